This design comes from an exercise in tuning for small area on the open sky130 flow, not from production work.
Where RTL was checked, it was by simulation tests only, not by an equivalence proof against the original.
The runs stand in the order in which they began. Some may have run side by side, so a run need not build on the results above it, and the first need not be the original design.
Not every run is shown, and edits may drop behaviour that the tests do not exercise.
The RTL of runs 3, 4, 6 and 7 was laid out without a check of its function.
The clock port is modelled as an ideal driver; clocking choices that lean on that would not hold on a real chip.
Power and IR drop assume default switching activity.

$ cat design/flow/run.sh
#!/bin/bash
# synth_recipe.tcl (not shown) runs the flow's synth.tcl, then flattens the netlist and writes it again
# the make line also repeats each setting of config.mk as NAME=value (left out here)
make -C /OpenROAD-flow-scripts/flow DESIGN_CONFIG=/design/flow/config.mk WORK_HOME=/design/flow/orfs CLKGATE_MAP_FILE= SYNTH_SCRIPT=/design/flow/synth_recipe.tcl finish
$ cat design/flow/config.mk
export PLATFORM = sky130hd
export DESIGN_NAME = usb2_packet
export DESIGN_NICKNAME = usb2_packet
export VERILOG_FILES = /design/flow/design.v
export SDC_FILE = /design/flow/constraint.sdc
export NUM_CORES = 4
export LEC_CHECK = 0
export CAP_MARGIN = 20
export CORE_MARGIN = 2
export CORE_UTILIZATION = 40
export PLACE_DENSITY = 0.6
export SLEW_MARGIN = 20
$ cat design/flow/constraint.sdc
create_clock -name core_clock -period 10.0 [get_ports {phy_clk}]
set_input_delay 2.0000 -clock core_clock [delete_from_list [all_inputs] [get_ports {phy_clk}]]
set_output_delay 2.0000 -clock core_clock [all_outputs]
set_load 0.01 [all_outputs]
$ cat design/flow/design.v
module usb2_crc5 (
input	wire	[4:0]	c,
input	wire	[10:0]	data,
output	wire	[4:0]	next_crc
);
	wire	[10:0]	d = { 	data[0], data[1], data[2], data[3], data[4],
							data[5], data[6], data[7], data[8], data[9],
							data[10] };
	wire	[4:0]	q = {
		^d[10:9] ^ ^d[6:5] ^ d[3] ^ d[0] ^ c[0] ^ ^c[4:3],
		d[10] ^ ^d[7:6] ^ d[4] ^ d[1] ^ ^c[1:0] ^ c[4],
		^d[10:7] ^ d[6] ^ ^d[3:2] ^ d[0] ^ ^c[4:0],
		^d[10:7] ^^ d[4:3] ^ d[1] ^ ^c[4:1],
		^d[10:8] ^ ^d[5:4] ^ d[2] ^ ^c[4:2]
	};
	assign	next_crc = ~q;
endmodule
module usb2_crc16 (
input	wire	[15:0]	c,
input	wire	[7:0]	data,
output	wire	[15:0]	next_crc
);
	wire	[7:0]	d = {data[0], data[1], data[2], data[3],
						data[4], data[5], data[6], data[7]};
	assign next_crc = {
		^d[7:0] ^ ^c[15:7],
		c[6],
		c[5],
		c[4],
		c[3],
		c[2],
		d[7] ^ c[1] ^ c[15],
		^d[7:6] ^ ^c[0] ^ ^c[15:14],
		^d[6:5] ^ ^c[14:13],
		^d[5:4] ^ ^c[13:12],
		^d[4:3] ^ ^c[12:11],
		^d[3:2] ^ ^c[11:10],
		^d[2:1] ^ ^c[10:9],
		^d[1:0] ^ ^c[9:8],
		^d[7:1] ^ ^c[15:9],
		^d[7:0] ^ ^c[15:8]
	};
endmodule
module usb2_packet (
input	wire			phy_clk,
input	wire			reset_n,
input	wire			in_act,
input	wire	[7:0]	in_byte,
input	wire			in_latch,
input	wire			out_cts,
input	wire			out_nxt,
output	wire	[7:0]	out_byte,
output	reg				out_latch,
output	reg				out_stp,
output	reg		[3:0]	sel_endp,
output	wire	[8:0]	buf_in_addr,
output	wire	[7:0]	buf_in_data,
output	wire			buf_in_wren,
input	wire			buf_in_ready,
output	reg				buf_in_commit,
output	reg		[9:0]	buf_in_commit_len,
input	wire			buf_in_commit_ack,
output	reg		[9:0]	buf_out_addr,
input	wire	[7:0]	buf_out_q,
input	wire	[9:0]	buf_out_len,
input	wire			buf_out_hasdata,
output	reg				buf_out_arm,
input	wire			buf_out_arm_ack,
input	wire	[1:0]	endp_mode,
output	reg				data_toggle_act,
input	wire	[1:0]	data_toggle,
input	wire	[6:0]	dev_addr,
output	reg				err_crc_pid,
output	reg				err_crc_tok,
output	reg				err_crc_pkt,
output	reg				err_pid_out_of_seq,
output	reg		[10:0]	dbg_frame_num,
output	wire	[2:0]	dbg_pkt_type
);
	reg 			reset_1, reset_2;
	reg				in_act_1;
	reg				out_nxt_1, out_nxt_2;
	wire	[3:0]	pid					= in_byte[7:4];
	wire			pid_valid 			= (pid == ~in_byte[3:0]);
	reg		[3:0]	pid_stored;
	reg		[3:0]	pid_last;
	reg		[3:0]	pid_send;
	parameter [3:0]	PID_TOKEN_OUT		= 4'hE,
					PID_TOKEN_IN		= 4'h6,
					PID_TOKEN_SOF		= 4'hA,
					PID_TOKEN_SETUP		= 4'h2,
					PID_TOKEN_PING		= 4'hB,
					PID_DATA_0			= 4'hC,
					PID_DATA_1			= 4'h4,
					PID_DATA_2			= 4'h8,
					PID_DATA_M			= 4'h0,
					PID_HAND_ACK		= 4'hD,
					PID_HAND_NAK		= 4'h5,
					PID_HAND_STALL		= 4'h1,
					PID_HAND_NYET		= 4'h9,
					PID_SPEC_PREERR		= 4'h3,
					PID_SPEC_SPLIT		= 4'h7,
					PID_SPEC_LPM		= 4'hF;
	reg		[2:0]	pkt_type;
	parameter [2:0]	PKT_TYPE_UNDEF		= 3'h0,
					PKT_TYPE_TOKEN		= 3'h1,
					PKT_TYPE_DATA		= 3'h2,
					PKT_TYPE_HAND		= 3'h3,
					PKT_TYPE_SPEC		= 3'h4;
	reg		[15:0]	packet_crc;
	parameter [1:0]	EP_MODE_CONTROL		= 2'd0,
					EP_MODE_ISOCH		= 2'd1,
					EP_MODE_BULK		= 2'd2,
					EP_MODE_INTERRUPT	= 2'd3;
	wire	[3:0]	data_pid 			= 	data_toggle == DATA_TOGGLE_1 ? PID_DATA_1 :
											data_toggle == DATA_TOGGLE_2 ? PID_DATA_2 :
											data_toggle == DATA_TOGGLE_M ? PID_DATA_M : PID_DATA_0;
	parameter [1:0]	DATA_TOGGLE_0		= 2'b00;
	parameter [1:0]	DATA_TOGGLE_1		= 2'b01;
	parameter [1:0]	DATA_TOGGLE_2		= 2'b10;
	parameter [1:0]	DATA_TOGGLE_M		= 2'b11;
	reg		[15:0]	packet_token;
	wire	[6:0]	packet_token_addr	= packet_token[14:8]  ;
	reg		[6:0]	packet_token_addr_stored;
	wire	[3:0]	packet_token_endp	= {packet_token[2:0], packet_token[15]}  ;
	wire	[4:0]	packet_token_crc5 	= packet_token[7:3];
	wire	[10:0]	packet_token_frame	= {packet_token[2:0], packet_token[15:8]};
	reg		[10:0]	dc;		 
	reg		[10:0]	bc;		 
	reg		[6:0]	local_dev_addr;
	reg		[15:0]	crc16, crc16_1, crc16_2;
	wire	[15:0]	crc16_fix = ~{crc16_2[8], crc16_2[9], crc16_2[10], crc16_2[11], 
									crc16_2[12], crc16_2[13], crc16_2[14], crc16_2[15],
									crc16_2[0], crc16_2[1], crc16_2[2], crc16_2[3], 
									crc16_2[4], crc16_2[5], crc16_2[6], crc16_2[7]}; 
	wire	[15:0]	crc16_fix_out = ~{crc16[8], crc16[9], crc16[10], crc16[11], 
									crc16[12], crc16[13], crc16[14], crc16[15],
									crc16[0], crc16[1], crc16[2], crc16[3], 
									crc16[4], crc16[5], crc16[6], crc16[7]}; 
	assign			buf_in_addr = buf_in_addr_0;
	assign			buf_in_data = buf_in_data_0;
	assign			buf_in_wren = buf_in_wren_0 && (state == ST_IN_1) && (pkt_type == PKT_TYPE_DATA);
	reg		[8:0]	buf_in_addr_2, buf_in_addr_1, buf_in_addr_0;
	reg		[7:0]	buf_in_data_1, buf_in_data_0;
	reg				buf_in_wren_1, buf_in_wren_0;
	reg				buf_in_ready_latch;
	reg				buf_out_ready_latch;
	reg				out_byte_buf;
	reg		[7:0]	out_byte_out;
	reg		[1:0]	out_byte_crc;
	wire	[7:0]	out_crc_mux = 	out_byte_crc[0] ? crc16_fix_out[15:8] : crc16_fix_out[7:0];
	assign			out_byte	= 	out_byte_crc[1] ? out_crc_mux :
									out_byte_buf ? buf_out_q : out_byte_out;
	reg		[5:0]	state;
	parameter [5:0]	ST_RST_0			= 6'd0,
					ST_RST_1			= 6'd1,
					ST_IDLE				= 6'd10,
					ST_IN_1				= 6'd21,
					ST_IN_TOK			= 6'd22,
					ST_IN_TOK_PING		= 6'd23,
					ST_PRE_EOP			= 6'd24,
					ST_WAIT_EOP			= 6'd25,
					ST_DATA_CRC			= 6'd26,
					ST_OUT_PRE_0		= 6'd38,
					ST_OUT_PRE_1		= 6'd39,
					ST_OUT_0			= 6'd40,
					ST_OUT_1			= 6'd41,
					ST_OUT_2			= 6'd42,
					ST_OUT_3			= 6'd43;
	assign dbg_pkt_type = pkt_type;
always @(posedge phy_clk) begin
	in_act_1 <= in_act;
	out_nxt_1 <= out_nxt;
	out_nxt_2 <= out_nxt_1;
	{reset_2, reset_1} <= {reset_1, reset_n};
	if(in_latch) begin
		{buf_in_addr_1, buf_in_addr_0} <= {buf_in_addr_2, buf_in_addr_1};
		{buf_in_data_1, buf_in_data_0} <= {in_byte, buf_in_data_1};
		{buf_in_wren_1, buf_in_wren_0} <= {in_latch && (bc < 512) && buf_in_ready_latch && 
											(packet_token_addr_stored == dev_addr), buf_in_wren_1};
	end
	dc <= dc + 1'b1;
	out_stp <= 0;
	buf_in_commit <= 0;
	buf_out_arm <= 0;
	data_toggle_act <= 0;
	case(state)
	ST_RST_0: begin
		bc <= 0;
		err_crc_pid <= 0;
		err_crc_tok <= 0;
		err_crc_pkt <= 0;
		err_pid_out_of_seq <= 0;
		pid_send <= 0;
		pid_stored <= 0;
		pid_last <= 0;
		local_dev_addr <= 0;
		buf_in_commit <= 0;
		buf_out_arm <= 0;
		pkt_type <= PKT_TYPE_UNDEF;
		packet_token <= 0;
		packet_token_addr_stored <= 0;
		packet_crc <= 0;
		sel_endp <= 0;
		dbg_frame_num <= 0;
		crc16 <= 0;
		crc16_1 <= 0;
		crc16_2 <= 0;
		crc5_data <= 0;
		crc16_byte_sel <= 0;
		dc <= 0;
		{buf_in_addr_2, buf_in_addr_1, buf_in_addr_0} <= 0;
		{buf_in_data_1, buf_in_data_0} <= 0;
		{buf_in_wren_1, buf_in_wren_0} <= 0;
		buf_in_ready_latch <= 0;
		buf_in_commit_len <= 0;
		buf_out_addr <= 0;
		out_byte_buf <= 0;
		out_byte_out <= 0;
		out_byte_crc <= 0;
		out_latch <= 0;
		state <= ST_RST_1;
	end
	ST_RST_1: begin
		state <= ST_IDLE;
	end
	ST_IDLE: begin
		if(in_act) begin
			if(in_latch) begin
				if(pid_valid) begin
					pid_stored <= pid;
					pid_last <= pid_stored;
					case(pid) 
					PID_TOKEN_OUT, 	
					PID_TOKEN_IN, 
					PID_TOKEN_SOF, 
					PID_TOKEN_PING,
					PID_TOKEN_SETUP: pkt_type <= PKT_TYPE_TOKEN;  
					PID_DATA_0,	
					PID_DATA_1, 
					PID_DATA_2,	
					PID_DATA_M:  	pkt_type <= PKT_TYPE_DATA; 	 
					PID_HAND_ACK, 
					PID_HAND_NAK, 
					PID_HAND_STALL, 
					PID_HAND_NYET:  pkt_type <= PKT_TYPE_HAND; 	 
					PID_SPEC_PREERR, 
					PID_SPEC_SPLIT, 
					PID_SPEC_LPM:  	pkt_type <= PKT_TYPE_SPEC; 	 
					endcase
					bc <= 0;
					crc16 <= 16'hffff;
					buf_in_addr_2 <= 0;
					state <= ST_IN_1;
					buf_in_ready_latch <= buf_in_ready;
				end else begin
					err_crc_pid <= 1;
					state <= ST_WAIT_EOP;
				end
			end
		end
	end
	ST_IN_1: begin
		crc16_byte_sel <= 0;
		if(in_latch) begin
			bc <= bc + 1'b1;
			buf_in_addr_2 <= buf_in_addr_2 + 1'b1;
			crc16 <= next_crc16;
			crc16_1 <= crc16;
			crc16_2 <= crc16_1;
			if(pkt_type == PKT_TYPE_TOKEN) begin
				case(bc)
				0: packet_token[15:8] <= in_byte;
				1: begin 
					packet_token[7:0] <= in_byte;
					crc5_data <= {in_byte[2:0], packet_token[15:8]};
					state <= ST_IN_TOK;
				end
				endcase
			end
			packet_crc <= {packet_crc[7:0], in_byte};
		end
		if(~in_act) begin
			state <= ST_IDLE;
			if(packet_token_addr_stored == local_dev_addr) begin
				if(pid_stored == PID_HAND_ACK) begin
					data_toggle_act <= 1;
					if(pid_last == PID_TOKEN_IN) begin
						buf_out_arm <= 1;
					end
				end
			end
			if(packet_token_addr == local_dev_addr) begin
				if(pid_last == PID_TOKEN_OUT && bc == 2) begin
					pid_send <= PID_HAND_ACK;
					bc <= 0;
					state <= ST_OUT_0;
					buf_in_commit <= 1;
					buf_in_commit_len <= 0;
				end else if(pid_last == PID_TOKEN_OUT || pid_last == PID_TOKEN_SETUP) begin
					state <= ST_DATA_CRC;
					buf_in_commit <= 1;
					buf_in_commit_len <= bc-10'h2;
				end
			end
		end
	end
	ST_IN_TOK: begin
		state <= ST_WAIT_EOP;
		if(packet_token_crc5 != next_crc5) begin
			err_crc_tok <= 1;
			state <= ST_PRE_EOP;
		end
		case(pid_stored)
		PID_TOKEN_SOF: begin
			dbg_frame_num <= packet_token_frame;
		end
		endcase
		if(packet_token_addr == local_dev_addr) begin
			case(pid_stored)
			PID_TOKEN_IN: begin
				local_dev_addr <= dev_addr;
				state <= ST_OUT_PRE_0;
			end
			PID_TOKEN_OUT: begin
			end
			PID_TOKEN_SETUP: begin
			end
			PID_TOKEN_PING: begin
				dc <= 0;
				state <= ST_IN_TOK_PING;
			end
			endcase
			if(pid_stored != PID_TOKEN_SOF) begin
				sel_endp <= packet_token_endp;
			end
		end
		if(pid_stored != PID_TOKEN_SOF) begin
			packet_token_addr_stored <= packet_token_addr;
		end
	end
	ST_IN_TOK_PING: begin
		if(dc == 7) begin
			pid_send <= buf_in_ready ? PID_HAND_ACK : PID_HAND_NAK;
			bc <= 0;
			state <= ST_OUT_0;
		end		
	end
	ST_PRE_EOP: begin				
		state <= ST_WAIT_EOP;
	end
	ST_WAIT_EOP: begin
		out_latch <= 0;
		if(~in_act) state <= ST_IDLE;
	end
	ST_DATA_CRC: begin
		if(packet_crc == crc16_fix) begin
			pid_send <= buf_in_ready_latch ? PID_HAND_ACK : PID_HAND_NAK;
			bc <= 0;
			state <= (endp_mode == EP_MODE_ISOCH) ? ST_WAIT_EOP : ST_OUT_0;
		end else begin
			err_crc_pkt <= 1;
			state <= ST_WAIT_EOP;
		end
	end
	ST_OUT_PRE_0: begin
		dc <= 0;
		pid_send <= data_pid;
		state <= ST_OUT_PRE_1;
	end
	ST_OUT_PRE_1: begin
		if(buf_out_hasdata) begin
			bc <= buf_out_len + 11'h2;
			state <= ST_OUT_0;
		end else begin
			if(dc == 31) begin
					pid_send <= PID_HAND_NAK;
					bc <= 0;
				state <= (endp_mode == EP_MODE_ISOCH) ? ST_WAIT_EOP : ST_OUT_0;
			end
		end
	end
	ST_OUT_0: begin
		crc16_byte_sel <= 1;
		crc16 <= 16'hffff;
		out_byte_buf <= 0;
		if(out_cts) state <= ST_OUT_1;
	end
	ST_OUT_1: begin
		out_byte_out <= {4'h4, ~pid_send};
		out_latch <= 1;
		buf_out_addr <= 0;
		state <= ST_OUT_2;
	end
	ST_OUT_2: begin
		out_latch <= 1'b0;
		if(bc > 0) begin
			out_latch <= 1;
			state <= ST_OUT_3;
		end else begin
			if(out_nxt) begin
				out_stp <= 1;
				if(endp_mode == EP_MODE_ISOCH) begin
					data_toggle_act <= 1;
					buf_out_arm <= 1;
				end
				state <= ST_WAIT_EOP;
			end
		end
	end
	ST_OUT_3: begin
		if(out_nxt) begin
			if(bc == 0) begin
				out_stp <= 1;
				state <= ST_WAIT_EOP;
				buf_out_ready_latch <= 0;
				out_byte_crc <= 2'b00;
			end else begin
				out_byte_buf <= 1;
			end
			buf_out_addr <= buf_out_addr + 1'b1;
			bc <= bc - 1'b1;
			if(buf_out_addr > 0 && bc > 1) begin
				crc16 <= next_crc16;
			end
			if(bc == 2) out_byte_crc <= 2'b11;
			if(bc == 1) out_byte_crc <= 2'b10;
		end
		if(~out_nxt & out_nxt_1 ) begin 
			out_byte_out <= buf_out_q;
			out_byte_buf <= 0;
		end
	end
	default: state <= ST_RST_0;
	endcase
	if(~reset_2) begin
		state <= ST_RST_0;
	end
end
	wire	[4:0]	next_crc5;
	reg		[10:0]	crc5_data;
usb2_crc5 ic5 (
	.c			( 5'h1F ),
	.data		( crc5_data ),
	.next_crc	( next_crc5 )
);
	wire	[15:0]	next_crc16;
	reg				crc16_byte_sel;
	wire	[7:0]	crc16_byte	= crc16_byte_sel ? out_byte : in_byte;
usb2_crc16 ic16 ( 
	.c			( crc16 ),
	.data		( crc16_byte ),
	.next_crc	( next_crc16 )
);
endmodule
==> results.ini, run 1 <==
[layout]
design_area_um2=15000
syn_to_final_growth_pct=19.82
antenna_cells=0
final_nets=1301
drive_above_1_share_pct=6.825
fillers=2794

[floorplanning]
dieHeight_um=180.9
io_pins=120
die_w_um=180.9
coreArea_um2=30670
die_area_um2=32730
initial_core_util_pct=40.82
rows=64

[timing]
relSlewSlack_pct=30.09
fmax_ghz=0.1799
setup_viol=0
fin_crit_sh_pct=55.59
min_period_ns=5.559
tns_ns=0
clock_skew_ns=0.02550
worstMarginPinSlew_ns=1.039
finalMaxSlewViolations=0
final_hold_viol_count=0
timing.hold.ws_ns=0.3458
rsz0062_at_grt=no
setup_ws_ns=4.441

[logic_synthesis]
synthFlopType=edfxtp_1
synth_most_common_cell=edfxtp_1
syn_area_um2=12520
ys_warn_count=1
yosysTopAreaCellShare_pct=45.82
ys_ff_latch=251
synth_top_area_cell=edfxtp_1
synth_area_leaders=edfxtp_1 46%, dfxtp_1 9.6%, xnor2_1 5.3%
syn_nets=1197
synth-seq-area-share_pct=55.41
syn_inst=1135
synth.distinct_cells=70
synthArstFlopShare_pct=0
synth_common_cells=191 x edfxtp_1, 135 x nor2_1, 94 x and2_1, 82 x nand2_1, 76 x xnor2_1
avgSynthCellArea_um2=11.03
synth_edf_count=191

[placement]
placed_cell_area_um2=14070
portBuffers=116
dp_hpwl_um=21020
place_ws_ns=4.418
gp_congestion=0.9024

[cts]
cts.htree.levels=1
clk_latency_ns=0.56
cts_setup_buffers=0
cts_root_buffer=clkbuf_16
cts_resized=0
clkTransAtPathRegs_ns=0.06
cts.sinks=251
cts_hold_buffers=0
cts_buffer_depth=3
cts_buffers=28
cts_tree=yes

[worst_setup_path]
path_cells=clkdlybuf4s50_1 -> mux2i_1 -> mux2i_1 -> clkdlybuf4s50_1
worstSetupStartpoint=buf_out_q[0]
worst-path-buf-inv=2
worstSetupPathType=primary input to primary output
path_delay_family=buffers and inverters
reg2reg_depth=6
worstPathMaxFanout=2
cp_data_required_time_ns=8.00
rrSetupSlack_ns=6.55
cpMaxStageDelayCell=clkdlybuf4s50_1
setup.worst_path.start_class=primary input
r2r-start=state[2]$_SDFFE_PN0P_
arrival_ns=3.56
critPathMaxStageDelay_ns=0.61
regToRegEndpoint=sel_endp[3]$_SDFFCE_PN0P_
worstSetupEndpointType=primary output

[detailed_routing]
wl_met2_um=13720
m1WireLength_um=13700
drc=0
routed_wl_um=30030
first_pass_iters=5
topRoutingLayerUsed=met4
first_iter_violations=747
ant_nets=0
viasPerCell=5.281
vias=8746
met3_length_um=1881
wire_per_inst_um=18.14

[pwr]
p_leak_nw=5.564
seqPwrFrac_pct=42.8
combPwrFrac_pct=36.3
p_clk_share_pct=21.0
max-vdd-ir-drop_uv=137.4
p_int_w=0.003121
switching_share_pct=35.61
switching_power_w=0.001726
power_w=0.004847
powerDensity_nw_per_um2=323.2

[outcome]
status=complete, no violations

[global_routing]
grt_usage_pct=18.40
antenna_found_initial=0
grt_remaining_overflow=0
grt_max_degree=71
grt_pass1_wl_um=48110
grt_pass1_vias=8533

[worst_hold_path]
whs_path_depth=0
hold_path_class=flop to flop
worstHoldEndpoint=reset_2$_DFF_P_
worstHoldStart=reset_1$_DFF_P_

[flow_run]
maxCapViolations=0

-- cells by family after synthesis --
group / Yosys count / synth area share, %
other cells: 1 / 0.02996
simple gates: 466 / 18.99
xor+xnor: 128 / 9.525
fa+ha+maj: 15 / 1.499
buf+inv: 81 / 2.619
flops: 251 / 55.41
compound gates: 130 / 6.807
mux: 63 / 5.117
-- metal layers --
layer  vias to the layer above  GRT usage (%)
li1                       4242              -
met1                      4194          26.45
met2                       260          28.65
met3                        50          3.427
met4                         0          4.710
met5                         -              0
-- worst register-to-register path: cells and delay by family (launching register included) --
family,cells,cell delay (ns)
buffers and inverters,1,0.54
AND/OR/NAND/NOR,4,1.34
AO/OA/AOI/OAI,1,0.61
flip-flops,1,0.60
-- sequential cells by signal (all words and copies together), names as in the netlist, 4 cells and up --
name and cells:
crc5_data 11, buf_in_addr_2 9, pid_stored 4, buf_in_data_1 8, crc16_1 16, pid_last 4, crc16_2 16, packet_crc 16
crc16 16, state 6, dbg_frame_num 11, sel_endp 4, buf_in_commit_len 10, out_byte_out 8, dc 11, packet_token 16
packet_token_addr_stored 7, buf_out_addr 10, buf_in_addr_0 9, local_dev_addr 7, buf_in_data_0 8, buf_in_addr_1 9, bc 11
-- power groups by stage --
| stage | clock, W | sequential (W) | combinational (W) |
|---|---|---|---|
| 3_3_place_gp | 0 | 0.00209 | 0.00174 |
| 5_1_grt | 0.00108 | 0.00214 | 0.00193 |
| 6_report | 0.00102 | 0.00207 | 0.00176 |
| 4_1_cts | 0.00104 | 0.00207 | 0.00177 |
| 2_1_floorplan | 0 | 0.00196 | 0.00123 |
| 3_5_place_dp | 0 | 0.00209 | 0.00176 |
-- final cells by class --
type                       instances  area (µm²)  area share (%)
clock inverter                    17       171.4           1.143
sequential                       251        6937           46.25
tap                              396       495.5           3.303
clock buffer                      34       753.2           5.022
multi-input combinational        803        5269           35.13
timing repair buffer             135        1299           8.659
inverter                          20       75.07          0.5005
-- stage by stage --
stage	util, %	std cells
2_1_floorplan	-	1135
3_3_place_gp	45.87	1604
3_5_place_dp	45.87	1604
4_1_cts	48.88	1655
5_1_grt	48.91	1656
6_report	48.91	1656
-- worst max path at each step --
stage	endpoint	depth (start not counted)	slack, ns
floorplan	crc16[0]$_DFFE_PP_	4	5.54
global placement	out_byte[2]	5	4.40
detailed placement	out_byte[2]	5	4.42
CTS	out_byte[2]	5	4.41
global route	out_byte[1]	4	4.38
finish	out_byte[0]	4	4.44
-- cell usage in the layout, fill, tap and decap left out, drive strengths merged, types with 9 or more instances in the layout --
cell	instances
xor2	47
nand2	82
dfxtp	60
buf	19
edfxtp	191
clkinv	12
inv	21
and2	95
nor4	18
clkbuf	35
o21ai	36
nor2b	9
nor3	21
ha	15
nand2b	11
nand4	13
nand3	35
a21oi	28
xnor2	76
mux2i	55
clkdlybuf4s50	115
nor2	135
and3	10
==> run 2: changes to the inputs <==
==> design/flow/design.v (replaced) <==
module usb2_crc16 (
input	wire	[15:0]	c,
input	wire	[7:0]	data,
output	wire	[15:0]	next_crc
);
	wire	[7:0]	d = {data[0], data[1], data[2], data[3],
						data[4], data[5], data[6], data[7]};
	assign next_crc = {
		^d[7:0] ^ ^c[15:7],
		c[6],
		c[5],
		c[4],
		c[3],
		c[2],
		d[7] ^ c[1] ^ c[15],
		^d[7:6] ^ ^c[0] ^ ^c[15:14],
		^d[6:5] ^ ^c[14:13],
		^d[5:4] ^ ^c[13:12],
		^d[4:3] ^ ^c[12:11],
		^d[3:2] ^ ^c[11:10],
		^d[2:1] ^ ^c[10:9],
		^d[1:0] ^ ^c[9:8],
		^d[7:1] ^ ^c[15:9],
		^d[7:0] ^ ^c[15:8]
	};
endmodule
module usb2_crc5 (
input	wire	[4:0]	c,
input	wire	[10:0]	data,
output	wire	[4:0]	next_crc
);
	wire	[10:0]	d = { 	data[0], data[1], data[2], data[3], data[4],
							data[5], data[6], data[7], data[8], data[9],
							data[10] };
	wire	[4:0]	q = {
		^d[10:9] ^ ^d[6:5] ^ d[3] ^ d[0] ^ c[0] ^ ^c[4:3],
		d[10] ^ ^d[7:6] ^ d[4] ^ d[1] ^ ^c[1:0] ^ c[4],
		^d[10:7] ^ d[6] ^ ^d[3:2] ^ d[0] ^ ^c[4:0],
		^d[10:7] ^^ d[4:3] ^ d[1] ^ ^c[4:1],
		^d[10:8] ^ ^d[5:4] ^ d[2] ^ ^c[4:2]
	};
	assign	next_crc = ~q;
endmodule
module usb2_packet (
input	wire			phy_clk,
input	wire			reset_n,
input	wire			in_act,
input	wire	[7:0]	in_byte,
input	wire			in_latch,
input	wire			out_cts,
input	wire			out_nxt,
output	wire	[7:0]	out_byte,
output	reg				out_latch,
output	reg				out_stp,
output	reg		[3:0]	sel_endp,
output	wire	[8:0]	buf_in_addr,
output	wire	[7:0]	buf_in_data,
output	wire			buf_in_wren,
input	wire			buf_in_ready,
output	reg				buf_in_commit,
output	reg		[9:0]	buf_in_commit_len,
input	wire			buf_in_commit_ack,
output	reg		[9:0]	buf_out_addr,
input	wire	[7:0]	buf_out_q,
input	wire	[9:0]	buf_out_len,
input	wire			buf_out_hasdata,
output	reg				buf_out_arm,
input	wire			buf_out_arm_ack,
input	wire	[1:0]	endp_mode,
output	reg				data_toggle_act,
input	wire	[1:0]	data_toggle,
input	wire	[6:0]	dev_addr,
output	reg				err_crc_pid,
output	reg				err_crc_tok,
output	reg				err_crc_pkt,
output	wire			err_pid_out_of_seq,
output	reg		[10:0]	dbg_frame_num,
output	wire	[2:0]	dbg_pkt_type
);
	parameter [3:0]	PID_TOKEN_OUT		= 4'hE,
					PID_TOKEN_IN		= 4'h6,
					PID_TOKEN_SOF		= 4'hA,
					PID_TOKEN_SETUP		= 4'h2,
					PID_TOKEN_PING		= 4'hB,
					PID_DATA_0			= 4'hC,
					PID_DATA_1			= 4'h4,
					PID_DATA_2			= 4'h8,
					PID_DATA_M			= 4'h0,
					PID_HAND_ACK		= 4'hD,
					PID_HAND_NAK		= 4'h5;
	parameter [2:0]	PKT_TYPE_UNDEF		= 3'h0,
					PKT_TYPE_TOKEN		= 3'h1,
					PKT_TYPE_DATA		= 3'h2,
					PKT_TYPE_HAND		= 3'h3,
					PKT_TYPE_SPEC		= 3'h4;
	parameter [1:0]	EP_MODE_ISOCH		= 2'd1;
	parameter [1:0]	PL_OTHER			= 2'd0,
					PL_IN				= 2'd1,
					PL_OUT				= 2'd2,
					PL_SETUP			= 2'd3;
	parameter [3:0]	ST_RST_0			= 4'd0,
					ST_RST_1			= 4'd1,
					ST_IDLE				= 4'd2,
					ST_IN_1				= 4'd3,
					ST_IN_TOK			= 4'd4,
					ST_IN_TOK_PING		= 4'd5,
					ST_PRE_EOP			= 4'd6,
					ST_WAIT_EOP			= 4'd7,
					ST_DATA_CRC			= 4'd8,
					ST_OUT_PRE_0		= 4'd9,
					ST_OUT_PRE_1		= 4'd10,
					ST_OUT_0			= 4'd11,
					ST_OUT_1			= 4'd12,
					ST_OUT_2			= 4'd13,
					ST_OUT_3			= 4'd14;
	reg				reset_1, reset_2;
	reg				out_nxt_1;
	wire	[3:0]	pid			= in_byte[7:4];
	wire			pid_valid	= (pid == ~in_byte[3:0]);
	reg		[3:0]	pid_stored;
	reg		[1:0]	pid_last;
	reg		[3:0]	pid_send;
	reg		[2:0]	pkt_type;
	wire	[3:0]	data_pid	= data_toggle == 2'b01 ? PID_DATA_1 :
								  data_toggle == 2'b10 ? PID_DATA_2 :
								  data_toggle == 2'b11 ? PID_DATA_M : PID_DATA_0;
	reg		[6:0]	tok_addr;
	reg		[6:0]	packet_token_addr_stored;
	reg		[6:0]	local_dev_addr;
	reg		[10:0]	bc;
	wire	[6:0]	tok_addr_now	= buf_in_data_0[6:0];
	wire	[3:0]	tok_endp_now	= {buf_in_data_1[2:0], buf_in_data_0[7]};
	wire	[4:0]	tok_crc5_now	= buf_in_data_1[7:3];
	wire	[10:0]	tok_frame_now	= {buf_in_data_1[2:0], buf_in_data_0};
	reg		[15:0]	crc16;
	reg				crc16_byte_sel;
	reg				crc_v;
	reg		[7:0]	crc_e;
	reg				crc_ok;
	wire	[15:0]	crc16_fix_out = ~{crc16[8], crc16[9], crc16[10], crc16[11],
									crc16[12], crc16[13], crc16[14], crc16[15],
									crc16[0], crc16[1], crc16[2], crc16[3],
									crc16[4], crc16[5], crc16[6], crc16[7]};
	reg		[8:0]	buf_in_addr_2, buf_in_addr_1, buf_in_addr_0;
	reg		[7:0]	buf_in_data_1, buf_in_data_0;
	reg				buf_in_wren_1, buf_in_wren_0;
	reg				buf_in_ready_latch;
	reg		[3:0]	state;
	assign			buf_in_addr = buf_in_addr_0;
	assign			buf_in_data = buf_in_data_0;
	assign			buf_in_wren = buf_in_wren_0 && (state == ST_IN_1) && (pkt_type == PKT_TYPE_DATA);
	reg				out_byte_buf;
	reg		[7:0]	out_byte_out;
	reg		[1:0]	out_byte_crc;
	wire	[7:0]	out_crc_mux = 	out_byte_crc[0] ? crc16_fix_out[15:8] : crc16_fix_out[7:0];
	assign			out_byte	= 	out_byte_crc[1] ? out_crc_mux :
									out_byte_buf ? buf_out_q : out_byte_out;
	assign dbg_pkt_type = pkt_type;
	assign err_pid_out_of_seq = 1'b0;
	wire	[4:0]	next_crc5;
	usb2_crc5 ic5 (
		.c			( 5'h1F ),
		.data		( tok_frame_now ),
		.next_crc	( next_crc5 )
	);
	wire	[15:0]	next_crc16;
	wire	[7:0]	crc16_byte	= crc16_byte_sel ? out_byte : in_byte;
	usb2_crc16 ic16 (
		.c			( crc16 ),
		.data		( crc16_byte ),
		.next_crc	( next_crc16 )
	);
	wire	[15:0]	first_crc16;
	usb2_crc16 ic16f (
		.c			( 16'hffff ),
		.data		( in_byte ),
		.next_crc	( first_crc16 )
	);
	wire	[7:0]	p_hi	= crc16_byte_sel ? first_crc16[15:8] : next_crc16[15:8];
	wire			p_v		= crc16_byte_sel ? (in_byte == 8'h00) : (next_crc16[7:0] == 8'h02);
always @(posedge phy_clk) begin
	out_nxt_1 <= out_nxt;
	{reset_2, reset_1} <= {reset_1, reset_n};
	if(in_latch) begin
		{buf_in_addr_1, buf_in_addr_0} <= {buf_in_addr_2, buf_in_addr_1};
		{buf_in_data_1, buf_in_data_0} <= {in_byte, buf_in_data_1};
		{buf_in_wren_1, buf_in_wren_0} <= {(bc < 512) && buf_in_ready_latch &&
											(packet_token_addr_stored == dev_addr), buf_in_wren_1};
	end
	out_stp <= 0;
	buf_in_commit <= 0;
	buf_out_arm <= 0;
	data_toggle_act <= 0;
	case(state)
	ST_RST_0: begin
		bc <= 0;
		err_crc_pid <= 0;
		err_crc_tok <= 0;
		err_crc_pkt <= 0;
		pid_stored <= 0;
		local_dev_addr <= 0;
		pkt_type <= PKT_TYPE_UNDEF;
		tok_addr <= 0;
		packet_token_addr_stored <= 0;
		sel_endp <= 0;
		dbg_frame_num <= 0;
		crc_v <= 0;
		crc_ok <= 0;
		crc16_byte_sel <= 0;
		{buf_in_addr_2, buf_in_addr_1, buf_in_addr_0} <= 0;
		{buf_in_data_1, buf_in_data_0} <= 0;
		{buf_in_wren_1, buf_in_wren_0} <= 0;
		buf_in_ready_latch <= 0;
		buf_in_commit_len <= 0;
		buf_out_addr <= 0;
		out_byte_buf <= 0;
		out_byte_out <= 0;
		out_byte_crc <= 0;
		out_latch <= 0;
		state <= ST_RST_1;
	end
	ST_RST_1: begin
		state <= ST_IDLE;
	end
	ST_IDLE: begin
		if(in_act & in_latch) begin
			if(pid_valid) begin
				pid_stored <= pid;
				pid_last <= (pid_stored == PID_TOKEN_IN) ? PL_IN :
							(pid_stored == PID_TOKEN_OUT) ? PL_OUT :
							(pid_stored == PID_TOKEN_SETUP) ? PL_SETUP : PL_OTHER;
				case(pid[1:0])
				2'b10:	pkt_type <= PKT_TYPE_TOKEN;
				2'b00:	pkt_type <= PKT_TYPE_DATA;
				2'b01:	pkt_type <= PKT_TYPE_HAND;
				2'b11:	pkt_type <= (pid == PID_TOKEN_PING) ? PKT_TYPE_TOKEN : PKT_TYPE_SPEC;
				endcase
				bc <= 0;
				crc16 <= 16'hffff;
				buf_in_addr_2 <= 0;
				state <= ST_IN_1;
				buf_in_ready_latch <= buf_in_ready;
			end else begin
				err_crc_pid <= 1;
				state <= ST_WAIT_EOP;
			end
		end
	end
	ST_IN_1: begin
		crc16_byte_sel <= 0;
		if(in_latch) begin
			bc <= bc + 1'b1;
			buf_in_addr_2 <= buf_in_addr_2 + 1'b1;
			crc16 <= next_crc16;
			crc_ok <= crc_v && (in_byte == crc_e);
			crc_v <= p_v;
			crc_e <= {p_hi[0], p_hi[1], p_hi[2], p_hi[3], p_hi[4], p_hi[5], p_hi[6], p_hi[7]} ^ 8'hbf;
			if(pkt_type == PKT_TYPE_TOKEN) begin
				if(bc == 0) tok_addr <= in_byte[6:0];
				if(bc == 1) state <= ST_IN_TOK;
			end
		end
		if(~in_act) begin
			state <= ST_IDLE;
			if(packet_token_addr_stored == local_dev_addr) begin
				if(pid_stored == PID_HAND_ACK) begin
					data_toggle_act <= 1;
					if(pid_last == PL_IN) buf_out_arm <= 1;
				end
			end
			if(tok_addr == local_dev_addr) begin
				if(pid_last == PL_OUT && bc == 2) begin
					pid_send <= PID_HAND_ACK;
					bc <= 0;
					state <= ST_OUT_0;
					buf_in_commit <= 1;
					buf_in_commit_len <= 0;
				end else if(pid_last == PL_OUT || pid_last == PL_SETUP) begin
					state <= ST_DATA_CRC;
					buf_in_commit <= 1;
					buf_in_commit_len <= bc - 10'h2;
				end
			end
		end
	end
	ST_IN_TOK: begin
		state <= ST_WAIT_EOP;
		if(tok_crc5_now != next_crc5) begin
			err_crc_tok <= 1;
			state <= ST_PRE_EOP;
		end
		if(pid_stored == PID_TOKEN_SOF)
			dbg_frame_num <= tok_frame_now;
		if(tok_addr_now == local_dev_addr) begin
			case(pid_stored)
			PID_TOKEN_IN: begin
				local_dev_addr <= dev_addr;
				state <= ST_OUT_PRE_0;
			end
			PID_TOKEN_PING: begin
				bc <= 0;
				state <= ST_IN_TOK_PING;
			end
			endcase
			if(pid_stored != PID_TOKEN_SOF)
				sel_endp <= tok_endp_now;
		end
		if(pid_stored != PID_TOKEN_SOF)
			packet_token_addr_stored <= tok_addr_now;
	end
	ST_IN_TOK_PING: begin
		bc <= bc + 1'b1;
		if(bc == 7) begin
			pid_send <= buf_in_ready ? PID_HAND_ACK : PID_HAND_NAK;
			bc <= 0;
			state <= ST_OUT_0;
		end
	end
	ST_PRE_EOP: begin
		state <= ST_WAIT_EOP;
	end
	ST_WAIT_EOP: begin
		out_latch <= 0;
		if(~in_act) state <= ST_IDLE;
	end
	ST_DATA_CRC: begin
		if(crc_ok) begin
			pid_send <= buf_in_ready_latch ? PID_HAND_ACK : PID_HAND_NAK;
			bc <= 0;
			state <= (endp_mode == EP_MODE_ISOCH) ? ST_WAIT_EOP : ST_OUT_0;
		end else begin
			err_crc_pkt <= 1;
			state <= ST_WAIT_EOP;
		end
	end
	ST_OUT_PRE_0: begin
		bc <= 0;
		pid_send <= data_pid;
		state <= ST_OUT_PRE_1;
	end
	ST_OUT_PRE_1: begin
		bc <= bc + 1'b1;
		if(buf_out_hasdata) begin
			bc <= buf_out_len + 11'h2;
			state <= ST_OUT_0;
		end else if(bc == 31) begin
			pid_send <= PID_HAND_NAK;
			bc <= 0;
			state <= (endp_mode == EP_MODE_ISOCH) ? ST_WAIT_EOP : ST_OUT_0;
		end
	end
	ST_OUT_0: begin
		crc16_byte_sel <= 1;
		crc16 <= 16'hffff;
		out_byte_buf <= 0;
		if(out_cts) state <= ST_OUT_1;
	end
	ST_OUT_1: begin
		out_byte_out <= {4'h4, ~pid_send};
		out_latch <= 1;
		buf_out_addr <= 0;
		state <= ST_OUT_2;
	end
	ST_OUT_2: begin
		out_latch <= 1'b0;
		if(bc > 0) begin
			out_latch <= 1;
			state <= ST_OUT_3;
		end else begin
			if(out_nxt) begin
				out_stp <= 1;
				if(endp_mode == EP_MODE_ISOCH) begin
					data_toggle_act <= 1;
					buf_out_arm <= 1;
				end
				state <= ST_WAIT_EOP;
			end
		end
	end
	ST_OUT_3: begin
		if(out_nxt) begin
			if(bc == 0) begin
				out_stp <= 1;
				state <= ST_WAIT_EOP;
				out_byte_crc <= 2'b00;
			end else begin
				out_byte_buf <= 1;
			end
			buf_out_addr <= buf_out_addr + 1'b1;
			bc <= bc - 1'b1;
			if(buf_out_addr > 0 && bc > 1)
				crc16 <= next_crc16;
			if(bc == 2) out_byte_crc <= 2'b11;
			if(bc == 1) out_byte_crc <= 2'b10;
		end
		if(~out_nxt & out_nxt_1) begin
			out_byte_out <= buf_out_q;
			out_byte_buf <= 0;
		end
	end
	default: state <= ST_RST_0;
	endcase
	if(~reset_2) begin
		state <= ST_RST_0;
	end
end
endmodule
==> results.ini, run 2 <==
[timing]
rsz0062_at_grt=no
clock_skew_ns=0.009357  ; -0.01614 ns
fin_crit_sh_pct=55.27  ; -0.33 points
fmax_ghz=0.1809  ; +0.59%
final_hold_viol_count=0  ; unchanged
worstMarginPinSlew_ns=0.8616  ; -0.1774 ns
timing.hold.ws_ns=0.3365  ; -0.009316 ns
setup_viol=0  ; unchanged
relSlewSlack_pct=42.35  ; +12 points
finalMaxSlewViolations=0  ; unchanged
min_period_ns=5.527  ; -0.03258 ns
tns_ns=0  ; unchanged

[layout]
syn_to_final_growth_pct=20.08
design_area_um2=11960  ; -20%
final_nets=1148  ; -12%
layout_common_cells=142 x nor2_1, 131 x edfxtp_1, 115 x clkdlybuf4s50_1
stdcell_count=1419  ; -14%
reg.largest.list=crc16 (16), bc (11), dbg_frame_num (11)
layout_commonest_cell=nor2_1
largest-register=crc16
antenna_cells=0  ; unchanged
drive_above_1_share_pct=5.936  ; -0.89 points
fillers=2296  ; -18%
largest_reg_flops=16

[logic_synthesis]
synth-seq-area-share_pct=48.94  ; -6.5 points
ys_warn_count=1  ; unchanged
synthFlopType=edfxtp_1
synth_edf_count=131  ; -31%
synth_area_leaders=edfxtp_1 39%, dfxtp_1 9.4%, xnor2_1 6.1%
synth_most_common_cell=nor2_1
avgSynthCellArea_um2=10.10  ; -8.4%
yosysTopAreaCellShare_pct=39.50  ; -6.3 points
syn_area_um2=9960  ; -20%
synthArstFlopShare_pct=0  ; unchanged
synth-simple-area-share_pct=18.12  ; -0.87 points
syn_inst=986  ; -13%
synth_top_area_cell=edfxtp_1
synth_xor_area_share_pct=11.23  ; +1.7 points
ys_ff_latch=178  ; -29%
synth_top_family_by_area=simple AND/OR/NAND/NOR gates
synth_common_cells=142 x nor2_1, 131 x edfxtp_1, 80 x nand2_1, 69 x xnor2_1, 56 x xor2_1
muxShareOfSynthArea_pct=6.608  ; +1.5 points
synth_compound_area_share_pct=9.359  ; +2.6 points
synth.distinct_cells=71  ; +1.4%
yosys.area_share.adder_pct=2.387  ; +0.89 points
syn_nets=1052  ; -12%

[worst_setup_path]
rrSetupSlack_ns=6.68  ; +0.13 ns
r2r-start=out_byte_crc[0]$_SDFFCE_PP0P_
worst-path-buf-inv=2  ; unchanged
path_common_cell=clkdlybuf4s50_1
path_cells=clkdlybuf4s50_1 -> mux2i_1 -> mux2i_2 -> clkdlybuf4s50_1
cpMaxStageDelayCell=clkdlybuf4s50_1
setup.worst_path.start_class=primary input
critPathMaxStageDelay_ns=0.60  ; about the same
worstSetupPathType=primary input to primary output
arrival_ns=3.53  ; -0.03 ns
path_delay_family=buffers and inverters
worstSetupEndpointType=primary output
regToRegEndpoint=crc16[15]$_SDFFCE_PP1P_
reg2reg_depth=8  ; +2
cp_data_required_time_ns=8.00  ; about the same
crit_cells=4  ; unchanged
worstPathMaxFanout=2  ; unchanged

[cts]
cts_buffer_depth=2  ; -1
cts_root_buffer=clkbuf_16
clk_latency_ns=0.44  ; -0.12 ns
cts_hold_buffers=0  ; unchanged
cts.sinks=178  ; -29%
cts_buffers=17  ; -39%
clkTransAtPathRegs_ns=0.07  ; about the same
cts_resized=0  ; unchanged
cts_setup_buffers=0  ; unchanged
cts.htree.levels=4  ; +3
cts_tree=yes

[outcome]
status=complete, no violations

[floorplanning]
rows=57  ; -11%
initial_core_util_pct=40.83  ; about the same
dieHeight_um=161.8  ; -11%
die_area_um2=26180  ; -20%
die_w_um=161.8  ; -11%
coreArea_um2=24390  ; -20%
io_pins=120  ; unchanged

[pwr]
p_leak_nw=4.389  ; -21%
max-vdd-ir-drop_uv=124.6  ; -9.3%
powerDensity_nw_per_um2=322.5  ; -0.20%

[detailed_routing]
first_pass_iters=6  ; +1
wire_per_inst_um=18.47  ; +1.9%
ant_nets=0  ; unchanged
first_iter_violations=614  ; -18%
vias=7683  ; -12%
routed_wl_um=26210  ; -13%
viasPerCell=5.414  ; +2.5%
drc=0  ; unchanged

[global_routing]
grt_remaining_overflow=0  ; unchanged
grt_pass1_wl_um=41300  ; -14%
grt_usage_pct=20.22  ; +1.8 points
grt_max_degree=52  ; -27%
antenna_found_initial=0  ; unchanged
grt_pass1_vias=7399  ; -13%

[worst_hold_path]
hold_path_class=flop to flop
worstHoldEndpoint=reset_2$_DFF_P_
worstHoldStart=reset_1$_DFF_P_
whs_path_depth=0  ; unchanged

[placement]
placed_cell_area_um2=11430  ; -19%
gp_congestion=0.9052  ; +0.31%
portBuffers=116  ; unchanged
dp.cells=1387  ; -14%
dp_hpwl_um=19020  ; -9.5%

[flow_run]
maxCapViolations=0  ; unchanged

-- run 2: worst register-to-register path: cells and delay by family, from the launching register on --
| family | cells | cell delay [ns] |
|---|---|---|
| XOR/XNOR | 4 | 1.48 |
| flip-flops | 1 | 0.72 |
| multiplexers | 4 | 0.87 |
-- run 2: how the worst max path moves through the flow --
stage / startpoint / end / slack, ns
floorplan: in_byte[1] / buf_in_addr_2[0]$_SDFFCE_PN0P_ / 4.95
global placement: buf_out_q[0] / out_byte[0] / 4.48
detailed placement: buf_out_q[0] / out_byte[0] / 4.50
CTS: buf_out_q[0] / out_byte[0] / 4.49
global route: buf_out_q[0] / out_byte[0] / 4.41
finish: buf_out_q[3] / out_byte[3] / 4.47
-- run 2: cells by family after synthesis --
family	after synthesis
AOI/OAI and AO/OA	140
other	1
buffers and inverters	82
xor gates and xnor gates	126
adders and majority gates	19
DFF	178
muxes	62
and+or+nand+nor	378
-- run 2: stage by stage --
| step | utilization (%) | setup WS (ns) | power (W) |
|---|---|---|---|
| 2_1_floorplan | - | 4.952 | 0.002565 |
| 3_3_place_gp | 46.85 | 4.484 | 0.003233 |
| 3_5_place_dp | 46.85 | 4.503 | 0.003242 |
| 4_1_cts | 49.03 | 4.486 | 0.003874 |
| 5_1_grt | 49.03 | 4.406 | 0.004107 |
| 6_report | 49.03 | 4.473 | 0.003857 |
-- run 2: per-layer routing --
metal	routed length [µm]	track usage (%)	vias up
met4	590	7.200	0
met5	0	0	-
li1	-	-	3716
met3	1467	3.907	46
met2	12250	32.01	232
met1	11900	27.74	3689
-- run 2: layout make-up --
class / instances / area [µm²] / share of cell area, %
Clock inverter: 13 / 98.84 / 0.8265
Inverter: 26 / 97.59 / 0.8161
Clock buffer: 19 / 432.9 / 3.620
Timing Repair Buffer: 133 / 1284 / 10.73
Sequential cell: 178 / 4875 / 40.76
Multi-Input combinational cell: 726 / 4766 / 39.85
Tap cell: 324 / 405.4 / 3.390
-- run 2: where the power goes --
group	internal (W)	leakage (nW)	switching (W)
sequential	0.00119	1.64	0.000305
clock	0.000322	0.259	0.000301
combinational	0.000778	2.49	0.000962
total	0.00229	4.39	0.00157
==> run 3: changes to the inputs <==
--- a/design/flow/design.v
+++ b/design/flow/design.v
@@ -94,6 +94,18 @@
 					PKT_TYPE_HAND		= 3'h3,
 					PKT_TYPE_SPEC		= 3'h4;
 	parameter [1:0]	EP_MODE_ISOCH		= 2'd1;
+	parameter [3:0]	PC_UNDEF			= 4'b0000,
+					PC_DATA				= 4'b0010,
+					PC_HAND				= 4'b0011,
+					PC_ACK				= 4'b0111,
+					PC_SPEC				= 4'b0100,
+					PC_IN				= 4'b1001,
+					PC_OUT				= 4'b1010,
+					PC_SETUP			= 4'b1011,
+					PC_SOF				= 4'b1100,
+					PC_PING				= 4'b1101;
+	parameter [2:0]	PS_ACK				= 3'b111,
+					PS_NAK				= 3'b011;
 	parameter [1:0]	PL_OTHER			= 2'd0,
 					PL_IN				= 2'd1,
 					PL_OUT				= 2'd2,
@@ -117,13 +129,13 @@
 	reg				out_nxt_1;
 	wire	[3:0]	pid			= in_byte[7:4];
 	wire			pid_valid	= (pid == ~in_byte[3:0]);
-	reg		[3:0]	pid_stored;
+	reg		[3:0]	pid_code;
 	reg		[1:0]	pid_last;
-	reg		[3:0]	pid_send;
-	reg		[2:0]	pkt_type;
-	wire	[3:0]	data_pid	= data_toggle == 2'b01 ? PID_DATA_1 :
-								  data_toggle == 2'b10 ? PID_DATA_2 :
-								  data_toggle == 2'b11 ? PID_DATA_M : PID_DATA_0;
+	reg		[2:0]	pid_send;
+	wire	[2:0]	pkt_type = {~pid_code[3] & pid_code[2] & ~pid_code[1],
+								~pid_code[3] & pid_code[1],
+								pid_code[3] | (pid_code[1] & pid_code[0])};
+	wire	[2:0]	data_pid	= {~data_toggle[0], ~data_toggle[1], 1'b0};
 	reg		[6:0]	tok_addr;
 	reg		[6:0]	packet_token_addr_stored;
 	reg		[6:0]	local_dev_addr;
@@ -197,9 +209,8 @@
 		err_crc_pid <= 0;
 		err_crc_tok <= 0;
 		err_crc_pkt <= 0;
-		pid_stored <= 0;
+		pid_code <= PC_UNDEF;
 		local_dev_addr <= 0;
-		pkt_type <= PKT_TYPE_UNDEF;
 		tok_addr <= 0;
 		packet_token_addr_stored <= 0;
 		sel_endp <= 0;
@@ -225,15 +236,20 @@
 	ST_IDLE: begin
 		if(in_act & in_latch) begin
 			if(pid_valid) begin
-				pid_stored <= pid;
-				pid_last <= (pid_stored == PID_TOKEN_IN) ? PL_IN :
-							(pid_stored == PID_TOKEN_OUT) ? PL_OUT :
-							(pid_stored == PID_TOKEN_SETUP) ? PL_SETUP : PL_OTHER;
-				case(pid[1:0])
-				2'b10:	pkt_type <= PKT_TYPE_TOKEN;
-				2'b00:	pkt_type <= PKT_TYPE_DATA;
-				2'b01:	pkt_type <= PKT_TYPE_HAND;
-				2'b11:	pkt_type <= (pid == PID_TOKEN_PING) ? PKT_TYPE_TOKEN : PKT_TYPE_SPEC;
+				pid_last <= (pid_code[3:2] == 2'b10) ? pid_code[1:0] : PL_OTHER;
+				case(pid)
+				PID_TOKEN_OUT:		pid_code <= PC_OUT;
+				PID_TOKEN_IN:		pid_code <= PC_IN;
+				PID_TOKEN_SOF:		pid_code <= PC_SOF;
+				PID_TOKEN_SETUP:	pid_code <= PC_SETUP;
+				PID_TOKEN_PING:		pid_code <= PC_PING;
+				PID_HAND_ACK:		pid_code <= PC_ACK;
+				default:
+					case(pid[1:0])
+					2'b00:	pid_code <= PC_DATA;
+					2'b01:	pid_code <= PC_HAND;
+					default:	pid_code <= PC_SPEC;
+					endcase
 				endcase
 				bc <= 0;
 				crc16 <= 16'hffff;
@@ -263,14 +279,14 @@
 		if(~in_act) begin
 			state <= ST_IDLE;
 			if(packet_token_addr_stored == local_dev_addr) begin
-				if(pid_stored == PID_HAND_ACK) begin
+				if(pid_code == PC_ACK) begin
 					data_toggle_act <= 1;
 					if(pid_last == PL_IN) buf_out_arm <= 1;
 				end
 			end
 			if(tok_addr == local_dev_addr) begin
 				if(pid_last == PL_OUT && bc == 2) begin
-					pid_send <= PID_HAND_ACK;
+					pid_send <= PS_ACK;
 					bc <= 0;
 					state <= ST_OUT_0;
 					buf_in_commit <= 1;
@@ -289,29 +305,29 @@
 			err_crc_tok <= 1;
 			state <= ST_PRE_EOP;
 		end
-		if(pid_stored == PID_TOKEN_SOF)
+		if(pid_code == PC_SOF)
 			dbg_frame_num <= tok_frame_now;
 		if(tok_addr_now == local_dev_addr) begin
-			case(pid_stored)
-			PID_TOKEN_IN: begin
+			case(pid_code)
+			PC_IN: begin
 				local_dev_addr <= dev_addr;
 				state <= ST_OUT_PRE_0;
 			end
-			PID_TOKEN_PING: begin
+			PC_PING: begin
 				bc <= 0;
 				state <= ST_IN_TOK_PING;
 			end
 			endcase
-			if(pid_stored != PID_TOKEN_SOF)
+			if(pid_code != PC_SOF)
 				sel_endp <= tok_endp_now;
 		end
-		if(pid_stored != PID_TOKEN_SOF)
+		if(pid_code != PC_SOF)
 			packet_token_addr_stored <= tok_addr_now;
 	end
 	ST_IN_TOK_PING: begin
 		bc <= bc + 1'b1;
 		if(bc == 7) begin
-			pid_send <= buf_in_ready ? PID_HAND_ACK : PID_HAND_NAK;
+			pid_send <= buf_in_ready ? PS_ACK : PS_NAK;
 			bc <= 0;
 			state <= ST_OUT_0;
 		end
@@ -325,7 +341,7 @@
 	end
 	ST_DATA_CRC: begin
 		if(crc_ok) begin
-			pid_send <= buf_in_ready_latch ? PID_HAND_ACK : PID_HAND_NAK;
+			pid_send <= buf_in_ready_latch ? PS_ACK : PS_NAK;
 			bc <= 0;
 			state <= (endp_mode == EP_MODE_ISOCH) ? ST_WAIT_EOP : ST_OUT_0;
 		end else begin
@@ -344,7 +360,7 @@
 			bc <= buf_out_len + 11'h2;
 			state <= ST_OUT_0;
 		end else if(bc == 31) begin
-			pid_send <= PID_HAND_NAK;
+			pid_send <= PS_NAK;
 			bc <= 0;
 			state <= (endp_mode == EP_MODE_ISOCH) ? ST_WAIT_EOP : ST_OUT_0;
 		end
@@ -356,7 +372,7 @@
 		if(out_cts) state <= ST_OUT_1;
 	end
 	ST_OUT_1: begin
-		out_byte_out <= {4'h4, ~pid_send};
+		out_byte_out <= {4'h4, ~pid_send[2:1], 1'b1, ~pid_send[0]};
 		out_latch <= 1;
 		buf_out_addr <= 0;
 		state <= ST_OUT_2;
==> design/flow/flow/run.sh (new file) <==
#!/bin/bash
# Own layout flow: the standard synthesis, then an area-oriented re-mapping of
# the combinational logic only (every register instance is kept as it is),
# then the standard ORFS layout with smaller port buffers and a leaner clock tree.
set -euo pipefail
WORK=$(pwd)
FLOWDIR=$WORK/flow
LIB=$FLOW_HOME/platforms/sky130hd/lib/sky130_fd_sc_hd__tt_025C_1v80.lib
R=$WORK/orfs/results/sky130hd/usb2_packet/base

# 1. standard synthesis
bash standard.sh synth > $WORK/log_synth_std.txt 2>&1
cp $R/1_2_yosys.v $WORK/std_netlist.v

# 2. re-map the combinational logic for area, several ABC seeds, keep the best
FLOPS=$(grep -o "sky130_fd_sc_hd__[a-z0-9_]*" $WORK/std_netlist.v | sort -u | grep -E "__(df|edf|sdf|dl[a-z]|sedf|conb)" | tr '\n' ' ')
DU="-dont_use *lpflow* -dont_use *probe* -dont_use *clkdly* -dont_use *dlygate* -dont_use *dlymetal* -dont_use *clkbuf* -dont_use *clkinv*"
for S in $(seq 1 ${RESYN_SEEDS:-4}); do
  cat > $WORK/resyn_$S.abc <<EOA
strash; &get -n; &st; &deepsyn -T ${RESYN_T:-30} -S $S; &dch -f; &nf -R 1000; &put; strash; &get -n; &st; &dch -f; &nf -R 1000; &put
EOA
  cat > $WORK/resyn_$S.ys <<EOY
read_liberty -ignore_miss_func $LIB
setattr -mod -set blackbox 1 $FLOPS
read_verilog $WORK/std_netlist.v
hierarchy -top $FLOW_TOP
flatten
opt -purge
abc -liberty $LIB $DU -script $WORK/resyn_$S.abc
opt_clean -purge
hilomap -singleton -hicell sky130_fd_sc_hd__conb_1 HI -locell sky130_fd_sc_hd__conb_1 LO
splitnets
opt_clean -purge
tee -o $WORK/resyn_$S.stat stat -liberty $LIB
select $FLOW_TOP
write_verilog -noattr -selected $WORK/resyn_$S.v
EOY
  ( yosys -l $WORK/log_resyn_$S.txt $WORK/resyn_$S.ys > /dev/null 2>&1 || true ) &
done
wait
BEST=""; BESTA=1e18
for S in $(seq 1 ${RESYN_SEEDS:-4}); do
  [[ -f $WORK/resyn_$S.v && -f $WORK/resyn_$S.stat ]] || continue
  A=$(grep "Chip area" $WORK/resyn_$S.stat | awk '{print $NF}')
  # prove the re-mapped netlist equals the standard one (registers paired by name)
  cat > $WORK/eqv_$S.ys <<EOY
read_liberty -ignore_miss_func $LIB
read_verilog $WORK/std_netlist.v
rename $FLOW_TOP gold
read_verilog $WORK/resyn_$S.v
rename $FLOW_TOP gate
flatten gold gate
opt_clean
equiv_make gold gate equiv
hierarchy -top equiv
equiv_simple -seq 2
equiv_induct
equiv_status -assert
EOY
  if yosys -l $WORK/log_eqv_$S.txt $WORK/eqv_$S.ys > /dev/null 2>&1; then
    if python3 -c "import sys; sys.exit(0 if float('$A') < float('$BESTA') else 1)"; then BEST=$S; BESTA=$A; fi
  fi
done
echo "resyn best seed: ${BEST:-none} area ${BESTA}" > $WORK/log_resyn_choice.txt
if [[ -n "$BEST" ]]; then
  cp $WORK/resyn_$BEST.v $R/1_2_yosys.v
  touch $R/1_2_yosys.v
  rm -f $R/1_synth.odb $R/1_synth.sdc
  bash standard.sh synth > $WORK/log_synth_odb.txt 2>&1
fi

# 3. layout
export BUFFER_PORTS_ARGS="-buffer_cell sky130_fd_sc_hd__buf_1"
if [[ -n "${OWN_CTS_ARGS:-}" ]]; then export CTS_ARGS="$OWN_CTS_ARGS"; fi
bash standard.sh > $WORK/log_layout.txt 2>&1
==> design/flow/standard.sh (new file) <==
#!/bin/bash
# synth_recipe.tcl (not shown) runs the flow's synth.tcl, then flattens the netlist and writes it again
# the make line also repeats each setting of config.mk as NAME=value (left out here)
make -C /OpenROAD-flow-scripts/flow DESIGN_CONFIG=/design/flow/config.mk WORK_HOME=/design/flow/orfs CLKGATE_MAP_FILE= SYNTH_SCRIPT=/design/flow/synth_recipe.tcl "${@:-finish}"
removed: design/flow/run.sh
==> results.ini, run 3 <==
[outcome]
status=complete, no violations

[pwr]
p_int_w=0.002079  ; -9.2%
combPwrFrac_pct=39.7  ; -5.4 points
switching_power_w=0.001478  ; -5.7%
switching_share_pct=41.56  ; +0.91 points
max-vdd-ir-drop_uv=134.0  ; +7.6%
p_leak_nw=3.567  ; -19%
powerDensity_nw_per_um2=359.4  ; +11%
seqPwrFrac_pct=40.1  ; +1.4 points
p_clk_share_pct=20.3  ; +4.1 points

[floorplanning]
coreArea_um2=20430  ; -16%
die_area_um2=22130  ; -15%
die_w_um=148.8  ; -8.1%
initial_core_util_pct=41.03  ; +0.19 points
rows=52  ; -8.8%
dieHeight_um=148.8  ; -8.1%
io_pins=120  ; unchanged

[timing]
tns_ns=0  ; unchanged
finalMaxSlewViolations=0  ; unchanged
fmax_ghz=0.2044  ; +13%
fin_crit_sh_pct=48.93  ; -6.3 points
rsz0062_at_grt=no
clock_skew_ns=0.01499  ; +0.005632 ns
final_hold_viol_count=0  ; unchanged
min_period_ns=4.893  ; -0.6338 ns
relSlewSlack_pct=32.27  ; -10 points
setup_viol=0  ; unchanged
worstMarginPinSlew_ns=1.016  ; +0.1544 ns

[worst_hold_path]
hold_path_class=flop to flop

[placement]
dp.cells=1172  ; -16%
gp_congestion=0.9603  ; +6.1%
dp_hpwl_um=15990  ; -16%
portBuffers=116  ; unchanged

[logic_synthesis]
avgSynthCellArea_um2=10.82  ; +7.1%
syn_area_um2=8382  ; -16%
ys_warn_count=1  ; unchanged
syn_inst=775  ; -21%
syn_nets=822  ; -22%

[cts]
clkTransAtPathRegs_ns=0.07  ; about the same
cts_hold_buffers=0  ; unchanged
cts_root_buffer=clkbuf_16
cts_resized=0  ; unchanged
cts_buffers=17  ; unchanged
clk_latency_ns=0.44  ; about the same
cts_setup_buffers=0  ; unchanged
cts.sinks=175  ; -1.7%
cts_buffer_depth=2  ; unchanged
cts_tree=yes
cts.htree.levels=4  ; unchanged

[layout]
layout_commonest_cell=edfxtp_1
drive_above_1_share_pct=4.925  ; -1.0 points
fillers=1935  ; -16%
reg.largest.list=crc16 (16), bc (11), dbg_frame_num (11)
final_nets=968  ; -16%
layout_common_cells=128 x edfxtp_1, 116 x buf_1, 73 x nor2_1
largest-register=crc16
stdcell_count=1205  ; -15%
largest_reg_flops=16  ; unchanged
multiInputGateArea_um2=3520  ; -26%
ff_latch_area_um2=4785  ; -1.8%
syn_to_final_growth_pct=18.09

[detailed_routing]
first_pass_iters=5  ; -1
wire_per_inst_um=18.83  ; +1.9%
first_iter_violations=641  ; +4.4%
ant_nets=0  ; unchanged
vias=6804  ; -11%
viasPerCell=5.646  ; +4.3%
routed_wl_um=22690  ; -13%
drc=0  ; unchanged

[global_routing]
grt_max_degree=37  ; -29%
grt_remaining_overflow=0  ; unchanged
grt_pass1_vias=6366  ; -14%
antenna_found_initial=0  ; unchanged
grt_pass1_wl_um=35780  ; -13%
grt_usage_pct=20.92  ; +0.70 points

[worst_setup_path]
worstSetupEndpointType=primary output
worstSetupPathType=primary input to primary output
arrival_ns=2.89  ; -0.64 ns
cp_data_required_time_ns=8.00  ; about the same
setup.worst_path.start_class=primary input
worstPathMaxFanout=2  ; unchanged

[flow_run]
maxCapViolations=0  ; unchanged

[run 3: path summary, 6_finish.rpt]
check	depth (start not counted)	end	from	slack [ns]
worst min-delay path	0	reset_2$_DFF_P_	reset_1$_DFF_P_	0.33
worst min register to register	0	reset_2$_DFF_P_	reset_1$_DFF_P_	0.33
worst max-delay path	4	out_byte[6]	buf_out_q[6]	5.11
worst max register to register	13	bc[6]$_DFFE_PP_	bc[9]$_DFFE_PP_	6.40
[run 3: critical path, cell delays in order]
cell      delay (ns)
buf_1           0.15
o22ai_1         0.14
a221oi_1        0.37
buf_1           0.23
[run 3: per-stage QoR]
step	worst slack (ns)	power (W)	hold WS (ns)	cell area (µm²)	utilization (%)
floorplan	5.523	0.002327	0.3096	8382	-
CTS	5.148	0.003565	0.3386	9892	48.42
global route	5.039	0.003793	0.3400	9896	48.44
global placement	5.143	0.002819	0.3216	9246	45.26
detailed placement	5.153	0.002834	0.3208	9246	45.26
finish	5.107	0.003557	0.3325	9898	48.45
[run 3: routing by layer]
metal / vias up / part of all wire, % / track usage, %
met3: 25 / 6.2 / 3.700
li1: 3229 / - / -
met4: 0 / 1.5 / 6.381
met2: 268 / 45 / 30.81
met5: - / 0 / 0
met1: 3282 / 48 / 31.49
[run 3: final cells by class]
type | instances | share of cell area (%)
antenna | 1 | 0.02528
clock buffer | 17 | 4.298
clock inverter | 15 | 2.225
inverter | 24 | 0.9101
multi-input combinational | 576 | 35.56
sequential | 175 | 48.34
tap | 270 | 3.413
timing repair buffer | 127 | 5.233
[run 3: power by group through the flow]
| stage | Clock (W) | Sequential, W | Combinational, W |
|---|---|---|---|
| finish | 0.000721 | 0.00142 | 0.00141 |
| global route | 0.000764 | 0.00147 | 0.00156 |
| CTS | 0.000733 | 0.00143 | 0.00140 |
| detailed placement | 0 | 0.00144 | 0.00139 |
| global placement | 0 | 0.00143 | 0.00139 |
| floorplan | 0 | 0.00143 | 0.000894 |
==> run 4: changes to the inputs <==
--- a/design/flow/flow/run.sh
+++ b/design/flow/flow/run.sh
@@ -71,5 +71,5 @@
 
 # 3. layout
 export BUFFER_PORTS_ARGS="-buffer_cell sky130_fd_sc_hd__buf_1"
-if [[ -n "${OWN_CTS_ARGS:-}" ]]; then export CTS_ARGS="$OWN_CTS_ARGS"; fi
+export CTS_ARGS="-sink_clustering_enable -repair_clock_nets -dont_use_dummy_load"
 bash standard.sh > $WORK/log_layout.txt 2>&1
==> results.ini, run 4 <==
[detailed_routing]
drc=0  ; unchanged
vias=6753  ; -0.75%
routed_wl_um=22560  ; -0.58%
ant_nets=0  ; unchanged
wire_per_inst_um=18.97  ; +0.76%
first_pass_iters=5  ; unchanged
viasPerCell=5.680  ; +0.59%
first_iter_violations=564  ; -12%

[flow_run]
maxCapViolations=0  ; unchanged

[floorplanning]
dieHeight_um=148.8  ; unchanged
die_area_um2=22130  ; unchanged
rows=52  ; unchanged
initial_core_util_pct=41.03  ; unchanged
coreArea_um2=20430  ; unchanged
die_w_um=148.8  ; unchanged
io_pins=120  ; unchanged

[timing]
worstMarginPinSlew_ns=1.032  ; +0.01562 ns
clock_skew_ns=0.02502  ; +0.01003 ns
relSlewSlack_pct=31.22  ; -1.0 points
rsz0062_at_grt=no
setup_viol=0  ; unchanged
tns_ns=0  ; unchanged
min_period_ns=4.927  ; +0.03411 ns
fin_crit_sh_pct=49.27  ; +0.34 points
final_hold_viol_count=0  ; unchanged
finalMaxSlewViolations=0  ; unchanged
fmax_ghz=0.2030  ; -0.69%

[cts]
cts_hold_buffers=0  ; unchanged
cts.htree.levels=4  ; unchanged
cts_buffer_depth=2  ; unchanged
cts_setup_buffers=0  ; unchanged
clkTransAtPathRegs_ns=0.06  ; about the same
cts_resized=0  ; unchanged
cts_buffers=17  ; unchanged
cts.sinks=175  ; unchanged
cts_tree=yes
clk_latency_ns=0.43  ; about the same
cts_root_buffer=clkbuf_16

[layout]
antenna_cells=0  ; -1
syn_to_final_growth_pct=15.44
drive_above_1_share_pct=3.373  ; -1.6 points
fillers=1960  ; +1.3%
largest-register=crc16
largest_reg_flops=16  ; unchanged
reg.largest.list=crc16 (16), bc (11), dbg_frame_num (11)
final_nets=968  ; unchanged
layout_commonest_cell=edfxtp_1
layout_common_cells=128 x edfxtp_1, 116 x buf_1, 73 x nor2_1
stdcell_count=1189  ; -1.3%
utilization_pct=47.36  ; -1.1 points

[global_routing]
antenna_found_initial=0  ; unchanged
grt_pass1_wl_um=35740  ; -0.13%
grt_remaining_overflow=0  ; unchanged
grt_pass1_vias=6356  ; -0.16%
grt_usage_pct=20.87  ; -0.055 points
grt_max_degree=37  ; unchanged

[logic_synthesis]
avgSynthCellArea_um2=10.82  ; unchanged
syn_area_um2=8382  ; unchanged
ys_warn_count=1  ; unchanged
syn_inst=775  ; unchanged
syn_nets=822  ; unchanged

[worst_hold_path]
whs_path_depth=0  ; unchanged
hold_path_class=flop to flop
worstHoldEndpoint=reset_2$_DFF_P_
worstHoldStart=reset_1$_DFF_P_

[worst_setup_path]
arrival_ns=2.93  ; +0.04 ns
worstSetupPathType=primary input to primary output
worstPathMaxFanout=2  ; unchanged
rrSetupSlack_ns=6.35  ; -0.05 ns
worstSetupEndpointType=primary output
setup.worst_path.start_class=primary input
cp_data_required_time_ns=8.00  ; about the same
regToRegEndpoint=bc[6]$_DFFE_PP_
r2r-start=bc[9]$_DFFE_PP_
reg2reg_depth=13  ; unchanged

[pwr]
power_w=0.003377  ; -5.1%
powerDensity_nw_per_um2=349.0  ; -2.9%
max-vdd-ir-drop_uv=139.8  ; +4.3%
p_leak_nw=3.467  ; -2.8%

[placement]
portBuffers=116  ; unchanged
dp.cells=1172  ; unchanged
dp_hpwl_um=15990  ; unchanged
gp_congestion=0.9603  ; unchanged

[outcome]
status=complete, no violations

## run 4: cell type report
| cell class | instances | area [µm²] | area share (%) |
|---|---|---|---|
| Sequential cell | 175 | 4785 | 49.45 |
| Clock buffer | 17 | 425.4 | 4.397 |
| Tap cell | 270 | 337.8 | 3.492 |
| Inverter | 24 | 90.09 | 0.9311 |
| Timing Repair Buffer | 127 | 518.0 | 5.354 |
| Multi-Input combinational cell | 576 | 3520 | 36.38 |
## run 4: through the flow
stage               instance area, µm²  worst slack, ns  hold WS, ns
floorplan                         8382            5.523       0.3096
global placement                  9246            5.143       0.3216
detailed placement                9246            5.153       0.3208
CTS                               9672            5.148       0.3364
global route                      9676            5.039       0.3378
finish                            9676            5.073       0.3305
## run 4: power by group
| group | switching (W) | total [W] | internal (W) |
|---|---|---|---|
| sequential | 0.000251 | 0.00143 | 0.00117 |
| combinational | 0.000917 | 0.00141 | 0.000497 |
| clock | 0.000242 | 0.000537 | 0.000295 |
| total | 0.00141 | 0.00338 | 0.00197 |
## run 4: worst max-delay path by stage
stage / start / to / slack (ns) / depth (start not counted)
after global routing: buf_out_q[2] / out_byte[2] / 5.04 / 4
final: buf_out_q[2] / out_byte[2] / 5.07 / 4
after CTS: buf_out_q[1] / out_byte[1] / 5.15 / 4
after floorplan: buf_out_q[0] / out_byte[0] / 5.52 / 2
after detailed placement: buf_out_q[1] / out_byte[1] / 5.15 / 4
after global placement: buf_out_q[2] / out_byte[2] / 5.14 / 4
## run 4: critical path: stages
cell and delay [ns]:
buf_1 0.11, o21ai_0 0.10, a211oi_1 0.51, buf_1 0.21
## run 4: metal layers
metal	vias up	global-route usage, %	routed length [µm]
met5	-	0	0
met4	0	6.286	387
met3	24	3.547	1458
met2	266	30.90	9961
met1	3254	31.38	10750
li1	3209	-	-
==> run 5: changes to the inputs <==
--- a/design/flow/design.v
+++ b/design/flow/design.v
@@ -140,7 +140,6 @@
 	reg		[6:0]	packet_token_addr_stored;
 	reg		[6:0]	local_dev_addr;
 	reg		[10:0]	bc;
-	wire	[6:0]	tok_addr_now	= buf_in_data_0[6:0];
 	wire	[3:0]	tok_endp_now	= {buf_in_data_1[2:0], buf_in_data_0[7]};
 	wire	[4:0]	tok_crc5_now	= buf_in_data_1[7:3];
 	wire	[10:0]	tok_frame_now	= {buf_in_data_1[2:0], buf_in_data_0};
@@ -160,7 +159,7 @@
 	reg		[3:0]	state;
 	assign			buf_in_addr = buf_in_addr_0;
 	assign			buf_in_data = buf_in_data_0;
-	assign			buf_in_wren = buf_in_wren_0 && (state == ST_IN_1) && (pkt_type == PKT_TYPE_DATA);
+	assign			buf_in_wren = buf_in_wren_0 && (state == ST_IN_1) && (pid_code == PC_DATA);
 	reg				out_byte_buf;
 	reg		[7:0]	out_byte_out;
 	reg		[1:0]	out_byte_crc;
@@ -271,7 +270,7 @@
 			crc_ok <= crc_v && (in_byte == crc_e);
 			crc_v <= p_v;
 			crc_e <= {p_hi[0], p_hi[1], p_hi[2], p_hi[3], p_hi[4], p_hi[5], p_hi[6], p_hi[7]} ^ 8'hbf;
-			if(pkt_type == PKT_TYPE_TOKEN) begin
+			if(pid_code[3]) begin
 				if(bc == 0) tok_addr <= in_byte[6:0];
 				if(bc == 1) state <= ST_IN_TOK;
 			end
@@ -307,7 +306,7 @@
 		end
 		if(pid_code == PC_SOF)
 			dbg_frame_num <= tok_frame_now;
-		if(tok_addr_now == local_dev_addr) begin
+		if(tok_addr == local_dev_addr) begin
 			case(pid_code)
 			PC_IN: begin
 				local_dev_addr <= dev_addr;
@@ -322,7 +321,7 @@
 				sel_endp <= tok_endp_now;
 		end
 		if(pid_code != PC_SOF)
-			packet_token_addr_stored <= tok_addr_now;
+			packet_token_addr_stored <= tok_addr;
 	end
 	ST_IN_TOK_PING: begin
 		bc <= bc + 1'b1;
--- a/design/flow/flow/run.sh
+++ b/design/flow/flow/run.sh
@@ -71,5 +71,5 @@
 
 # 3. layout
 export BUFFER_PORTS_ARGS="-buffer_cell sky130_fd_sc_hd__buf_1"
-export CTS_ARGS="-sink_clustering_enable -repair_clock_nets -dont_use_dummy_load"
+export CTS_ARGS="-sink_clustering_enable -repair_clock_nets -dont_use_dummy_load -buf_list sky130_fd_sc_hd__clkbuf_8"
 bash standard.sh > $WORK/log_layout.txt 2>&1
==> results.ini, run 5 <==
[detailed_routing]
viasPerCell=5.553  ; -2.2%
wire_per_inst_um=18.33  ; -3.4%
ant_nets=0  ; unchanged
first_iter_violations=583  ; +3.4%
routed_wl_um=21950  ; -2.7%
vias=6647  ; -1.6%
first_pass_iters=5  ; unchanged
drc=0  ; unchanged

[cts]
cts.sinks=175  ; unchanged
cts_buffers=17  ; unchanged
clk_latency_ns=0.46  ; +0.03 ns
cts_tree=yes
cts_resized=0  ; unchanged
cts_root_buffer=clkbuf_8
cts_hold_buffers=0  ; unchanged
clkTransAtPathRegs_ns=0.07  ; about the same
cts_buffer_depth=2  ; unchanged
cts_setup_buffers=0  ; unchanged
cts.htree.levels=4  ; unchanged

[pwr]
powerDensity_nw_per_um2=327.2  ; -6.2%
max-vdd-ir-drop_uv=129.5  ; -7.3%
p_leak_nw=3.394  ; -2.1%

[floorplanning]
rows=52  ; unchanged
initial_core_util_pct=41.05  ; about the same
dieHeight_um=148.6  ; -0.13%
coreArea_um2=20360  ; -0.32%
io_pins=120  ; unchanged
die_w_um=148.6  ; -0.13%
die_area_um2=22070  ; -0.26%

[worst_hold_path]
hold_path_class=flop to flop
worstHoldStart=reset_1$_DFF_P_
worstHoldEndpoint=reset_2$_DFF_P_
whs_path_depth=0  ; unchanged

[worst_setup_path]
worstSetupPathType=primary input to primary output
cp_data_required_time_ns=8.00  ; about the same
cpMaxStageDelayCell=a221oi_1
regToRegEndpoint=crc16[8]$_SDFFCE_PP1P_
path_delay_family=compound AO/OA/AOI/OAI gates
worstPathMaxFanout=2  ; unchanged
reg2reg_depth=8  ; -5
arrival_ns=3.05  ; +0.12 ns
r2r-start=state[0]$_SDFFE_PN0P_
worstSetupStartpoint=buf_out_q[6]
worst-path-buf-inv=4  ; +2
rrSetupSlack_ns=5.76  ; -0.59 ns
critPathMaxStageDelay_ns=0.33  ; -0.18 ns
setup.worst_path.start_class=primary input
path_cells=buf_1 -> inv_1 -> a221oi_1 -> inv_1 -> a31oi_1 -> buf_1
worstSetupEndpointType=primary output

[layout]
syn_to_final_growth_pct=12.95
layout_common_cells=128 x edfxtp_1, 116 x buf_1, 77 x nand2_1
layout_commonest_cell=edfxtp_1
largest-register=crc16
largest_reg_flops=16  ; unchanged
final_nets=976  ; +0.83%
fillers=1954  ; -0.31%
drive_above_1_share_pct=3.020  ; -0.35 points
design_area_um2=9442  ; -2.4%
antenna_cells=0  ; unchanged
reg.largest.list=crc16 (16), bc (11), dbg_frame_num (11)

[global_routing]
met1_usage_pct=29.94  ; -1.4 points
grt_max_degree=42  ; +14%
grt_remaining_overflow=0  ; unchanged
grt_pass1_vias=6374  ; +0.28%
grtUsageMet2_pct=30.42  ; -0.49 points
gr-usage-met3_pct=3.313  ; -0.23 points
antenna_found_initial=0  ; unchanged
grt_pass1_wl_um=34690  ; -2.9%
grt_usage_pct=20.22  ; -0.64 points
busiest_layer=met2

[timing]
fin_crit_sh_pct=50.50  ; +1.2 points
tns_ns=0  ; unchanged
relSlewSlack_pct=26.86  ; -4.4 points
fmax_ghz=0.1980  ; -2.4%
rsz0062_at_grt=no
setup_viol=0  ; unchanged
worstMarginPinSlew_ns=1.087  ; +0.05569 ns
final_hold_viol_count=0  ; unchanged
clock_skew_ns=0.02774  ; +0.002724 ns
min_period_ns=5.050  ; +0.1233 ns
finalMaxSlewViolations=0  ; unchanged

[logic_synthesis]
syn_nets=832  ; +1.2%
syn_inst=785  ; +1.3%
syn_area_um2=8359  ; -0.27%
ys_warn_count=1  ; unchanged
avgSynthCellArea_um2=10.65  ; -1.5%

[flow_run]
maxCapViolations=0  ; unchanged

[placement]
portBuffers=116  ; unchanged
gp_congestion=0.9263  ; -3.5%
dp_hpwl_um=15770  ; -1.3%
placed_cell_area_um2=9208  ; -0.42%

[outcome]
status=complete, no violations

run 5: where the power goes:
group          switching, W  internal [W]
sequential         0.000249       0.00118
clock              0.000225      0.000151
combinational      0.000836      0.000452
run 5: final cells by class:
cell class                 instances  area, µm²  share of cell area (%)
sequential                       175       4785                   50.68
multi-input combinational        585       3488                   36.95
timing repair buffer             125      503.0                   5.327
tap                              270      337.8                   3.578
clock buffer                      17      234.0                   2.478
inverter                          25      93.84                  0.9939
run 5: worst reg2reg max path, stage by stage, from the launching register on:
cell,delay [ns]
dfxtp_1,0.51
inv_1,0.22
nand2_1,0.17
nor3_1,0.69
nand3_1,0.19
nor3_1,0.57
or2_0,0.75
a22oi_1,0.20
nand2_1,0.57
run 5: how the worst max path moves through the flow:
stage / endpoint / cells past startpoint
2_1_floorplan: out_byte[6] / 4
3_3_place_gp: crc16[13]$_SDFFCE_PP1P_ / 7
3_5_place_dp: crc16[14]$_SDFFCE_PP1P_ / 7
4_1_cts: out_byte[6] / 6
5_1_grt: out_byte[6] / 6
6_report: out_byte[6] / 6
run 5: stage by stage:
| stage | setup slack (ns) | hold WS [ns] | utilization, % | cells | power, W |
|---|---|---|---|---|---|
| floorplan | 5.354 | 0.3096 | - | 785 | 0.002256 |
| global placement | 4.709 | 0.3532 | 45.21 | 1180 | 0.002710 |
| detailed placement | 4.629 | 0.3593 | 45.21 | 1180 | 0.002721 |
| CTS | 4.998 | 0.3660 | 46.36 | 1197 | 0.003097 |
| global route | 4.874 | 0.3756 | 46.36 | 1197 | 0.003302 |
| finish | 4.950 | 0.3666 | 46.36 | 1197 | 0.003089 |
run 5: metal layers:
layer  vias up  part of all wire, %  routed length (µm)
li1       3210                    -                   -
met1      3181                   48               10600
met2       223                   44                9604
met3        33                  6.0                1326
met4         0                  1.9                 419
met5         -                    0                   0
==> run 6: changes to the inputs <==
--- a/design/flow/design.v
+++ b/design/flow/design.v
@@ -126,6 +126,10 @@
 					ST_OUT_2			= 4'd13,
 					ST_OUT_3			= 4'd14;
 	reg				reset_1, reset_2;
+	reg		[8:0]	buf_in_addr_2, buf_in_addr_1, buf_in_addr_0;
+	reg		[7:0]	buf_in_data_1, buf_in_data_0;
+	reg				buf_in_wren_1, buf_in_wren_0;
+	reg				buf_in_ready_latch;
 	reg				out_nxt_1;
 	wire	[3:0]	pid			= in_byte[7:4];
 	wire			pid_valid	= (pid == ~in_byte[3:0]);
@@ -140,6 +144,7 @@
 	reg		[6:0]	packet_token_addr_stored;
 	reg		[6:0]	local_dev_addr;
 	reg		[10:0]	bc;
+	wire	[10:0]	bc_inc = bc + 1'b1;
 	wire	[3:0]	tok_endp_now	= {buf_in_data_1[2:0], buf_in_data_0[7]};
 	wire	[4:0]	tok_crc5_now	= buf_in_data_1[7:3];
 	wire	[10:0]	tok_frame_now	= {buf_in_data_1[2:0], buf_in_data_0};
@@ -152,10 +157,6 @@
 									crc16[12], crc16[13], crc16[14], crc16[15],
 									crc16[0], crc16[1], crc16[2], crc16[3],
 									crc16[4], crc16[5], crc16[6], crc16[7]};
-	reg		[8:0]	buf_in_addr_2, buf_in_addr_1, buf_in_addr_0;
-	reg		[7:0]	buf_in_data_1, buf_in_data_0;
-	reg				buf_in_wren_1, buf_in_wren_0;
-	reg				buf_in_ready_latch;
 	reg		[3:0]	state;
 	assign			buf_in_addr = buf_in_addr_0;
 	assign			buf_in_data = buf_in_data_0;
@@ -164,8 +165,8 @@
 	reg		[7:0]	out_byte_out;
 	reg		[1:0]	out_byte_crc;
 	wire	[7:0]	out_crc_mux = 	out_byte_crc[0] ? crc16_fix_out[15:8] : crc16_fix_out[7:0];
-	assign			out_byte	= 	out_byte_crc[1] ? out_crc_mux :
-									out_byte_buf ? buf_out_q : out_byte_out;
+	wire	[7:0]	tx_byte		= out_byte_buf ? buf_out_q : out_byte_out;
+	assign			out_byte	= 	out_byte_crc[1] ? out_crc_mux : tx_byte;
 	assign dbg_pkt_type = pkt_type;
 	assign err_pid_out_of_seq = 1'b0;
 	wire	[4:0]	next_crc5;
@@ -175,7 +176,7 @@
 		.next_crc	( next_crc5 )
 	);
 	wire	[15:0]	next_crc16;
-	wire	[7:0]	crc16_byte	= crc16_byte_sel ? out_byte : in_byte;
+	wire	[7:0]	crc16_byte	= crc16_byte_sel ? tx_byte : in_byte;
 	usb2_crc16 ic16 (
 		.c			( crc16 ),
 		.data		( crc16_byte ),
@@ -204,7 +205,7 @@
 	data_toggle_act <= 0;
 	case(state)
 	ST_RST_0: begin
-		bc <= 0;
+		bc[10:9] <= 0;
 		err_crc_pid <= 0;
 		err_crc_tok <= 0;
 		err_crc_pkt <= 0;
@@ -219,7 +220,7 @@
 		crc16_byte_sel <= 0;
 		{buf_in_addr_2, buf_in_addr_1, buf_in_addr_0} <= 0;
 		{buf_in_data_1, buf_in_data_0} <= 0;
-		{buf_in_wren_1, buf_in_wren_0} <= 0;
+		buf_in_wren_1 <= 0;
 		buf_in_ready_latch <= 0;
 		buf_in_commit_len <= 0;
 		buf_out_addr <= 0;
@@ -264,8 +265,8 @@
 	ST_IN_1: begin
 		crc16_byte_sel <= 0;
 		if(in_latch) begin
-			bc <= bc + 1'b1;
-			buf_in_addr_2 <= buf_in_addr_2 + 1'b1;
+			bc <= bc_inc;
+			buf_in_addr_2 <= bc_inc[8:0];
 			crc16 <= next_crc16;
 			crc_ok <= crc_v && (in_byte == crc_e);
 			crc_v <= p_v;
@@ -324,7 +325,7 @@
 			packet_token_addr_stored <= tok_addr;
 	end
 	ST_IN_TOK_PING: begin
-		bc <= bc + 1'b1;
+		bc <= bc_inc;
 		if(bc == 7) begin
 			pid_send <= buf_in_ready ? PS_ACK : PS_NAK;
 			bc <= 0;
@@ -354,7 +355,7 @@
 		state <= ST_OUT_PRE_1;
 	end
 	ST_OUT_PRE_1: begin
-		bc <= bc + 1'b1;
+		bc <= bc_inc;
 		if(buf_out_hasdata) begin
 			bc <= buf_out_len + 11'h2;
 			state <= ST_OUT_0;
==> design/flow/flow/run.sh (replaced) <==
#!/bin/bash
# Own layout flow:
#  1. the standard synthesis (bash standard.sh synth);
#  2. a second synthesis of the same design with an area-oriented ABC script in
#     place of ORFS's speed script (everything before ABC, and so every
#     register, is the same as in the standard synthesis);
#  3. area-oriented re-mapping of the combinational logic of both netlists with
#     several ABC seeds, registers kept as they are; each candidate is proved
#     equivalent to the standard netlist (registers paired by name) and the
#     smallest one replaces the standard netlist;
#  4. the standard ORFS layout from there, with buf_1 port buffers and a clock
#     tree built from clkbuf_8.
# Every tool writes its full output to a log_*.txt file in this folder.
set -uo pipefail
WORK=$(pwd)
LIB=$FLOW_HOME/platforms/sky130hd/lib/sky130_fd_sc_hd__tt_025C_1v80.lib
R=$WORK/orfs/results/sky130hd/usb2_packet/base
TOP=$FLOW_TOP
DU="-dont_use *lpflow* -dont_use *probe* -dont_use *clkdly* -dont_use *dlygate* -dont_use *dlymetal* -dont_use *clkbuf* -dont_use *clkinv*"

# 1. standard synthesis
bash standard.sh synth > $WORK/log_synth_std.txt 2>&1 || exit 1
cp $R/1_2_yosys.v $WORK/std_netlist.v

regs() { grep -oE "sky130_fd_sc_hd__(df|edf|sdf|dl|sedf)[a-z0-9_]* +[^ ]+ *\(" "$1" | sed 's/ *($//' | sort; }
regs $WORK/std_netlist.v > $WORK/std_regs.txt

# 2. area-oriented synthesis
cat > $WORK/my_abc.script <<'EOA'
strash; &get -n; &st; &deepsyn -T 30; &dch -f; &nf -R 1000; &put; strash; &get -n; &st; &dch -f; &nf -R 1000; &put
EOA
cat > $WORK/my_synth.tcl <<EOT
proc abc {args} {
  set out {}
  set skip 0
  foreach a \$args {
    if {\$skip} { set skip 0; continue }
    if {\$a eq "-script"} { set skip 1; lappend out -script $WORK/my_abc.script; continue }
    if {\$a eq "-D"} { set skip 1; continue }
    lappend out \$a
  }
  yosys abc {*}\$out
}
source $WORK/synth_recipe.tcl
EOT
sed -e "s|WORK_HOME=[^ ]*|WORK_HOME=$WORK/myorfs|" -e "s|SYNTH_SCRIPT=[^ ]*|SYNTH_SCRIPT=$WORK/my_synth.tcl|" -e '/^if /,$d' standard.sh > $WORK/my_synth.sh
CANDS="std"
if bash $WORK/my_synth.sh synth > $WORK/log_synth_my.txt 2>&1; then
  cp $WORK/myorfs/results/sky130hd/usb2_packet/base/1_2_yosys.v $WORK/my_netlist.v
  regs $WORK/my_netlist.v > $WORK/my_regs.txt
  if cmp -s $WORK/std_regs.txt $WORK/my_regs.txt; then CANDS="std my"; fi
fi

resyn() { # resyn IN.v TAG SEED
  local IN=$1 TAG=$2 S=$3
  local FLOPS
  FLOPS=$(grep -o "sky130_fd_sc_hd__[a-z0-9_]*" $IN | sort -u | grep -E "__(df|edf|sdf|dl[a-z]|sedf|conb)" | tr '\n' ' ')
  echo "strash; &get -n; &st; &deepsyn -T 30 -S $S; &dch -f; &nf -R 1000; &put; strash; &get -n; &st; &dch -f; &nf -R 1000; &put" > $WORK/rs_$TAG.abc
  cat > $WORK/rs_$TAG.ys <<EOY
read_liberty -ignore_miss_func $LIB
setattr -mod -set blackbox 1 $FLOPS
read_verilog $IN
hierarchy -top $TOP
flatten
opt -purge
abc -liberty $LIB $DU -script $WORK/rs_$TAG.abc
opt_clean -purge
hilomap -singleton -hicell sky130_fd_sc_hd__conb_1 HI -locell sky130_fd_sc_hd__conb_1 LO
splitnets
opt_clean -purge
tee -o $WORK/rs_$TAG.stat stat -liberty $LIB
select $TOP
write_verilog -noattr -selected $WORK/rs_$TAG.v
EOY
  yosys -l $WORK/log_rs_$TAG.txt $WORK/rs_$TAG.ys > /dev/null 2>&1
}
check() { # check CAND.v TAG -> prints area if equivalent to std netlist with the same registers
  local V=$1 TAG=$2
  [[ -f $V ]] || return 1
  regs $V > $WORK/regs_$TAG.txt
  cmp -s $WORK/std_regs.txt $WORK/regs_$TAG.txt || return 1
  cat > $WORK/eq_$TAG.ys <<EOY
read_liberty -ignore_miss_func $LIB
read_verilog $WORK/std_netlist.v
rename $TOP gold
read_verilog $V
rename $TOP gate
flatten gold gate
opt_clean
equiv_make gold gate equiv
hierarchy -top equiv
equiv_simple -seq 2
equiv_induct
equiv_status -assert
EOY
  yosys -l $WORK/log_eq_$TAG.txt $WORK/eq_$TAG.ys > /dev/null 2>&1 || return 1
  return 0
}
area() { grep "Chip area" $1 | awk '{print $NF}'; }

# 3. round 1: 4 seeds on each starting netlist
for C in $CANDS; do
  for S in 1 2 3 4; do resyn $WORK/${C}_netlist.v r1_${C}_$S $S & done
done
wait
BEST=""; BESTA=1e18
pick() { # pick TAG
  local TAG=$1 A
  [[ -f $WORK/rs_$TAG.stat ]] || return
  A=$(area $WORK/rs_$TAG.stat)
  if python3 -c "import sys; sys.exit(0 if float('$A') < float('$BESTA') else 1)"; then
    if check $WORK/rs_$TAG.v $TAG; then BEST=$TAG; BESTA=$A; fi
  fi
}
for C in $CANDS; do for S in 1 2 3 4; do pick r1_${C}_$S; done; done
echo "round 1 best: ${BEST:-none} $BESTA" >> $WORK/log_resyn_choice.txt
if [[ -n "$BEST" ]]; then
  B1=$BEST
  for S in 5 6 7 8; do resyn $WORK/rs_$B1.v r2_$S $S & done
  wait
  for S in 5 6 7 8; do pick r2_$S; done
  echo "round 2 best: $BEST $BESTA" >> $WORK/log_resyn_choice.txt
  cp $WORK/rs_$BEST.v $R/1_2_yosys.v
  touch $R/1_2_yosys.v
  rm -f $R/1_synth.odb $R/1_synth.sdc
  bash standard.sh synth > $WORK/log_synth_odb.txt 2>&1 || exit 1
fi

# 4. layout
export BUFFER_PORTS_ARGS="-buffer_cell sky130_fd_sc_hd__buf_1"
export CTS_ARGS="-sink_clustering_enable -repair_clock_nets -dont_use_dummy_load -buf_list sky130_fd_sc_hd__clkbuf_8"
bash standard.sh > $WORK/log_layout.txt 2>&1
==> results.ini, run 6 <==
[outcome]
status=complete, no violations

[detailed_routing]
routed_wl_um=21550  ; -1.8%
wire_per_inst_um=18.34  ; about the same
first_iter_violations=523  ; -10%
ant_nets=0  ; unchanged
drc=0  ; unchanged
first_pass_iters=7  ; +2
vias=6486  ; -2.4%
viasPerCell=5.520  ; -0.60%

[flow_run]
maxCapViolations=0  ; unchanged

[layout]
utilization_pct=46.38  ; about the same
reg.largest.list=crc16 (16), bc (11), dbg_frame_num (11)
largest-register=crc16
stdcell_count=1175  ; -1.8%
layout_commonest_cell=edfxtp_1
largest_reg_flops=16  ; unchanged
syn_to_final_growth_pct=13.03  ; about the same
drive_above_1_share_pct=3.315  ; +0.29 points
final_nets=954  ; -2.3%
layout_common_cells=129 x edfxtp_1, 116 x buf_1, 69 x nor2_1
antenna_cells=0  ; unchanged

[timing]
fin_crit_sh_pct=51.01  ; +0.51 points
setup_viol=0  ; unchanged
rsz0062_at_grt=no
fmax_ghz=0.1960  ; -1.0%
final_hold_viol_count=0  ; unchanged
tns_ns=0  ; unchanged
worstMarginPinSlew_ns=0.9873  ; -0.09999 ns
min_period_ns=5.101  ; +0.05094 ns
finalMaxSlewViolations=0  ; unchanged
clock_skew_ns=0.02707  ; -0.0006672 ns
relSlewSlack_pct=33.57  ; +6.7 points
timing.hold.ws_ns=0.3650  ; -0.001542 ns

[cts]
cts_root_buffer=clkbuf_8
cts.sinks=175  ; unchanged
clk_latency_ns=0.46  ; about the same
cts_hold_buffers=0  ; unchanged
cts_tree=yes
cts.htree.levels=4  ; unchanged
cts_buffer_depth=2  ; unchanged
cts_buffers=17  ; unchanged
clkTransAtPathRegs_ns=0.07  ; about the same
cts_setup_buffers=0  ; unchanged
cts_resized=0  ; unchanged

[placement]
portBuffers=116  ; unchanged
dp.cells=1158  ; -1.9%
dp_hpwl_um=15540  ; -1.5%
gp_congestion=0.8884  ; -4.1%

[worst_hold_path]
hold_path_class=flop to flop

[worst_setup_path]
worst-path-buf-inv=2  ; -2
worstPathMaxFanout=13  ; +11
worstSetupPathType=flop to primary output
cp_data_required_time_ns=8.00  ; about the same
worstSetupEndpointType=primary output
path_delay_family=simple AND/OR/NAND/NOR gates
path_common_cell=nor2_1
arrival_ns=3.10  ; +0.05 ns
critPathMaxStageDelay_ns=0.66  ; +0.33 ns
path_cells=inv_1 -> nor2_1 -> nand2_1 -> nor2_1 -> and4_1 -> buf_1
setup.worst_path.start_class=flop
cpMaxStageDelayCell=dfxtp_1

[global_routing]
grt_max_degree=39  ; -7.1%
grtUsageMet2_pct=29.75  ; -0.67 points
grt_remaining_overflow=0  ; unchanged
antenna_found_initial=0  ; unchanged
busiest_layer=met2
grt_pass1_wl_um=33330  ; -3.9%
grt_pass1_vias=6069  ; -4.8%
gr-usage-met3_pct=4.785  ; +1.5 points
met1_usage_pct=28.43  ; -1.5 points
grt_usage_pct=19.54  ; -0.68 points

[logic_synthesis]
syn_inst=764  ; -2.7%
avgSynthCellArea_um2=10.94  ; +2.7%
syn_nets=811  ; -2.5%
syn_area_um2=8356  ; about the same
ys_warn_count=1  ; unchanged

[floorplanning]
dieHeight_um=148.5  ; about the same
initial_core_util_pct=41.03  ; about the same
die_area_um2=22060  ; about the same
die_w_um=148.5  ; about the same
io_pins=120  ; unchanged
rows=52  ; unchanged
coreArea_um2=20360  ; unchanged

[pwr]
power_w=0.002970  ; -3.8%
p_leak_nw=3.412  ; +0.52%
powerDensity_nw_per_um2=314.5  ; -3.9%
max-vdd-ir-drop_uv=156.2  ; +21%

[run 6: where the power goes]
part / leakage [nW] / switching, W / internal (W)
clock: 0.122 / 0.000220 / 0.000150
combinational: 1.66 / 0.000751 / 0.000433
sequential: 1.63 / 0.000260 / 0.00116
[run 6: layer usage]
metal / up-vias / wire length (µm)
met2: 251 / 9564
met3: 21 / 1722
li1: 3150 / -
met5: - / 0
met4: 0 / 232
met1: 3064 / 10030
[run 6: cell type report]
cell class / instances / area [µm²]
clock buffer: 17 / 234.0
fill: 1952 / 10920
inverter: 23 / 86.33
multi-input combinational: 566 / 3496
sequential: 175 / 4795
tap: 270 / 337.8
timing repair buffer: 124 / 495.5
[run 6: worst paths after layout]
path                         start         endpoint  slack [ns]  cells past startpoint
min reg2reg        reset_1$_DFF_P_  reset_2$_DFF_P_        0.37                      0
max reg2reg  state[1]$_SDFFE_PN0P_  bc[9]$_DFFE_PP_        6.25                      8
max          state[1]$_SDFFE_PN0P_      buf_in_wren        4.90                      6
min                reset_1$_DFF_P_  reset_2$_DFF_P_        0.37                      0
[run 6: through the flow]
step | setup slack [ns] | instance area (µm²)
5_1_grt | 4.689 | 9444
2_1_floorplan | 5.504 | 8356
3_5_place_dp | 5.085 | 9206
3_3_place_gp | 5.108 | 9206
4_1_cts | 4.936 | 9440
6_report | 4.899 | 9444
==> run 7: changes to the inputs <==
==> design/flow/config.mk (replaced) <==
export PLATFORM = sky130hd
export DESIGN_NAME = usb2_packet
export DESIGN_NICKNAME = usb2_packet
export VERILOG_FILES = /design/flow/design.v
export SDC_FILE = /design/flow/constraint.sdc
export NUM_CORES = 4
export LEC_CHECK = 0
export CAP_MARGIN = 0
export CORE_MARGIN = 2
export CORE_UTILIZATION = 65
export PLACE_DENSITY = 0.8
export SLEW_MARGIN = 0
==> results.ini, run 7 <==
[detailed_routing]
wire_per_inst_um=18.68  ; +1.8%
vias=6751  ; +4.1%
first_iter_violations=845  ; +62%
viasPerCell=6.251  ; +13%
first_pass_iters=7  ; unchanged
routed_wl_um=20170  ; -6.4%
drc=0  ; unchanged
ant_nets=0  ; unchanged

[pwr]
p_clk_share_pct=11.9  ; -0.6 points
p_int_w=0.001782  ; +2.5%
seqPwrFrac_pct=47.0  ; -0.7 points
switching_power_w=0.001293  ; +5.0%
powerDensity_nw_per_um2=330.9  ; +5.2%
p_leak_nw=3.373  ; -1.2%
max-vdd-ir-drop_uv=337.8  ; +120%
switching_share_pct=42.04  ; +0.60 points
combPwrFrac_pct=41.1  ; +1.2 points

[worst_setup_path]
endpoint=out_byte[6]
r2r-start=state[0]$_SDFFE_PN0P_
rrSetupSlack_ns=6.38  ; +0.13 ns
worstPathMaxFanout=3  ; -10
worstSetupStartpoint=buf_out_q[6]
crit_cells=6  ; unchanged
worstSetupEndpointType=primary output
regToRegEndpoint=bc[10]$_DFFE_PP_
critPathMaxStageDelay_ns=0.28  ; -0.38 ns
cpMaxStageDelayCell=a221oi_1
path_delay_family=compound AO/OA/AOI/OAI gates
setup.worst_path.start_class=primary input
arrival_ns=2.94  ; -0.16 ns
worstSetupPathType=primary input to primary output
cp_data_required_time_ns=8.00  ; about the same
path_cells=buf_1 -> inv_1 -> a21oi_1 -> nor2_1 -> a221oi_1 -> buf_1
worst-path-buf-inv=3  ; +1
reg2reg_depth=9  ; +1
path_common_cell=buf_1

[layout]
largest_reg_flops=16  ; unchanged
antenna_cells=0  ; unchanged
reg.largest.list=crc16 (16), bc (11), dbg_frame_num (11)
largest-register=crc16
layout_common_cells=129 x edfxtp_1, 116 x buf_1, 73 x nor2_1
utilization_pct=73.94  ; +28 points
layout_commonest_cell=edfxtp_1
drive_above_1_share_pct=3.194  ; -0.12 points
final_nets=957  ; +0.31%
syn_to_final_growth_pct=11.55

[cts]
cts_buffers=17  ; unchanged
cts_resized=0  ; unchanged
cts_hold_buffers=0  ; unchanged
cts_setup_buffers=0  ; unchanged
cts_buffer_depth=2  ; unchanged
cts_tree=yes
cts.htree.levels=4  ; unchanged
cts.sinks=175  ; unchanged
clkTransAtPathRegs_ns=0.08  ; about the same
cts_root_buffer=clkbuf_8
clk_latency_ns=0.46  ; about the same

[floorplanning]
die_area_um2=13740  ; -38%
coreArea_um2=12570  ; -38%
dieHeight_um=117.2  ; -21%
die_w_um=117.2  ; -21%
initial_core_util_pct=66.28  ; +25 points
io_pins=120  ; unchanged
rows=41  ; -21%

[timing]
worstMarginPinSlew_ns=1.249  ; +0.2617 ns
setup_viol=0  ; unchanged
clock_skew_ns=0.02333  ; -0.003746 ns
finalMaxSlewViolations=0  ; unchanged
fin_crit_sh_pct=49.42  ; -1.6 points
tns_ns=0  ; unchanged
min_period_ns=4.942  ; -0.1597 ns
rsz0062_at_grt=no
fmax_ghz=0.2024  ; +3.2%
relSlewSlack_pct=16.27  ; -17 points
final_hold_viol_count=0  ; unchanged

[global_routing]
grt_remaining_overflow=0  ; unchanged
grt_usage_pct=29.99  ; +10 points
grt_max_degree=41  ; +5.1%
grt_pass1_vias=5936  ; -2.2%
grt_pass1_wl_um=30950  ; -7.2%
antenna_found_initial=0  ; unchanged

[placement]
portBuffers=116  ; unchanged
dp_hpwl_um=14520  ; -6.6%
gp_congestion=0.9859  ; +11%

[logic_synthesis]
ys_warn_count=1  ; unchanged
syn_inst=767  ; +0.39%
avgSynthCellArea_um2=10.86  ; -0.69%
syn_area_um2=8330  ; -0.30%
syn_nets=814  ; +0.37%

[flow_run]
maxCapViolations=0  ; unchanged

[outcome]
status=complete, no violations

[worst_hold_path]
hold_path_class=flop to flop

## run 7: final cells by class
class                           instances  area, µm²
Inverter                               22      82.58
Multi-Input combinational cell        570       3471
Tap cell                              172      215.2
Timing Repair Buffer                  124      495.5
Clock buffer                           17      234.0
Sequential cell                       175       4795
Fill cell                             925       3276
## run 7: worst register-to-register path, cell delays in order, from the launching register on
cell and delay, ns:
dfxtp_1 0.70, nor2b_1 0.62, nand2_1 0.16, buf_4 0.27, nor3_1 0.53, nand2_1 0.14, o21ai_0 0.40, nand2_1 0.18
a22oi_1 0.25, xnor2_1 0.10
## run 7: through the flow
| stage | setup slack [ns] | std cells | total power [W] | instance area [µm²] | hold slack, ns |
|---|---|---|---|---|---|
| after floorplan | 5.370 | 767 | 0.002259 | 8330 | 0.3096 |
| after detailed placement | 5.083 | 1063 | 0.002696 | 9059 | 0.3273 |
| after global routing | 4.891 | 1080 | 0.003270 | 9293 | 0.3583 |
| final | 5.058 | 1080 | 0.003075 | 9293 | 0.3495 |
| after global placement | 5.097 | 1063 | 0.002657 | 9059 | 0.3141 |
| after CTS | 5.080 | 1080 | 0.003059 | 9293 | 0.3543 |
## run 7: power by group through the flow
stage	logic, W	registers (W)	clock network, W
2_1_floorplan	0.000833	0.00143	0
3_3_place_gp	0.00122	0.00144	0
3_5_place_dp	0.00124	0.00145	0
4_1_cts	0.00125	0.00144	0.000368
5_1_grt	0.00139	0.00148	0.000392
6_report	0.00126	0.00145	0.000365
## run 7: worst min-delay path by stage
| stage | from | slack (ns) | depth (start not counted) | to |
|---|---|---|---|---|
| floorplan | reset_1$_DFF_P_ | 0.31 | 0 | reset_2$_DFF_P_ |
| global placement | reset_1$_DFF_P_ | 0.31 | 0 | reset_2$_DFF_P_ |
| detailed placement | reset_1$_DFF_P_ | 0.33 | 0 | reset_2$_DFF_P_ |
| CTS | reset_1$_DFF_P_ | 0.35 | 0 | reset_2$_DFF_P_ |
| global route | reset_1$_DFF_P_ | 0.36 | 0 | reset_2$_DFF_P_ |
| finish | reset_1$_DFF_P_ | 0.35 | 0 | reset_2$_DFF_P_ |
## run 7: routing by layer
metal	track usage, %	vias up	wire, µm	part of all wire (%)
li1	-	3163	-	-
met1	43.19	3188	8712	43
met2	45.82	358	9355	46
met3	5.716	42	1649	8.2
met4	10.75	0	453	2.2
met5	0	-	0	0
==> run 8: changes to the inputs <==
--- a/design/flow/design.v
+++ b/design/flow/design.v
@@ -144,7 +144,9 @@
 	reg		[6:0]	packet_token_addr_stored;
 	reg		[6:0]	local_dev_addr;
 	reg		[10:0]	bc;
+	reg				bc_neg;
 	wire	[10:0]	bc_inc = bc + 1'b1;
+	wire			bc_lt512 = bc_neg ? ((bc == 0) || (bc > 11'd1536)) : (bc < 512);
 	wire	[3:0]	tok_endp_now	= {buf_in_data_1[2:0], buf_in_data_0[7]};
 	wire	[4:0]	tok_crc5_now	= buf_in_data_1[7:3];
 	wire	[10:0]	tok_frame_now	= {buf_in_data_1[2:0], buf_in_data_0};
@@ -196,7 +198,7 @@
 	if(in_latch) begin
 		{buf_in_addr_1, buf_in_addr_0} <= {buf_in_addr_2, buf_in_addr_1};
 		{buf_in_data_1, buf_in_data_0} <= {in_byte, buf_in_data_1};
-		{buf_in_wren_1, buf_in_wren_0} <= {(bc < 512) && buf_in_ready_latch &&
+		{buf_in_wren_1, buf_in_wren_0} <= {bc_lt512 && buf_in_ready_latch &&
 											(packet_token_addr_stored == dev_addr), buf_in_wren_1};
 	end
 	out_stp <= 0;
@@ -206,6 +208,7 @@
 	case(state)
 	ST_RST_0: begin
 		bc[10:9] <= 0;
+		bc_neg <= 0;
 		err_crc_pid <= 0;
 		err_crc_tok <= 0;
 		err_crc_pkt <= 0;
@@ -252,6 +255,7 @@
 					endcase
 				endcase
 				bc <= 0;
+				bc_neg <= 0;
 				crc16 <= 16'hffff;
 				buf_in_addr_2 <= 0;
 				state <= ST_IN_1;
@@ -357,7 +361,8 @@
 	ST_OUT_PRE_1: begin
 		bc <= bc_inc;
 		if(buf_out_hasdata) begin
-			bc <= buf_out_len + 11'h2;
+			bc <= ~({1'b0, buf_out_len} + 11'h1);
+			bc_neg <= 1;
 			state <= ST_OUT_0;
 		end else if(bc == 31) begin
 			pid_send <= PS_NAK;
@@ -403,11 +408,11 @@
 				out_byte_buf <= 1;
 			end
 			buf_out_addr <= buf_out_addr + 1'b1;
-			bc <= bc - 1'b1;
-			if(buf_out_addr > 0 && bc > 1)
+			bc <= bc_inc;
+			if(buf_out_addr > 0 && bc != 0 && bc != 11'h7ff)
 				crc16 <= next_crc16;
-			if(bc == 2) out_byte_crc <= 2'b11;
-			if(bc == 1) out_byte_crc <= 2'b10;
+			if(bc == 11'h7fe) out_byte_crc <= 2'b11;
+			if(bc == 11'h7ff) out_byte_crc <= 2'b10;
 		end
 		if(~out_nxt & out_nxt_1) begin
 			out_byte_out <= buf_out_q;
==> results.ini, run 8 <==
[layout]
ff_latch_area_um2=4825  ; +0.63%
drive_above_1_share_pct=3.017  ; -0.18 points
final_nets=944  ; -1.4%
fillers=934  ; +0.97%
syn_to_final_growth_pct=11.49  ; about the same
antenna_cells=0  ; unchanged
reg.largest.list=crc16 (16), bc (11), dbg_frame_num (11)
layout_common_cells=130 x edfxtp_1, 116 x buf_1, 73 x nor2_1
layout_commonest_cell=edfxtp_1
largest_reg_flops=16  ; unchanged
stdcell_count=1067  ; -1.2%
largest-register=crc16
multiInputGateArea_um2=3377  ; -2.7%

[cts]
cts_tree=yes
cts_setup_buffers=0  ; unchanged
clk_latency_ns=0.46  ; about the same
cts.sinks=176  ; +0.57%
clkTransAtPathRegs_ns=0.07  ; about the same
cts_resized=0  ; unchanged
cts_hold_buffers=0  ; unchanged
cts.htree.levels=4  ; unchanged
cts_buffers=17  ; unchanged
cts_buffer_depth=2  ; unchanged
cts_root_buffer=clkbuf_8

[pwr]
combPwrFrac_pct=39.0  ; -2.1 points
powerDensity_nw_per_um2=316.1  ; -4.5%
max-vdd-ir-drop_uv=213.9  ; -37%
switching_power_w=0.001198  ; -7.3%
seqPwrFrac_pct=48.4  ; +1.4 points
p_int_w=0.001721  ; -3.4%
switching_share_pct=41.03  ; -1.0 points
p_clk_share_pct=12.6  ; +0.7 points
p_leak_nw=3.241  ; -3.9%

[worst_setup_path]
worstPathMaxFanout=24  ; +21
cp_data_required_time_ns=8.00  ; about the same
worst-path-buf-inv=1  ; -2
cpMaxStageDelayCell=dfxtp_1
path_delay_family=simple AND/OR/NAND/NOR gates
critPathMaxStageDelay_ns=0.81  ; +0.53 ns
arrival_ns=3.10  ; +0.16 ns
setup.worst_path.start_class=flop
worstSetupEndpointType=primary output
path_cells=nand2_1 -> or3_1 -> nor4_1 -> buf_1
worstSetupPathType=flop to primary output

[floorplanning]
coreArea_um2=12520  ; -0.41%
dieHeight_um=116.9  ; -0.27%
rows=41  ; unchanged
die_w_um=116.9  ; -0.27%
io_pins=120  ; unchanged
initial_core_util_pct=66.18  ; -0.098 points
die_area_um2=13660  ; -0.54%

[timing]
finalMaxSlewViolations=0  ; unchanged
relSlewSlack_pct=31.81  ; +16 points
final_hold_viol_count=0  ; unchanged
rsz0062_at_grt=no
worstMarginPinSlew_ns=1.023  ; -0.2262 ns
clock_skew_ns=0.02687  ; +0.003543 ns
tns_ns=0  ; unchanged
setup_viol=0  ; unchanged
min_period_ns=5.097  ; +0.1559 ns
fin_crit_sh_pct=50.97  ; +1.6 points
fmax_ghz=0.1962  ; -3.1%

[logic_synthesis]
syn_inst=754  ; -1.7%
avgSynthCellArea_um2=10.99  ; +1.2%
syn_area_um2=8284  ; -0.56%
ys_warn_count=1  ; unchanged
syn_nets=801  ; -1.6%

[global_routing]
antenna_found_initial=0  ; unchanged
grt_pass1_wl_um=31850  ; +2.9%
grt_remaining_overflow=0  ; unchanged
grt_pass1_vias=6205  ; +4.5%
grt_usage_pct=30.80  ; +0.80 points
grt_max_degree=36  ; -12%

[flow_run]
maxCapViolations=0  ; unchanged

[detailed_routing]
first_iter_violations=881  ; +4.3%
vias=6748  ; -0.044%
wire_per_inst_um=19.49  ; +4.4%
drc=0  ; unchanged
ant_nets=0  ; unchanged
routed_wl_um=20800  ; +3.1%
first_pass_iters=5  ; -2
viasPerCell=6.324  ; +1.2%

[placement]
portBuffers=116  ; unchanged
dp_hpwl_um=15090  ; +4.0%
dp.cells=1050  ; -1.2%
gp_congestion=0.9471  ; -3.9%

[outcome]
status=complete, no violations

[worst_hold_path]
hold_path_class=flop to flop

## run 8: metrics by stage
stage / setup slack [ns] / total power, W / util, % / hold slack [ns] / cell area, µm²
6_report: 4.903 / 0.002919 / 73.79 / 0.3564 / 9236
5_1_grt: 4.755 / 0.003093 / 73.79 / 0.3567 / 9236
4_1_cts: 4.954 / 0.002904 / 73.79 / 0.3604 / 9236
3_5_place_dp: 5.130 / 0.002539 / 71.92 / 0.3372 / 9002
3_3_place_gp: 5.156 / 0.002499 / 71.92 / 0.3127 / 9002
2_1_floorplan: 5.463 / 0.002145 / - / 0.3096 / 8284
## run 8: area by class of cell
type	instances	share of cell area (%)
flip-flops and latches	176	52.24
well taps	172	2.330
inverters	24	0.9753
multi-input cells	554	36.56
clock buffers	17	2.533
repair buffers	124	5.364
## run 8: worst paths after layout
| path | startpoint | to | slack [ns] | depth (start not counted) |
|---|---|---|---|---|
| worst max-delay path | state[1]$_SDFFE_PN0P_ | buf_in_wren | 4.90 | 4 |
| worst min-delay path | reset_1$_DFF_P_ | reset_2$_DFF_P_ | 0.36 | 0 |
| worst max register to register | state[1]$_SDFFE_PN0P_ | pid_send[1]$_DFFE_PP_ | 6.26 | 8 |
| worst min register to register | reset_1$_DFF_P_ | reset_2$_DFF_P_ | 0.36 | 0 |
## run 8: power groups by stage
stage	logic [W]	registers, W	clock network (W)
after floorplan	0.000745	0.00140	0
after global placement	0.00109	0.00140	0
after detailed placement	0.00112	0.00142	0
after CTS	0.00113	0.00140	0.000368
after global routing	0.00125	0.00145	0.000395
final	0.00114	0.00141	0.000368
## run 8: layer usage
metal	track usage [%]	part of all wire, %
met3	7.209	8.4
met2	50.48	50
met1	40.59	39
met4	10.82	2.6
met5	0	0
==> run 9: changes to the inputs <==
--- a/design/flow/design.v
+++ b/design/flow/design.v
@@ -146,7 +146,8 @@
 	reg		[10:0]	bc;
 	reg				bc_neg;
 	wire	[10:0]	bc_inc = bc + 1'b1;
-	wire			bc_lt512 = bc_neg ? ((bc == 0) || (bc > 11'd1536)) : (bc < 512);
+	wire			bc_hi0 = (bc[8:1] == 0);
+	wire			bc_lt512 = bc_neg ? ((bc_hi0 && bc[10:9] == 0) || (bc >= 11'd1538)) : (bc < 512);
 	wire	[3:0]	tok_endp_now	= {buf_in_data_1[2:0], buf_in_data_0[7]};
 	wire	[4:0]	tok_crc5_now	= buf_in_data_1[7:3];
 	wire	[10:0]	tok_frame_now	= {buf_in_data_1[2:0], buf_in_data_0};
@@ -184,14 +185,10 @@
 		.data		( crc16_byte ),
 		.next_crc	( next_crc16 )
 	);
-	wire	[15:0]	first_crc16;
-	usb2_crc16 ic16f (
-		.c			( 16'hffff ),
-		.data		( in_byte ),
-		.next_crc	( first_crc16 )
-	);
-	wire	[7:0]	p_hi	= crc16_byte_sel ? first_crc16[15:8] : next_crc16[15:8];
 	wire			p_v		= crc16_byte_sel ? (in_byte == 8'h00) : (next_crc16[7:0] == 8'h02);
+	wire	[7:0]	p_e		= crc16_byte_sel ? 8'h00 :
+								({next_crc16[8], next_crc16[9], next_crc16[10], next_crc16[11],
+								  next_crc16[12], next_crc16[13], next_crc16[14], next_crc16[15]} ^ 8'hbf);
 always @(posedge phy_clk) begin
 	out_nxt_1 <= out_nxt;
 	{reset_2, reset_1} <= {reset_1, reset_n};
@@ -274,7 +271,7 @@
 			crc16 <= next_crc16;
 			crc_ok <= crc_v && (in_byte == crc_e);
 			crc_v <= p_v;
-			crc_e <= {p_hi[0], p_hi[1], p_hi[2], p_hi[3], p_hi[4], p_hi[5], p_hi[6], p_hi[7]} ^ 8'hbf;
+			crc_e <= p_e;
 			if(pid_code[3]) begin
 				if(bc == 0) tok_addr <= in_byte[6:0];
 				if(bc == 1) state <= ST_IN_TOK;
@@ -298,7 +295,8 @@
 				end else if(pid_last == PL_OUT || pid_last == PL_SETUP) begin
 					state <= ST_DATA_CRC;
 					buf_in_commit <= 1;
-					buf_in_commit_len <= bc - 10'h2;
+					buf_in_commit_len <= {bc[9] ^ bc_hi0,
+						bc_hi0 ? {8'hff, bc[0]} : buf_in_addr_0};
 				end
 			end
 		end
@@ -361,7 +359,7 @@
 	ST_OUT_PRE_1: begin
 		bc <= bc_inc;
 		if(buf_out_hasdata) begin
-			bc <= ~({1'b0, buf_out_len} + 11'h1);
+			bc <= {1'b1, ~buf_out_len};
 			bc_neg <= 1;
 			state <= ST_OUT_0;
 		end else if(bc == 31) begin
@@ -384,7 +382,7 @@
 	end
 	ST_OUT_2: begin
 		out_latch <= 1'b0;
-		if(bc > 0) begin
+		if(bc != {10'd0, bc_neg}) begin
 			out_latch <= 1;
 			state <= ST_OUT_3;
 		end else begin
@@ -400,7 +398,7 @@
 	end
 	ST_OUT_3: begin
 		if(out_nxt) begin
-			if(bc == 0) begin
+			if(bc == 1) begin
 				out_stp <= 1;
 				state <= ST_WAIT_EOP;
 				out_byte_crc <= 2'b00;
@@ -409,10 +407,10 @@
 			end
 			buf_out_addr <= buf_out_addr + 1'b1;
 			bc <= bc_inc;
-			if(buf_out_addr > 0 && bc != 0 && bc != 11'h7ff)
+			if(buf_out_addr > 0 && (bc[10:1] != 0))
 				crc16 <= next_crc16;
-			if(bc == 11'h7fe) out_byte_crc <= 2'b11;
-			if(bc == 11'h7ff) out_byte_crc <= 2'b10;
+			if(bc == 11'h7ff) out_byte_crc <= 2'b11;
+			if(bc == 11'h000) out_byte_crc <= 2'b10;
 		end
 		if(~out_nxt & out_nxt_1) begin
 			out_byte_out <= buf_out_q;
--- a/design/flow/flow/run.sh
+++ b/design/flow/flow/run.sh
@@ -9,7 +9,7 @@
 #     equivalent to the standard netlist (registers paired by name) and the
 #     smallest one replaces the standard netlist;
 #  4. the standard ORFS layout from there, with buf_1 port buffers and a clock
-#     tree built from clkbuf_8.
+#     tree built from clkbuf_8, then sized down where the clock slew allows.
 # Every tool writes its full output to a log_*.txt file in this folder.
 set -uo pipefail
 WORK=$(pwd)
@@ -129,4 +129,5 @@
 # 4. layout
 export BUFFER_PORTS_ARGS="-buffer_cell sky130_fd_sc_hd__buf_1"
 export CTS_ARGS="-sink_clustering_enable -repair_clock_nets -dont_use_dummy_load -buf_list sky130_fd_sc_hd__clkbuf_8"
+export POST_CTS_TCL=$WORK/flow/post_cts.tcl
 bash standard.sh > $WORK/log_layout.txt 2>&1
==> design/flow/flow/post_cts.tcl (new file) <==
proc clk_max_slew {} {
  set ms 0
  foreach pin [get_pins -hierarchical */CLK] { set s [get_property $pin slew_max]; if {$s > $ms} {set ms $s} }
  return $ms
}
proc clk_downsize {limit smaller_list} {
  set changed 0
  foreach inst [get_cells *] {
    set m [get_property $inst ref_name]
    if {![string match "sky130_fd_sc_hd__clkbuf_*" $m]} continue
    foreach cand $smaller_list {
      set ca [get_property [get_lib_cells */$cand] area]
      set ma [get_property [get_lib_cells */$m] area]
      if {$ca >= $ma} continue
      replace_cell $inst [get_lib_cells */$cand]
      estimate_parasitics -placement
      if {[clk_max_slew] <= $limit} { set m $cand; incr changed; break } else { replace_cell $inst [get_lib_cells */$m]; estimate_parasitics -placement }
    }
  }
  return $changed
}
estimate_parasitics -placement
puts "post_cts: clock slew before [clk_max_slew]"
set n [clk_downsize 0.100 {sky130_fd_sc_hd__clkbuf_2 sky130_fd_sc_hd__clkbuf_4}]
puts "post_cts: downsized $n clock buffers, clock slew now [clk_max_slew]"
detailed_placement
estimate_parasitics -placement
==> results.ini, run 9 <==
[outcome]
status=complete, no violations

[detailed_routing]
routed_wl_um=20250  ; -2.6%
viasPerCell=6.303  ; -0.34%
drc=0  ; unchanged
vias=6580  ; -2.5%
first_pass_iters=8  ; +3
wire_per_inst_um=19.40  ; -0.46%
ant_nets=0  ; unchanged
first_iter_violations=971  ; +10%

[timing]
min_period_ns=4.851  ; -0.2468 ns
timing.hold.ws_ns=0.3492  ; -0.007216 ns
finalMaxSlewViolations=0  ; unchanged
fmax_ghz=0.2062  ; +5.1%
final_hold_viol_count=0  ; unchanged
tns_ns=0  ; unchanged
worstMarginPinSlew_ns=1.334  ; +0.3114 ns
setup_viol=0  ; unchanged
relSlewSlack_pct=10.37  ; -21 points
rsz0062_at_grt=no
clock_skew_ns=0.04079  ; +0.01392 ns
fin_crit_sh_pct=48.51  ; -2.5 points

[cts]
clk_latency_ns=0.62  ; +0.16 ns
cts.sinks=176  ; unchanged
cts_tree=yes
clkTransAtPathRegs_ns=0.08  ; about the same

[global_routing]
grt_remaining_overflow=0  ; unchanged
grt_pass1_wl_um=32130  ; +0.89%
antenna_found_initial=0  ; unchanged
grt_max_degree=38  ; +5.6%
grt_pass1_vias=6223  ; +0.29%
grt_usage_pct=31.41  ; +0.61 points

[pwr]
powerDensity_nw_per_um2=317.8  ; +0.55%
p_leak_nw=3.327  ; +2.6%
max-vdd-ir-drop_uv=205.5  ; -3.9%

[layout]
drive_above_1_share_pct=2.854  ; -0.16 points
fillers=895  ; -4.2%
antenna_cells=0  ; unchanged
layout_common_cells=130 x edfxtp_1, 116 x buf_1, 66 x nor2_1
syn_to_final_growth_pct=11.05
reg.largest.list=crc16 (16), bc (11), dbg_frame_num (11)
layout_commonest_cell=edfxtp_1
ff_latch_area_um2=4825  ; unchanged
largest-register=crc16
final_nets=925  ; -2.0%
largest_reg_flops=16  ; unchanged
multiInputGateArea_um2=3263  ; -3.4%

[worst_hold_path]
hold_path_class=flop to flop

[logic_synthesis]
avgSynthCellArea_um2=11.11  ; +1.1%
syn_nets=784  ; -2.1%
syn_inst=737  ; -2.3%
ys_warn_count=1  ; unchanged
syn_area_um2=8188  ; -1.2%

[floorplanning]
die_w_um=116.2  ; -0.56%
die_area_um2=13510  ; -1.1%
coreArea_um2=12160  ; -2.8%
rows=40  ; -2.4%
dieHeight_um=116.2  ; -0.56%
io_pins=120  ; unchanged
initial_core_util_pct=67.33  ; +1.1 points

[worst_setup_path]
cp_data_required_time_ns=8.00  ; about the same
arrival_ns=2.85  ; -0.25 ns
worstSetupPathType=primary input to primary output
setup.worst_path.start_class=primary input
worstSetupEndpointType=primary output
worstPathMaxFanout=3  ; -88%

[flow_run]
maxCapViolations=0  ; unchanged

[placement]
dp_hpwl_um=14970  ; -0.85%
portBuffers=116  ; unchanged
gp_congestion=0.9570  ; +1.0%

[run 9: cell types whose count changed in the layout (fill, tap and decap cells not counted), moves of 10 or more]
cell     change
and2_0      -23
xnor2_1     -14
o21ai_0     -15
and3_1      +22
a21oi_1     -10
[run 9: cell type report]
| class | count | area share (%) |
|---|---|---|
| Clock buffer | 17 | 2.298 |
| Inverter | 28 | 1.156 |
| Multi-Input combinational cell | 533 | 35.89 |
| Sequential cell | 176 | 53.06 |
| Tap cell | 168 | 2.312 |
| Timing Repair Buffer | 122 | 5.284 |
[run 9: routing by layer]
metal	vias to the layer above	wire (µm)	GRT usage [%]
met5	-	0	0
met4	0	528	11.90
met3	48	1785	6.642
met2	381	9826	50.97
met1	3114	8113	41.96
li1	3037	-	-
[run 9: through the flow]
stage	power, W	worst slack, ns	util, %	instance area, µm²	std cells
global route	0.003071	5.108	74.76	9092	1044
detailed placement	0.002542	5.190	73.05	8884	1027
floorplan	0.002136	5.474	-	8188	737
global placement	0.002498	5.215	73.05	8884	1027
finish	0.002890	5.149	74.76	9092	1044
[run 9: critical path: stages]
cell and delay [ns]:
buf_1 0.13, mux2_1 0.20, nor2_1 0.05, a221oi_1 0.28, buf_1 0.19
[run 9: power by group]
part           switching (W)  internal (W)
Clock               0.000213      0.000132
Sequential          0.000242       0.00116
Combinational       0.000738      0.000405
Total                0.00119       0.00170
[run 9: worst paths after layout]
check / cells after the start / to / startpoint / slack (ns)
hold reg to reg: 0 / reset_2$_DFF_P_ / reset_1$_DFF_P_ / 0.35
hold / removal: 0 / reset_2$_DFF_P_ / reset_1$_DFF_P_ / 0.35
setup reg to reg: 7 / pid_send[1]$_DFFE_PP_ / bc[5]$_DFFE_PP_ / 6.11
setup / recovery: 5 / out_byte[2] / buf_out_q[2] / 5.15
==> run 10: changes to the inputs <==
--- a/design/flow/design.v
+++ b/design/flow/design.v
@@ -204,30 +204,6 @@
 	data_toggle_act <= 0;
 	case(state)
 	ST_RST_0: begin
-		bc[10:9] <= 0;
-		bc_neg <= 0;
-		err_crc_pid <= 0;
-		err_crc_tok <= 0;
-		err_crc_pkt <= 0;
-		pid_code <= PC_UNDEF;
-		local_dev_addr <= 0;
-		tok_addr <= 0;
-		packet_token_addr_stored <= 0;
-		sel_endp <= 0;
-		dbg_frame_num <= 0;
-		crc_v <= 0;
-		crc_ok <= 0;
-		crc16_byte_sel <= 0;
-		{buf_in_addr_2, buf_in_addr_1, buf_in_addr_0} <= 0;
-		{buf_in_data_1, buf_in_data_0} <= 0;
-		buf_in_wren_1 <= 0;
-		buf_in_ready_latch <= 0;
-		buf_in_commit_len <= 0;
-		buf_out_addr <= 0;
-		out_byte_buf <= 0;
-		out_byte_out <= 0;
-		out_byte_crc <= 0;
-		out_latch <= 0;
 		state <= ST_RST_1;
 	end
 	ST_RST_1: begin
@@ -419,6 +395,36 @@
 	end
 	default: state <= ST_RST_0;
 	endcase
+	if(state == ST_RST_0) begin
+		bc <= 0;
+		bc_neg <= 0;
+		crc16 <= 0;
+		crc_e <= 0;
+		pid_last <= PL_OTHER;
+		pid_send <= 0;
+		err_crc_pid <= 0;
+		err_crc_tok <= 0;
+		err_crc_pkt <= 0;
+		pid_code <= PC_UNDEF;
+		local_dev_addr <= 0;
+		tok_addr <= 0;
+		packet_token_addr_stored <= 0;
+		sel_endp <= 0;
+		dbg_frame_num <= 0;
+		crc_v <= 0;
+		crc_ok <= 0;
+		crc16_byte_sel <= 0;
+		{buf_in_addr_2, buf_in_addr_1, buf_in_addr_0} <= 0;
+		{buf_in_data_1, buf_in_data_0} <= 0;
+		{buf_in_wren_1, buf_in_wren_0} <= 0;
+		buf_in_ready_latch <= 0;
+		buf_in_commit_len <= 0;
+		buf_out_addr <= 0;
+		out_byte_buf <= 0;
+		out_byte_out <= 0;
+		out_byte_crc <= 0;
+		out_latch <= 0;
+	end
 	if(~reset_2) begin
 		state <= ST_RST_0;
 	end
--- a/design/flow/flow/post_cts.tcl
+++ b/design/flow/flow/post_cts.tcl
@@ -21,7 +21,7 @@
 }
 estimate_parasitics -placement
 puts "post_cts: clock slew before [clk_max_slew]"
-set n [clk_downsize 0.100 {sky130_fd_sc_hd__clkbuf_2 sky130_fd_sc_hd__clkbuf_4}]
+set n [clk_downsize 0.110 {sky130_fd_sc_hd__clkbuf_2 sky130_fd_sc_hd__clkbuf_4}]
 puts "post_cts: downsized $n clock buffers, clock slew now [clk_max_slew]"
 detailed_placement
 estimate_parasitics -placement
==> results.ini, run 10 <==
[worst_hold_path]
worstHoldStart=reset_1$_DFF_P_
hold_path_class=flop to flop
worstHoldEndpoint=reset_2$_DFF_P_
whs_path_depth=0  ; unchanged

[timing]
setup_ws_ns=5.171  ; +0.02146 ns
fmax_ghz=0.2071  ; +0.44%
relSlewSlack_pct=18.31  ; +7.9 points
worstMarginPinSlew_ns=1.221  ; -0.1134 ns
finalMaxSlewViolations=0  ; unchanged
setup_viol=0  ; unchanged
rsz0062_at_grt=no
fin_crit_sh_pct=48.29  ; -0.21 points
clock_skew_ns=0.03263  ; -0.008159 ns
min_period_ns=4.829  ; -0.02146 ns
tns_ns=0  ; unchanged
final_hold_viol_count=0  ; unchanged
timing.hold.ws_ns=0.3400  ; -0.009162 ns

[placement]
dp_hpwl_um=14180  ; -5.2%
gp_congestion=0.9211  ; -3.8%
place_ws_ns=4.514  ; -0.6762 ns
portBuffers=116  ; unchanged
placed_cell_area_um2=7941  ; -11%

[layout]
reg.largest.list=crc16 (16), bc (11), dbg_frame_num (11)
ff_latch_area_um2=3523  ; -27%
drive_above_1_share_pct=2.735  ; -0.12 points
largest_reg_flops=16  ; unchanged
syn_to_final_growth_pct=11.58
layout_commonest_cell=dfxtp_1
final_nets=963  ; +4.1%
largest-register=crc16
layout_common_cells=176 x dfxtp_1, 116 x buf_1, 84 x a22o_1
design_area_um2=8125  ; -11%
fillers=825  ; -7.8%
multiInputGateArea_um2=3717  ; +14%

[floorplanning]
io_pins=120  ; unchanged
rows=38  ; -5.0%
initial_core_util_pct=66.88  ; -0.44 points
dieHeight_um=109.8  ; -5.5%
coreArea_um2=10890  ; -10%
die_w_um=109.8  ; -5.5%
die_area_um2=12070  ; -11%

[logic_synthesis]
ys_warn_count=1  ; unchanged
syn_inst=776  ; +5.3%
syn_nets=823  ; +5.0%
avgSynthCellArea_um2=9.384  ; -16%
syn_area_um2=7282  ; -11%

[worst_setup_path]
path_cells=buf_1 -> mux2i_1 -> o22a_1 -> o21ai_0 -> buf_1
regToRegEndpoint=bc[1]$_SDFFE_PP0P_
rrSetupSlack_ns=5.31  ; -0.80 ns
worstSetupPathType=primary input to primary output
setup.worst_path.start_class=primary input
worstSetupStartpoint=buf_out_q[7]
worstPathMaxFanout=2  ; -1
critPathMaxStageDelay_ns=0.32  ; +0.04 ns
path_delay_family=multiplexers
path_common_cell=buf_1
r2r-start=state[1]$_SDFFE_PN0P_
worstSetupEndpointType=primary output
cp_data_required_time_ns=8.00  ; about the same
worst-path-buf-inv=2  ; unchanged
reg2reg_depth=11  ; +4
arrival_ns=2.83  ; -0.02 ns
cpMaxStageDelayCell=mux2i_1

[detailed_routing]
viasPerCell=6.370  ; +1.1%
vias=6720  ; +2.1%
first_pass_iters=6  ; -2
wire_per_inst_um=18.65  ; -3.9%
first_iter_violations=681  ; -30%
routed_wl_um=19680  ; -2.8%
drc=0  ; unchanged
ant_nets=0  ; unchanged

[pwr]
p_leak_nw=3.090  ; -7.1%
max-vdd-ir-drop_uv=245.4  ; +19%
powerDensity_nw_per_um2=280.0  ; -12%

[global_routing]
grt_usage_pct=32.81  ; +1.4 points
grt_remaining_overflow=0  ; unchanged
grt_pass1_vias=6211  ; -0.19%
grt_max_degree=32  ; -16%
antenna_found_initial=1  ; +1
grt_pass1_wl_um=30510  ; -5.0%

[flow_run]
maxCapViolations=0  ; unchanged

[cts]
cts.sinks=176  ; unchanged
clk_latency_ns=0.80  ; +0.18 ns
cts_tree=yes
clkTransAtPathRegs_ns=0.09  ; about the same

[outcome]
status=complete, no violations

## run 10: cell types whose count changed in the layout (fill, tap and decap cells not counted), sizes merged, moves of 8 or more
cell	previous run	this run
a22o	35	84
inv	28	14
a21oi	47	38
nor2	67	84
o22ai	11	19
nor3	28	10
o22a	0	8
o21a	11	3
and3	34	7
edfxtp	130	0
or2	9	1
a22oi	1	9
dfxtp	46	176
o21ai	36	56
## run 10: worst register-to-register path: cells and delay by family, from the launching register on
kind / cells / cell delay (ns)
AOI/OAI and AO/OA: 5 / 1.63
buffers and inverters: 1 / 0.10
and+or+nand+nor: 5 / 2.13
DFF: 1 / 0.76
## run 10: power breakdown
| part | internal [W] | total, W | switching [W] |
|---|---|---|---|
| registers | 0.000811 | 0.000942 | 0.000131 |
| logic | 0.000355 | 0.00101 | 0.000651 |
| clock network | 0.000114 | 0.000328 | 0.000215 |
| total | 0.00128 | 0.00228 | 0.000996 |
## run 10: layer usage
metal / vias to the layer above / track usage (%) / wire [µm]
li1: 3150 / - / -
met1: 3168 / 41.46 / 8200
met2: 340 / 53.90 / 9279
met3: 62 / 6.758 / 1498
met4: 0 / 14.74 / 701
met5: - / 0 / 0
## run 10: final cells by class
| cell class | count | share of cell area (%) |
|---|---|---|
| Antenna cell | 1 | 0.03080 |
| Multi-Input combinational cell | 586 | 45.75 |
| Sequential cell | 176 | 43.36 |
| Tap cell | 140 | 2.156 |
| Clock buffer | 17 | 2.233 |
| Inverter | 14 | 0.6468 |
| Timing Repair Buffer | 121 | 5.821 |
## run 10: how the worst max path moves through the flow
stage | end | slack, ns | cells after the start
3_3_place_gp | bc[1]$_SDFFE_PP0P_ | 4.63 | 10
3_5_place_dp | bc[1]$_SDFFE_PP0P_ | 4.51 | 10
2_1_floorplan | bc[0]$_SDFFE_PP0P_ | 4.95 | 9
6_report | out_byte[7] | 5.17 | 5
5_1_grt | bc[0]$_SDFFE_PP0P_ | 4.95 | 13
## run 10: metrics by stage
stage | cells | utilization, % | total power, W
floorplan | 776 | - | 0.001646
global placement | 1037 | 72.94 | 0.001896
detailed placement | 1037 | 72.94 | 0.001933
global route | 1055 | 74.63 | 0.002410
finish | 1055 | 74.63 | 0.002275
==> run 11: changes to the inputs <==
--- a/design/flow/design.v
+++ b/design/flow/design.v
@@ -112,19 +112,19 @@
 					PL_SETUP			= 2'd3;
 	parameter [3:0]	ST_RST_0			= 4'd0,
 					ST_RST_1			= 4'd1,
-					ST_IDLE				= 4'd2,
-					ST_IN_1				= 4'd3,
-					ST_IN_TOK			= 4'd4,
-					ST_IN_TOK_PING		= 4'd5,
-					ST_PRE_EOP			= 4'd6,
-					ST_WAIT_EOP			= 4'd7,
-					ST_DATA_CRC			= 4'd8,
-					ST_OUT_PRE_0		= 4'd9,
-					ST_OUT_PRE_1		= 4'd10,
-					ST_OUT_0			= 4'd11,
-					ST_OUT_1			= 4'd12,
-					ST_OUT_2			= 4'd13,
-					ST_OUT_3			= 4'd14;
+					ST_IDLE				= 4'd8,
+					ST_IN_1				= 4'd12,
+					ST_IN_TOK			= 4'd14,
+					ST_IN_TOK_PING		= 4'd6,
+					ST_PRE_EOP			= 4'd9,
+					ST_WAIT_EOP			= 4'd10,
+					ST_DATA_CRC			= 4'd13,
+					ST_OUT_PRE_0		= 4'd2,
+					ST_OUT_PRE_1		= 4'd3,
+					ST_OUT_0			= 4'd4,
+					ST_OUT_1			= 4'd5,
+					ST_OUT_2			= 4'd7,
+					ST_OUT_3			= 4'd15;
 	reg				reset_1, reset_2;
 	reg		[8:0]	buf_in_addr_2, buf_in_addr_1, buf_in_addr_0;
 	reg		[7:0]	buf_in_data_1, buf_in_data_0;
--- a/design/flow/flow/run.sh
+++ b/design/flow/flow/run.sh
@@ -85,6 +85,10 @@
 rename $TOP gold
 read_verilog $V
 rename $TOP gate
+rename -hide gold/c:_*_
+rename -hide gate/c:_*_
+rename -hide gold/w:_*_
+rename -hide gate/w:_*_
 flatten gold gate
 opt_clean
 equiv_make gold gate equiv
==> results.ini, run 11 <==
[outcome]
status=complete, no violations

[timing]
clock_skew_ns=0.03687  ; +0.004235 ns
tns_ns=0  ; unchanged
relSlewSlack_pct=26.87  ; +8.6 points
worstMarginPinSlew_ns=1.087  ; -0.1339 ns
fmax_ghz=0.2087  ; +0.76%
rsz0062_at_grt=no
fin_crit_sh_pct=47.93  ; -0.37 points
setup_viol=0  ; unchanged
final_hold_viol_count=0  ; unchanged
timing.hold.ws_ns=0.3400  ; -0.00003900 ns
min_period_ns=4.793  ; -0.03657 ns
finalMaxSlewViolations=0  ; unchanged

[worst_setup_path]
setup.worst_path.start_class=primary input
path_common_cell=buf_1
worstSetupEndpointType=primary output
worstPathMaxFanout=2  ; unchanged
cp_data_required_time_ns=8.00  ; about the same
arrival_ns=2.79  ; -0.04 ns
critPathMaxStageDelay_ns=0.36  ; +0.04 ns
cpMaxStageDelayCell=a222oi_1
worstSetupPathType=primary input to primary output
path_cells=buf_1 -> mux2i_1 -> a222oi_1 -> buf_1

[layout]
reg.largest.list=crc16 (16), bc (11), dbg_frame_num (11)
largest_reg_flops=16  ; unchanged
layout_commonest_cell=dfxtp_1
largest-register=crc16
antenna_cells=0  ; -1
drive_above_1_share_pct=2.373  ; -0.36 points
final_nets=976  ; +1.3%
syn_to_final_growth_pct=11.61  ; about the same
layout_common_cells=176 x dfxtp_1, 116 x buf_1, 86 x a22o_1
utilization_pct=74.69  ; about the same
stdcell_count=1067  ; +1.1%

[global_routing]
grt_pass1_wl_um=30550  ; +0.11%
grt_pass1_vias=6173  ; -0.61%
grt_usage_pct=32.63  ; -0.18 points
antenna_found_initial=0  ; -1
grt_remaining_overflow=0  ; unchanged
grt_max_degree=37  ; +16%

[placement]
portBuffers=116  ; unchanged
dp_hpwl_um=14080  ; -0.69%
gp_congestion=0.9883  ; +7.3%
dp.cells=1050  ; +1.3%

[floorplanning]
coreArea_um2=10940  ; +0.44%
dieHeight_um=110.1  ; +0.24%
die_area_um2=12120  ; +0.47%
io_pins=120  ; unchanged
initial_core_util_pct=66.92  ; about the same
rows=38  ; unchanged
die_w_um=110.1  ; +0.24%

[detailed_routing]
first_iter_violations=753  ; +11%
wire_per_inst_um=18.32  ; -1.8%
first_pass_iters=7  ; +1
ant_nets=0  ; unchanged
drc=0  ; unchanged
routed_wl_um=19540  ; -0.69%
vias=6807  ; +1.3%
viasPerCell=6.380  ; +0.16%

[pwr]
p_leak_nw=3.148  ; +1.9%
seqPwrFrac_pct=43.8  ; +2.4 points
max-vdd-ir-drop_uv=232.8  ; -5.1%
p_int_w=0.001197  ; -6.5%
switching_power_w=0.0008485  ; -15%
combPwrFrac_pct=39.4  ; -4.8 points
switching_share_pct=41.48  ; -2.3 points
powerDensity_nw_per_um2=250.4  ; -11%
p_clk_share_pct=16.8  ; +2.4 points

[cts]
clkTransAtPathRegs_ns=0.08  ; about the same
cts_tree=yes
clk_latency_ns=0.82  ; +0.02 ns
cts.sinks=176  ; unchanged

[logic_synthesis]
avgSynthCellArea_um2=9.264  ; -1.3%
ys_warn_count=1  ; unchanged
syn_nets=837  ; +1.7%
syn_inst=790  ; +1.8%
syn_area_um2=7318  ; +0.50%

[worst_hold_path]
hold_path_class=flop to flop

[flow_run]
maxCapViolations=0  ; unchanged

run 11: final timing paths:
| kind | from | to | slack, ns | cells past startpoint |
|---|---|---|---|---|
| setup / recovery | buf_out_q[1] | out_byte[1] | 5.21 | 4 |
| hold / removal | reset_1$_DFF_P_ | reset_2$_DFF_P_ | 0.34 | 0 |
| setup reg to reg | bc[8]$_SDFFE_PP0P_ | crc16[7]$_SDFFE_PP0P_ | 6.07 | 8 |
| hold reg to reg | reset_1$_DFF_P_ | reset_2$_DFF_P_ | 0.34 | 0 |
run 11: stage by stage:
stage	total power (W)	setup WS, ns	cell area [µm²]
global route	0.002159	5.073	8168
finish	0.002046	5.207	8168
detailed placement	0.001688	4.863	7961
global placement	0.001658	4.910	7961
floorplan	0.001453	5.450	7318
run 11: area by class of cell:
cell class                 count  area, µm²
sequential                   176       3523
inverter                      18      67.56
multi-input combinational    596       3730
clock buffer                  17      206.4
tap                          140      175.2
fill                         838       2768
timing repair buffer         120      465.4
run 11: power groups by stage:
stage | registers [W] | logic (W) | clock network (W)
after detailed placement | 0.000907 | 0.000780 | 0
after global routing | 0.000906 | 0.000881 | 0.000372
after global placement | 0.000903 | 0.000754 | 0
final | 0.000896 | 0.000806 | 0.000344
after floorplan | 0.000879 | 0.000574 | 0
run 11: worst max-delay path: cells and delay by family:
kind,cells,cell delay [ns]
compound gates,1,0.36
buf+inv,2,0.29
mux,1,0.14
run 11: per-layer routing:
metal  GRT usage [%]  wire length [µm]  vias to the layer above
met3           6.349              1489                       52
met1           41.66              8213                     3211
met2           53.02              9211                      338
met5               0                 0                        -
met4           15.80               630                        0
li1                -                 -                     3206
==> run 12: changes to the inputs <==
--- a/design/flow/design.v
+++ b/design/flow/design.v
@@ -229,7 +229,6 @@
 				endcase
 				bc <= 0;
 				bc_neg <= 0;
-				crc16 <= 16'hffff;
 				buf_in_addr_2 <= 0;
 				state <= ST_IN_1;
 				buf_in_ready_latch <= buf_in_ready;
@@ -346,7 +345,6 @@
 	end
 	ST_OUT_0: begin
 		crc16_byte_sel <= 1;
-		crc16 <= 16'hffff;
 		out_byte_buf <= 0;
 		if(out_cts) state <= ST_OUT_1;
 	end
@@ -398,7 +396,6 @@
 	if(state == ST_RST_0) begin
 		bc <= 0;
 		bc_neg <= 0;
-		crc16 <= 0;
 		crc_e <= 0;
 		pid_last <= PL_OTHER;
 		pid_send <= 0;
@@ -425,6 +422,8 @@
 		out_byte_crc <= 0;
 		out_latch <= 0;
 	end
+	if((state == ST_IDLE && in_act && in_latch && pid_valid) || state == ST_OUT_0)
+		crc16 <= 16'hffff;
 	if(~reset_2) begin
 		state <= ST_RST_0;
 	end
--- a/design/flow/flow/run.sh
+++ b/design/flow/flow/run.sh
@@ -102,9 +102,9 @@
 }
 area() { grep "Chip area" $1 | awk '{print $NF}'; }
 
-# 3. round 1: 4 seeds on each starting netlist
+# 3. round 1: 5 seeds on each starting netlist
 for C in $CANDS; do
-  for S in 1 2 3 4; do resyn $WORK/${C}_netlist.v r1_${C}_$S $S & done
+  for S in 1 2 3 4 5; do resyn $WORK/${C}_netlist.v r1_${C}_$S $S & done
 done
 wait
 BEST=""; BESTA=1e18
@@ -116,14 +116,19 @@
     if check $WORK/rs_$TAG.v $TAG; then BEST=$TAG; BESTA=$A; fi
   fi
 }
-for C in $CANDS; do for S in 1 2 3 4; do pick r1_${C}_$S; done; done
+for C in $CANDS; do for S in 1 2 3 4 5; do pick r1_${C}_$S; done; done
 echo "round 1 best: ${BEST:-none} $BESTA" >> $WORK/log_resyn_choice.txt
 if [[ -n "$BEST" ]]; then
   B1=$BEST
-  for S in 5 6 7 8; do resyn $WORK/rs_$B1.v r2_$S $S & done
+  for S in 6 7 8 9 10 11; do resyn $WORK/rs_$B1.v r2_$S $S & done
   wait
-  for S in 5 6 7 8; do pick r2_$S; done
+  for S in 6 7 8 9 10 11; do pick r2_$S; done
   echo "round 2 best: $BEST $BESTA" >> $WORK/log_resyn_choice.txt
+  B2=$BEST
+  for S in 12 13 14 15; do resyn $WORK/rs_$B2.v r3_$S $S & done
+  wait
+  for S in 12 13 14 15; do pick r3_$S; done
+  echo "round 3 best: $BEST $BESTA" >> $WORK/log_resyn_choice.txt
   cp $WORK/rs_$BEST.v $R/1_2_yosys.v
   touch $R/1_2_yosys.v
   rm -f $R/1_synth.odb $R/1_synth.sdc
==> results.ini, run 12 <==
[worst_setup_path]
cp_data_required_time_ns=8.00  ; about the same
worstSetupEndpointType=primary output
arrival_ns=2.89  ; +0.10 ns
setup.worst_path.start_class=primary input
worstSetupPathType=primary input to primary output
worstPathMaxFanout=4  ; +2

[layout]
fillers=819  ; -2.3%
syn_to_final_growth_pct=11.55  ; about the same
layout_commonest_cell=dfxtp_1
final_nets=962  ; -1.4%
largest_reg_flops=16  ; unchanged
utilization_pct=74.82  ; +0.13 points
antenna_cells=0  ; unchanged
largest-register=crc16
layout_common_cells=176 x dfxtp_1, 116 x buf_1, 90 x a22o_1
drive_above_1_share_pct=2.410  ; +0.036 points
reg.largest.list=crc16 (16), bc (11), dbg_frame_num (11)

[logic_synthesis]
ys_warn_count=1  ; unchanged
syn_nets=823  ; -1.7%
syn_area_um2=7303  ; -0.21%
avgSynthCellArea_um2=9.411  ; +1.6%
syn_inst=776  ; -1.8%

[timing]
setup_viol=0  ; unchanged
fmax_ghz=0.2046  ; -1.9%
finalMaxSlewViolations=0  ; unchanged
final_hold_viol_count=0  ; unchanged
relSlewSlack_pct=21.83  ; -5.0 points
setup_ws_ns=5.113  ; -0.09458 ns
worstMarginPinSlew_ns=1.170  ; +0.08310 ns
tns_ns=0  ; unchanged
rsz0062_at_grt=no
fin_crit_sh_pct=48.87  ; +0.95 points
min_period_ns=4.887  ; +0.09458 ns
clock_skew_ns=0.04243  ; +0.005562 ns
timing.hold.ws_ns=0.3667  ; +0.02666 ns

[global_routing]
grt_usage_pct=33.07  ; +0.45 points
grt_pass1_wl_um=30840  ; +0.97%
grt_remaining_overflow=0  ; unchanged
grt_max_degree=37  ; unchanged
grt_pass1_vias=6218  ; +0.73%
antenna_found_initial=0  ; unchanged

[floorplanning]
coreArea_um2=10890  ; -0.44%
io_pins=120  ; unchanged
initial_core_util_pct=67.08  ; +0.15 points
rows=38  ; unchanged
dieHeight_um=110  ; about the same
die_w_um=110  ; about the same
die_area_um2=12100  ; -0.19%

[detailed_routing]
ant_nets=0  ; unchanged
first_pass_iters=8  ; +1
first_iter_violations=771  ; +2.4%
drc=0  ; unchanged
routed_wl_um=19720  ; +0.88%
vias=6846  ; +0.57%
wire_per_inst_um=18.72  ; +2.2%
viasPerCell=6.501  ; +1.9%

[outcome]
status=complete, no violations

[pwr]
powerDensity_nw_per_um2=223.9  ; -11%
max-vdd-ir-drop_uv=181.7  ; -22%
p_leak_nw=3.140  ; -0.25%

[placement]
portBuffers=116  ; unchanged
gp_congestion=0.9685  ; -2.0%
dp_hpwl_um=14170  ; +0.66%
place_ws_ns=4.643  ; -0.2199 ns

[cts]
clkTransAtPathRegs_ns=0.09  ; about the same
clk_latency_ns=0.84  ; +0.02 ns
cts_tree=yes
cts.sinks=176  ; unchanged

[flow_run]
maxCapViolations=0  ; unchanged

[worst_hold_path]
hold_path_class=flop to flop

==> run 12: worst max-delay path, cell delays in order <==
cell and delay [ns]:
buf_1 0.12, mux2_1 0.22, nor2_1 0.06, a221oi_1 0.30, buf_1 0.19
==> run 12: per-stage QoR <==
step | instances | total power, W | instance area (µm²)
after floorplan | 776 | 0.001285 | 7303
after global placement | 1036 | 0.001454 | 7946
after detailed placement | 1036 | 0.001479 | 7946
after global routing | 1053 | 0.001922 | 8147
final | 1053 | 0.001824 | 8147
==> run 12: final cells by class <==
cell class	count	area, µm²	share of cell area (%)
clock buffer	17	200.2	2.457
timing repair buffer	120	465.4	5.713
tap	140	175.2	2.150
inverter	20	75.07	0.9215
multi-input combinational	580	3707	45.51
sequential	176	3523	43.25
==> run 12: power breakdown <==
group | internal [W] | switching [W] | total, W
combinational | 0.000217 | 0.000410 | 0.000626
sequential | 0.000758 | 0.0000970 | 0.000855
clock | 0.000126 | 0.000216 | 0.000342
total | 0.00110 | 0.000723 | 0.00182
==> run 12: worst paths after layout <==
kind                            cells past startpoint               start                     to  slack [ns]
worst min register to register                      0     reset_1$_DFF_P_        reset_2$_DFF_P_        0.37
worst max register to register                     10  bc[5]$_SDFFE_PP0P_  crc16[1]$_SDFFE_PP1P_        5.84
worst min-delay path                                0     reset_1$_DFF_P_        reset_2$_DFF_P_        0.37
worst max-delay path                                5        buf_out_q[6]            out_byte[6]        5.11
==> run 12: layer usage <==
metal	vias up	GRT usage [%]	part of all wire (%)
li1	3204	-	-
met1	3252	42.15	42
met2	345	54.95	48
met3	45	8.348	8.5
met4	0	10.67	2.1
met5	-	0	0
==> run 13: changes to the inputs <==
--- a/design/flow/design.v
+++ b/design/flow/design.v
@@ -126,7 +126,7 @@
 					ST_OUT_2			= 4'd7,
 					ST_OUT_3			= 4'd15;
 	reg				reset_1, reset_2;
-	reg		[8:0]	buf_in_addr_2, buf_in_addr_1, buf_in_addr_0;
+	reg		[8:0]	buf_in_addr_1, buf_in_addr_0;
 	reg		[7:0]	buf_in_data_1, buf_in_data_0;
 	reg				buf_in_wren_1, buf_in_wren_0;
 	reg				buf_in_ready_latch;
@@ -144,9 +144,14 @@
 	reg		[6:0]	packet_token_addr_stored;
 	reg		[6:0]	local_dev_addr;
 	reg		[10:0]	bc;
-	reg				bc_neg;
+	parameter [1:0]	A2_BC = 2'd0, A2_TWO = 2'd1, A2_LEN = 2'd2, A2_NEG = 2'd3;
+	reg		[1:0]	a2_mode;
+	reg				a2_p;
+	wire			bc_neg = (a2_mode == A2_NEG);
 	wire	[10:0]	bc_inc = bc + 1'b1;
 	wire			bc_hi0 = (bc[8:1] == 0);
+	wire	[8:0]	buf_in_addr_2 = (a2_mode == A2_BC) ? bc[8:0] :
+								(a2_mode == A2_LEN) ? (buf_in_commit_len[8:0] + 9'd2 + a2_p) : 9'd2;
 	wire			bc_lt512 = bc_neg ? ((bc_hi0 && bc[10:9] == 0) || (bc >= 11'd1538)) : (bc < 512);
 	wire	[3:0]	tok_endp_now	= {buf_in_data_1[2:0], buf_in_data_0[7]};
 	wire	[4:0]	tok_crc5_now	= buf_in_data_1[7:3];
@@ -228,8 +233,7 @@
 					endcase
 				endcase
 				bc <= 0;
-				bc_neg <= 0;
-				buf_in_addr_2 <= 0;
+				a2_mode <= A2_BC;
 				state <= ST_IN_1;
 				buf_in_ready_latch <= buf_in_ready;
 			end else begin
@@ -242,7 +246,6 @@
 		crc16_byte_sel <= 0;
 		if(in_latch) begin
 			bc <= bc_inc;
-			buf_in_addr_2 <= bc_inc[8:0];
 			crc16 <= next_crc16;
 			crc_ok <= crc_v && (in_byte == crc_e);
 			crc_v <= p_v;
@@ -254,6 +257,7 @@
 		end
 		if(~in_act) begin
 			state <= ST_IDLE;
+			a2_p <= in_latch;
 			if(packet_token_addr_stored == local_dev_addr) begin
 				if(pid_code == PC_ACK) begin
 					data_toggle_act <= 1;
@@ -264,6 +268,7 @@
 				if(pid_last == PL_OUT && bc == 2) begin
 					pid_send <= PS_ACK;
 					bc <= 0;
+					a2_mode <= A2_LEN;
 					state <= ST_OUT_0;
 					buf_in_commit <= 1;
 					buf_in_commit_len <= 0;
@@ -292,6 +297,7 @@
 			end
 			PC_PING: begin
 				bc <= 0;
+				a2_mode <= A2_TWO;
 				state <= ST_IN_TOK_PING;
 			end
 			endcase
@@ -320,6 +326,7 @@
 		if(crc_ok) begin
 			pid_send <= buf_in_ready_latch ? PS_ACK : PS_NAK;
 			bc <= 0;
+			a2_mode <= A2_LEN;
 			state <= (endp_mode == EP_MODE_ISOCH) ? ST_WAIT_EOP : ST_OUT_0;
 		end else begin
 			err_crc_pkt <= 1;
@@ -328,6 +335,7 @@
 	end
 	ST_OUT_PRE_0: begin
 		bc <= 0;
+		a2_mode <= A2_TWO;
 		pid_send <= data_pid;
 		state <= ST_OUT_PRE_1;
 	end
@@ -335,7 +343,7 @@
 		bc <= bc_inc;
 		if(buf_out_hasdata) begin
 			bc <= {1'b1, ~buf_out_len};
-			bc_neg <= 1;
+			a2_mode <= A2_NEG;
 			state <= ST_OUT_0;
 		end else if(bc == 31) begin
 			pid_send <= PS_NAK;
@@ -395,7 +403,6 @@
 	endcase
 	if(state == ST_RST_0) begin
 		bc <= 0;
-		bc_neg <= 0;
 		crc_e <= 0;
 		pid_last <= PL_OTHER;
 		pid_send <= 0;
@@ -411,7 +418,9 @@
 		crc_v <= 0;
 		crc_ok <= 0;
 		crc16_byte_sel <= 0;
-		{buf_in_addr_2, buf_in_addr_1, buf_in_addr_0} <= 0;
+		{buf_in_addr_1, buf_in_addr_0} <= 0;
+		a2_mode <= A2_BC;
+		a2_p <= 0;
 		{buf_in_data_1, buf_in_data_0} <= 0;
 		{buf_in_wren_1, buf_in_wren_0} <= 0;
 		buf_in_ready_latch <= 0;
==> results.ini, run 13 <==
[pwr]
switching_power_w=0.0009843  ; +36%
powerDensity_nw_per_um2=274.5  ; +23%
p_int_w=0.001221  ; +11%
p_clk_share_pct=14.6  ; -4.2 points
p_leak_nw=2.996  ; -4.6%
max-vdd-ir-drop_uv=241.8  ; +33%
combPwrFrac_pct=44.1  ; +9.8 points
switching_share_pct=44.64  ; +5.0 points
seqPwrFrac_pct=41.4  ; -5.5 points

[layout]
syn_to_final_growth_pct=12.04
largest_reg_flops=16  ; unchanged
fillers=867  ; +5.9%
drive_above_1_share_pct=2.820  ; +0.41 points
layout_common_cells=169 x dfxtp_1, 116 x buf_1, 74 x a22o_1
stdcell_count=1063  ; +0.95%
reg.largest.list=crc16 (16), bc (11), dbg_frame_num (11)
final_nets=971  ; +0.94%
design_area_um2=8034  ; -1.4%
layout_commonest_cell=dfxtp_1
largest-register=crc16

[worst_setup_path]
arrival_ns=2.81  ; -0.08 ns
worstSetupPathType=primary input to primary output
path_cells=buf_1 -> mux2i_1 -> a222oi_1 -> buf_1
cp_data_required_time_ns=8.00  ; about the same
cpMaxStageDelayCell=a222oi_1
path_common_cell=buf_1
worst-path-buf-inv=2  ; unchanged
critPathMaxStageDelay_ns=0.36  ; +0.06 ns
worstSetupEndpointType=primary output
setup.worst_path.start_class=primary input
path_delay_family=compound AO/OA/AOI/OAI gates
worstPathMaxFanout=2  ; -2

[placement]
dp_hpwl_um=14670  ; +3.5%
place_ws_ns=5.204  ; +0.5609 ns
dp.cells=1045  ; +0.87%
portBuffers=116  ; unchanged
placed_cell_area_um2=7844  ; -1.3%
gp_congestion=0.9641  ; -0.45%

[global_routing]
grt_usage_pct=35.23  ; +2.2 points
grt_remaining_overflow=0  ; unchanged
antenna_found_initial=1  ; +1
grtUsageMet2_pct=57.59  ; +2.6 points
busiest_layer=met2
met1_usage_pct=44.39  ; +2.2 points
gr-usage-met3_pct=8.129  ; -0.22 points
grt_max_degree=37  ; unchanged
grt_pass1_wl_um=32270  ; +4.6%
grt_pass1_vias=6493  ; +4.4%

[floorplanning]
rows=38  ; unchanged
coreArea_um2=10790  ; -0.87%
dieHeight_um=109.0  ; -0.88%
die_area_um2=11890  ; -1.8%
io_pins=120  ; unchanged
die_w_um=109.0  ; -0.88%
initial_core_util_pct=66.44  ; -0.64 points

[timing]
fmax_ghz=0.2077  ; +1.5%
min_period_ns=4.814  ; -0.07291 ns
rsz0062_at_grt=no
finalMaxSlewViolations=0  ; unchanged
setup_ws_ns=5.186  ; +0.07291 ns
relSlewSlack_pct=23.03  ; +1.2 points
clock_skew_ns=0.03979  ; -0.002638 ns
final_hold_viol_count=0  ; unchanged
worstMarginPinSlew_ns=1.145  ; -0.02534 ns
tns_ns=0  ; unchanged
fin_crit_sh_pct=48.14  ; -0.73 points
setup_viol=0  ; unchanged

[cts]
cts_tree=yes
cts.sinks=169  ; -4.0%
clk_latency_ns=0.79  ; -0.05 ns
clkTransAtPathRegs_ns=0.09  ; about the same

[detailed_routing]
ant_nets=0  ; unchanged
first_pass_iters=5  ; -3
drc=0  ; unchanged
vias=6857  ; +0.16%
routed_wl_um=20370  ; +3.3%
wire_per_inst_um=19.16  ; +2.3%
viasPerCell=6.451  ; -0.78%
first_iter_violations=701  ; -9.1%

[logic_synthesis]
syn_inst=781  ; +0.64%
ys_warn_count=1  ; unchanged
avgSynthCellArea_um2=9.181  ; -2.4%
syn_nets=828  ; +0.61%
syn_area_um2=7171  ; -1.8%

[worst_hold_path]
hold_path_class=flop to flop

[outcome]
status=complete, no violations

[flow_run]
maxCapViolations=0  ; unchanged

==> run 13: changes by cell type in the layout (fill, tap and decap cells not counted), moves of 5 or more <==
| cell | before | now |
|---|---|---|
| a22o_1 | 90 | 74 |
| nand2_1 | 63 | 73 |
| nor2_1 | 79 | 69 |
| nor3_1 | 17 | 26 |
| o21ai_0 | 57 | 66 |
| a22oi_1 | 14 | 7 |
| dfxtp_1 | 176 | 169 |
| a21oi_1 | 43 | 49 |
| a221o_1 | 2 | 7 |
==> run 13: final timing paths <==
kind | startpoint | slack [ns] | endpoint | depth (start not counted)
max | buf_out_q[0] | 5.19 | out_byte[0] | 4
min | reset_1$_DFF_P_ | 0.34 | reset_2$_DFF_P_ | 0
max reg2reg | bc[7]$_SDFFE_PP0P_ | 6.19 | state[2]$_SDFFE_PN0P_ | 12
min reg2reg | reset_1$_DFF_P_ | 0.34 | reset_2$_DFF_P_ | 0
==> run 13: per-stage QoR <==
stage / util [%] / hold slack, ns / power, W
6_report: 74.44 / 0.3402 / 0.002205
3_3_place_gp: 72.68 / 0.3118 / 0.001835
5_1_grt: 74.44 / 0.3599 / 0.002341
3_5_place_dp: 72.68 / 0.3207 / 0.001867
2_1_floorplan: - / 0.3096 / 0.001557
==> run 13: final cells by class <==
| type | instances | area [µm²] | area share [%] |
|---|---|---|---|
| diodes | 1 | 2.502 | 0.03115 |
| clock buffers | 17 | 187.7 | 2.336 |
| inverters | 19 | 71.32 | 0.8877 |
| multi-input cells | 593 | 3719 | 46.29 |
| flip-flops and latches | 169 | 3383 | 42.11 |
| well taps | 140 | 175.2 | 2.180 |
| repair buffers | 124 | 495.5 | 6.167 |
==> run 13: per-layer routing <==
layer,share of wire (%),wire (µm)
met4,3.2,656
met5,0,0
met3,7.9,1604
met2,48,9712
met1,41,8393
==> run 13: power by group through the flow <==
| stage | Sequential [W] | Clock [W] | Combinational, W |
|---|---|---|---|
| 2_1_floorplan | 0.000883 | 0 | 0.000674 |
| 3_3_place_gp | 0.000918 | 0 | 0.000917 |
| 3_5_place_dp | 0.000922 | 0 | 0.000945 |
| 5_1_grt | 0.000926 | 0.000342 | 0.00107 |
| 6_report | 0.000913 | 0.000321 | 0.000971 |
==> run 14: changes to the inputs <==
--- a/design/flow/design.v
+++ b/design/flow/design.v
@@ -146,13 +146,12 @@
 	reg		[10:0]	bc;
 	parameter [1:0]	A2_BC = 2'd0, A2_TWO = 2'd1, A2_LEN = 2'd2, A2_NEG = 2'd3;
 	reg		[1:0]	a2_mode;
-	reg				a2_p;
 	wire			bc_neg = (a2_mode == A2_NEG);
 	wire	[10:0]	bc_inc = bc + 1'b1;
 	wire			bc_hi0 = (bc[8:1] == 0);
-	wire	[8:0]	buf_in_addr_2 = (a2_mode == A2_BC) ? bc[8:0] :
-								(a2_mode == A2_LEN) ? (buf_in_commit_len[8:0] + 9'd2 + a2_p) : 9'd2;
-	wire			bc_lt512 = bc_neg ? ((bc_hi0 && bc[10:9] == 0) || (bc >= 11'd1538)) : (bc < 512);
+	wire	[8:0]	buf_in_addr_2 = (a2_mode[0] == 1'b0) ? bc[8:0] : 9'd2;
+	wire			bc_zero = (a2_mode == A2_LEN);
+	wire			bc_lt512 = bc_zero || (bc_neg ? ((bc_hi0 && bc[10:9] == 0) || (bc >= 11'd1538)) : (bc < 512));
 	wire	[3:0]	tok_endp_now	= {buf_in_data_1[2:0], buf_in_data_0[7]};
 	wire	[4:0]	tok_crc5_now	= buf_in_data_1[7:3];
 	wire	[10:0]	tok_frame_now	= {buf_in_data_1[2:0], buf_in_data_0};
@@ -257,7 +256,6 @@
 		end
 		if(~in_act) begin
 			state <= ST_IDLE;
-			a2_p <= in_latch;
 			if(packet_token_addr_stored == local_dev_addr) begin
 				if(pid_code == PC_ACK) begin
 					data_toggle_act <= 1;
@@ -267,7 +265,6 @@
 			if(tok_addr == local_dev_addr) begin
 				if(pid_last == PL_OUT && bc == 2) begin
 					pid_send <= PS_ACK;
-					bc <= 0;
 					a2_mode <= A2_LEN;
 					state <= ST_OUT_0;
 					buf_in_commit <= 1;
@@ -325,7 +322,6 @@
 	ST_DATA_CRC: begin
 		if(crc_ok) begin
 			pid_send <= buf_in_ready_latch ? PS_ACK : PS_NAK;
-			bc <= 0;
 			a2_mode <= A2_LEN;
 			state <= (endp_mode == EP_MODE_ISOCH) ? ST_WAIT_EOP : ST_OUT_0;
 		end else begin
@@ -364,7 +360,7 @@
 	end
 	ST_OUT_2: begin
 		out_latch <= 1'b0;
-		if(bc != {10'd0, bc_neg}) begin
+		if(!bc_zero && bc != {10'd0, bc_neg}) begin
 			out_latch <= 1;
 			state <= ST_OUT_3;
 		end else begin
@@ -420,7 +416,6 @@
 		crc16_byte_sel <= 0;
 		{buf_in_addr_1, buf_in_addr_0} <= 0;
 		a2_mode <= A2_BC;
-		a2_p <= 0;
 		{buf_in_data_1, buf_in_data_0} <= 0;
 		{buf_in_wren_1, buf_in_wren_0} <= 0;
 		buf_in_ready_latch <= 0;
==> results.ini, run 14 <==
[timing]
fmax_ghz=0.1693  ; -19%
min_period_ns=5.908  ; +1.093 ns
rsz0062_at_grt=no
worstMarginPinSlew_ns=1.352  ; +0.2069 ns
final_hold_viol_count=0  ; unchanged
finalMaxSlewViolations=0  ; unchanged
relSlewSlack_pct=9.558  ; -13 points
tns_ns=0  ; unchanged
clock_skew_ns=0.04757  ; +0.007778 ns
setup_viol=0  ; unchanged
fin_crit_sh_pct=59.08  ; +11 points

[worst_hold_path]
hold_path_class=flop to flop
worstHoldEndpoint=reset_2$_DFF_P_
worstHoldStart=reset_1$_DFF_P_
whs_path_depth=0  ; unchanged

[layout]
largest_reg_flops=16  ; unchanged
design_area_um2=7794  ; -3.0%
stdcell_count=1012  ; -4.8%
drive_above_1_share_pct=2.626  ; -0.19 points
fillers=776  ; -10%
largest-register=crc16
final_nets=925  ; -4.7%
layout_common_cells=168 x dfxtp_1, 116 x buf_1, 84 x a22o_1
layout_commonest_cell=dfxtp_1
reg.largest.list=crc16 (16), bc (11), dbg_frame_num (11)
antenna_cells=0  ; -1
syn_to_final_growth_pct=12.03  ; about the same

[worst_setup_path]
critPathMaxStageDelay_ns=0.65  ; +0.29 ns
arrival_ns=6.61  ; +3.80 ns
worst-path-buf-inv=2  ; unchanged
cpMaxStageDelayCell=nor3_2
path_common_cell=nand2_1
worstPathMaxFanout=11  ; +9
worstSetupEndpointType=flop
setup.worst_path.start_class=primary input
path_cells=buf_1 -> a22o_1 -> a221oi_1 -> o221ai_1 -> nor3_1 -> nand2_1 -> a21oi_1 -> inv_1 -> nor3_2 -> mux2i_1 -> a31oi_1 -> nand2_1 -> a311oi_1 -> nand2_1 -> a21oi_1 -> a21boi_0 -> o31a_1
cp_data_required_time_ns=10.70  ; +2.70 ns
r2r-start=state[3]$_SDFFE_PN0P_
path_delay_family=compound AO/OA/AOI/OAI gates
regToRegEndpoint=state[2]$_SDFFE_PN0P_
worstSetupPathType=primary input to flop
reg2reg_depth=16  ; +4
rrSetupSlack_ns=5.24  ; -0.95 ns

[detailed_routing]
met3_length_um=1424  ; -11%
drc=0  ; unchanged
ant_nets=0  ; unchanged
viasPerCell=6.354  ; -1.5%
wire_per_inst_um=18.57  ; -3.1%
first_pass_iters=7  ; +2
wl_met2_um=8997  ; -7.4%
vias=6430  ; -6.2%
routed_wl_um=18790  ; -7.7%
m1WireLength_um=7781  ; -7.3%
topRoutingLayerUsed=met4
first_iter_violations=609  ; -13%

[floorplanning]
rows=37  ; -2.6%
io_pins=120  ; unchanged
die_w_um=107.5  ; -1.4%
die_area_um2=11550  ; -2.9%
coreArea_um2=10370  ; -3.9%
dieHeight_um=107.5  ; -1.4%
initial_core_util_pct=67.08  ; +0.65 points

[logic_synthesis]
syn_inst=739  ; -5.4%
syn_area_um2=6957  ; -3.0%
avgSynthCellArea_um2=9.414  ; +2.5%
syn_nets=786  ; -5.1%
ys_warn_count=1  ; unchanged

[outcome]
status=complete, no violations

[global_routing]
grt_max_degree=37  ; unchanged
grt_remaining_overflow=0  ; unchanged
grt_usage_pct=32.64  ; -2.6 points
grt_pass1_vias=5930  ; -8.7%
antenna_found_initial=0  ; -1
grt_pass1_wl_um=29440  ; -8.8%

[placement]
placed_cell_area_um2=7595  ; -3.2%
dp.cells=995  ; -4.8%
dp_hpwl_um=13650  ; -7.0%
portBuffers=116  ; unchanged
gp_congestion=0.9562  ; -0.82%

[cts]
clkTransAtPathRegs_ns=0.11  ; +0.02 ns
cts_tree=yes
cts.sinks=168  ; -0.59%
clk_latency_ns=0.84  ; +0.05 ns

[flow_run]
maxCapViolations=0  ; unchanged

[pwr]
max-vdd-ir-drop_uv=258.8  ; +7.0%
powerDensity_nw_per_um2=271.0  ; -1.2%
p_leak_nw=2.945  ; -1.7%

[run 14: worst max-delay path by stage]
stage	startpoint	to	slack, ns	cells after the start
6_report	in_byte[7]	state[2]$_SDFFE_PN0P_	4.09	17
3_3_place_gp	in_byte[7]	state[2]$_SDFFE_PN0P_	3.11	17
3_5_place_dp	in_byte[7]	state[2]$_SDFFE_PN0P_	2.93	17
5_1_grt	in_byte[7]	state[2]$_SDFFE_PN0P_	3.63	17
2_1_floorplan	in_byte[3]	state[2]$_SDFFE_PN0P_	4.29	16
[run 14: routing by layer]
| layer | vias up | track usage, % |
|---|---|---|
| met5 | - | 0 |
| met3 | 48 | 5.993 |
| met1 | 3024 | 41.84 |
| met2 | 339 | 53.98 |
| met4 | 0 | 14.29 |
| li1 | 3019 | - |
[run 14: area by class of cell]
type | instances | area (µm²) | share of cell area [%]
clock buffers | 17 | 193.9 | 2.488
inverters | 12 | 45.04 | 0.5779
multi-input cells | 559 | 3556 | 45.63
flip-flops and latches | 168 | 3363 | 43.15
well taps | 136 | 170.2 | 2.183
repair buffers | 120 | 465.4 | 5.972
[run 14: report_power, final]
part / internal (W) / switching (W)
logic: 0.000320 / 0.000538
clock network: 0.000122 / 0.000206
registers: 0.000781 / 0.000146
[run 14: worst register-to-register path, delay by kind of cell (launching register included)]
family,cells,cell delay (ns)
AND/OR/NAND/NOR,6,1.62
AO/OA/AOI/OAI,6,1.63
multiplexers,1,0.34
buffers and inverters,3,0.43
flip-flops,1,0.61
[run 14: stage by stage]
step / utilization [%] / hold WS [ns] / worst slack, ns / total power [W]
2_1_floorplan: - / 0.3096 / 4.286 / 0.001519
3_3_place_gp: 73.24 / 0.3110 / 3.110 / 0.001732
3_5_place_dp: 73.24 / 0.3154 / 2.926 / 0.001768
5_1_grt: 75.16 / 0.3531 / 3.626 / 0.002237
6_report: 75.16 / 0.3393 / 4.092 / 0.002112

-- separate check: timing with driven ports --
No port has a modelled driver above. Below, the same layouts with a new extraction and two added sets of constraints.
Step 1 sets driving cells, clkbuf_16 on the clock port and buf_2 on the other inputs (assumed; they add their load-dependent delay and slew).
Step 2, shift: input delay + t, output delay - t, t = (earliest + latest rising clock arrival at the registers) / 2. This alone moves slack from input paths to output paths.
Slacks: no drivers / after step 1 / after step 2; pairs: no drivers / after step 1.
run	t, ns	setup WS [ns]	hold WS [ns]	slew at the worst register clock pin (ns)
run 1	0.600	4.441 / 4.375 / 4.375	0.346 / 0.346 / 0.346	0.07 / 0.07
run 2	0.480	4.473 / 4.443 / 4.443	0.336 / 0.336 / 0.336	0.07 / 0.07
run 3	0.472	5.107 / 5.085 / 5.085	0.333 / 0.333 / 0.333	0.08 / 0.08
run 4	0.463	5.073 / 5.043 / 5.043	0.330 / 0.330 / 0.330	0.07 / 0.07
run 5	0.483	4.950 / 4.927 / 4.687	0.367 / 0.367 / 0.367	0.10 / 0.10
run 6	0.483	4.899 / 4.858 / 5.124	0.365 / 0.365 / 0.365	0.09 / 0.09
run 7	0.490	5.058 / 5.037 / 5.037	0.349 / 0.349 / 0.349	0.09 / 0.09
run 8	0.490	4.903 / 4.865 / 5.103	0.356 / 0.356 / 0.356	0.10 / 0.10
run 9	0.639	5.149 / 5.126 / 5.126	0.349 / 0.349 / 0.349	0.10 / 0.10
run 10	0.821	5.171 / 5.149 / 4.406	0.340 / 0.340 / 0.340	0.10 / 0.10
run 11	0.832	5.207 / 5.186 / 4.734	0.340 / 0.340 / 0.340	0.10 / 0.10
run 12	0.853	5.113 / 5.081 / 4.483	0.367 / 0.367 / 0.367	0.11 / 0.11
run 13	0.804	5.186 / 5.154 / 5.154	0.340 / 0.340 / 0.340	0.11 / 0.11
run 14	0.850	4.092 / 4.104 / 3.254	0.339 / 0.339 / 0.339	0.11 / 0.11
After both steps every run listed still meets setup and hold. For run 14, which loses most, drivers alone change the setup slack by +0.012 ns; drivers and shift together by -0.838 ns.
